This design comes from an exercise in tuning for small area on the open sky130 flow, not from production work. RTL that was checked went through simulation tests only; none was proved equivalent to the original. The runs stand in the order in which they began. Some may have run side by side, so a run need not build on the results above it, and the first need not be the original design. Not every run is shown, and edits may drop behaviour that the tests do not exercise. Function not checked in runs 1 to 11 and 22: the RTL went through the layout flow alone. The clock port is modelled as an ideal driver, which makes a skipped or thinned clock tree look cheaper than it is; a real chip needs a root buffer or a tree. Power figures rest on the tool's default switching activity, not on a simulated workload.

===== design.v =====
module FPAdder(
  input 			 clk,
  input	[31:0] A_56,
  input 	[31:0] B_56,
  output reg  [31:0] sum_56
);  
	wire			 sA_56;
	wire			 sB_56;
	wire	 [7:0] eA_56;
	wire	 [7:0] eB_56;
	wire	[22:0] mA_56;
	wire	[22:0] mB_56;
  reg 	[22:0]t_mA_56;
  reg 	[22:0]t_mB_56;
  reg 	[7:0]t_eA_56;
  reg 	[7:0]t_eB_56;
	reg	   	 eA_larger_eB_56;
  reg	 [7:0] eA_minus_eB_56;
  reg	 [7:0] eB_minus_eA_56;
	reg	 [7:0] e_diff_56;
	reg  [22:0] m_small_56;
	reg  [22:0] m_large_56;
	reg	 [7:0] e_small_56;
	reg	 [7:0] e_large_56;
	reg	[22:0] m_shifted_56;
	reg	[22:0] m_sum_56;
	reg 			 m_of_56;
	reg		    sum_sign_56;
  reg [7:0]	e_large_of_56;
  reg [7:0]	e_large_nof_56;
	reg   [31:0] s1_A_56;
	reg   [31:0] s1_B_56;
	reg    [7:0] s1_eA_56;
	reg    [7:0] s1_eB_56;
	reg   [22:0] s1_mA_56;
	reg   [22:0] s1_mB_56;
	reg   [31:0] s2_A_56;
	reg   [31:0] s2_B_56;
	reg    [7:0] s2_eA_56;
	reg    [7:0] s2_eB_56;
	reg   [22:0] s2_mA_56;
	reg   [22:0] s2_mB_56;
	reg   [31:0] s3_A_56;
	reg   [31:0] s3_B_56;
	reg    [7:0] s3_eA_56;
	reg    [7:0] s3_eB_56;
	reg   [22:0] s3_mA_56;
	reg   [22:0] s3_mB_56;
	reg   [31:0] s4_A_56;
	reg   [31:0] s4_B_56;
	reg    [7:0] s4_eA_56;
	reg    [7:0] s4_eB_56;
	reg   [22:0] s4_mA_56;
	reg   [22:0] s4_mB_56;
  reg	   	 s1_eA_larger_eB_56;
  reg	 [7:0] s1_eA_minus_eB_56;
  reg	 [7:0] s1_eB_minus_eA_56;
	reg	 [7:0] s1_e_diff_56;
	reg 	[22:0] s1_m_small_56;
	reg 	[22:0] s1_m_large_56;
	reg	 [7:0] s1_e_small_56;
	reg	 [7:0] s1_e_large_56;
	reg	[22:0] s1_m_shifted_56;
	reg	[22:0] s1_m_sum_56;
	reg 			 s1_m_of_56;
	reg		    s1_sum_sign_56;
	reg [7:0]	 s1_e_large_of_56;
  reg [7:0]	 s1_e_large_nof_56;
  reg	   	 s2_eA_larger_eB_56;
  reg	 [7:0] s2_eA_minus_eB_56;
  reg	 [7:0] s2_eB_minus_eA_56;
	reg	 [7:0] s2_e_diff_56;
	reg 	[22:0] s2_m_small_56;
	reg 	[22:0] s2_m_large_56;
	reg	 [7:0] s2_e_small_56;
	reg	 [7:0] s2_e_large_56;
	reg	[22:0] s2_m_shifted_56;
	reg	[22:0] s2_m_sum_56;
	reg 			 s2_m_of_56;
	reg		    s2_sum_sign_56;
	reg [7:0]	 s2_e_large_of_56;
  reg [7:0]	 s2_e_large_nof_56;	
  reg	   	 s3_eA_larger_eB_56;
  reg	 [7:0] s3_eA_minus_eB_56;
  reg	 [7:0] s3_eB_minus_eA_56;
	reg	 [7:0] s3_e_diff_56;
	reg 	[22:0] s3_m_small_56;
	reg 	[22:0] s3_m_large_56;
	reg	 [7:0] s3_e_small_56;
	reg	 [7:0] s3_e_large_56;
	reg	[22:0] s3_m_shifted_56;
	reg	[22:0] s3_m_sum_56;
	reg 			 s3_m_of_56;
	reg		    s3_sum_sign_56;
	reg [7:0]	 s3_e_large_of_56;
  reg [7:0]	 s3_e_large_nof_56;	
  reg	   	 s4_eA_larger_eB_56;
  reg	 [7:0] s4_eA_minus_eB_56;
  reg	 [7:0] s4_eB_minus_eA_56;
	reg	 [7:0] s4_e_diff_56;
	reg 	[22:0] s4_m_small_56;
	reg 	[22:0] s4_m_large_56;
	reg	 [7:0] s4_e_small_56;
	reg	 [7:0] s4_e_large_56;
	reg	[22:0] s4_m_shifted_56;
	reg	[22:0] s4_m_sum_56;
	reg 			 s4_m_of_56;
	reg		    s4_sum_sign_56;
	reg [7:0]	 s4_e_large_of_56;
  reg [7:0]	 s4_e_large_nof_56;
	assign   eA_56[7:0] = A_56[30:23];
	assign  mA_56[22:0] = A_56[22:0];
	assign   eB_56[7:0] = B_56[30:23];
	assign  mB_56[22:0] = B_56[22:0];
	always@(posedge clk)
		begin
		  t_mA_56 <= A_56[22:0];
		  t_mB_56 <= B_56[22:0];
        t_eA_56 <= A_56[30:23];
		  t_eB_56 <= B_56[30:23];
		end
	always@(posedge clk)
		begin
			 s1_eA_larger_eB_56 <= (eA_56 > eB_56);
			 s1_eA_minus_eB_56  <=  eA_56 - eB_56;
			 s1_eB_minus_eA_56  <=  eB_56 - eA_56;
 			 s1_e_diff_56 <= 0;
			 s1_m_small_56 <= 0;
			 s1_m_large_56 <= 0;
			 s1_e_small_56 <= 0;
			 s1_e_large_56 <= 0;
			 s1_m_shifted_56 <= 0;
			 s1_m_sum_56 <= 0;
			 s1_m_of_56 <= 0;
			 s1_sum_sign_56 <= 0;
			 s1_e_large_of_56 <= 0;
			 s1_e_large_nof_56 <= 0;
			 s1_A_56 <= A_56;
			 s1_B_56 <= B_56;
			 s1_eA_56 <= eA_56;
			 s1_eB_56 <= eB_56;
			 s1_mA_56 <= mA_56;
			 s1_mB_56 <= mB_56;
	 	end
	always@(posedge clk)
		begin
			s2_e_small_56 <= s1_eA_larger_eB_56 ? s1_eB_56 : s1_eA_56;
			s2_m_small_56 <= s1_eA_larger_eB_56 ? s1_mB_56 : s1_mA_56;
			s2_e_large_56 <= s1_eA_larger_eB_56 ? s1_eA_56 : s1_eB_56;
			s2_m_large_56 <= s1_eA_larger_eB_56 ? s1_mA_56 : s1_mB_56;
			s2_e_diff_56  <= s1_eA_larger_eB_56 ? s1_eA_minus_eB_56 : s1_eB_minus_eA_56;
			s2_m_shifted_56	<=	s1_m_shifted_56;
			s2_m_sum_56			<=	s1_m_sum_56;
			s2_m_of_56			<=	s1_m_of_56;
			s2_sum_sign_56		<=	s1_sum_sign_56;
			s2_e_large_of_56	<=	s1_e_large_of_56;
			s2_e_large_nof_56	<=	s1_e_large_nof_56;
			s2_A_56 <= s1_A_56; 
			s2_B_56 <= s1_B_56; 
			s2_eA_56 <= s1_eA_56; 
			s2_eB_56 <= s1_eB_56;
			s2_mA_56 <= s1_mA_56;
			s2_mB_56 <= s1_mB_56;
		end
	always@(posedge clk)
		begin
			s3_m_shifted_56 <= s2_m_small_56 >> s2_e_diff_56;
	 		s3_eA_larger_eB_56<=	s2_eA_larger_eB_56;
			s3_eA_minus_eB_56	<=	s2_eA_minus_eB_56;
			s3_eB_minus_eA_56	<=	s2_eB_minus_eA_56;
			s3_e_diff_56		<=	s2_e_diff_56;
			s3_m_small_56		<=	s2_m_small_56;
			s3_m_large_56		<=	s2_m_large_56;
			s3_e_small_56		<=	s2_e_small_56;
			s3_e_large_56		<=	s2_e_large_56;
			s3_m_sum_56			<=	s2_m_sum_56;
			s3_m_of_56			<=	s2_m_of_56;
			s3_sum_sign_56		<=	s2_sum_sign_56;
			s3_e_large_of_56	<=	s2_e_large_of_56;
			s3_e_large_nof_56	<=	s2_e_large_nof_56;
			s3_A_56 <= s2_A_56; 
			s3_B_56 <= s2_B_56; 
			s3_eA_56 <= s2_eA_56; 
			s3_eB_56 <= s2_eB_56;
			s3_mA_56 <= s2_mA_56;
			s3_mB_56 <= s2_mB_56;
		end
	always@(posedge clk)
		begin
				if(s3_A_56[31] == s3_B_56[31])
				  begin
					 {s4_m_of_56,s4_m_sum_56} <= s3_m_large_56 + s3_m_shifted_56;
					 s4_e_large_of_56 <= s3_e_large_56 + 1;
					 s4_e_large_nof_56 <= s3_e_large_56;
				  end
				else
				  begin
					 if(s3_m_large_56 > s3_m_shifted_56)
					   begin
						 {s4_m_of_56,s4_m_sum_56} <= s3_m_large_56 - s3_m_shifted_56;
						 s4_e_large_of_56 <= s3_e_large_56 + 1;
						 s4_e_large_nof_56 <= s3_e_large_56;
						end 
					  else
					   begin
						 {s4_m_of_56,s4_m_sum_56} <= s3_m_shifted_56 - s3_m_large_56;
						 s4_e_large_of_56 <= s3_e_large_56 + 1;
						 s4_e_large_nof_56 <= s3_e_large_56;
						end 	
				  end
				if((s3_A_56[31]==1 & (s3_eA_56 > s3_eB_56))|(s3_B_56[31]==1 & (s3_eB_56 > s3_eA_56))|(s3_A_56[31]==1 & s3_B_56[31]==1))		 
					begin
						s4_sum_sign_56 <= 1;
					end
				else if((s3_eA_56 == s3_eB_56) & ((s3_A_56[31]==1 & (s3_mA_56 > s3_mB_56)) | (s3_B_56[31]==1 & (s3_mB_56 > s3_mA_56))))
					begin
						s4_sum_sign_56 <= 1;
					end
				else
					begin
						s4_sum_sign_56 <= 0;
					end	
			s4_eA_larger_eB_56<=	s3_eA_larger_eB_56;	
			s4_eA_minus_eB_56	<=	s3_eA_minus_eB_56;
			s4_eB_minus_eA_56	<=	s3_eB_minus_eA_56;	
			s4_e_diff_56		<=	s3_e_diff_56;
			s4_m_small_56		<=	s3_m_small_56;
			s4_m_large_56		<=	s3_m_large_56;
			s4_e_small_56		<=	s3_e_small_56;
			s4_e_large_56		<=	s3_e_large_56;
			s4_m_shifted_56	<=	s3_m_shifted_56;
			s4_A_56 <= s3_A_56;
			s4_B_56 <= s3_B_56;
			s4_eA_56 <= s3_eA_56;
			s4_eB_56 <= s3_eB_56;
			s4_mA_56 <= s3_mA_56;
			s4_mB_56 <= s3_mB_56;
		end
	always@(posedge clk)
		begin
			if(s4_A_56==32'b0)
			  begin
				 sum_56 = s4_B_56;
			  end
			else if(s4_B_56==32'b0)
			  begin
				 sum_56 = s4_A_56;
			  end
			else
			  begin
					if(s4_m_of_56==0 && s4_m_sum_56[22]==1)
					  begin
						 sum_56[31]   = s4_sum_sign_56;
						 sum_56[30:0] = {s4_e_large_nof_56,s4_m_sum_56};
					  end
					else if(s4_m_of_56==0 && s4_m_sum_56[22]==0)
					  begin
						 sum_56[31]   = s4_sum_sign_56;
						 sum_56[30:0] = {s4_e_large_nof_56-1,s4_m_sum_56[21:0],1'b0};
					  end	 
					else if(s4_m_of_56==1)
					  begin
						 sum_56[31]   = s4_sum_sign_56;
						 sum_56[30:0] = {s4_e_large_of_56,1'b1,s4_m_sum_56[22:1]}; 
					  end	 
				end
		end
endmodule		

===== run.sh =====
#!/bin/bash
# synth_recipe.tcl (not shown) runs the flow's synth.tcl, then flattens the netlist and writes it again
# the make line also repeats each setting of config.mk as NAME=value (left out here)
make -C /OpenROAD-flow-scripts/flow DESIGN_CONFIG=/design/flow/config.mk WORK_HOME=/design/flow/orfs CLKGATE_MAP_FILE= SYNTH_SCRIPT=/design/flow/synth_recipe.tcl finish

===== config.mk =====
export PLATFORM = sky130hd
export DESIGN_NAME = FPAdder
export DESIGN_NICKNAME = FPAdder
export VERILOG_FILES = /design/flow/design.v
export SDC_FILE = /design/flow/constraint.sdc
export NUM_CORES = 4
export LEC_CHECK = 0
export CAP_MARGIN = 20
export CORE_MARGIN = 2
export CORE_UTILIZATION = 40
export SLEW_MARGIN = 20

===== constraint.sdc =====
create_clock -name core_clock -period 4.0 [get_ports {clk}]
set_input_delay 0.8000 -clock core_clock [delete_from_list [all_inputs] [get_ports {clk}]]
set_output_delay 0.8000 -clock core_clock [all_outputs]
set_load 0.01 [all_outputs]

==> results.yml, run 1 <==
floorplanning:
  die_h_um: 216
  die_area_um2: 46600
  io_pins: 97
  initial_utilization_pct: 40.6
  core.rowCount: 77
  core_um2: 44200
  die_width_um: 216
detailed_routing:
  routed_wl_mm: 46.1
  drt-vias-per-instance: 5.07
  wl_per_cell_um: 18.7
  drtPass1Iterations: 6
  ant_nets: 0
  drc: 0
  drtIter0Drc: 1010
  vias: 12500
critical_path:
  critical-path-max-stage-delay_ns: 0.77
  rr_endpoint: "s4_m_sum_56[6]"
  r2r_slack_ns: 0.48
  worst-path-max-fanout: 19
  cp-start-kind: "flip-flop"
  setup.worst_path.start: "s3_m_large_56[19]"
  cp_cell_sequence: "inv_1 -> ha_1 -> nand2_2 -> o211ai_1 -> a31oi_1 -> nor2b_1 -> a21o_1 -> mux2_2 -> a32oi_1 -> xnor2_1"
  cp.required_ns: 4.51
  r2r_cells: 10
  slowest_stage: "a21o_1"
  crit_arrival_ns: 4.03
  r2r_start: "s3_m_large_56[19]"
  worst_setup_path_end_kind: "flip-flop"
  critPathKind: "reg -> reg"
clocking:
  cts_root_buffer: "clkbuf_16"
  ctsHtreeMaxLevel: 2
  cts_buffers: 47
  postCtsSetupRepairBufs: 0
  clk_latency_ns: 0.58
  cts-resized-gates: 0
  cts.sinks: 461
  clk_pin_slew_worst_paths_ns: 0.07
  cts_buffer_depth: 3
  cts_tree: "done"
  cts_hold_buf: 0
finish:
  nFillCells: 4067
  final_cells: 2461
  stdcell_area_um2: 21200
  nets: 2020
  diodes: 0
  synthToLayoutAreaGrowth_pct: 18.0
  layout-drive-gt1-share_pct: 10.8
yosys:
  avgSynthCellArea_um2: 10.4
  yosysUniqueCellTypes: 75
  synth-seq-cells: 461
  ys_seq_area_share_pct: 53.2
  synth_ff_type: "dfxtp_1"
  synth_area_um2: 17900
  async_flop_share_pct: 0
  yosysWarnings: 1
  synth_edf_count: 32
  netlist_instances: 1725
timing:
  max_slew_margin_pct: 31.6
  fin_skew_ns: 0.0125
  setup_tns_ns: 0
  hold_slack_ns: 0.322
  finalCritPeriodShare_pct: 88.0
  hold_viol: 0
  clock.fmax_ghz: 0.284
  rsz0062_at_grt: "false"
  layout_setup_ws_ns: 0.481
  setup_viol: 0
  worstMarginPinSlew_ns: 1.02
  drv_slew: 0
  period_needed_ns: 3.52
grt:
  antenna_found_initial: 1
  grt_max_degree: 62
  grt_usage_pct: 19.6
  grt_pass1_vias: 12100
  overflow: 0
  grt_pass1_wl_mm: 69.8
power:
  p_comb_share_pct: 20.2
  p_per_area_nw_per_um2: 610
  swShare_pct: 29.3
  p_leak_nw: 9.02
  switching_power_mw: 3.79
  p_seq_share_pct: 44.2
  peakVddDrop_uv: 374
  p_int_mw: 9.12
  clockPowerShare_pct: 35.6
min_path:
  hold_class: "reg -> reg"
  min_path_cells: 0
  min_from: "s2_mB_56[12]"
  whs_endpoint: "s3_mB_56[12]"
placed_design:
  dp.cells: 2374
  dpl_worst_slack_ns: 0.544
  dp_hpwl_mm: 35.5
  io_buffers: 96
  place_area_um2: 19500
  place_congestion: 0.941
outcome:
  outcome: "no timing/DRC/antenna violations"
run:
  drv_cap: 0
## how the worst max path moves through the flow
stage                                end  slack, ns  cells past startpoint
after global routing      s4_m_sum_56[6]       0.32                     10
after CTS                 s4_m_sum_56[6]       0.54                     11
after detailed placement  s4_m_sum_56[6]       0.54                     10
after floorplan           s4_m_sum_56[5]       1.33                     11
after global placement    s4_m_sum_56[6]       0.63                     11
final                     s4_m_sum_56[6]       0.48                     10
## power groups by stage
stage	Sequential (mW)	Clock, mW	Combinational, mW
detailed placement	5.83	0	2.55
CTS	5.73	4.71	2.57
finish	5.71	4.59	2.61
global placement	5.82	0	2.54
floorplan	5.57	0	1.85
global route	5.77	4.88	2.89
## critical path, delay by kind of cell (launching register included)
kind	cells	cell delay (ns)
adder cells (fa/ha/maj)	1	0.48
flip-flops	1	0.36
AND/OR/NAND/NOR	2	0.70
multiplexers	1	0.41
AO/OA/AOI/OAI	4	1.30
XOR/XNOR	1	0.14
buffers and inverters	1	0.06
## synthesized netlist by cell type, types with 3 or more instances
| master | n | area, µm² |
|---|---|---|
| a211o_1 | 4 | 35.0 |
| a211oi_1 | 20 | 150 |
| a21boi_0 | 3 | 22.5 |
| a21o_1 | 42 | 315 |
| a21oi_1 | 125 | 626 |
| a221oi_1 | 4 | 35.0 |
| a2bb2oi_1 | 3 | 26.3 |
| a311oi_1 | 3 | 26.3 |
| a31oi_1 | 27 | 169 |
| a32oi_1 | 6 | 52.6 |
| and2_1 | 6 | 37.5 |
| and3_1 | 5 | 31.3 |
| and4_1 | 3 | 26.3 |
| buf_1 | 12 | 45.0 |
| buf_2 | 10 | 50.1 |
| buf_4 | 10 | 75.1 |
| clkbuf_1 | 48 | 180 |
| dfxtp_1 | 429 | 8590 |
| edfxtp_1 | 32 | 961 |
| fa_1 | 5 | 100 |
| ha_1 | 118 | 1480 |
| inv_1 | 128 | 480 |
| mux2_2 | 83 | 935 |
| mux2i_1 | 47 | 470 |
| nand2_1 | 103 | 387 |
| nand2b_1 | 11 | 68.8 |
| nand3_1 | 17 | 85.1 |
| nand4_1 | 16 | 100 |
| nand4b_1 | 4 | 35.0 |
| nor2_1 | 130 | 488 |
| nor2b_1 | 19 | 119 |
| nor3_1 | 18 | 90.1 |
| nor4_1 | 19 | 119 |
| o211ai_1 | 16 | 120 |
| o21ai_0 | 80 | 400 |
| o21bai_1 | 10 | 75.1 |
| o221ai_1 | 3 | 26.3 |
| o22ai_1 | 5 | 31.3 |
| o31ai_1 | 5 | 37.5 |
| or2_2 | 6 | 37.5 |
| or3_1 | 5 | 31.3 |
| or4_1 | 3 | 22.5 |
| xnor2_1 | 34 | 298 |
| xor2_1 | 11 | 96.3 |
## kinds of logic (layout without fill, tap and decap cells)
logic type      after synthesis  count (layout)  synth area share [%]
buf+inv                     213             326                  4.83
xor+xnor                     45              45                  2.20
simple gates                372             372                  9.81
mux                         130             130                  7.83
other cells                   1              32                0.0209
flops                       461             461                  53.2
fa+ha+maj                   123             123                  8.79
compound gates              380             380                  13.3
## state kept, by name, summed over array words and instances, names as in the netlist, 8 cells and up
| signal | count |
|---|---|
| s3_m_shifted_56 | 23 |
| s2_m_large_56 | 23 |
| s1_mA_56 | 22 |
| s4_B_56 | 32 |
| s2_e_large_56 | 8 |
| s1_mB_56 | 22 |
| s3_mB_56 | 22 |
| s3_e_large_56 | 8 |
| s1_eB_minus_eA_56 | 8 |
| s2_mA_56 | 22 |
| s3_mA_56 | 22 |
| s2_mB_56 | 22 |
| s2_e_diff_56 | 8 |
| s4_A_56 | 32 |
| sum_56 | 32 |
| s2_m_small_56 | 23 |
| s4_e_large_of_56 | 8 |
| s4_m_sum_56 | 23 |
| s4_e_large_nof_56 | 8 |
| s3_m_large_56 | 23 |
## metrics by stage
step	util, %	total power [mW]
6_report	47.9	12.9
4_1_cts	47.8	13.0
2_1_floorplan	-	7.43
3_5_place_dp	44.1	8.38
5_1_grt	47.9	13.5
3_3_place_gp	44.1	8.37
## cells in the final DEF, fill, tap and decap left out, drive strengths merged, types with 5 or more instances in the layout
cell type      count
dfxtp            429
inv              138
nor2             130
a21oi            127
ha               118
nand2            104
clkdlybuf4s50     96
mux2              83
o21ai             81
clkbuf            57
mux2i             47
a21o              42
xnor2             34
edfxtp            32
conb              32
a31oi             27
a211oi            21
nor4              21
nor2b             19
nand3             19
nor3              18
nand4             16
o211ai            16
buf               14
nand2b            11
xor2              11
clkinv            11
o21bai            10
or2                7
and2               6
a32oi              6
bufinv             6
and3               5
o31ai              5
or3                5
o22ai              5
fa                 5
a221oi             5
## final cells by class
class	count	area [µm²]	share of cell area, %
timing repair buffer	110	1090	5.15
inverter	130	488	2.31
clock buffer	57	1310	6.16
tap	592	741	3.50
multi-input combinational	1082	7650	36.2
clock inverter	29	338	1.60
sequential	461	9550	45.1
## routing by layer
layer | vias up | GRT usage [%] | wire, µm
met4 | 0 | 4.85 | 902
met1 | 5934 | 28.5 | 22600
met5 | - | 0 | 0
li1 | 6124 | - | -
met2 | 357 | 30.1 | 19900
met3 | 68 | 3.51 | 2680
==> inputs of run 2 (changes only) <==
==> design.v (replaced) <==
module FPAdder(
  input             clk,
  input      [31:0] A_56,
  input      [31:0] B_56,
  output reg [31:0] sum_56
);
  wire        sA = A_56[31];
  wire        sB = B_56[31];
  wire  [7:0] eA = A_56[30:23];
  wire  [7:0] eB = B_56[30:23];
  wire [22:0] mA = A_56[22:0];
  wire [22:0] mB = B_56[22:0];
  wire        larger = eA > eB;
  wire  [7:0] ediff  = larger ? eA - eB : eB - eA;
  wire [22:0] ml     = larger ? mA : mB;
  wire [22:0] ms     = larger ? mB : mA;
  wire  [7:0] el     = larger ? eA : eB;
  wire        sL     = larger ? sA : sB;
  wire [22:0] sh     = ms >> ediff;
  wire        gt     = ml > sh;
  wire        lt     = sh > ml;
  wire        same   = sA == sB;
  wire [23:0] t      = same ? ml + sh : (gt ? ml - sh : sh - ml);
  wire        sign   = same ? sA : ((eA != eB) ? sL : (sL ? gt : lt));
  wire        zA     = A_56 == 32'b0;
  wire        zB     = B_56 == 32'b0;
  wire        byp    = zA | zB;
  reg         r1_byp, r1_sign;
  reg   [7:0] r1_e;
  reg  [23:0] r1_t;
  always @(posedge clk) begin
    r1_byp  <= byp;
    r1_sign <= zA ? sB : (zB ? sA : sign);
    r1_e    <= zA ? eB : (zB ? eA : el);
    r1_t    <= zA ? {1'b0, mB} : (zB ? {1'b0, mA} : t);
  end
  wire        keep = r1_byp | (~r1_t[23] & r1_t[22]);
  reg  [31:0] res;
  always @(*) begin
    if (keep)
      res = {r1_sign, r1_e, r1_t[22:0]};
    else if (r1_t[23])
      res = {r1_sign, r1_e + 8'd1, r1_t[23:1]};
    else
      res = {r1_sign, r1_e - 8'd1, r1_t[21:0], 1'b0};
  end
  reg [31:0] r2, r3, r4;
  always @(posedge clk) begin
    r2     <= res;
    r3     <= r2;
    r4     <= r3;
    sum_56 <= r4;
  end
endmodule
==> results.yml, run 2 <==
critical_path:
  path_delay_family: "compound AO/OA/AOI/OAI gates"
  worst-path-max-fanout: 5
  crit_arrival_ns: 6.36
  setup.worst_path.start: "A_56[23]"
  r2r_slack_ns: 1.24
  cp.required_ns: 4.31
  slowest_stage: "mux4_2"
  crit_path_end: "r1_t[7]"
  r2r_cells: 12
  worst_setup_path_end_kind: "flip-flop"
  cp_num_buf_inv: 7
  r2r_start: "r1_t[23]"
  rr_endpoint: "r2[30]"
  cp-start-kind: "input pin"
  critical-path-max-stage-delay_ns: 0.51
  cp_num_cells: 30
  critPathKind: "in -> reg"
finish:
  synthToLayoutAreaGrowth_pct: 59.4
  diodes: 0
  final_cell_mix: "buf_4, nand2_1, dfxtp_1"
  nets: 1950
  layout-drive-gt1-share_pct: 39.8
  final_common_cell: "buf_4"
  stdcell_area_um2: 17300
outcome:
  so_faults: "negative setup slack"
  outcome: "complete, but fails checks"
detailed_routing:
  routed_wl_mm: 42.0
  drt-vias-per-instance: 5.48
  drtPass1Iterations: 6
  vias: 11700
  ant_nets: 0
  wl_per_cell_um: 19.6
  drc: 0
  drtIter0Drc: 996
timing:
  clock.fmax_ghz: 0.165
  rsz0062_at_grt: "true"
  period_needed_ns: 6.05
  drv_slew: 0
  setup_viol: 25
  fin_skew_ns: 0.0201
  max_slew_margin_pct: 46.1
  hold_viol: 0
  finalCritPeriodShare_pct: 151
  layout_setup_ws_ns: -2.05
  worstMarginPinSlew_ns: 0.808
clocking:
  cts.sinks: 162
  clk_latency_ns: 0.43
  cts_root_buffer: "clkbuf_16"
  ctsHtreeMaxLevel: 4
  clk_pin_slew_worst_paths_ns: 0.07
  cts_buffers: 17
  cts_tree: "done"
  cts_hold_buf: 0
  cts_buffer_depth: 2
placed_design:
  dp_hpwl_mm: 32.6
  place_area_um2: 15200
  io_buffers: 96
  place_congestion: 0.985
yosys:
  synth-simple-area-share_pct: 17.2
  yosys.area.top_type_share_pct: 29.9
  synth_top_cell_by_area: "dfxtp_1"
  synth_compound_area_share_pct: 21.3
  synth_edf_count: 0
  avgSynthCellArea_um2: 8.39
  yosysWarnings: 1
  synth-adder-area-share_pct: 11.5
  async_flop_share_pct: 0
  synth_area_leaders: "dfxtp_1, ha_1, nand2_1"
  netlist_instances: 1293
  ys_seq_area_share_pct: 29.9
  yosysUniqueCellTypes: 79
  synth_area_um2: 10900
  ys_top_cells_by_count: "nand2_1, dfxtp_1, ha_1, a21oi_1, o21ai_0"
  synth-seq-cells: 162
  synth_xor_area_share_pct: 2.81
  yosysMostFrequentCell: "nand2_1"
  synth_top_family_by_area: "compound AO/OA/AOI/OAI gates"
  synth_mux_area_share_pct: 11.6
  synth_ff_type: "dfxtp_1"
grt:
  antenna_found_initial: 0
  grt_pass1_vias: 11600
  grt_usage_pct: 29.0
  overflow: 0
  grt_pass1_wl_mm: 64.1
  grt_max_degree: 42
floorplanning:
  core_um2: 26800
  core.rowCount: 60
  initial_utilization_pct: 40.5
  die_area_um2: 28500
  io_pins: 97
  die_h_um: 169
  die_width_um: 169
power:
  power_mw: 8.80
  p_leak_nw: 7.85
  peakVddDrop_uv: 309
  p_per_area_nw_per_um2: 509
min_path:
  hold_class: "reg -> reg"
run:
  drv_cap: 0
==> run 2: what timing repair did <==
item,4_1_cts,5_1_grt
pin swaps,101,78
endpoints found under the setup margin,25,25
cloned,2,0
gates resized for setup,228,92
setup buffers,40,15
==> run 2: layer usage <==
metal | part of all wire, % | global-route usage [%]
met5 | 0 | 0
met4 | 3.7 | 10.9
met3 | 6.1 | 3.11
met2 | 48 | 50.2
met1 | 43 | 37.4
==> run 2: worst reg2reg max path, cell delays in order, from the launching register on <==
cell and delay [ns]:
dfxtp_1 0.31, buf_4 0.34, inv_1 0.30, ha_1 0.35, a21o_1 0.16, a21oi_1 0.22
o21bai_1 0.09, a21oi_1 0.23, o21bai_1 0.10, a21oi_1 0.17, xnor2_1 0.13, nand2_1 0.08
xnor2_1 0.14
==> run 2: how the worst min path moves through the flow <==
stage,from,end,slack (ns),depth (start not counted)
after floorplan,r1_sign,r2[31],0.31,0
final,r2[9],r3[9],0.32,0
after global routing,r4[26],sum_56[26],0.32,0
after CTS,r2[9],r3[9],0.32,0
after global placement,r2[14],r3[14],0.31,0
after detailed placement,r2[3],r3[3],0.31,0
==> run 2: area by class of cell <==
class                   instances  area (µm²)
clock buffers                  17         425
clock inverters                14         121
fillers                      2222        9500
inverters                      86         330
multi-input cells             979        8220
flip-flops and latches        162        3240
well taps                     341         427
repair buffers                543        4540
==> run 2: per-stage QoR <==
step	TNS (ns)	hold WS, ns	instances	utilization [%]	setup WS [ns]
after floorplan	-42.01	0.310	1293	-	-1.92
after global placement	-72.13	0.310	2061	56.8	-3.25
after detailed placement	-72.33	0.312	2061	56.8	-3.20
after CTS	-43.41	0.321	2129	63.0	-1.94
after global routing	-50.94	0.324	2142	64.6	-2.27
final	-45.41	0.320	2142	64.6	-2.05
==> run 2: cell families (layout without fill, tap and decap cells) <==
| family | Yosys count | in the layout |
|---|---|---|
| xor gates and xnor gates | 34 | 34 |
| and+or+nand+nor | 404 | 405 |
| DFF | 162 | 162 |
| buffers and inverters | 153 | 660 |
| muxes | 93 | 93 |
| AOI/OAI and AO/OA | 351 | 351 |
| adders and majority gates | 96 | 96 |
==> run 2: report_power, final <==
| part | switching (mW) | internal (mW) |
|---|---|---|
| sequential | 0.259 | 2.37 |
| combinational | 2.30 | 2.35 |
| clock | 0.714 | 0.811 |
| total | 3.27 | 5.53 |
==> inputs of run 3 (changes only) <==
--- a/design.v
+++ b/design.v
@@ -27,24 +27,17 @@
   wire        byp    = zA | zB;
-  reg         r1_byp, r1_sign;
-  reg   [7:0] r1_e;
-  reg  [23:0] r1_t;
-  always @(posedge clk) begin
-    r1_byp  <= byp;
-    r1_sign <= zA ? sB : (zB ? sA : sign);
-    r1_e    <= zA ? eB : (zB ? eA : el);
-    r1_t    <= zA ? {1'b0, mB} : (zB ? {1'b0, mA} : t);
-  end
-  wire        keep = r1_byp | (~r1_t[23] & r1_t[22]);
-  reg  [31:0] res;
+  wire        keep = ~t[23] & t[22];
+  reg  [31:0] nrm;
   always @(*) begin
     if (keep)
-      res = {r1_sign, r1_e, r1_t[22:0]};
-    else if (r1_t[23])
-      res = {r1_sign, r1_e + 8'd1, r1_t[23:1]};
+      nrm = {sign, el, t[22:0]};
+    else if (t[23])
+      nrm = {sign, el + 8'd1, t[23:1]};
     else
-      res = {r1_sign, r1_e - 8'd1, r1_t[21:0], 1'b0};
+      nrm = {sign, el - 8'd1, t[21:0], 1'b0};
   end
-  reg [31:0] r2, r3, r4;
+  wire [31:0] res = zA ? B_56 : (zB ? A_56 : nrm);
+  reg [31:0] r1, r2, r3, r4;
   always @(posedge clk) begin
-    r2     <= res;
+    r1     <= res;
+    r2     <= r1;
     r3     <= r2;
==> results.yml, run 3 <==
outcome:
  outcome: "complete, but fails checks"
  so_faults: "negative setup slack"
floorplanning:
  core.rowCount: 61
  die_width_um: 172
  die_h_um: 172
  die_area_um2: 29400
  core_um2: 27700
  initial_utilization_pct: 40.5
  io_pins: 97
yosys:
  yosysUniqueCellTypes: 90
  ys_seq_area_share_pct: 28.5
  yosysMostFrequentCell: "dfxtp_1"
  netlist_instances: 1361
  synth_mux_area_share_pct: 9.03
  synth_ff_type: "dfxtp_1"
  synth_top_cell_by_area: "dfxtp_1"
  synth_xor_area_share_pct: 2.65
  synth-simple-area-share_pct: 18.8
  synth_area_leaders: "dfxtp_1, ha_1, nand2_1"
  avgSynthCellArea_um2: 8.25
  async_flop_share_pct: 0
  synth-adder-area-share_pct: 11.1
  synth_edf_count: 0
  synth_top_family_by_area: "compound AO/OA/AOI/OAI gates"
  synth-seq-cells: 160
  yosys.area.top_type_share_pct: 28.5
  synth_area_um2: 11200
  yosysWarnings: 1
  synth_compound_area_share_pct: 23.7
  ys_top_cells_by_count: "dfxtp_1, nand2_1, a21oi_1, nor2_1, ha_1"
critical_path:
  crit_arrival_ns: 7.71
  cp.required_ns: 4.32
  worst_setup_path_end_kind: "flip-flop"
  slowest_stage: "or4_4"
  critical-path-max-stage-delay_ns: 0.49
  path_delay_family: "compound AO/OA/AOI/OAI gates"
  cp-start-kind: "input pin"
  path_common_cell: "ha_4"
  critPathKind: "in -> reg"
  cp_num_buf_inv: 4
  worst-path-max-fanout: 8
timing:
  rsz0062_at_grt: "true"
  period_needed_ns: 7.39
  layout_setup_ws_ns: -3.39
  max_slew_margin_pct: 41.8
  setup_viol: 32
  hold_viol: 0
  worstMarginPinSlew_ns: 0.871
  fin_skew_ns: 0.0128
  clock.fmax_ghz: 0.135
  hold_slack_ns: 0.310
  finalCritPeriodShare_pct: 185
  drv_slew: 0
run:
  drv_cap: 0
detailed_routing:
  wl_per_cell_um: 21.4
  drtIter0Drc: 1720
  drt-vias-per-instance: 5.75
  routed_wl_mm: 51.4
  drc: 0
  ant_nets: 0
  vias: 13800
  drtPass1Iterations: 5
finish:
  final_common_cell: "buf_4"
  final_cell_mix: "buf_4, dfxtp_1, nand2_1"
  final_core_util_pct: 68.6
  layout-drive-gt1-share_pct: 43.6
  nets: 2179
  diodes: 0
  stdcell_area_um2: 19000
  synthToLayoutAreaGrowth_pct: 69.2
grt:
  overflow: 0
  grt_pass1_wl_mm: 77.1
  grt_pass1_vias: 13600
  antenna_found_initial: 0
  grt_usage_pct: 34.5
  grt_max_degree: 27
placed_design:
  io_buffers: 96
  place_area_um2: 16300
  place_congestion: 1.01
  dpl_worst_slack_ns: -4.61
  dp_hpwl_mm: 38.8
clocking:
  cts_tree: "done"
  clk_latency_ns: 0.45
  cts_root_buffer: "clkbuf_16"
  cts_buffers: 25
  cts.sinks: 160
  cts_buffer_depth: 3
  ctsHtreeMaxLevel: 4
  clk_pin_slew_worst_paths_ns: 0.05
  cts_hold_buf: 0
min_path:
  hold_class: "reg -> reg"
power:
  p_per_area_nw_per_um2: 540
  peakVddDrop_uv: 309
  p_leak_nw: 8.53
==> run 3: cells by family after synthesis <==
| kind of cell | count (synthesis) |
|---|---|
| buf+inv | 161 |
| xor+xnor | 34 |
| fa+ha+maj | 96 |
| mux | 75 |
| compound gates | 398 |
| flops | 160 |
| simple gates | 437 |
==> run 3: final cells by class <==
cell class                 instances  area [µm²]
fill                            2253        8710
clock buffer                      28         647
multi-input combinational       1041        8600
inverter                          84         318
tap                              378         473
timing repair buffer             706        5750
clock inverter                     2        10.0
sequential                       160        3200
==> run 3: per-layer routing <==
layer,part of all wire [%],GRT usage [%]
met1,41,44.4
met5,0,0
met4,5.1,16.4
met3,9.1,5.34
met2,45,56.4
==> run 3: final timing paths <==
kind                            startpoint  slack, ns     end  cells after the start
worst min-delay path                r2[13]       0.31  r3[13]                      0
worst max-delay path              A_56[23]      -3.39  r1[30]                     32
worst min register to register      r2[13]       0.31  r3[13]                      0
worst max register to register       r3[4]       3.59   r4[4]                      0
==> run 3: through the flow <==
stage / std cells / power [mW] / TNS, ns
floorplan: 1361 / 5.00 / -79.43
global placement: 2252 / 7.43 / -130.29
detailed placement: 2252 / 7.48 / -129.34
CTS: 2382 / 9.94 / -85.11
global route: 2399 / 10.8 / -97.25
finish: 2399 / 10.3 / -93.27
==> run 3: repair_timing <==
action	in CTS	in global routing
cloned	3	0
setup buffers	102	17
gates resized for setup	245	57
pin swaps	74	44
endpoints found under the setup margin	32	32
==> run 3: where the power goes <==
part	switching [mW]	total, mW	internal (mW)	leakage [nW]
Combinational	3.01	5.97	2.96	6.86
Sequential	0.182	2.58	2.40	1.35
Clock	0.586	1.71	1.12	0.325
==> inputs of run 4 (changes only) <==
==> design.v (replaced) <==
module FPAdder(
  input             clk,
  input      [31:0] A_56,
  input      [31:0] B_56,
  output reg [31:0] sum_56
);
  wire        sA = A_56[31];
  wire        sB = B_56[31];
  wire  [7:0] eA = A_56[30:23];
  wire  [7:0] eB = B_56[30:23];
  wire [22:0] mA = A_56[22:0];
  wire [22:0] mB = B_56[22:0];
  wire  [8:0] dsum   = {1'b0, eA} + {1'b0, ~eB};
  wire        larger = dsum[8];
  wire  [7:0] amt    = dsum[7:0] ^ {8{~larger}};
  wire [22:0] ms1    = larger ? {1'b0, mB[22:1]} : mA;
  wire [22:0] sh     = (|amt[7:5]) ? 23'd0 : (ms1 >> amt[4:0]);
  wire [22:0] ml     = larger ? mA : mB;
  wire  [7:0] el     = larger ? eA : eB;
  wire        sL     = larger ? sA : sB;
  wire        op     = sA ^ sB;
  wire        eqe    = eA == eB;
  wire        byp    = (A_56 == 32'd0) | (B_56 == 32'd0);
  wire        sg     = byp ? (sA | sB) : (op ? sL : sA);
  wire        f      = ~byp & op & eqe;
  reg  [22:0] r1_ml, r1_sh;
  reg   [7:0] r1_e;
  reg         r1_sg, r1_f, r1_op, r1_byp;
  always @(posedge clk) begin
    r1_ml  <= ml;
    r1_sh  <= sh;
    r1_e   <= el;
    r1_sg  <= sg;
    r1_f   <= f;
    r1_op  <= op;
    r1_byp <= byp;
  end
  wire [22:0] b  = r1_sh ^ {23{r1_op}};
  wire [22:0] p  = r1_ml ^ b;
  wire [22:0] g  = r1_ml & b;
  wire [22:0] G, P;              
  genvar i;
  generate
    for (i = 0; i < 23; i = i + 1) begin : pfx
      if (i == 0) begin : b0
        assign G[0] = g[0];
        assign P[0] = p[0];
      end else begin : bi
        assign G[i] = g[i] | (p[i] & G[i-1]);
        assign P[i] = p[i] & P[i-1];
      end
    end
  endgenerate
  wire        c   = G[22];
  wire        cin = r1_op & c;
  wire [22:0] cy  = {G[21:0] | (P[21:0] & {22{cin}}), cin};
  wire [22:0] z   = p ^ cy;
  wire        inv = r1_op & ~c;
  wire [23:0] t   = {~r1_op & c, z ^ {23{inv}}};
  wire        gt   = c;
  wire        lt   = ~c & ~P[22];
  wire        sign = r1_f ? (r1_sg ? gt : lt) : r1_sg;
  reg  [23:0] r2_t;
  reg   [7:0] r2_e;
  reg         r2_sign, r2_byp;
  always @(posedge clk) begin
    r2_t    <= t;
    r2_e    <= r1_e;
    r2_sign <= sign;
    r2_byp  <= r1_byp;
  end
  wire        keep = r2_byp | (~r2_t[23] & r2_t[22]);
  reg  [31:0] res;
  always @(*) begin
    if (keep)
      res = {r2_sign, r2_e, r2_t[22:0]};
    else if (r2_t[23])
      res = {r2_sign, r2_e + 8'd1, r2_t[23:1]};
    else
      res = {r2_sign, r2_e - 8'd1, r2_t[21:0], 1'b0};
  end
  reg [31:0] r3, r4;
  always @(posedge clk) begin
    r3     <= res;
    r4     <= r3;
    sum_56 <= r4;
  end
endmodule
==> results.yml, run 4 <==
critical_path:
  cp_num_buf_inv: 2
  worst_setup_path_end_kind: "flip-flop"
  worst-path-max-fanout: 6
  cp-start-kind: "input pin"
  critPathKind: "in -> reg"
  path_delay_family: "simple AND/OR/NAND/NOR gates"
  cp_cell_sequence: "clkdlybuf4s50_1 -> ha_1 -> inv_1 -> fa_1 -> nand2b_1 -> a21oi_1 -> o311ai_0 -> or4_1 -> mux2_4 -> or2_4 -> o21bai_1 -> o211ai_1"
  crit_arrival_ns: 3.97
  slowest_stage: "or4_1"
  cp.required_ns: 4.35
  critical-path-max-stage-delay_ns: 0.58
power:
  p_per_area_nw_per_um2: 646
  p_leak_nw: 4.44
  power_mw: 7.02
  peakVddDrop_uv: 346
placed_design:
  dpl_worst_slack_ns: -0.0381
  place_congestion: 0.939
  dp_hpwl_mm: 15.5
  io_buffers: 96
  place_area_um2: 10300
yosys:
  yosysMostFrequentCell: "dfxtp_1"
  netlist_instances: 864
  ys_top_cells_by_count: "dfxtp_1, nand2_1, nor2_1, a21oi_1, mux2i_1"
  yosysWarnings: 1
  synth_area_leaders: "dfxtp_1, mux2i_1, ha_1"
  synth_ff_type: "dfxtp_1"
  ys_seq_area_share_pct: 43.5
  async_flop_share_pct: 0
  yosysUniqueCellTypes: 67
  avgSynthCellArea_um2: 10.0
  synth-seq-cells: 188
  synth_area_um2: 8650
  synth_edf_count: 0
  synth_top_cell_by_area: "dfxtp_1"
  yosys.area.top_type_share_pct: 43.5
grt:
  grt_max_degree: 43
  grt_pass1_vias: 6075
  grt_pass1_wl_mm: 31.3
  antenna_found_initial: 0
  grt_usage_pct: 17.5
  overflow: 0
clocking:
  ctsHtreeMaxLevel: 4
  cts_hold_buf: 0
  cts-resized-gates: 0
  clk_pin_slew_worst_paths_ns: 0.07
  postCtsSetupRepairBufs: 0
  cts_tree: "done"
  cts_buffer_depth: 2
  clk_latency_ns: 0.43
  cts_buffers: 17
  cts_root_buffer: "clkbuf_16"
  cts.sinks: 188
floorplanning:
  die_area_um2: 22800
  core.rowCount: 53
  die_width_um: 151
  initial_utilization_pct: 40.9
  core_um2: 21200
  io_pins: 97
  die_h_um: 151
timing:
  hold_viol: 0
  period_needed_ns: 3.62
  setup_tns_ns: 0
  layout_setup_ws_ns: 0.382
  finalCritPeriodShare_pct: 90.5
  worstMarginPinSlew_ns: 0.977
  fin_skew_ns: 0.0110
  max_slew_margin_pct: 34.9
  clock.fmax_ghz: 0.276
  drv_slew: 0
  setup_viol: 0
  rsz0062_at_grt: "false"
detailed_routing:
  routed_wl_mm: 19.4
  drt-vias-per-instance: 5.04
  drtPass1Iterations: 4
  drtIter0Drc: 345
  wl_per_cell_um: 15.1
  ant_nets: 0
  drc: 0
  vias: 6470
run:
  drv_cap: 0
finish:
  diodes: 0
  final_core_util_pct: 51.3
  final_common_cell: "dfxtp_1"
  stdcell_area_um2: 10900
  synthToLayoutAreaGrowth_pct: 25.4
  nets: 1100
  layout-drive-gt1-share_pct: 14.5
  final_cell_mix: "dfxtp_1, clkdlybuf4s50_1, nand2_1"
outcome:
  outcome: "no timing/DRC/antenna violations"
min_path:
  hold_class: "reg -> reg"
## run 4: cell count changes after synthesis, sizes merged, moves of 17 or more
cell / before / now
nand2: 152 / 75
inv: 83 / 26
a21oi: 102 / 50
ha: 90 / 38
nor2: 102 / 60
o21ai: 83 / 42
buf: 42 / 11
dfxtp: 160 / 188
xor2: 9 / 32
mux2: 7 / 28
o22ai: 23 / 4
nand3: 32 / 15
## run 4: layout make-up
cell class | count | area [µm²]
fillers | 1923 | 10300
multi-input cells | 610 | 4620
flip-flops and latches | 188 | 3760
repair buffers | 152 | 1430
clock buffers | 17 | 425
well taps | 275 | 344
clock inverters | 15 | 176
inverters | 26 | 97.6
## run 4: routing by layer
layer,track usage (%),routed length [µm],vias to the layer above
met5,0,0,-
met4,6.26,399,0
met3,2.32,775,22
met2,28.6,8770,174
met1,23.7,9430,2900
li1,-,-,3374
## run 4: path summary, 6_finish.rpt
check	startpoint	endpoint	slack, ns	depth (start not counted)
max reg2reg	r1_op	r2_t[10]	0.44	11
min	r3[9]	r4[9]	0.32	0
min reg2reg	r3[9]	r4[9]	0.32	0
max	A_56[23]	r1_sh[3]	0.38	12
## run 4: kinds of logic after synthesis
family	after synthesis	share of synthesized area [%]
muxes	98	14.8
buffers and inverters	66	3.15
DFF	188	43.5
AOI/OAI and AO/OA	176	13.0
and+or+nand+nor	225	12.2
adders and majority gates	40	5.96
xor gates and xnor gates	71	7.36
## run 4: worst register-to-register path, cell delays in order, from the launching register on
cell	delay, ns
dfxtp_1	0.48
buf_4	0.29
xor2_1	0.10
ha_1	0.41
a211oi_1	0.12
o21ai_0	0.42
a221o_1	0.26
nand3_1	0.10
a21oi_1	0.69
a211oi_1	0.16
a211oi_1	0.29
xor2_1	0.16
## run 4: where the power goes
part           internal, mW  total, mW  switching [mW]
Sequential             2.58       2.81           0.224
Clock                 0.843       1.64           0.799
Combinational          1.29       2.57            1.28
## run 4: per-stage QoR
| step | std cells | hold slack, ns |
|---|---|---|
| after floorplan | 864 | 0.310 |
| after global placement | 1251 | 0.310 |
| after detailed placement | 1251 | 0.312 |
| after CTS | 1283 | 0.322 |
| after global routing | 1283 | 0.329 |
| final | 1283 | 0.323 |
==> inputs of run 5 (changes only) <==
--- a/config.mk
+++ b/config.mk
@@ -7,2 +7,3 @@
 export LEC_CHECK = 0
+export ABC_AREA = 1
 export CAP_MARGIN = 20
==> results.yml, run 5 <==
power:
  peakVddDrop_uv: 298
  p_leak_nw: 5.99
  power_mw: 7.97
  p_per_area_nw_per_um2: 646
yosys:
  yosysUniqueCellTypes: 42
  avgSynthCellArea_um2: 7.39
  yosysWarnings: 1
  async_flop_share_pct: 0
  synth_edf_count: 0
  synth_area_um2: 8740
  ys_seq_area_share_pct: 43.1
  synth-seq-cells: 188
  synth_area_leaders: "dfxtp_1, nand2_1, inv_1"
  yosys.area.top_type_share_pct: 43.1
  netlist_instances: 1182
  synth_top_cell_by_area: "dfxtp_1"
  ys_top_cells_by_count: "nand2_1, dfxtp_1, inv_1, o21ai_0, nor2_1"
  synth_ff_type: "dfxtp_1"
  yosysMostFrequentCell: "nand2_1"
grt:
  grt_pass1_vias: 7743
  grt_usage_pct: 19.7
  antenna_found_initial: 0
  grt_max_degree: 45
  grt_pass1_wl_mm: 37.2
  overflow: 0
clocking:
  cts_tree: "done"
  cts_root_buffer: "clkbuf_16"
  cts_buffer_depth: 2
  clk_latency_ns: 0.44
  clk_pin_slew_worst_paths_ns: 0.07
  cts_hold_buf: 0
  ctsHtreeMaxLevel: 4
  cts.sinks: 188
  cts_buffers: 17
detailed_routing:
  drtPass1Iterations: 7
  vias: 8216
  wl_per_cell_um: 13.1
  ant_nets: 0
  drtIter0Drc: 486
  routed_wl_mm: 23.1
  drt-vias-per-instance: 4.66
  drc: 0
finish:
  nets: 1576
  synthToLayoutAreaGrowth_pct: 41.1
  diodes: 0
  final_common_cell: "nand2_1"
  final_cell_mix: "nand2_1, buf_4, dfxtp_1"
  stdcell_area_um2: 12300
  layout-drive-gt1-share_pct: 23.8
floorplanning:
  initial_utilization_pct: 40.4
  die_area_um2: 23100
  die_width_um: 152
  core_um2: 21600
  core.rowCount: 54
  io_pins: 97
  die_h_um: 152
critical_path:
  crit_arrival_ns: 4.78
  crit_path_end: "r2_sign"
  worst-path-max-fanout: 4
  worst_setup_path_end_kind: "flip-flop"
  cp.required_ns: 4.32
  slowest_stage: "dfxtp_4"
  r2r_start: "r1_op"
  rr_endpoint: "r2_sign"
  cp-start-kind: "flip-flop"
  r2r_slack_ns: -0.47
  critical-path-max-stage-delay_ns: 0.37
  critPathKind: "reg -> reg"
  r2r_cells: 53
  path_common_cell: "nand2_2"
  setup.worst_path.start: "r1_op"
timing:
  clock.fmax_ghz: 0.224
  setup_tns_ns: -9.25
  fin_skew_ns: 0.0183
  drv_slew: 0
  finalCritPeriodShare_pct: 112
  rsz0062_at_grt: "true"
  worstMarginPinSlew_ns: 0.783
  setup_viol: 24
  period_needed_ns: 4.47
  layout_setup_ws_ns: -0.466
  max_slew_margin_pct: 47.5
  hold_viol: 0
placed_design:
  io_buffers: 96
  dp_hpwl_mm: 16.7
  dpl_worst_slack_ns: -0.384
  place_area_um2: 10900
  place_congestion: 0.899
outcome:
  so_faults: "negative setup slack"
  outcome: "complete, but fails checks"
run:
  drv_cap: 0
min_path:
  hold_class: "reg -> reg"
## run 5: repair_timing
item / in CTS / in global routing
pin swaps: 17 / 19
endpoints found under the setup margin: 23 / 38
gates cloned: 2 / 2
buffers inserted: 75 / 11
gates resized for setup: 18 / 56
## run 5: routing by layer
| metal | track usage [%] | share of wire, % | up-vias |
|---|---|---|---|
| li1 | - | - | 4352 |
| met1 | 24.4 | 44 | 3626 |
| met2 | 35.0 | 49 | 193 |
| met3 | 2.71 | 3.3 | 45 |
| met4 | 7.43 | 2.9 | 0 |
| met5 | 0 | 0 | - |
## run 5: worst min path at each step
stage,cells after the start,slack (ns),end,startpoint
5_1_grt,0,0.33,r2_e[6],r1_e[6]
4_1_cts,0,0.33,sum_56[16],r4[16]
3_5_place_dp,0,0.31,r4[12],r3[12]
2_1_floorplan,0,0.31,r2_byp,r1_byp
6_report,0,0.32,r2_e[4],r1_e[4]
3_3_place_gp,0,0.31,sum_56[30],r4[30]
## run 5: stage by stage
step | hold WS, ns | std cells | utilization, %
final | 0.325 | 1763 | 57.0
after global routing | 0.331 | 1763 | 57.0
after CTS | 0.327 | 1751 | 56.1
after detailed placement | 0.312 | 1644 | 50.3
after global placement | 0.310 | 1644 | 50.3
after floorplan | 0.310 | 1182 | -
## run 5: critical path, delay by kind of cell, from the launching register on
kind	cells	cell delay [ns]
XOR/XNOR	1	0.14
buffers and inverters	4	0.43
flip-flops	1	0.37
AO/OA/AOI/OAI	2	0.15
adder cells (fa/ha/maj)	1	0.32
AND/OR/NAND/NOR	45	2.98
## run 5: power breakdown
group,internal [mW],switching [mW]
clock,0.830,0.789
sequential,2.58,0.236
combinational,1.74,1.79
total,5.16,2.81
## run 5: area by class of cell
class,count,area [µm²]
Clock inverter,14,149
Tap cell,280,350
Sequential cell,188,3770
Timing Repair Buffer,317,2740
Multi-Input combinational cell,794,4320
Clock buffer,17,425
Fill cell,1994,9290
Inverter,153,581
## run 5: logic make-up (layout without fill, tap and decap cells)
family                     after synthesis  after routing  share of synthesized area [%]
DFF                                    188            188                           43.1
AOI/OAI and AO/OA                      196            196                           12.6
xor gates and xnor gates                38             38                           3.81
muxes                                    3              3                          0.344
adders and majority gates               40             40                           5.90
buffers and inverters                  200            501                           8.97
and+or+nand+nor                        517            517                           25.3
==> inputs of run 6 (changes only) <==
--- a/config.mk
+++ b/config.mk
@@ -7,6 +7,6 @@
 export LEC_CHECK = 0
-export ABC_AREA = 1
 export CAP_MARGIN = 20
 export CORE_MARGIN = 2
-export CORE_UTILIZATION = 40
+export CORE_UTILIZATION = 65
+export PLACE_DENSITY = 0.8
 export SLEW_MARGIN = 20
==> results.yml, run 6 <==
detailed_routing:
  met2WireLength_mm: 11.0
  drt-vias-per-instance: 6.17
  wl_per_cell_um: 19.4
  drc: 0
  vias: 7224
  wl_met1_mm: 9.17
  highest_layer: "met4"
  routed_wl_mm: 22.7
  routed-wl-met3_mm: 1.70
  drtIter0Drc: 678
  ant_nets: 0
  drtPass1Iterations: 6
floorplanning:
  io_pins: 97
  core_um2: 13100
  die_width_um: 119
  initial_utilization_pct: 65.9
  core.rowCount: 42
  die_h_um: 119
  die_area_um2: 14300
clocking:
  cts_root_buffer: "clkbuf_16"
  postCtsSetupRepairBufs: 0
  cts-resized-gates: 0
  clk_pin_slew_worst_paths_ns: 0.07
  cts_hold_buf: 0
  cts_tree: "done"
  cts_buffers: 17
  cts.sinks: 188
  clk_latency_ns: 0.43
  cts_buffer_depth: 2
  ctsHtreeMaxLevel: 4
grt:
  grt_usage_pct: 32.6
  grt_max_degree: 54
  overflow: 0
  grt_pass1_vias: 6981
  antenna_found_initial: 0
  grt_pass1_wl_mm: 36.4
critical_path:
  critical-path-max-stage-delay_ns: 0.57
  cp-start-kind: "flip-flop"
  worst-path-max-fanout: 29
  worst_setup_path_end_kind: "flip-flop"
  r2r_cells: 11
  crit_arrival_ns: 4.01
  r2r_slack_ns: 0.31
  critPathKind: "reg -> reg"
  cp_cell_sequence: "buf_12 -> xor2_1 -> ha_1 -> a21o_1 -> a2111oi_0 -> o31ai_1 -> nor3_2 -> nand2_1 -> a21boi_0 -> a21oi_1 -> a2bb2oi_1"
  r2r_start: "r1_op"
  cp_num_buf_inv: 1
  rr_endpoint: "r2_t[8]"
  cp.required_ns: 4.32
  slowest_stage: "a2111oi_0"
  cp_num_cells: 11
  path_delay_family: "compound AO/OA/AOI/OAI gates"
finish:
  final_core_util_pct: 80.8
  regArea_um2: 3760
  synthToLayoutAreaGrowth_pct: 22.7
  nets: 1086
  nFillCells: 777
  multi_input_area_um2: 4620
  final_cell_mix: "dfxtp_1, clkdlybuf4s50_1, nand2_1"
  layout-drive-gt1-share_pct: 13.2
  final_common_cell: "dfxtp_1"
  diodes: 0
yosys:
  avgSynthCellArea_um2: 10.0
  synth_area_um2: 8650
  ys_top_cells_by_count: "dfxtp_1, nand2_1, nor2_1, a21oi_1, mux2i_1"
  yosys.area.top_type_share_pct: 43.5
  yosysWarnings: 1
  async_flop_share_pct: 0
  ys_seq_area_share_pct: 43.5
  yosysUniqueCellTypes: 67
  synth_top_cell_by_area: "dfxtp_1"
  netlist_instances: 864
  synth_edf_count: 0
  yosysMostFrequentCell: "dfxtp_1"
  synth-seq-cells: 188
  synth_ff_type: "dfxtp_1"
  synth_area_leaders: "dfxtp_1, mux2i_1, ha_1"
timing:
  layout_setup_ws_ns: 0.311
  hold_slack_ns: 0.323
  setup_viol: 0
  rsz0062_at_grt: "false"
  worstMarginPinSlew_ns: 0.726
  max_slew_margin_pct: 51.2
  clock.fmax_ghz: 0.271
  drv_slew: 0
  period_needed_ns: 3.69
  fin_skew_ns: 0.00995
  finalCritPeriodShare_pct: 92.2
  hold_viol: 0
power:
  p_int_mw: 4.73
  switching_power_mw: 2.50
  p_seq_share_pct: 39.8
  peakVddDrop_uv: 366
  clockPowerShare_pct: 22.7
  p_leak_nw: 4.36
  p_per_area_nw_per_um2: 681
  swShare_pct: 34.6
  p_comb_share_pct: 37.5
placed_design:
  dp_hpwl_mm: 16.1
  io_buffers: 96
  dpl_worst_slack_ns: -0.0498
  place_congestion: 0.929
min_path:
  min_from: "r3[7]"
  hold_class: "reg -> reg"
  min_path_cells: 0
  whs_endpoint: "r4[7]"
outcome:
  outcome: "no timing/DRC/antenna violations"
run:
  drv_cap: 0
-- run 6: kinds of logic after synthesis --
group	after synthesis	share of synthesized area, %
xor+xnor	71	7.36
buf+inv	66	3.15
fa+ha+maj	40	5.96
compound gates	176	13.0
flops	188	43.5
mux	98	14.8
simple gates	225	12.2
-- run 6: worst max path at each step --
stage                        start   endpoint  slack (ns)
final                        r1_op    r2_t[8]        0.31
after global routing         r1_op    r2_t[8]         0.1
after CTS                 A_56[23]  r1_sh[19]        0.39
after detailed placement  A_56[23]  r1_sh[19]       -0.05
after global placement    A_56[23]   r1_sh[3]        0.05
after floorplan              r1_op   r2_t[16]        0.47
-- run 6: final cells by class --
class                   count  area share [%]
inverters                  26           0.919
clock inverters            14            1.41
flip-flops and latches    188            35.5
repair buffers            138            12.6
multi-input cells         610            43.5
clock buffers              18            4.04
well taps                 176            2.07
-- run 6: metal layers --
layer | global-route usage [%] | vias to the layer above
met4 | 15.8 | 0
met1 | 41.4 | 3351
met5 | 0 | -
li1 | - | 3350
met3 | 4.55 | 78
met2 | 54.7 | 445
-- run 6: power by group through the flow --
| stage | registers (mW) | logic [mW] | clock network (mW) |
|---|---|---|---|
| 3_3_place_gp | 2.83 | 2.47 | 0 |
| 4_1_cts | 2.88 | 2.66 | 1.65 |
| 2_1_floorplan | 2.88 | 1.57 | 0 |
| 5_1_grt | 2.93 | 2.90 | 1.73 |
| 6_report | 2.88 | 2.71 | 1.64 |
| 3_5_place_dp | 2.89 | 2.57 | 0 |
-- run 6: stage by stage --
stage	cell area (µm²)	setup TNS [ns]	instances	total power, mW
4_1_cts	10600	0	1170	7.18
3_5_place_dp	10000	-0.245	1138	5.46
2_1_floorplan	8650	0	864	4.45
3_3_place_gp	10000	0	1138	5.30
5_1_grt	10600	0	1170	7.56
6_report	10600	0	1170	7.23
==> inputs of run 7 (changes only) <==
--- a/config.mk
+++ b/config.mk
@@ -9,4 +9,6 @@
 export CORE_MARGIN = 2
-export CORE_UTILIZATION = 65
-export PLACE_DENSITY = 0.8
+export CORE_UTILIZATION = 40
+export CTS_BUF_LIST = sky130_fd_sc_hd__clkbuf_8
+export CTS_CLUSTER_DIAMETER = 100
+export CTS_CLUSTER_SIZE = 40
 export SLEW_MARGIN = 20
==> results.yml, run 7 <==
timing:
  worstMarginPinSlew_ns: 0.975
  period_needed_ns: 3.61
  rsz0062_at_grt: "false"
  hold_viol: 0
  clock.fmax_ghz: 0.277
  max_slew_margin_pct: 35.0
  finalCritPeriodShare_pct: 90.3
  fin_skew_ns: 0.0120
  drv_slew: 0
  setup_viol: 0
grt:
  grt_pass1_vias: 6078
  antenna_found_initial: 0
  grt_max_degree: 43
  grt_pass1_wl_mm: 31.3
  grt_usage_pct: 17.4
  overflow: 0
min_path:
  whs_endpoint: "r4[9]"
  hold_class: "reg -> reg"
  min_from: "r3[9]"
  min_path_cells: 0
finish:
  synthToLayoutAreaGrowth_pct: 23.2
  regArea_um2: 3760
  final_cell_mix: "dfxtp_1, clkdlybuf4s50_1, nand2_1"
  nets: 1100
  multi_input_area_um2: 4620
  nFillCells: 1953
  final_cells: 1283
  final_core_util_pct: 50.4
  final_common_cell: "dfxtp_1"
  diodes: 0
  layout-drive-gt1-share_pct: 14.5
clocking:
  ctsHtreeMaxLevel: 4
  postCtsSetupRepairBufs: 0
  cts.sinks: 188
  cts_root_buffer: "clkbuf_8"
  cts_buffer_depth: 2
  cts_buffers: 17
  cts_tree: "done"
  clk_latency_ns: 0.45
  cts_hold_buf: 0
  clk_pin_slew_worst_paths_ns: 0.11
  cts-resized-gates: 0
floorplanning:
  core_um2: 21200
  core.rowCount: 53
  die_width_um: 151
  initial_utilization_pct: 40.9
  io_pins: 97
  die_h_um: 151
  die_area_um2: 22800
yosys:
  synth_edf_count: 0
  synth_compound_area_share_pct: 13.0
  ys_top_cells_by_count: "dfxtp_1, nand2_1, nor2_1, a21oi_1, mux2i_1"
  async_flop_share_pct: 0
  synth_top_cell_by_area: "dfxtp_1"
  synth_area_leaders: "dfxtp_1, mux2i_1, ha_1"
  synth-adder-area-share_pct: 5.96
  netlist_instances: 864
  synth-simple-area-share_pct: 12.2
  synth-seq-cells: 188
  synth_area_um2: 8650
  synth_ff_type: "dfxtp_1"
  yosys.area.top_type_share_pct: 43.5
  yosysWarnings: 1
  synth_xor_area_share_pct: 7.36
  ys_seq_area_share_pct: 43.5
  yosysUniqueCellTypes: 67
  synth_mux_area_share_pct: 14.8
  synth_top_family_by_area: "multiplexers"
  yosysMostFrequentCell: "dfxtp_1"
  avgSynthCellArea_um2: 10.0
power:
  p_per_area_nw_per_um2: 618
  p_leak_nw: 4.35
  peakVddDrop_uv: 240
detailed_routing:
  routed_wl_mm: 19.4
  drt-vias-per-instance: 5.02
  ant_nets: 0
  drc: 0
  wl_per_cell_um: 15.1
  drtIter0Drc: 391
  drtPass1Iterations: 5
  vias: 6447
placed_design:
  dp_hpwl_mm: 15.5
  place_congestion: 0.939
  io_buffers: 96
  dp.cells: 1251
critical_path:
  r2r_slack_ns: 0.44
  worst-path-max-fanout: 6
  r2r_start: "r1_op"
  crit_arrival_ns: 3.99
  worst_setup_path_end_kind: "flip-flop"
  cp-start-kind: "input pin"
  setup.worst_path.start: "A_56[23]"
  rr_endpoint: "r2_t[10]"
  critPathKind: "in -> reg"
  r2r_cells: 12
  cp.required_ns: 4.37
run:
  drv_cap: 0
outcome:
  outcome: "no timing/DRC/antenna violations"
==> run 7: how the worst max path moves through the flow <==
stage / end / slack, ns / cells past startpoint
5_1_grt: r2_t[15] / 0.19 / 12
6_report: r1_sh[3] / 0.39 / 12
2_1_floorplan: r2_t[16] / 0.47 / 13
4_1_cts: r2_t[10] / 0.42 / 11
3_5_place_dp: r1_sh[3] / -0.04 / 12
3_3_place_gp: r1_sh[0] / 0.02 / 11
==> run 7: kinds of logic (layout without fill, tap and decap cells) <==
logic type	count (synthesis)	count (layout)
simple gates	225	225
flops	188	188
buf+inv	66	210
xor+xnor	71	71
mux	98	98
compound gates	176	176
fa+ha+maj	40	40
==> run 7: worst max-delay path, stage by stage <==
cell	delay [ns]
clkdlybuf4s50_1	0.54
ha_1	0.19
inv_1	0.05
fa_1	0.37
nand2b_1	0.21
a21oi_1	0.14
o311ai_0	0.27
or4_1	0.58
mux2_4	0.28
or2_4	0.28
o21bai_1	0.17
o211ai_1	0.10
==> run 7: area by class of cell <==
| cell class | instances | area share [%] |
|---|---|---|
| flip-flops and latches | 188 | 35.3 |
| repair buffers | 152 | 13.4 |
| clock buffers | 17 | 2.19 |
| inverters | 26 | 0.915 |
| multi-input cells | 610 | 43.3 |
| well taps | 275 | 3.23 |
| clock inverters | 15 | 1.65 |
==> run 7: power breakdown <==
part | internal, mW | total (mW) | switching (mW) | leakage [nW]
registers | 2.58 | 2.80 | 0.223 | 1.58
logic | 1.29 | 2.57 | 1.28 | 2.57
clock network | 0.477 | 1.22 | 0.747 | 0.198
total | 4.34 | 6.59 | 2.25 | 4.35
==> run 7: layer usage <==
| layer | GRT usage, % | up-vias | wire, µm |
|---|---|---|---|
| met4 | 6.26 | 0 | 449 |
| met3 | 2.56 | 29 | 796 |
| li1 | - | 3373 | - |
| met2 | 28.5 | 179 | 8750 |
| met5 | 0 | - | 0 |
| met1 | 23.5 | 2866 | 9440 |
==> run 7: metrics by stage <==
stage | TNS (ns) | setup WS (ns) | power, mW | hold WS (ns) | cell area [µm²]
final | 0 | 0.386 | 6.59 | 0.325 | 10700
after global routing | 0 | 0.189 | 7.04 | 0.330 | 10700
after CTS | 0 | 0.416 | 6.65 | 0.324 | 10700
after detailed placement | -0.0834 | -0.0381 | 5.41 | 0.312 | 10300
after global placement | 0 | 0.0192 | 5.38 | 0.310 | 10300
after floorplan | 0 | 0.467 | 4.45 | 0.310 | 8650
==> inputs of run 8 (changes only) <==
==> flow/run.sh (new file) <==
#!/bin/bash
# Standard ORFS layout, with plain buf_1 cells as the port buffers.
set -euo pipefail
bash standard.sh "BUFFER_PORTS_ARGS=-buffer_cell sky130_fd_sc_hd__buf_1" finish > flow_make.log 2>&1
==> standard.sh (new file) <==
#!/bin/bash
# synth_recipe.tcl (not shown) runs the flow's synth.tcl, then flattens the netlist and writes it again
# the make line also repeats each setting of config.mk as NAME=value (left out here)
make -C /OpenROAD-flow-scripts/flow DESIGN_CONFIG=/design/flow/config.mk WORK_HOME=/design/flow/orfs CLKGATE_MAP_FILE= SYNTH_SCRIPT=/design/flow/synth_recipe.tcl "${@:-finish}"
removed: run.sh
==> results.yml, run 8 <==
clocking:
  cts.sinks: 188
  cts_tree: "done"
  cts-resized-gates: 0
  cts_buffer_depth: 2
  postCtsSetupRepairBufs: 0
  cts_buffers: 17
  ctsHtreeMaxLevel: 4
  clk_pin_slew_worst_paths_ns: 0.09
  cts_hold_buf: 0
  cts_root_buffer: "clkbuf_8"
  clk_latency_ns: 0.47
grt:
  antenna_found_initial: 0
  grt_max_degree: 33
  grt_usage_pct: 17.4
  overflow: 0
  grt_pass1_wl_mm: 30.8
  grt_pass1_vias: 5915
timing:
  period_needed_ns: 3.50
  fin_skew_ns: 0.0137
  clock.fmax_ghz: 0.286
  drv_slew: 0
  hold_viol: 0
  rsz0062_at_grt: "false"
  finalCritPeriodShare_pct: 87.5
  worstMarginPinSlew_ns: 0.735
  setup_viol: 0
  max_slew_margin_pct: 50.4
  layout_setup_ws_ns: 0.499
  setup_tns_ns: 0
yosys:
  async_flop_share_pct: 0
  synth-seq-cells: 188
  ys_top_cells_by_count: "dfxtp_1, nand2_1, nor2_1, a21oi_1, mux2i_1"
  synth_top_cell_by_area: "dfxtp_1"
  yosys.area.top_type_share_pct: 43.5
  avgSynthCellArea_um2: 10.0
  yosysWarnings: 1
  synth_area_um2: 8650
  synth_area_leaders: "dfxtp_1, mux2i_1, ha_1"
  yosysMostFrequentCell: "dfxtp_1"
  synth_edf_count: 0
  synth_ff_type: "dfxtp_1"
  yosysUniqueCellTypes: 67
  ys_seq_area_share_pct: 43.5
  netlist_instances: 864
critical_path:
  worst_setup_path_end_kind: "flip-flop"
  cp-start-kind: "flip-flop"
  r2r_cells: 11
  crit_arrival_ns: 3.89
  worst-path-max-fanout: 13
  rr_endpoint: "r2_t[10]"
  critPathKind: "reg -> reg"
  crit_path_end: "r2_t[10]"
  setup.worst_path.start: "r1_op"
  cp.required_ns: 4.39
  r2r_slack_ns: 0.50
  r2r_start: "r1_op"
placed_design:
  place_congestion: 0.895
  io_buffers: 96
  dpl_worst_slack_ns: 0.194
  dp.cells: 1220
  dp_hpwl_mm: 15.4
min_path:
  hold_class: "reg -> reg"
  min_path_cells: 0
finish:
  final_cells: 1252
  final_cell_mix: "dfxtp_1, buf_1, nand2_1"
  nets: 1069
  final_common_cell: "dfxtp_1"
  layout-drive-gt1-share_pct: 11.9
  diodes: 0
  synthToLayoutAreaGrowth_pct: 13.9
detailed_routing:
  wl_per_cell_um: 15.5
  ant_nets: 0
  routed_wl_mm: 19.4
  drt-vias-per-instance: 5.12
  drtPass1Iterations: 5
  vias: 6412
  drtIter0Drc: 330
  drc: 0
power:
  peakVddDrop_uv: 268
  p_per_area_nw_per_um2: 640
  p_leak_nw: 3.96
floorplanning:
  die_width_um: 151
  die_h_um: 151
  initial_utilization_pct: 40.9
  io_pins: 97
  core.rowCount: 53
  core_um2: 21200
  die_area_um2: 22800
run:
  drv_cap: 0
outcome:
  outcome: "no timing/DRC/antenna violations"
[run 8: cell families (layout without fill, tap and decap cells)]
family                   Yosys count  after routing  synth area share (%)
AND/OR/NAND/NOR                  225            225                  12.2
flip-flops                       188            188                  43.5
AO/OA/AOI/OAI                    176            176                  13.0
multiplexers                      98             98                  14.8
XOR/XNOR                          71             71                  7.36
buffers and inverters             66            179                  3.15
adder cells (fa/ha/maj)           40             40                  5.96
[run 8: worst min-delay path by stage]
stage / startpoint / endpoint / slack, ns
floorplan: r1_byp / r2_byp / 0.31
global placement: r4[31] / sum_56[31] / 0.31
detailed placement: r3[21] / r4[21] / 0.31
CTS: r3[21] / r4[21] / 0.33
global route: r3[20] / r4[20] / 0.33
finish: r3[21] / r4[21] / 0.33
[run 8: stage by stage]
| stage | hold WS [ns] | util, % | cell area, µm² | power, mW |
|---|---|---|---|---|
| after floorplan | 0.310 | - | 8650 | 4.45 |
| after global placement | 0.311 | 44.6 | 9430 | 5.08 |
| after detailed placement | 0.312 | 44.6 | 9430 | 5.10 |
| after CTS | 0.330 | 46.5 | 9850 | 6.36 |
| after global routing | 0.332 | 46.6 | 9850 | 6.76 |
| final | 0.330 | 46.6 | 9850 | 6.30 |
[run 8: cell type report]
type | instances | area (µm²)
tap | 275 | 344
inverter | 26 | 97.6
multi-input combinational | 610 | 4620
sequential | 188 | 3760
clock inverter | 15 | 179
timing repair buffer | 121 | 611
clock buffer | 17 | 234
fill | 2044 | 11300
[run 8: report_power, final]
group / internal [mW] / switching, mW
clock network: 0.530 / 0.721
registers: 2.58 / 0.223
logic: 0.981 / 1.27
[run 8: worst max-delay path: stages, from the launching register on]
cell	delay [ns]
dfxtp_1	0.57
buf_12	0.21
xor2_1	0.15
ha_1	0.32
a211oi_1	0.29
o21ai_0	0.24
a221o_1	0.37
nand3_1	0.26
and3_1	0.46
a211oi_1	0.10
a211oi_1	0.28
xor2_1	0.18
[run 8: per-layer routing]
layer	vias up	global-route usage (%)	share of wire, %
met5	-	0	0
met4	0	7.38	2.6
met3	31	2.44	4.0
met2	193	26.9	44
met1	2886	24.3	49
li1	3302	-	-
==> inputs of run 9 (changes only) <==
==> flow/run.sh (replaced) <==
#!/bin/bash
# Standard ORFS layout, with plain buf_1 cells as the port buffers.
set -euo pipefail
bash standard.sh "BUFFER_PORTS_ARGS=-buffer_cell sky130_fd_sc_hd__buf_1" RECOVER_POWER=100 finish > flow_make.log 2>&1
==> results.yml, run 9 <==
outcome:
  outcome: "complete, but fails checks"
  so_faults: "max-capacitance violations, max-slew violations"
placed_design:
  dp_hpwl_mm: 15.4
  place_congestion: 0.895
  io_buffers: 96
  dp.cells: 1220
finish:
  nFillCells: 2053
  final_common_cell: "dfxtp_1"
  nets: 1069
  final_core_util_pct: 46.4
  layout-drive-gt1-share_pct: 9.42
  multi_input_area_um2: 4600
  regArea_um2: 3760
  final_cell_mix: "dfxtp_1, buf_1, nand2_1"
  diodes: 0
  final_cells: 1252
  synthToLayoutAreaGrowth_pct: 13.4
floorplanning:
  initial_utilization_pct: 40.9
  die_width_um: 151
  die_area_um2: 22800
  core_um2: 21200
  io_pins: 97
  die_h_um: 151
  core.rowCount: 53
critical_path:
  cp.required_ns: 4.41
  crit_arrival_ns: 4.09
  cp_cell_sequence: "buf_1 -> ha_1 -> inv_1 -> fa_1 -> nand2b_1 -> a211o_1 -> and2_0 -> or4_1 -> mux2_1 -> nor2b_1 -> a22o_1"
  worst_setup_path_end_kind: "flip-flop"
  cp-start-kind: "input pin"
  slowest_stage: "or4_1"
  critical-path-max-stage-delay_ns: 0.57
  path_delay_family: "simple AND/OR/NAND/NOR gates"
  worst-path-max-fanout: 10
  critPathKind: "in -> reg"
  cp_num_buf_inv: 2
grt:
  overflow: 0
  grt_usage_pct: 17.4
  grt_pass1_vias: 5915
  antenna_found_initial: 0
  grt_pass1_wl_mm: 30.8
  grt_max_degree: 33
yosys:
  netlist_instances: 864
  yosys.area.top_type_share_pct: 43.5
  synth-seq-cells: 188
  avgSynthCellArea_um2: 10.0
  synth_area_leaders: "dfxtp_1, mux2i_1, ha_1"
  async_flop_share_pct: 0
  ys_seq_area_share_pct: 43.5
  ys_top_cells_by_count: "dfxtp_1, nand2_1, nor2_1, a21oi_1, mux2i_1"
  synth_ff_type: "dfxtp_1"
  synth_edf_count: 0
  synth_area_um2: 8650
  synth_top_cell_by_area: "dfxtp_1"
  yosysUniqueCellTypes: 67
  yosysWarnings: 1
  yosysMostFrequentCell: "dfxtp_1"
timing:
  setup_viol: 0
  hold_viol: 0
  hold_slack_ns: 0.330
  clock.fmax_ghz: 0.272
  rsz0062_at_grt: "false"
  finalCritPeriodShare_pct: 91.9
  worstMarginPinSlew_ns: 1.54
  max_slew_margin_pct: -2.50
  drv_slew: 24
  period_needed_ns: 3.68
  setup_tns_ns: 0
  fin_skew_ns: 0.0125
clocking:
  cts_buffer_depth: 2
  ctsHtreeMaxLevel: 4
  cts_buffers: 17
  clk_pin_slew_worst_paths_ns: 0.10
  cts.sinks: 188
  cts_root_buffer: "clkbuf_8"
  postCtsSetupRepairBufs: 0
  cts_tree: "done"
  cts-resized-gates: 0
  clk_latency_ns: 0.47
  cts_hold_buf: 0
power:
  peakVddDrop_uv: 268
  p_per_area_nw_per_um2: 640
  p_leak_nw: 3.92
detailed_routing:
  wl_per_cell_um: 15.5
  drtIter0Drc: 403
  drtPass1Iterations: 5
  drt-vias-per-instance: 5.19
  ant_nets: 0
  drc: 0
  routed_wl_mm: 19.4
  vias: 6494
min_path:
  hold_class: "reg -> reg"
run:
  drv_cap: 1
-- run 9: changes by cell type in the layout (fill, tap and decap cells not counted), sizes merged --
cell and delta:
clkbuf +6, buf -6
-- run 9: final cells by class --
class                           instances  area share, %
Clock buffer                           17           2.38
Clock inverter                         15           1.82
Inverter                               26          0.995
Tap cell                              275           3.51
Sequential cell                       188           38.4
Timing Repair Buffer                  121           6.01
Multi-Input combinational cell        610           46.9
-- run 9: kinds of logic after synthesis --
kind of cell,synth area share [%]
and+or+nand+nor,12.2
DFF,43.5
AOI/OAI and AO/OA,13.0
muxes,14.8
xor gates and xnor gates,7.36
buffers and inverters,3.15
adders and majority gates,5.96
-- run 9: path summary, 6_finish.rpt --
check | start | to | slack [ns] | depth (start not counted)
max | A_56[23] | r1_sh[6] | 0.32 | 11
min | r3[21] | r4[21] | 0.33 | 0
max reg2reg | r1_op | r2_t[16] | 0.44 | 12
min reg2reg | r3[21] | r4[21] | 0.33 | 0
-- run 9: power by group --
group	internal (mW)	switching [mW]
logic	0.963	1.27
registers	2.58	0.223
clock network	0.530	0.718
-- run 9: through the flow --
| step | worst slack, ns | cell area [µm²] | total power, mW |
|---|---|---|---|
| floorplan | 0.467 | 8650 | 4.45 |
| global placement | 0.240 | 9430 | 5.08 |
| detailed placement | 0.194 | 9430 | 5.10 |
| CTS | 0.478 | 9850 | 6.36 |
| global route | 0.137 | 9810 | 6.74 |
| finish | 0.324 | 9810 | 6.28 |
-- run 9: metal layers --
metal	share of wire [%]	track usage, %	vias to the layer above
met5	0	0	-
met4	2.6	7.38	0
met3	4.6	2.44	31
met2	44	26.9	222
met1	49	24.3	2937
li1	-	-	3304
==> inputs of run 10 (changes only) <==
==> flow/run.sh (replaced) <==
#!/bin/bash
# Standard ORFS layout, with plain buf_1 cells as the port buffers.
set -euo pipefail
bash standard.sh "BUFFER_PORTS_ARGS=-buffer_cell sky130_fd_sc_hd__buf_1" finish > flow_make.log 2>&1
--- a/config.mk
+++ b/config.mk
@@ -9,3 +9,3 @@
 export CORE_MARGIN = 2
-export CORE_UTILIZATION = 40
+export CORE_UTILIZATION = 65
 export CTS_BUF_LIST = sky130_fd_sc_hd__clkbuf_8
@@ -13,2 +13,3 @@
 export CTS_CLUSTER_SIZE = 40
+export PLACE_DENSITY = 0.8
 export SLEW_MARGIN = 20
==> results.yml, run 10 <==
placed_design:
  place_congestion: 0.923
  dpl_worst_slack_ns: 0.198
  dp_hpwl_mm: 13.9
  io_buffers: 96
detailed_routing:
  vias: 6503
  ant_nets: 0
  drt-vias-per-instance: 5.64
  routed_wl_mm: 17.8
  drc: 0
  drtPass1Iterations: 4
  drtIter0Drc: 365
  wl_per_cell_um: 15.5
outcome:
  outcome: "no timing/DRC/antenna violations"
clocking:
  postCtsSetupRepairBufs: 0
  clk_latency_ns: 0.46
  cts_tree: "done"
  cts_buffers: 17
  cts-resized-gates: 0
  clk_pin_slew_worst_paths_ns: 0.10
  ctsHtreeMaxLevel: 4
  cts_root_buffer: "clkbuf_8"
  cts.sinks: 188
  cts_buffer_depth: 2
  cts_hold_buf: 0
power:
  power_mw: 6.25
  peakVddDrop_uv: 261
  p_per_area_nw_per_um2: 646
  p_leak_nw: 3.93
yosys:
  synth_area_um2: 8650
  synth_edf_count: 0
  netlist_instances: 864
  synth_top_cell_by_area: "dfxtp_1"
  ys_top_cells_by_count: "dfxtp_1, nand2_1, nor2_1, a21oi_1, mux2i_1"
  synth-seq-cells: 188
  avgSynthCellArea_um2: 10.0
  ys_seq_area_share_pct: 43.5
  synth_area_leaders: "dfxtp_1, mux2i_1, ha_1"
  yosysMostFrequentCell: "dfxtp_1"
  yosysWarnings: 1
  async_flop_share_pct: 0
  yosysUniqueCellTypes: 67
  synth_ff_type: "dfxtp_1"
  yosys.area.top_type_share_pct: 43.5
critical_path:
  rr_endpoint: "r2_sign"
  worst_setup_path_end_kind: "flip-flop"
  crit_arrival_ns: 3.93
  r2r_start: "r1_op"
  cp-start-kind: "flip-flop"
  cp.required_ns: 4.40
  r2r_cells: 11
  worst-path-max-fanout: 12
  r2r_slack_ns: 0.48
  critPathKind: "reg -> reg"
grt:
  grt_pass1_wl_mm: 28.6
  antenna_found_initial: 0
  overflow: 0
  grt_usage_pct: 25.3
  grt_max_degree: 54
  grt_pass1_vias: 5758
timing:
  layout_setup_ws_ns: 0.479
  hold_viol: 0
  period_needed_ns: 3.52
  rsz0062_at_grt: "false"
  finalCritPeriodShare_pct: 88.0
  setup_viol: 0
  max_slew_margin_pct: 47.0
  setup_tns_ns: 0
  worstMarginPinSlew_ns: 0.785
  drv_slew: 0
  clock.fmax_ghz: 0.284
  fin_skew_ns: 0.0111
floorplanning:
  die_h_um: 119
  core.rowCount: 42
  core_um2: 13100
  die_area_um2: 14300
  initial_utilization_pct: 65.9
  io_pins: 97
  die_width_um: 119
finish:
  nets: 1068
  synthToLayoutAreaGrowth_pct: 11.7
  final_cell_mix: "dfxtp_1, buf_1, nand2_1"
  final_common_cell: "dfxtp_1"
  final_core_util_pct: 73.6
  layout-drive-gt1-share_pct: 11.6
  diodes: 0
run:
  drv_cap: 0
min_path:
  min_path_cells: 0
  whs_endpoint: "sum_56[13]"
  hold_class: "reg -> reg"
  min_from: "r4[13]"
run 10: report_power, final:
part / leakage (nW) / switching, mW / internal (mW)
clock: 0.199 / 0.687 / 0.534
sequential: 1.58 / 0.232 / 2.58
combinational: 2.15 / 1.26 / 0.953
total: 3.93 / 2.18 / 4.07
run 10: per-layer routing:
metal	routed length, µm	global-route usage, %
met5	0	0
met4	530	9.49
met3	980	4.50
met2	8290	41.5
met1	8030	33.5
run 10: worst max-delay path: stages, from the launching register on:
cell and delay [ns]:
dfxtp_1 0.40, buf_4 0.25, buf_4 0.23, xor2_1 0.09, ha_1 0.19, a21o_1 0.21, a2111oi_1 0.49, nor4_1 0.17
nor3_2 0.42, nand2_1 0.39, or4_1 0.56, nand2_1 0.07
run 10: cell type report:
class                      count  area, µm²
inverter                      26       97.6
timing repair buffer         120        566
sequential                   188       3760
clock buffer                  18        248
clock inverter                14        158
tap                          176        220
multi-input combinational    610       4620
fill                        1010       3470
run 10: metrics by stage:
| stage | cells | hold WS, ns | area [µm²] |
|---|---|---|---|
| final | 1152 | 0.320 | 9670 |
| after global routing | 1152 | 0.328 | 9670 |
| after CTS | 1152 | 0.324 | 9670 |
| after detailed placement | 1120 | 0.312 | 9260 |
| after global placement | 1120 | 0.309 | 9260 |
| after floorplan | 864 | 0.310 | 8650 |
run 10: cells by family after synthesis:
family | after synthesis | synth area share (%)
AOI/OAI and AO/OA | 176 | 13.0
xor gates and xnor gates | 71 | 7.36
adders and majority gates | 40 | 5.96
buffers and inverters | 66 | 3.15
DFF | 188 | 43.5
muxes | 98 | 14.8
and+or+nand+nor | 225 | 12.2
run 10: how the worst max path moves through the flow:
| stage | end | cells after the start | startpoint |
|---|---|---|---|
| 2_1_floorplan | r2_t[16] | 13 | r1_op |
| 3_3_place_gp | r1_sh[1] | 13 | B_56[23] |
| 3_5_place_dp | r1_sh[1] | 12 | A_56[23] |
| 4_1_cts | r2_sign | 11 | r1_op |
| 5_1_grt | r2_t[8] | 12 | r1_op |
| 6_report | r2_sign | 11 | r1_op |
==> inputs of run 11 (changes only) <==
--- a/config.mk
+++ b/config.mk
@@ -9,3 +9,3 @@
 export CORE_MARGIN = 2
-export CORE_UTILIZATION = 65
+export CORE_UTILIZATION = 40
 export CTS_BUF_LIST = sky130_fd_sc_hd__clkbuf_8
@@ -13,3 +13,3 @@
 export CTS_CLUSTER_SIZE = 40
-export PLACE_DENSITY = 0.8
+export GPL_TIMING_DRIVEN = 0
 export SLEW_MARGIN = 20
==> results.yml, run 11 <==
finish:
  nets: 1084
  layout-drive-gt1-share_pct: 10.8
  synthToLayoutAreaGrowth_pct: 13.0
  final_cell_mix: "dfxtp_1, buf_1, nand2_1"
  nFillCells: 2082
  multi_input_area_um2: 4660
  regArea_um2: 3760
  final_core_util_pct: 46.2
  final_common_cell: "dfxtp_1"
  stdcell_area_um2: 9780
  diodes: 0
power:
  p_leak_nw: 3.89
  p_per_area_nw_per_um2: 637
  peakVddDrop_uv: 231
  power_mw: 6.22
critical_path:
  critPathKind: "reg -> reg"
  worst_setup_path_end_kind: "flip-flop"
  path_common_cell: "clkbuf_2"
  critical-path-max-stage-delay_ns: 0.64
  cp-start-kind: "flip-flop"
  slowest_stage: "a2111oi_1"
  crit_arrival_ns: 4.23
  worst-path-max-fanout: 10
  cp.required_ns: 4.38
  r2r_cells: 12
  cp_cell_sequence: "clkbuf_2 -> clkbuf_2 -> xor2_1 -> ha_1 -> a21o_1 -> a2111oi_1 -> o31ai_1 -> nor2_1 -> nand3_2 -> buf_2 -> a21oi_1 -> xnor2_1"
floorplanning:
  core.rowCount: 53
  core_um2: 21200
  die_width_um: 151
  die_h_um: 151
  die_area_um2: 22800
  io_pins: 97
  initial_utilization_pct: 40.9
yosys:
  synth_top_cell_by_area: "dfxtp_1"
  yosysUniqueCellTypes: 67
  yosys.area.top_type_share_pct: 43.5
  synth_area_leaders: "dfxtp_1, mux2i_1, ha_1"
  netlist_instances: 864
  yosysWarnings: 1
  synth_area_um2: 8650
  synth_ff_type: "dfxtp_1"
  ys_top_cells_by_count: "dfxtp_1, nand2_1, nor2_1, a21oi_1, mux2i_1"
  yosysMostFrequentCell: "dfxtp_1"
  synth_edf_count: 0
  ys_seq_area_share_pct: 43.5
  async_flop_share_pct: 0
  synth-seq-cells: 188
  avgSynthCellArea_um2: 10.0
detailed_routing:
  drtPass1Iterations: 5
  drt-vias-per-instance: 5.10
  drc: 0
  vias: 6459
  ant_nets: 0
  drtIter0Drc: 379
  wl_per_cell_um: 16.5
  routed_wl_mm: 20.9
timing:
  setup_viol: 0
  layout_setup_ws_ns: 0.148
  fin_skew_ns: 0.00948
  worstMarginPinSlew_ns: 0.837
  drv_slew: 0
  finalCritPeriodShare_pct: 96.3
  hold_slack_ns: 0.327
  period_needed_ns: 3.85
  rsz0062_at_grt: "false"
  clock.fmax_ghz: 0.260
  max_slew_margin_pct: 44.2
  hold_viol: 0
clocking:
  ctsHtreeMaxLevel: 4
  cts.sinks: 188
  cts_buffer_depth: 2
  cts_root_buffer: "clkbuf_8"
  clk_pin_slew_worst_paths_ns: 0.09
  clk_latency_ns: 0.46
  cts_buffers: 17
  cts_tree: "done"
grt:
  grt_max_degree: 17
  grt_pass1_wl_mm: 33.3
  overflow: 0
  grt_pass1_vias: 6248
  antenna_found_initial: 0
  grt_usage_pct: 18.9
placed_design:
  dpl_worst_slack_ns: -0.591
  dp_hpwl_mm: 16.6
  place_congestion: 0.926
  io_buffers: 96
  place_area_um2: 9360
outcome:
  outcome: "no timing/DRC/antenna violations"
min_path:
  hold_class: "reg -> reg"
  min_path_cells: 0
run:
  drv_cap: 0
[run 11: changes by cell type in the layout (fill, tap and decap cells not counted), sizes merged]
cell / previous run / this run
inv: 32 / 30
clkinvlp: 3 / 2
clkbuf: 18 / 47
clkinv: 4 / 6
buf: 120 / 107
[run 11: timing repair]
item                       in CTS  in global routing
setup endpoints to repair      23                 30
setup buffers                   0                  1
hold buffers                    0                  0
pin swaps                       0                  1
gates resized for setup         4                  9
[run 11: path summary, 6_finish.rpt]
check             startpoint  endpoint  slack (ns)
setup / recovery       r1_op   r2_t[1]        0.15
hold / removal         r3[1]     r4[1]        0.33
setup reg to reg       r1_op   r2_t[1]        0.15
hold reg to reg        r3[1]     r4[1]        0.33
[run 11: logic make-up (layout without fill, tap and decap cells)]
group           count (synthesis)  count (layout)  synth area share [%]
compound gates                176             176                  13.0
xor+xnor                       71              71                  7.36
fa+ha+maj                      40              40                  5.96
buf+inv                        66             193                  3.15
flops                         188             188                  43.5
mux                            98              98                  14.8
simple gates                  225             225                  12.2
[run 11: routing by layer]
layer	wire, µm	track usage (%)	vias up	part of all wire (%)
met2	9510	30.8	177	46
met1	10000	25.7	2925	48
li1	-	-	3331	-
met5	0	0	-	0
met3	891	2.50	26	4.3
met4	465	7.34	0	2.2
[run 11: area by class of cell]
| type | count | area share, % |
|---|---|---|
| inverter | 26 | 0.998 |
| timing repair buffer | 97 | 3.76 |
| clock inverter | 13 | 1.25 |
| tap | 275 | 3.52 |
| buffer | 39 | 1.80 |
| clock buffer | 18 | 2.53 |
| multi-input combinational | 610 | 47.6 |
| sequential | 188 | 38.5 |
[run 11: power by group]
| part | total [mW] | internal, mW | switching, mW | leakage, nW |
|---|---|---|---|---|
| clock | 1.16 | 0.509 | 0.649 | 0.191 |
| sequential | 2.80 | 2.58 | 0.222 | 1.58 |
| combinational | 2.27 | 0.937 | 1.33 | 2.12 |
| total | 6.22 | 4.02 | 2.20 | 3.89 |
[run 11: per-stage QoR]
stage | cells | setup TNS (ns)
6_report | 1266 | 0
5_1_grt | 1266 | 0
4_1_cts | 1266 | 0
3_5_place_dp | 1235 | -13.55
3_3_place_gp | 1235 | -13.63
2_1_floorplan | 864 | 0
[run 11: worst max-delay path, delay by kind of cell, from the launching register on]
family / cells / cell delay [ns]
buf+inv: 3 / 0.96
fa+ha+maj: 1 / 0.31
flops: 1 / 0.34
xor+xnor: 2 / 0.35
simple gates: 2 / 0.54
compound gates: 4 / 1.27
==> inputs of run 12 (changes only) <==
--- a/design.v
+++ b/design.v
@@ -25,2 +25,3 @@
   wire        f      = ~byp & op & eqe;
+  wire [22:0] mlx    = ml ^ {23{op}};
   reg  [22:0] r1_ml, r1_sh;
@@ -29,3 +30,3 @@
   always @(posedge clk) begin
-    r1_ml  <= ml;
+    r1_ml  <= mlx;
     r1_sh  <= sh;
@@ -37,5 +38,4 @@
   end
-  wire [22:0] b  = r1_sh ^ {23{r1_op}};
-  wire [22:0] p  = r1_ml ^ b;
-  wire [22:0] g  = r1_ml & b;
+  wire [22:0] p  = r1_ml ^ r1_sh;
+  wire [22:0] g  = r1_ml & r1_sh;
   wire [22:0] G, P;              
@@ -59,4 +59,4 @@
   wire [23:0] t   = {~r1_op & c, z ^ {23{inv}}};
-  wire        gt   = c;
-  wire        lt   = ~c & ~P[22];
+  wire        gt   = ~c & ~P[22];
+  wire        lt   = c;
   wire        sign = r1_f ? (r1_sg ? gt : lt) : r1_sg;
@@ -72,11 +72,15 @@
   wire        keep = r2_byp | (~r2_t[23] & r2_t[22]);
-  reg  [31:0] res;
+  wire        dec  = ~keep & ~r2_t[23];
+  wire        inc  = ~keep & r2_t[23];
+  wire  [7:0] eo   = r2_e + {{7{dec}}, inc | dec};
+  reg  [22:0] mo;
   always @(*) begin
     if (keep)
-      res = {r2_sign, r2_e, r2_t[22:0]};
+      mo = r2_t[22:0];
     else if (r2_t[23])
-      res = {r2_sign, r2_e + 8'd1, r2_t[23:1]};
+      mo = r2_t[23:1];
     else
-      res = {r2_sign, r2_e - 8'd1, r2_t[21:0], 1'b0};
+      mo = {r2_t[21:0], 1'b0};
   end
+  wire [31:0] res = {r2_sign, eo, mo};
   reg [31:0] r3, r4;
==> flow/run.sh (replaced) <==
#!/bin/bash
# Layout flow: the standard ORFS flow (standard.sh) with two changes:
#  - synthesis maps the logic with the ABC script flow/abc.script; the rest of
#    synthesis (register mapping, flattening, renaming) is the standard
#    synthesis script, unchanged;
#  - the port buffers are plain buf_1 cells.
# Each tool's output goes to the ORFS logs under orfs/logs/; make's own output
# to flow_make.log here.
set -euo pipefail
here=$(pwd)
# ORFS's synth.tcl with only the ABC script replaced
sed 's|^source \$::env(SCRIPTS_DIR)/synth_preamble.tcl$|&\nset abc_args [lreplace $abc_args 1 1 '"$here"'/flow/abc.script]|' \
  "$FLOW_HOME/scripts/synth.tcl" > "$here/synth_area.tcl"
grep -q "flow/abc.script" "$here/synth_area.tcl"
# The standard flow's synthesis script, sourcing the copy above
sed 's|source \$::env(SCRIPTS_DIR)/synth.tcl|source '"$here"'/synth_area.tcl|' \
  synth_recipe.tcl > "$here/synth_recipe_area.tcl"
grep -q "synth_area.tcl" "$here/synth_recipe_area.tcl"
bash standard.sh "SYNTH_SCRIPT=$here/synth_recipe_area.tcl" \
  "BUFFER_PORTS_ARGS=-buffer_cell sky130_fd_sc_hd__buf_1" finish > flow_make.log 2>&1
==> flow/abc.script (new file) <==
&get -n
&st
&dch
&nf -R 100
&st
&syn2
&if -g -K 6
&synch2
&nf -R 100
&st
&syn2
&if -g -K 6
&synch2
&nf -R 100
&st
&syn2
&if -g -K 6
&synch2
&nf -R 100
&st
&syn2
&if -g -K 6
&synch2
&nf -R 100
&st
&syn2
&if -g -K 6
&synch2
&nf -R 100
&put
buffer -c
topo
stime -c
upsize -c
dnsize -c
--- a/config.mk
+++ b/config.mk
@@ -13,3 +13,2 @@
 export CTS_CLUSTER_SIZE = 40
-export GPL_TIMING_DRIVEN = 0
 export SLEW_MARGIN = 20
==> results.yml, run 12 <==
floorplanning:
  die_h_um: 147
  core.rowCount: 52
  die_width_um: 147
  io_pins: 97
  core_um2: 20200
  die_area_um2: 21700
  initial_utilization_pct: 40.7
power:
  peakVddDrop_uv: 191
  power_mw: 5.75
  p_leak_nw: 4.00
  p_per_area_nw_per_um2: 604
critical_path:
  r2r_cells: 14
  cp.required_ns: 4.35
  path_common_cell: "o21ai_0"
  crit_path_end: "r1_sh[7]"
  worst_setup_path_end_kind: "flip-flop"
  rr_endpoint: "r2_t[2]"
  critical-path-max-stage-delay_ns: 0.37
  cp_cell_sequence: "buf_1 -> ha_1 -> inv_1 -> fa_1 -> nor2b_1 -> nor2_1 -> o21ai_0 -> and2_1 -> nor3_1 -> nor2_1 -> or2_1 -> buf_12 -> nor2_1 -> or3_1 -> o31ai_1 -> o21ai_0 -> o21ai_0 -> buf_4 -> nand2_1 -> o21ai_0"
  cp-start-kind: "input pin"
  slowest_stage: "fa_1"
  worst-path-max-fanout: 21
  critPathKind: "in -> reg"
  r2r_slack_ns: 0.64
  r2r_start: "r1_ml[12]"
  setup.worst_path.start: "A_56[23]"
  crit_arrival_ns: 4.00
grt:
  grt_usage_pct: 16.3
  antenna_found_initial: 0
  grt_max_degree: 45
  overflow: 0
  grt_pass1_wl_mm: 28.2
  grt_pass1_vias: 5617
detailed_routing:
  vias: 6133
  drc: 0
  drt-vias-per-instance: 4.84
  wl_per_cell_um: 13.8
  routed_wl_mm: 17.4
  drtIter0Drc: 272
  drtPass1Iterations: 6
  ant_nets: 0
clocking:
  cts-resized-gates: 0
  cts_root_buffer: "clkbuf_8"
  cts.sinks: 188
  cts_buffers: 17
  cts_tree: "done"
  cts_buffer_depth: 2
  clk_pin_slew_worst_paths_ns: 0.09
  ctsHtreeMaxLevel: 4
  cts_hold_buf: 0
  postCtsSetupRepairBufs: 0
  clk_latency_ns: 0.45
yosys:
  ys_seq_area_share_pct: 45.7
  synth_area_um2: 8230
  synth_edf_count: 0
  yosysMostFrequentCell: "dfxtp_1"
  async_flop_share_pct: 0
  ys_top_cells_by_count: "dfxtp_1, nor2_1, mux2i_1, xnor2_1, a21oi_1"
  yosys.area.top_type_share_pct: 45.7
  avgSynthCellArea_um2: 9.55
  synth-seq-cells: 188
  yosysWarnings: 1
  synth_top_cell_by_area: "dfxtp_1"
  synth_area_leaders: "dfxtp_1, mux2i_1, ha_1"
  yosysUniqueCellTypes: 63
  netlist_instances: 862
  synth_ff_type: "dfxtp_1"
placed_design:
  io_buffers: 96
  dp.cells: 1234
  place_congestion: 0.941
  dpl_worst_slack_ns: -0.0768
  dp_hpwl_mm: 14.0
timing:
  setup_viol: 0
  worstMarginPinSlew_ns: 0.888
  finalCritPeriodShare_pct: 91.2
  clock.fmax_ghz: 0.274
  fin_skew_ns: 0.0134
  drv_slew: 0
  max_slew_margin_pct: 40.4
  rsz0062_at_grt: "false"
  layout_setup_ws_ns: 0.353
  hold_slack_ns: 0.334
  period_needed_ns: 3.65
  hold_viol: 0
run:
  drv_cap: 0
finish:
  final_cell_mix: "dfxtp_1, nor2_1, buf_1"
  nets: 1089
  final_cells: 1266
  layout-drive-gt1-share_pct: 9.34
  diodes: 0
  final_common_cell: "dfxtp_1"
  synthToLayoutAreaGrowth_pct: 15.8
outcome:
  outcome: "no timing/DRC/antenna violations"
min_path:
  min_from: "r4[31]"
  hold_class: "reg -> reg"
[run 12: cell types whose count changed after synthesis, sizes merged, moves of 7 or more]
| cell | delta |
|---|---|
| mux2i | +15 |
| clkbuf | -14 |
| a211oi | -7 |
| nand2 | -27 |
| mux4 | -19 |
| nor2 | +62 |
| mux2 | -26 |
| buf | +7 |
| o31ai | +12 |
| xnor2 | +17 |
| xor2 | -13 |
| or3 | +14 |
| a21oi | +7 |
[run 12: kinds of logic after synthesis]
| kind of cell | synth area share (%) |
|---|---|
| flops | 45.7 |
| fa+ha+maj | 6.41 |
| buf+inv | 3.34 |
| simple gates | 14.5 |
| compound gates | 13.4 |
| xor+xnor | 8.07 |
| mux | 8.60 |
[run 12: metal layers]
layer	wire length, µm	vias to the layer above	track usage, %
li1	-	3254	-
met2	7700	180	25.3
met4	423	0	6.97
met3	823	22	3.40
met1	8490	2677	22.1
met5	0	-	0
[run 12: worst min path at each step]
stage               slack, ns         end  cells after the start
floorplan                0.31      r2_byp                      0
global placement         0.31     r2_e[7]                      0
detailed placement       0.31      r4[12]                      0
CTS                      0.33     r2_e[1]                      0
global route             0.34       r4[5]                      0
finish                   0.33  sum_56[31]                      0
[run 12: critical path, delay by kind of cell]
| kind | cells | cell delay, ns |
|---|---|---|
| AND/OR/NAND/NOR | 9 | 1.23 |
| AO/OA/AOI/OAI | 5 | 0.85 |
| adder cells (fa/ha/maj) | 2 | 0.57 |
| buffers and inverters | 4 | 0.54 |
[run 12: metrics by stage]
step	instance area [µm²]	utilization, %	TNS [ns]
finish	9530	47.1	0
global route	9530	47.1	0
CTS	9530	47.1	0
detailed placement	9100	45.0	-0.219
global placement	9100	45.0	0
floorplan	8230	-	0
[run 12: layout make-up]
class	instances	area, µm²
tap	270	338
clock inverter	15	200
sequential	188	3760
multi-input combinational	611	4200
fill	1980	10700
inverter	30	113
clock buffer	17	234
timing repair buffer	135	678
[run 12: where the power goes]
group	internal, mW	leakage, nW	switching [mW]	total (mW)
combinational	0.733	2.22	0.969	1.70
clock	0.539	0.208	0.734	1.27
sequential	2.56	1.58	0.214	2.78
==> inputs of run 13 (changes only) <==
==> flow/abc.script (replaced) <==
strash
&get -n
&st
&dch
&nf -R 1000
&put
==> results.yml, run 13 <==
detailed_routing:
  vias: 5872
  wl_per_cell_um: 14.2
  drtIter0Drc: 219
  drtPass1Iterations: 4
  routed_wl_mm: 17.8
  drc: 0
  drt-vias-per-instance: 4.71
  ant_nets: 0
clocking:
  cts.sinks: 188
  clk_latency_ns: 0.45
  cts_root_buffer: "clkbuf_8"
  ctsHtreeMaxLevel: 4
  cts_buffer_depth: 2
  cts_buffers: 17
  clk_pin_slew_worst_paths_ns: 0.11
  cts_hold_buf: 0
  cts_tree: "done"
yosys:
  synth_edf_count: 0
  avgSynthCellArea_um2: 10.4
  yosys.area.top_type_share_pct: 48.7
  yosysUniqueCellTypes: 36
  synth_ff_type: "dfxtp_1"
  ys_seq_area_share_pct: 48.7
  synth_area_um2: 7730
  synth_area_leaders: "dfxtp_1, mux2i_1, xnor2_1"
  netlist_instances: 743
  yosysWarnings: 1
  yosysMostFrequentCell: "dfxtp_1"
  synth_top_cell_by_area: "dfxtp_1"
  async_flop_share_pct: 0
  synth-seq-cells: 188
  ys_top_cells_by_count: "dfxtp_1, nand2_1, mux2i_1, xnor2_1, a21oi_1"
grt:
  grt_max_degree: 49
  overflow: 0
  grt_pass1_vias: 5568
  grt_pass1_wl_mm: 27.7
  grt_usage_pct: 17.3
  antenna_found_initial: 0
critical_path:
  cp.required_ns: 4.38
  cp-start-kind: "flip-flop"
  critPathKind: "reg -> reg"
  worst-path-max-fanout: 2
  path_common_cell: "buf_4"
  path_delay_family: "buffers and inverters"
  crit_arrival_ns: 5.50
  cp_num_buf_inv: 19
  critical-path-max-stage-delay_ns: 0.35
  slowest_stage: "dfxtp_2"
  worst_setup_path_end_kind: "flip-flop"
timing:
  max_slew_margin_pct: 47.5
  drv_slew: 0
  layout_setup_ws_ns: -1.12
  finalCritPeriodShare_pct: 128
  fin_skew_ns: 0.0143
  rsz0062_at_grt: "true"
  setup_viol: 24
  period_needed_ns: 5.12
  hold_viol: 0
  clock.fmax_ghz: 0.195
  worstMarginPinSlew_ns: 0.781
finish:
  diodes: 0
  final_cell_mix: "dfxtp_1, buf_4, buf_1"
  synthToLayoutAreaGrowth_pct: 32.8
  final_cells: 1248
  layout-drive-gt1-share_pct: 21.3
  stdcell_area_um2: 10300
  nets: 1081
  final_common_cell: "dfxtp_1"
power:
  switching_power_mw: 2.20
  p_seq_share_pct: 44.0
  clockPowerShare_pct: 19.3
  p_per_area_nw_per_um2: 623
  swShare_pct: 34.4
  p_comb_share_pct: 36.7
  peakVddDrop_uv: 235
  p_int_mw: 4.20
  p_leak_nw: 4.54
min_path:
  hold_class: "reg -> reg"
floorplanning:
  die_h_um: 143
  core.rowCount: 50
  io_pins: 97
  die_area_um2: 20500
  initial_utilization_pct: 41.1
  die_width_um: 143
  core_um2: 18800
run:
  drv_cap: 0
placed_design:
  place_area_um2: 9150
  dpl_worst_slack_ns: -0.837
  io_buffers: 96
  dp.cells: 1153
  dp_hpwl_mm: 12.7
  place_congestion: 0.929
outcome:
  outcome: "complete, but fails checks"
  so_faults: "negative setup slack"
==> run 13: path summary, 6_finish.rpt <==
path	start	cells past startpoint	slack, ns	to
min	r4[6]	0	0.33	sum_56[6]
max	r1_sh[1]	36	-1.12	r2_t[12]
max reg2reg	r1_sh[1]	36	-1.12	r2_t[12]
min reg2reg	r4[6]	0	0.33	sum_56[6]
==> run 13: power groups by stage <==
stage | sequential, mW | clock, mW | combinational, mW
floorplan | 2.90 | 0 | 1.39
global placement | 2.85 | 0 | 2.09
detailed placement | 2.86 | 0 | 2.10
CTS | 2.82 | 1.27 | 2.25
global route | 2.89 | 1.36 | 2.60
finish | 2.82 | 1.23 | 2.35
==> run 13: through the flow <==
stage | util, % | hold slack (ns) | TNS [ns] | power, mW
floorplan | - | 0.310 | -133.94 | 4.29
finish | 54.5 | 0.330 | -23.71 | 6.40
CTS | 53.3 | 0.335 | -17.73 | 6.34
global route | 54.5 | 0.335 | -32.69 | 6.85
detailed placement | 48.6 | 0.312 | -18.32 | 4.97
global placement | 48.6 | 0.310 | -15.24 | 4.95
==> run 13: layer usage <==
metal | GRT usage (%) | vias up | routed length [µm]
met5 | 0 | - | 0
met4 | 7.19 | 0 | 553
met3 | 3.02 | 25 | 574
met2 | 28.6 | 121 | 8350
met1 | 22.4 | 2626 | 8280
li1 | - | 3100 | -
==> run 13: kinds of logic after synthesis <==
family | count (synthesis) | share of synthesized area (%)
AOI/OAI and AO/OA | 138 | 11.4
buffers and inverters | 26 | 1.26
muxes | 85 | 11.2
xor gates and xnor gates | 93 | 10.5
adders and majority gates | 41 | 6.83
and+or+nand+nor | 172 | 10.1
DFF | 188 | 48.7
==> run 13: cell type report <==
cell class / count / area (µm²)
clock buffer: 17 / 234
clock inverter: 15 / 188
fill: 1728 / 8560
inverter: 26 / 125
multi-input combinational: 532 / 4280
sequential: 188 / 3760
tap: 260 / 325
timing repair buffer: 210 / 1350
==> run 13: repair_timing <==
action / CTS / global route
gates cloned: 3 / 2
setup buffers: 50 / 9
pin swaps: 10 / 21
gates resized for setup: 7 / 25
setup endpoints to repair: 24 / 24
==> inputs of run 14 (changes only) <==
==> flow/abc.script (replaced) <==
strash
&get -n
&st
&dch
&nf -R 1000
&put
topo
buffer -c
topo
upsize -c
dnsize -c
==> results.yml, run 14 <==
yosys:
  synth-seq-cells: 188
  synth_ff_type: "dfxtp_1"
  yosysUniqueCellTypes: 45
  synth_xor_area_share_pct: 10.3
  yosysWarnings: 1
  ys_top_cells_by_count: "dfxtp_1, nand2_1, mux2i_1, xnor2_1, a21oi_1"
  synth_area_um2: 7900
  synth-simple-area-share_pct: 9.94
  netlist_instances: 774
  synth_mux_area_share_pct: 10.9
  async_flop_share_pct: 0
  yosys.area.top_type_share_pct: 47.6
  avgSynthCellArea_um2: 10.2
  synth_top_cell_by_area: "dfxtp_1"
  ys_seq_area_share_pct: 47.6
  synth-adder-area-share_pct: 6.68
  synth_edf_count: 0
  synth_top_family_by_area: "compound AO/OA/AOI/OAI gates"
  yosysMostFrequentCell: "dfxtp_1"
  synth_area_leaders: "dfxtp_1, mux2i_1, xnor2_1"
  synth_compound_area_share_pct: 11.7
finish:
  final_cells: 1246
  final_cell_mix: "dfxtp_1, buf_4, buf_1"
  multi_input_area_um2: 4120
  final_common_cell: "dfxtp_1"
  nFillCells: 1820
  layout-drive-gt1-share_pct: 18.9
  regArea_um2: 3770
  nets: 1074
  diodes: 0
  synthToLayoutAreaGrowth_pct: 27.4
grt:
  antenna_found_initial: 0
  grt_usage_pct: 17.1
  grt_pass1_wl_mm: 27.6
  overflow: 0
  grt_max_degree: 40
  grt_pass1_vias: 5546
power:
  power_mw: 6.40
  switching_power_mw: 2.22
  clockPowerShare_pct: 19.6
  p_leak_nw: 4.55
  p_seq_share_pct: 44.0
  p_per_area_nw_per_um2: 635
  p_int_mw: 4.18
  p_comb_share_pct: 36.4
  peakVddDrop_uv: 253
  swShare_pct: 34.7
critical_path:
  worst-path-max-fanout: 20
  r2r_cells: 35
  cp-start-kind: "flip-flop"
  path_common_cell: "a21oi_2"
  slowest_stage: "dfxtp_2"
  crit_arrival_ns: 5.29
  critical-path-max-stage-delay_ns: 0.34
  r2r_slack_ns: -0.94
  critPathKind: "reg -> reg"
  cp.required_ns: 4.35
  worst_setup_path_end_kind: "flip-flop"
placed_design:
  place_congestion: 0.884
  dp_hpwl_mm: 13.2
  dp.cells: 1163
  io_buffers: 96
detailed_routing:
  drtIter0Drc: 253
  drt-vias-per-instance: 4.70
  drtPass1Iterations: 4
  wl_per_cell_um: 14.4
  routed_wl_mm: 18.0
  vias: 5857
  ant_nets: 0
  drc: 0
clocking:
  cts_hold_buf: 0
  cts_root_buffer: "clkbuf_8"
  clk_pin_slew_worst_paths_ns: 0.11
  cts.sinks: 188
  ctsHtreeMaxLevel: 4
  clk_latency_ns: 0.46
  cts_buffer_depth: 2
  cts_buffers: 17
  cts_tree: "done"
floorplanning:
  io_pins: 97
  die_area_um2: 20900
  die_width_um: 145
  core.rowCount: 51
  die_h_um: 145
  initial_utilization_pct: 40.7
  core_um2: 19400
timing:
  hold_viol: 0
  finalCritPeriodShare_pct: 123
  fin_skew_ns: 0.0174
  layout_setup_ws_ns: -0.938
  setup_viol: 24
  max_slew_margin_pct: 26.4
  period_needed_ns: 4.94
  worstMarginPinSlew_ns: 1.10
  clock.fmax_ghz: 0.203
  drv_slew: 0
  rsz0062_at_grt: "true"
outcome:
  outcome: "complete, but fails checks"
  so_faults: "negative setup slack"
run:
  drv_cap: 0
min_path:
  hold_class: "reg -> reg"
  min_path_cells: 0
## run 14: cell types whose count changed in the layout (fill, tap and decap cells not counted), sizes merged
cell,change
clkinv,-22
inv,+22
clkbuf,+1
buf,-5
nor2b,-3
## run 14: logic make-up (layout without fill, tap and decap cells)
family,count (synthesis),after routing
compound gates,138,138
xor+xnor,93,93
fa+ha+maj,41,41
buf+inv,57,264
flops,188,188
mux,85,85
simple gates,172,172
## run 14: critical path: cells and delay by family (launching register included)
kind | cells | cell delay (ns)
DFF | 1 | 0.34
buffers and inverters | 3 | 0.27
xor gates and xnor gates | 2 | 0.28
AOI/OAI and AO/OA | 18 | 2.79
and+or+nand+nor | 11 | 0.90
adders and majority gates | 1 | 0.23
## run 14: area by class of cell
| type | instances | share of cell area (%) |
|---|---|---|
| timing repair buffer | 206 | 13.1 |
| clock buffer | 17 | 2.32 |
| tap | 265 | 3.29 |
| sequential | 188 | 37.4 |
| inverter | 26 | 0.969 |
| clock inverter | 15 | 1.94 |
| multi-input combinational | 529 | 40.9 |
## run 14: path summary, 6_finish.rpt
path         endpoint      from
max          r2_t[10]  r1_sh[1]
min            r3[31]   r2_sign
max reg2reg  r2_t[10]  r1_sh[1]
min reg2reg    r3[31]   r2_sign
## run 14: what timing repair did
| action | CTS | global route |
|---|---|---|
| setup endpoints to repair | 24 | 24 |
| pin swaps | 11 | 9 |
| buffers inserted | 41 | 11 |
| gates cloned | 0 | 2 |
| gates resized for setup | 13 | 15 |
## run 14: power groups by stage
stage	clock (mW)	sequential, mW	combinational, mW
2_1_floorplan	0	2.90	1.38
3_3_place_gp	0	2.85	2.13
3_5_place_dp	0	2.87	2.13
4_1_cts	1.29	2.82	2.24
5_1_grt	1.37	2.89	2.56
6_report	1.25	2.82	2.33
## run 14: layer usage
layer  GRT usage [%]  up-vias  routed length [µm]  part of all wire, %
met4            6.69        0                 417                  2.3
met3            2.98       26                 543                  3.0
met2            27.9      112                8420                   47
met5               0        -                   0                    0
li1                -     3084                   -                    -
met1            22.5     2635                8570                   48
## run 14: per-stage QoR
stage | setup TNS, ns | area (µm²) | setup WS, ns | utilization [%] | hold WS (ns)
2_1_floorplan | -11.29 | 7970 | -0.558 | - | 0.310
3_3_place_gp | -13.21 | 9080 | -0.610 | 46.8 | 0.310
3_5_place_dp | -15.76 | 9080 | -0.719 | 46.8 | 0.312
4_1_cts | -15.44 | 9880 | -0.704 | 50.9 | 0.336
5_1_grt | -30.39 | 10100 | -1.34 | 51.9 | 0.336
6_report | -20.63 | 10100 | -0.938 | 51.9 | 0.332
==> inputs of run 15 (changes only) <==
==> flow/abc.script (replaced) <==
&get -n
&st
&dch
&nf -R 50
&st
&syn2
&if -g -K 6
&synch2
&nf -R 50
&st
&syn2
&if -g -K 6
&synch2
&nf -R 50
&st
&syn2
&if -g -K 6
&synch2
&nf -R 50
&st
&syn2
&if -g -K 6
&synch2
&nf -R 50
&st
&syn2
&if -g -K 6
&synch2
&nf -R 50
&put
buffer -c
topo
stime -c
upsize -c
dnsize -c
==> results.yml, run 15 <==
timing:
  period_needed_ns: 3.56
  setup_viol: 0
  worstMarginPinSlew_ns: 0.799
  finalCritPeriodShare_pct: 89.1
  hold_slack_ns: 0.326
  setup_tns_ns: 0
  rsz0062_at_grt: "false"
  hold_viol: 0
  clock.fmax_ghz: 0.281
  fin_skew_ns: 0.0208
  drv_slew: 0
  max_slew_margin_pct: 46.2
detailed_routing:
  vias: 6046
  drt-vias-per-instance: 4.95
  routed_wl_mm: 18.0
  drc: 0
  ant_nets: 0
  drtPass1Iterations: 5
  drtIter0Drc: 333
  wl_per_cell_um: 14.7
min_path:
  hold_class: "reg -> reg"
  min_from: "r3[11]"
  min_path_cells: 0
power:
  p_leak_nw: 3.94
  p_per_area_nw_per_um2: 614
  power_mw: 5.84
  peakVddDrop_uv: 239
yosys:
  yosysUniqueCellTypes: 61
  synth_ff_type: "dfxtp_1"
  synth_edf_count: 0
  synth_top_cell_by_area: "dfxtp_1"
  synth-seq-cells: 188
  async_flop_share_pct: 0
  netlist_instances: 834
  synth_area_um2: 8290
  ys_seq_area_share_pct: 45.4
  synth_area_leaders: "dfxtp_1, mux2i_1, xnor2_1"
  ys_top_cells_by_count: "dfxtp_1, nor2_1, mux2i_1, a21oi_1, xnor2_1"
  avgSynthCellArea_um2: 9.95
  yosys.area.top_type_share_pct: 45.4
  yosysWarnings: 1
  yosysMostFrequentCell: "dfxtp_1"
grt:
  grt_usage_pct: 16.8
  antenna_found_initial: 0
  grt_max_degree: 45
  grt_pass1_vias: 5616
  grt_pass1_wl_mm: 29.3
  overflow: 0
placed_design:
  place_area_um2: 9080
  place_congestion: 0.866
  io_buffers: 96
  dp_hpwl_mm: 14.1
finish:
  layout-drive-gt1-share_pct: 9.45
  synthToLayoutAreaGrowth_pct: 14.7
  stdcell_area_um2: 9510
  nFillCells: 2007
  final_core_util_pct: 46.9
  diodes: 0
  final_common_cell: "dfxtp_1"
  nets: 1045
  final_cell_mix: "dfxtp_1, buf_1, nor2_1"
critical_path:
  setup.worst_path.start: "B_56[27]"
  worst_setup_path_end_kind: "flip-flop"
  crit_arrival_ns: 3.90
  r2r_start: "r1_ml[1]"
  r2r_cells: 13
  cp-start-kind: "input pin"
  worst-path-max-fanout: 7
  cp.required_ns: 4.34
  critPathKind: "in -> reg"
floorplanning:
  core.rowCount: 52
  io_pins: 97
  die_width_um: 148
  core_um2: 20300
  initial_utilization_pct: 40.9
  die_area_um2: 21900
  die_h_um: 148
clocking:
  clk_latency_ns: 0.45
  cts_hold_buf: 0
  cts_buffers: 17
  ctsHtreeMaxLevel: 4
  postCtsSetupRepairBufs: 0
  cts_root_buffer: "clkbuf_8"
  cts_buffer_depth: 2
  cts_tree: "done"
  cts.sinks: 188
  clk_pin_slew_worst_paths_ns: 0.11
  cts-resized-gates: 0
outcome:
  outcome: "no timing/DRC/antenna violations"
run:
  drv_cap: 0
run 15: area by class of cell:
class,count,area (µm²),share of cell area (%)
multi-input combinational,577,4250,44.7
sequential,188,3760,39.6
timing repair buffer,122,606,6.37
clock inverter,15,193,2.03
tap,270,338,3.55
inverter,33,124,1.30
clock buffer,17,234,2.46
run 15: path summary, 6_finish.rpt:
| kind | slack, ns | to |
|---|---|---|
| worst max-delay path | 0.44 | r1_sh[2] |
| worst min-delay path | 0.33 | r4[11] |
| worst max register to register | 0.62 | r2_t[21] |
| worst min register to register | 0.33 | r4[11] |
run 15: per-layer routing:
| metal | wire, µm | GRT usage, % | up-vias |
|---|---|---|---|
| li1 | - | - | 3149 |
| met1 | 8990 | 23.9 | 2699 |
| met2 | 7970 | 26.3 | 188 |
| met3 | 906 | 2.90 | 10 |
| met4 | 157 | 4.67 | 0 |
| met5 | 0 | 0 | - |
run 15: critical path, stage by stage:
cell	delay (ns)
buf_1	0.10
inv_1	0.06
ha_1	0.32
a21o_1	0.20
or4_1	0.48
o21ai_4	0.25
mux4_2	0.55
a221oi_1	0.43
nor2_1	0.07
a21oi_1	0.27
nand2_1	0.10
a32o_1	0.26
run 15: report_power, final:
| group | internal [mW] | switching [mW] |
|---|---|---|
| Clock | 0.487 | 0.755 |
| Sequential | 2.58 | 0.216 |
| Combinational | 0.774 | 1.03 |
run 15: logic make-up (layout without fill, tap and decap cells):
family | count (synthesis) | after routing | synth area share [%]
and+or+nand+nor | 204 | 204 | 11.4
adders and majority gates | 41 | 41 | 6.37
buffers and inverters | 69 | 187 | 3.48
DFF | 188 | 188 | 45.4
muxes | 77 | 77 | 11.4
xor gates and xnor gates | 75 | 75 | 7.92
AOI/OAI and AO/OA | 180 | 180 | 14.0
run 15: through the flow:
| step | cells | setup slack, ns |
|---|---|---|
| after CTS | 1222 | 0.540 |
| after global routing | 1222 | 0.268 |
| after floorplan | 834 | 0.359 |
| final | 1222 | 0.437 |
| after global placement | 1190 | 0.129 |
| after detailed placement | 1190 | 0.0449 |
==> inputs of run 16 (changes only) <==
--- a/flow/run.sh
+++ b/flow/run.sh
@@ -19,2 +19,3 @@
 bash standard.sh "SYNTH_SCRIPT=$here/synth_recipe_area.tcl" \
-  "BUFFER_PORTS_ARGS=-buffer_cell sky130_fd_sc_hd__buf_1" finish > flow_make.log 2>&1
+  "BUFFER_PORTS_ARGS=-buffer_cell sky130_fd_sc_hd__buf_1" \
+  "CTS_ARGS=-sink_clustering_enable -repair_clock_nets -dont_use_dummy_load -sink_clustering_size 30 -sink_clustering_max_diameter 100 -buf_list sky130_fd_sc_hd__clkbuf_8" finish > flow_make.log 2>&1
==> results.yml, run 16 <==
clocking:
  postCtsSetupRepairBufs: 0
  clk_pin_slew_worst_paths_ns: 0.11
  cts_buffer_depth: 2
  ctsHtreeMaxLevel: 4
  cts_buffers: 17
  cts_tree: "done"
  cts_hold_buf: 0
  clk_latency_ns: 0.46
  cts_root_buffer: "clkbuf_8"
  cts.sinks: 188
  cts-resized-gates: 0
critical_path:
  r2r_cells: 13
  cp_cell_sequence: "buf_1 -> inv_1 -> ha_1 -> a21o_1 -> or4_1 -> o21ai_4 -> mux4_2 -> a221oi_1 -> nor2_1 -> a21oi_1 -> nand2_1 -> a32o_1"
  critical-path-max-stage-delay_ns: 0.55
  rr_endpoint: "r2_t[21]"
  critPathKind: "in -> reg"
  slowest_stage: "mux4_2"
  path_delay_family: "compound AO/OA/AOI/OAI gates"
  worst-path-max-fanout: 7
  cp_num_buf_inv: 2
  r2r_slack_ns: 0.60
  r2r_start: "r1_ml[1]"
  worst_setup_path_end_kind: "flip-flop"
  cp-start-kind: "input pin"
  crit_arrival_ns: 3.89
  cp.required_ns: 4.31
grt:
  antenna_found_initial: 0
  grt_pass1_vias: 5590
  grt_pass1_wl_mm: 29.2
  grt_max_degree: 45
  grt_usage_pct: 16.7
  overflow: 0
detailed_routing:
  drt-vias-per-instance: 4.96
  vias: 5986
  wl_per_cell_um: 14.9
  ant_nets: 0
  routed_wl_mm: 17.9
  drc: 0
  drtIter0Drc: 328
  drtPass1Iterations: 5
yosys:
  ys_top_cells_by_count: "dfxtp_1, nor2_1, mux2i_1, a21oi_1, xnor2_1"
  synth_area_um2: 8290
  ys_seq_area_share_pct: 45.4
  yosysUniqueCellTypes: 61
  synth_area_leaders: "dfxtp_1, mux2i_1, xnor2_1"
  async_flop_share_pct: 0
  yosysWarnings: 1
  synth_top_cell_by_area: "dfxtp_1"
  yosysMostFrequentCell: "dfxtp_1"
  synth_ff_type: "dfxtp_1"
  yosys.area.top_type_share_pct: 45.4
  avgSynthCellArea_um2: 9.95
  synth_edf_count: 0
  netlist_instances: 834
  synth-seq-cells: 188
run:
  drv_cap: 0
placed_design:
  place_congestion: 0.866
  dp.cells: 1190
  place_area_um2: 9080
  dp_hpwl_mm: 14.1
  io_buffers: 96
power:
  p_int_mw: 3.73
  p_seq_share_pct: 50.7
  clockPowerShare_pct: 16.6
  p_leak_nw: 3.85
  power_mw: 5.51
  p_comb_share_pct: 32.8
  swShare_pct: 32.3
  peakVddDrop_uv: 239
  p_per_area_nw_per_um2: 591
  switching_power_mw: 1.78
timing:
  max_slew_margin_pct: 47.8
  worstMarginPinSlew_ns: 0.774
  fin_skew_ns: 0.0490
  hold_viol: 0
  setup_tns_ns: 0
  clock.fmax_ghz: 0.280
  setup_viol: 0
  period_needed_ns: 3.58
  drv_slew: 0
  rsz0062_at_grt: "false"
  finalCritPeriodShare_pct: 89.4
finish:
  stdcell_area_um2: 9320
  final_common_cell: "dfxtp_1"
  layout-drive-gt1-share_pct: 8.00
  final_cell_mix: "dfxtp_1, buf_1, nor2_1"
  diodes: 0
  synthToLayoutAreaGrowth_pct: 12.4
  final_cells: 1207
  nets: 1045
  final_core_util_pct: 45.9
min_path:
  whs_endpoint: "r4[11]"
  hold_class: "reg -> reg"
  min_from: "r3[11]"
  min_path_cells: 0
floorplanning:
  io_pins: 97
  core.rowCount: 52
  die_h_um: 148
  core_um2: 20300
  die_width_um: 148
  die_area_um2: 21900
  initial_utilization_pct: 40.9
outcome:
  outcome: "no timing/DRC/antenna violations"
[run 16: worst max path at each step]
stage | from | endpoint | slack (ns) | cells past startpoint
floorplan | B_56[27] | r1_sh[2] | 0.36 | 11
global placement | A_56[27] | r1_sh[2] | 0.13 | 11
detailed placement | B_56[27] | r1_sh[2] | 0.04 | 12
CTS | B_56[27] | r1_sh[2] | 0.51 | 12
global route | A_56[23] | r1_sh[2] | 0.24 | 15
finish | B_56[27] | r1_sh[2] | 0.42 | 12
[run 16: kinds of logic (layout without fill, tap and decap cells)]
kind of cell | count (synthesis) | in the layout | synth area share, %
simple gates | 204 | 204 | 11.4
flops | 188 | 188 | 45.4
compound gates | 180 | 180 | 14.0
mux | 77 | 77 | 11.4
xor+xnor | 75 | 75 | 7.92
buf+inv | 69 | 172 | 3.48
fa+ha+maj | 41 | 41 | 6.37
[run 16: power by group through the flow]
| stage | sequential [mW] | combinational [mW] | clock [mW] |
|---|---|---|---|
| floorplan | 2.87 | 1.21 | 0 |
| global placement | 2.83 | 1.79 | 0 |
| detailed placement | 2.85 | 1.80 | 0 |
| CTS | 2.80 | 1.81 | 0.962 |
| global route | 2.86 | 2.02 | 1.05 |
| finish | 2.79 | 1.81 | 0.912 |
[run 16: worst register-to-register path, stage by stage (launching register included)]
cell      delay [ns]
dfxtp_1         0.32
ha_1            0.37
a211oi_2        0.24
o21ai_1         0.13
a221o_2         0.42
o311a_4         0.35
nand3_2         0.10
nand2_1         0.11
nor3_2          0.17
o21ai_1         0.15
a21oi_4         0.17
buf_4           0.32
mux2i_1         0.29
xnor2_1         0.14
[run 16: layer usage]
metal	GRT usage (%)	vias to the layer above	routed length, µm
met2	26.0	173	7760
li1	-	3129	-
met1	23.8	2662	9080
met4	4.86	0	267
met3	2.99	22	840
met5	0	-	0
[run 16: per-stage QoR]
stage	hold WS [ns]	setup WS, ns
2_1_floorplan	0.310	0.359
3_3_place_gp	0.310	0.129
3_5_place_dp	0.312	0.0449
4_1_cts	0.303	0.509
5_1_grt	0.306	0.237
6_report	0.299	0.422
[run 16: cell type report]
cell class,instances,area [µm²]
timing repair buffer,122,606
inverter,33,124
tap,270,338
fill,2013,11000
clock buffer,17,234
multi-input combinational,577,4250
sequential,188,3760
==> inputs of run 17 (changes only) <==
--- a/flow/run.sh
+++ b/flow/run.sh
@@ -20,2 +20,2 @@
   "BUFFER_PORTS_ARGS=-buffer_cell sky130_fd_sc_hd__buf_1" \
-  "CTS_ARGS=-sink_clustering_enable -repair_clock_nets -dont_use_dummy_load -sink_clustering_size 30 -sink_clustering_max_diameter 100 -buf_list sky130_fd_sc_hd__clkbuf_8" finish > flow_make.log 2>&1
+  "CTS_ARGS=-sink_clustering_enable -repair_clock_nets -dont_use_dummy_load -sink_clustering_size 50 -sink_clustering_max_diameter 200 -buf_list sky130_fd_sc_hd__clkbuf_8" finish > flow_make.log 2>&1
==> results.yml, run 17 <==
timing:
  hold_viol: 0
  worstMarginPinSlew_ns: 0.774
  layout_setup_ws_ns: 0.422
  drv_slew: 0
  rsz0062_at_grt: "false"
  period_needed_ns: 3.58
  setup_tns_ns: 0
  clock.fmax_ghz: 0.280
  setup_viol: 0
  fin_skew_ns: 0.0490
  max_slew_margin_pct: 47.8
  hold_slack_ns: 0.299
  finalCritPeriodShare_pct: 89.4
yosys:
  synth_top_cell_by_area: "dfxtp_1"
  synth-adder-area-share_pct: 6.37
  synth-seq-cells: 188
  yosysUniqueCellTypes: 61
  avgSynthCellArea_um2: 9.95
  async_flop_share_pct: 0
  synth_ff_type: "dfxtp_1"
  yosys.area.top_type_share_pct: 45.4
  synth_xor_area_share_pct: 7.92
  synth_area_leaders: "dfxtp_1, mux2i_1, xnor2_1"
  netlist_instances: 834
  synth_compound_area_share_pct: 14.0
  synth-simple-area-share_pct: 11.4
  synth_mux_area_share_pct: 11.4
  ys_seq_area_share_pct: 45.4
  synth_top_family_by_area: "compound AO/OA/AOI/OAI gates"
  yosysMostFrequentCell: "dfxtp_1"
  yosysWarnings: 1
  synth_area_um2: 8290
  ys_top_cells_by_count: "dfxtp_1, nor2_1, mux2i_1, a21oi_1, xnor2_1"
  synth_edf_count: 0
critical_path:
  cp_num_buf_inv: 2
  r2r_start: "r1_ml[1]"
  worst-path-max-fanout: 7
  setup.worst_path.start: "B_56[27]"
  critPathKind: "in -> reg"
  path_delay_family: "compound AO/OA/AOI/OAI gates"
  cp-start-kind: "input pin"
  crit_arrival_ns: 3.89
  cp_cell_sequence: "buf_1 -> inv_1 -> ha_1 -> a21o_1 -> or4_1 -> o21ai_4 -> mux4_2 -> a221oi_1 -> nor2_1 -> a21oi_1 -> nand2_1 -> a32o_1"
  cp.required_ns: 4.31
  worst_setup_path_end_kind: "flip-flop"
  critical-path-max-stage-delay_ns: 0.55
  slowest_stage: "mux4_2"
grt:
  antenna_found_initial: 0
  grt_pass1_vias: 5590
  grt_max_degree: 45
  overflow: 0
  grt_usage_pct: 16.7
  grt_pass1_wl_mm: 29.2
finish:
  final_cell_mix: "dfxtp_1, buf_1, nor2_1"
  final_cells: 1207
  multi_input_area_um2: 4250
  layout-drive-gt1-share_pct: 8.00
  nFillCells: 2013
  diodes: 0
  stdcell_area_um2: 9320
  regArea_um2: 3760
  final_core_util_pct: 45.9
  nets: 1045
  synthToLayoutAreaGrowth_pct: 12.4
  final_common_cell: "dfxtp_1"
clocking:
  cts.sinks: 188
  cts-resized-gates: 0
  ctsHtreeMaxLevel: 4
  clk_latency_ns: 0.46
  cts_hold_buf: 0
  postCtsSetupRepairBufs: 0
  cts_tree: "done"
  cts_buffer_depth: 2
  clk_pin_slew_worst_paths_ns: 0.11
  cts_buffers: 17
  cts_root_buffer: "clkbuf_8"
placed_design:
  io_buffers: 96
  dpl_worst_slack_ns: 0.0449
  place_area_um2: 9080
  place_congestion: 0.866
  dp_hpwl_mm: 14.1
  dp.cells: 1190
detailed_routing:
  drc: 0
  drtPass1Iterations: 5
  drt-vias-per-instance: 4.96
  routed_wl_mm: 17.9
  vias: 5986
  wl_per_cell_um: 14.9
  ant_nets: 0
  drtIter0Drc: 328
power:
  p_leak_nw: 3.85
  p_int_mw: 3.73
  p_per_area_nw_per_um2: 591
  p_comb_share_pct: 32.8
  p_seq_share_pct: 50.7
  peakVddDrop_uv: 239
  swShare_pct: 32.3
  clockPowerShare_pct: 16.6
  power_mw: 5.51
  switching_power_mw: 1.78
min_path:
  hold_class: "reg -> reg"
  min_from: "r3[11]"
outcome:
  outcome: "no timing/DRC/antenna violations"
floorplanning:
  die_area_um2: 21900
  core_um2: 20300
  core.rowCount: 52
  initial_utilization_pct: 40.9
  die_width_um: 148
  io_pins: 97
  die_h_um: 148
run:
  drv_cap: 0
==> run 17: cell counts in the layout (fill, tap and decap cells not counted) <==
No cell type changed its count.
==> run 17: path summary, 6_finish.rpt <==
check,cells past startpoint,slack [ns],to
worst max-delay path,12,0.42,r1_sh[2]
worst min-delay path,0,0.30,r4[11]
worst max register to register,13,0.60,r2_t[21]
worst min register to register,0,0.30,r4[11]
==> run 17: per-layer routing <==
metal	GRT usage, %	vias to the layer above	part of all wire [%]
li1	-	3129	-
met1	23.8	2662	51
met2	26.0	173	43
met3	2.99	22	4.7
met4	4.86	0	1.5
met5	0	-	0
==> run 17: cell families after synthesis <==
logic type / count (synthesis)
compound gates: 180
buf+inv: 69
xor+xnor: 75
fa+ha+maj: 41
simple gates: 204
mux: 77
flops: 188
==> run 17: worst reg2reg max path: stages, from the launching register on <==
cell	delay, ns
dfxtp_1	0.32
ha_1	0.37
a211oi_2	0.24
o21ai_1	0.13
a221o_2	0.42
o311a_4	0.35
nand3_2	0.10
nand2_1	0.11
nor3_2	0.17
o21ai_1	0.15
a21oi_4	0.17
buf_4	0.32
mux2i_1	0.29
xnor2_1	0.14
==> run 17: area by class of cell <==
class,count,area share [%]
Timing Repair Buffer,122,6.50
Multi-Input combinational cell,577,45.6
Tap cell,270,3.63
Sequential cell,188,40.4
Clock buffer,17,2.51
Inverter,33,1.33
==> run 17: power groups by stage <==
| stage | Combinational [mW] | Sequential, mW | Clock [mW] |
|---|---|---|---|
| after floorplan | 1.21 | 2.87 | 0 |
| final | 1.81 | 2.79 | 0.912 |
| after global routing | 2.02 | 2.86 | 1.05 |
| after global placement | 1.79 | 2.83 | 0 |
| after CTS | 1.81 | 2.80 | 0.962 |
| after detailed placement | 1.80 | 2.85 | 0 |
==> inputs of run 18 (changes only) <==
--- a/flow/run.sh
+++ b/flow/run.sh
@@ -20,2 +20,2 @@
   "BUFFER_PORTS_ARGS=-buffer_cell sky130_fd_sc_hd__buf_1" \
-  "CTS_ARGS=-sink_clustering_enable -repair_clock_nets -dont_use_dummy_load -sink_clustering_size 50 -sink_clustering_max_diameter 200 -buf_list sky130_fd_sc_hd__clkbuf_8" finish > flow_make.log 2>&1
+  "CTS_ARGS=-sink_clustering_enable -repair_clock_nets -dont_use_dummy_load -sink_clustering_size 50 -sink_clustering_max_diameter 200 -buf_list sky130_fd_sc_hd__clkbuf_16" finish > flow_make.log 2>&1
==> results.yml, run 18 <==
clocking:
  clk_pin_slew_worst_paths_ns: 0.08
  ctsHtreeMaxLevel: 4
  cts.sinks: 188
  cts_root_buffer: "clkbuf_16"
  clk_latency_ns: 0.43
  cts_hold_buf: 0
  cts_buffers: 17
  cts-resized-gates: 0
  cts_buffer_depth: 2
  postCtsSetupRepairBufs: 0
  cts_tree: "done"
timing:
  setup_tns_ns: 0
  layout_setup_ws_ns: 0.409
  max_slew_margin_pct: 46.9
  period_needed_ns: 3.59
  drv_slew: 0
  fin_skew_ns: 0.0319
  hold_viol: 0
  rsz0062_at_grt: "false"
  finalCritPeriodShare_pct: 89.8
  worstMarginPinSlew_ns: 0.788
  setup_viol: 0
  clock.fmax_ghz: 0.279
placed_design:
  place_congestion: 0.866
  dp_hpwl_mm: 14.1
  place_area_um2: 9080
  io_buffers: 96
  dpl_worst_slack_ns: 0.0449
yosys:
  ys_top_cells_by_count: "dfxtp_1, nor2_1, mux2i_1, a21oi_1, xnor2_1"
  yosysUniqueCellTypes: 61
  yosys.area.top_type_share_pct: 45.4
  ys_seq_area_share_pct: 45.4
  async_flop_share_pct: 0
  synth_area_um2: 8290
  synth-seq-cells: 188
  yosysMostFrequentCell: "dfxtp_1"
  synth_edf_count: 0
  synth_top_cell_by_area: "dfxtp_1"
  synth_area_leaders: "dfxtp_1, mux2i_1, xnor2_1"
  yosysWarnings: 1
  netlist_instances: 834
  synth_ff_type: "dfxtp_1"
  avgSynthCellArea_um2: 9.95
finish:
  stdcell_area_um2: 9510
  synthToLayoutAreaGrowth_pct: 14.7
  layout-drive-gt1-share_pct: 8.00
  final_cell_mix: "dfxtp_1, buf_1, nor2_1"
  final_common_cell: "dfxtp_1"
  diodes: 0
  nets: 1045
  nFillCells: 1995
  final_core_util_pct: 46.9
critical_path:
  cp_cell_sequence: "buf_1 -> inv_1 -> ha_1 -> a21o_1 -> or4_1 -> o21ai_4 -> mux4_2 -> a221oi_1 -> nor2_1 -> a21oi_1 -> nand2_1 -> a32o_1"
  critical-path-max-stage-delay_ns: 0.55
  path_delay_family: "compound AO/OA/AOI/OAI gates"
  crit_arrival_ns: 3.88
  cp.required_ns: 4.29
  cp_num_buf_inv: 2
  critPathKind: "in -> reg"
  worst_setup_path_end_kind: "flip-flop"
  worst-path-max-fanout: 7
  cp-start-kind: "input pin"
  slowest_stage: "mux4_2"
power:
  p_leak_nw: 3.94
  peakVddDrop_uv: 303
  power_mw: 5.92
  p_per_area_nw_per_um2: 623
detailed_routing:
  vias: 6018
  drtIter0Drc: 369
  drt-vias-per-instance: 4.99
  drtPass1Iterations: 5
  routed_wl_mm: 17.9
  wl_per_cell_um: 14.9
  ant_nets: 0
  drc: 0
floorplanning:
  die_h_um: 148
  initial_utilization_pct: 40.9
  die_area_um2: 21900
  io_pins: 97
  core.rowCount: 52
  die_width_um: 148
  core_um2: 20300
grt:
  grt_pass1_vias: 5578
  grt_pass1_wl_mm: 29.2
  grt_max_degree: 45
  antenna_found_initial: 0
  overflow: 0
  grt_usage_pct: 16.8
min_path:
  hold_class: "reg -> reg"
run:
  drv_cap: 0
outcome:
  outcome: "no timing/DRC/antenna violations"
run 18: cell counts after synthesis:
No cell type changed its count.
run 18: worst paths after layout:
check,start,to,slack [ns],cells past startpoint
worst min-delay path,r3[11],r4[11],0.31,0
worst max-delay path,B_56[27],r1_sh[2],0.41,12
worst max register to register,r1_ml[1],r2_t[21],0.64,13
worst min register to register,r3[11],r4[11],0.31,0
run 18: stage by stage:
| step | cells | hold slack, ns |
|---|---|---|
| floorplan | 834 | 0.310 |
| global placement | 1190 | 0.310 |
| detailed placement | 1190 | 0.312 |
| CTS | 1207 | 0.310 |
| global route | 1207 | 0.321 |
| finish | 1207 | 0.307 |
run 18: cell families (layout without fill, tap and decap cells):
family | after synthesis | in the layout | synth area share (%)
compound gates | 180 | 180 | 14.0
flops | 188 | 188 | 45.4
mux | 77 | 77 | 11.4
xor+xnor | 75 | 75 | 7.92
fa+ha+maj | 41 | 41 | 6.37
buf+inv | 69 | 172 | 3.48
simple gates | 204 | 204 | 11.4
run 18: cell type report:
class | count | area, µm² | area share [%]
timing repair buffer | 122 | 606 | 6.37
inverter | 33 | 124 | 1.30
multi-input combinational | 577 | 4250 | 44.7
tap | 270 | 338 | 3.55
clock buffer | 17 | 425 | 4.47
sequential | 188 | 3760 | 39.6
run 18: power breakdown:
group / switching (mW) / total, mW / internal (mW)
combinational: 1.03 / 1.80 / 0.774
sequential: 0.215 / 2.80 / 2.58
clock: 0.586 / 1.32 / 0.739
run 18: metal layers:
metal	up-vias	track usage, %	part of all wire, %
li1	3135	-	-
met1	2672	23.8	50
met2	185	25.9	43
met3	26	2.47	5.1
met4	0	6.19	1.9
met5	-	0	0
run 18: worst register-to-register path: cells and delay by family, from the launching register on:
| family | cells | cell delay [ns] |
|---|---|---|
| adders and majority gates | 1 | 0.37 |
| and+or+nand+nor | 3 | 0.38 |
| muxes | 1 | 0.28 |
| DFF | 1 | 0.31 |
| buffers and inverters | 1 | 0.32 |
| xor gates and xnor gates | 1 | 0.14 |
| AOI/OAI and AO/OA | 6 | 1.46 |
==> inputs of run 19 (changes only) <==
--- a/flow/run.sh
+++ b/flow/run.sh
@@ -20,2 +20,2 @@
   "BUFFER_PORTS_ARGS=-buffer_cell sky130_fd_sc_hd__buf_1" \
-  "CTS_ARGS=-sink_clustering_enable -repair_clock_nets -dont_use_dummy_load -sink_clustering_size 50 -sink_clustering_max_diameter 200 -buf_list sky130_fd_sc_hd__clkbuf_16" finish > flow_make.log 2>&1
+  "CTS_ARGS=-sink_clustering_enable -repair_clock_nets -dont_use_dummy_load -sink_clustering_size 30 -sink_clustering_max_diameter 100 -buf_list sky130_fd_sc_hd__clkbuf_8" finish > flow_make.log 2>&1
--- a/config.mk
+++ b/config.mk
@@ -13,2 +13,3 @@
 export CTS_CLUSTER_SIZE = 40
+export GPL_TIMING_DRIVEN = 0
 export SLEW_MARGIN = 20
==> results.yml, run 19 <==
min_path:
  hold_class: "reg -> reg"
timing:
  hold_slack_ns: 0.295
  drv_slew: 0
  setup_tns_ns: 0
  finalCritPeriodShare_pct: 97.2
  clock.fmax_ghz: 0.257
  hold_viol: 0
  fin_skew_ns: 0.0517
  worstMarginPinSlew_ns: 0.959
  period_needed_ns: 3.89
  setup_viol: 0
  max_slew_margin_pct: 35.6
  rsz0062_at_grt: "true"
finish:
  nFillCells: 2028
  nets: 1054
  diodes: 0
  stdcell_area_um2: 9240
  final_cell_mix: "dfxtp_1, buf_1, nor2_1"
  regArea_um2: 3760
  multi_input_area_um2: 4250
  final_common_cell: "dfxtp_1"
  synthToLayoutAreaGrowth_pct: 11.4
  layout-drive-gt1-share_pct: 6.34
clocking:
  ctsHtreeMaxLevel: 4
  clk_latency_ns: 0.45
  cts_tree: "done"
  postCtsSetupRepairBufs: 0
  cts_buffer_depth: 2
  cts_buffers: 17
  cts_hold_buf: 0
  cts.sinks: 188
  cts_root_buffer: "clkbuf_8"
  cts-resized-gates: 0
  clk_pin_slew_worst_paths_ns: 0.11
grt:
  grt_pass1_vias: 5547
  overflow: 0
  antenna_found_initial: 0
  grt_usage_pct: 16.8
  grt_max_degree: 22
  grtUsageMet1_pct: 23.6
  busiest_layer: "met2"
  grt_pass1_wl_mm: 29.2
  grt_util_met3_pct: 2.78
  met2_usage_pct: 26.2
critical_path:
  slowest_stage: "mux4_2"
  critPathKind: "in -> reg"
  cp.required_ns: 4.31
  crit_arrival_ns: 4.19
  cp-start-kind: "input pin"
  worst-path-max-fanout: 9
  cp_cell_sequence: "buf_1 -> inv_1 -> ha_1 -> a21o_1 -> or4_1 -> o21ai_4 -> mux4_2 -> a221oi_1 -> nor2_1 -> a21oi_1 -> nand2_1 -> a32o_1"
  worst_setup_path_end_kind: "flip-flop"
  critical-path-max-stage-delay_ns: 0.60
detailed_routing:
  drc: 0
  drt-vias-per-instance: 4.96
  wl_per_cell_um: 14.9
  ant_nets: 0
  vias: 6034
  drtPass1Iterations: 5
  routed_wl_mm: 18.1
  drtIter0Drc: 293
power:
  p_per_area_nw_per_um2: 590
  p_comb_share_pct: 32.4
  p_leak_nw: 3.79
  switching_power_mw: 1.77
  swShare_pct: 32.5
  p_int_mw: 3.68
  clockPowerShare_pct: 16.4
  p_seq_share_pct: 51.2
  power_mw: 5.45
  peakVddDrop_uv: 212
placed_design:
  place_congestion: 0.905
  io_buffers: 96
  dp_hpwl_mm: 14.6
  place_area_um2: 8990
floorplanning:
  core_um2: 20300
  core.rowCount: 52
  die_width_um: 148
  io_pins: 97
  initial_utilization_pct: 40.9
  die_h_um: 148
  die_area_um2: 21900
yosys:
  yosysMostFrequentCell: "dfxtp_1"
  ys_top_cells_by_count: "dfxtp_1, nor2_1, mux2i_1, a21oi_1, xnor2_1"
  synth_area_um2: 8290
  yosysUniqueCellTypes: 61
  synth_area_leaders: "dfxtp_1, mux2i_1, xnor2_1"
  synth_edf_count: 0
  yosysWarnings: 1
  ys_seq_area_share_pct: 45.4
  synth-seq-cells: 188
  synth_ff_type: "dfxtp_1"
  netlist_instances: 834
  synth_top_cell_by_area: "dfxtp_1"
  avgSynthCellArea_um2: 9.95
  yosys.area.top_type_share_pct: 45.4
  async_flop_share_pct: 0
run:
  drv_cap: 0
outcome:
  outcome: "no timing/DRC/antenna violations"
[run 19: cell types whose count changed in the layout (fill, tap and decap cells not counted), sizes merged]
cell    change
clkbuf     +21
buf        -12
[run 19: worst paths after layout]
check	to	cells past startpoint	start	slack, ns
worst max-delay path	r1_sh[2]	12	B_56[27]	0.11
worst min-delay path	r4[3]	0	r3[3]	0.29
worst max register to register	r2_t[1]	13	r1_ml[4]	0.77
worst min register to register	r4[3]	0	r3[3]	0.29
[run 19: power by group through the flow]
stage | clock network, mW | registers, mW | logic (mW)
CTS | 0.952 | 2.80 | 1.76
detailed placement | 0 | 2.84 | 1.75
finish | 0.896 | 2.79 | 1.76
global placement | 0 | 2.83 | 1.74
floorplan | 0 | 2.87 | 1.21
global route | 1.03 | 2.84 | 1.97
[run 19: per-layer routing]
layer / part of all wire (%) / vias to the layer above / wire length, µm
met2: 44 / 201 / 7890
li1: - / 3148 / -
met3: 5.3 / 22 / 966
met4: 2.0 / 0 / 367
met1: 49 / 2663 / 8840
met5: 0 / - / 0
[run 19: kinds of logic after synthesis]
| family | count (synthesis) | synth area share, % |
|---|---|---|
| xor gates and xnor gates | 75 | 7.92 |
| adders and majority gates | 41 | 6.37 |
| muxes | 77 | 11.4 |
| AOI/OAI and AO/OA | 180 | 14.0 |
| and+or+nand+nor | 204 | 11.4 |
| DFF | 188 | 45.4 |
| buffers and inverters | 69 | 3.48 |
[run 19: cell type report]
type                            count  area share [%]
Multi-Input combinational cell    577            46.1
Sequential cell                   188            40.7
Timing Repair Buffer               96            3.90
Tap cell                          270            3.66
Clock buffer                       17            2.53
Buffer                             35            1.77
Inverter                           33            1.34
[run 19: through the flow]
stage                     std cells  util [%]  worst slack [ns]
after global routing           1216      45.5           -0.0260
after floorplan                 834         -             0.359
final                          1216      45.5             0.113
after global placement         1200      44.3            -0.416
after CTS                      1217      45.5            0.0229
after detailed placement       1200      44.3            -0.448
[run 19: worst max-delay path, delay by kind of cell]
kind	cells	cell delay, ns
compound gates	5	1.65
simple gates	3	0.63
mux	1	0.60
fa+ha+maj	1	0.32
buf+inv	2	0.18
==> inputs of run 20 (changes only) <==
--- a/config.mk
+++ b/config.mk
@@ -7,3 +7,3 @@
 export LEC_CHECK = 0
-export CAP_MARGIN = 20
+export CAP_MARGIN = 5
 export CORE_MARGIN = 2
@@ -14,2 +14,2 @@
 export GPL_TIMING_DRIVEN = 0
-export SLEW_MARGIN = 20
+export SLEW_MARGIN = 5
==> results.yml, run 20 <==
finish:
  final_cells: 1216
  final_cell_mix: "dfxtp_1, buf_1, nor2_1"
  regArea_um2: 3760
  diodes: 0
  stdcell_area_um2: 9240
  nets: 1054
  nFillCells: 2028
  synthToLayoutAreaGrowth_pct: 11.4
  multi_input_area_um2: 4250
  layout-drive-gt1-share_pct: 6.34
  final_common_cell: "dfxtp_1"
floorplanning:
  die_area_um2: 21900
  die_width_um: 148
  core.rowCount: 52
  io_pins: 97
  initial_utilization_pct: 40.9
  core_um2: 20300
  die_h_um: 148
yosys:
  ys_top_cells_by_count: "dfxtp_1, nor2_1, mux2i_1, a21oi_1, xnor2_1"
  synth_edf_count: 0
  synth_mux_area_share_pct: 11.4
  synth_compound_area_share_pct: 14.0
  netlist_instances: 834
  synth_xor_area_share_pct: 7.92
  synth_ff_type: "dfxtp_1"
  ys_seq_area_share_pct: 45.4
  async_flop_share_pct: 0
  avgSynthCellArea_um2: 9.95
  yosys.area.top_type_share_pct: 45.4
  yosysUniqueCellTypes: 61
  synth_area_leaders: "dfxtp_1, mux2i_1, xnor2_1"
  yosysMostFrequentCell: "dfxtp_1"
  synth_top_cell_by_area: "dfxtp_1"
  synth-adder-area-share_pct: 6.37
  yosysWarnings: 1
  synth-seq-cells: 188
  synth_area_um2: 8290
  synth_top_family_by_area: "compound AO/OA/AOI/OAI gates"
  synth-simple-area-share_pct: 11.4
power:
  p_int_mw: 3.68
  power_mw: 5.45
  switching_power_mw: 1.77
  peakVddDrop_uv: 212
  p_seq_share_pct: 51.2
  p_per_area_nw_per_um2: 590
  p_leak_nw: 3.79
  clockPowerShare_pct: 16.4
  p_comb_share_pct: 32.4
  swShare_pct: 32.5
detailed_routing:
  routed_wl_mm: 18.1
  drtPass1Iterations: 5
  wl_per_cell_um: 14.9
  drt-vias-per-instance: 4.96
  vias: 6034
  drtIter0Drc: 293
  drc: 0
  ant_nets: 0
placed_design:
  dp.cells: 1200
  place_congestion: 0.905
  place_area_um2: 8990
  dp_hpwl_mm: 14.6
  io_buffers: 96
run:
  drv_cap: 0
critical_path:
  setup.worst_path.start: "B_56[27]"
  worst-path-max-fanout: 9
  worst_setup_path_end_kind: "flip-flop"
  crit_arrival_ns: 4.19
  cp-start-kind: "input pin"
  cp.required_ns: 4.31
  r2r_start: "r1_ml[4]"
  critPathKind: "in -> reg"
clocking:
  clk_latency_ns: 0.45
  cts-resized-gates: 0
  postCtsSetupRepairBufs: 0
  ctsHtreeMaxLevel: 4
  cts_hold_buf: 0
  cts.sinks: 188
  clk_pin_slew_worst_paths_ns: 0.11
  cts_tree: "done"
  cts_buffers: 17
  cts_buffer_depth: 2
  cts_root_buffer: "clkbuf_8"
timing:
  setup_viol: 0
  fin_skew_ns: 0.0517
  max_slew_margin_pct: 35.6
  clock.fmax_ghz: 0.257
  finalCritPeriodShare_pct: 97.2
  period_needed_ns: 3.89
  hold_viol: 0
  worstMarginPinSlew_ns: 0.959
  drv_slew: 0
  rsz0062_at_grt: "true"
grt:
  busiest_layer: "met2"
  grtUsageMet1_pct: 23.6
  grt_pass1_vias: 5547
  overflow: 0
  grt_max_degree: 22
  antenna_found_initial: 0
  grt_usage_pct: 16.8
  met2_usage_pct: 26.2
  grt_pass1_wl_mm: 29.2
  grt_util_met3_pct: 2.78
outcome:
  outcome: "no timing/DRC/antenna violations"
min_path:
  hold_class: "reg -> reg"
  min_from: "r3[3]"
## run 20: through the flow
step	TNS (ns)	setup WS, ns	util (%)	hold WS, ns
3_3_place_gp	-6.30	-0.416	44.3	0.311
6_report	0	0.113	45.5	0.295
3_5_place_dp	-6.47	-0.448	44.3	0.312
5_1_grt	-0.0435	-0.0260	45.5	0.301
2_1_floorplan	0	0.359	-	0.310
4_1_cts	0	0.0229	45.5	0.293
## run 20: final cells by class
cell class | instances | share of cell area (%)
inverters | 33 | 1.34
flip-flops and latches | 188 | 40.7
well taps | 270 | 3.66
clock buffers | 17 | 2.53
plain buffers | 35 | 1.77
multi-input cells | 577 | 46.1
repair buffers | 96 | 3.90
## run 20: cells by family after synthesis
group	count (synthesis)
buffers and inverters	69
adder cells (fa/ha/maj)	41
XOR/XNOR	75
AND/OR/NAND/NOR	204
AO/OA/AOI/OAI	180
multiplexers	77
flip-flops	188
## run 20: per-layer routing
metal / routed length (µm) / vias up
met2: 7890 / 201
met4: 367 / 0
met1: 8840 / 2663
li1: - / 3148
met3: 966 / 22
met5: 0 / -
## run 20: power by group through the flow
stage | Combinational [mW] | Clock, mW | Sequential [mW]
3_5_place_dp | 1.75 | 0 | 2.84
5_1_grt | 1.97 | 1.03 | 2.84
3_3_place_gp | 1.74 | 0 | 2.83
6_report | 1.76 | 0.896 | 2.79
4_1_cts | 1.76 | 0.952 | 2.80
2_1_floorplan | 1.21 | 0 | 2.87
## run 20: path summary, 6_finish.rpt
path | end | slack (ns) | cells past startpoint
min | r4[3] | 0.29 | 0
max | r1_sh[2] | 0.11 | 12
max reg2reg | r2_t[1] | 0.77 | 13
min reg2reg | r4[3] | 0.29 | 0
## run 20: worst max-delay path: stages
cell	delay, ns
buf_1	0.10
inv_1	0.08
ha_1	0.32
a21o_1	0.20
or4_1	0.47
o21ai_4	0.39
mux4_2	0.60
a221oi_1	0.44
nor2_1	0.07
a21oi_1	0.33
nand2_1	0.09
a32o_1	0.29
==> inputs of run 21 (changes only) <==
==> flow/abc.script (replaced) <==
&get -n
&st
&dch
&nf -R 100
&st
&syn2
&if -g -K 6
&synch2
&nf -R 100
&st
&syn2
&if -g -K 6
&synch2
&nf -R 100
&st
&syn2
&if -g -K 6
&synch2
&nf -R 100
&st
&syn2
&if -g -K 6
&synch2
&nf -R 100
&st
&syn2
&if -g -K 6
&synch2
&nf -R 100
&put
buffer -c
topo
stime -c
upsize -c
dnsize -c
--- a/config.mk
+++ b/config.mk
@@ -7,3 +7,3 @@
 export LEC_CHECK = 0
-export CAP_MARGIN = 5
+export CAP_MARGIN = 20
 export CORE_MARGIN = 2
@@ -14,2 +14,2 @@
 export GPL_TIMING_DRIVEN = 0
-export SLEW_MARGIN = 5
+export SLEW_MARGIN = 20
==> results.yml, run 21 <==
power:
  p_seq_share_pct: 51.7
  swShare_pct: 32.2
  peakVddDrop_uv: 226
  p_per_area_nw_per_um2: 580
  p_leak_nw: 3.83
  p_int_mw: 3.64
  p_comb_share_pct: 31.7
  switching_power_mw: 1.73
  clockPowerShare_pct: 16.7
yosys:
  async_flop_share_pct: 0
  netlist_instances: 862
  synth_edf_count: 0
  ys_top_cells_by_count: "dfxtp_1, nor2_1, mux2i_1, xnor2_1, a21oi_1"
  yosysUniqueCellTypes: 63
  synth_ff_type: "dfxtp_1"
  avgSynthCellArea_um2: 9.55
  yosysMostFrequentCell: "dfxtp_1"
  synth_area_um2: 8230
  synth_area_leaders: "dfxtp_1, mux2i_1, ha_1"
  synth-seq-cells: 188
  yosysWarnings: 1
  yosys.area.top_type_share_pct: 45.7
  synth_top_cell_by_area: "dfxtp_1"
  ys_seq_area_share_pct: 45.7
grt:
  overflow: 0
  grt_max_degree: 22
  grt_usage_pct: 17.2
  grt_pass1_vias: 5850
  grt_pass1_wl_mm: 29.8
  antenna_found_initial: 0
detailed_routing:
  wl_per_cell_um: 14.7
  drtIter0Drc: 239
  drc: 0
  vias: 6115
  ant_nets: 0
  drtPass1Iterations: 6
  routed_wl_mm: 18.3
  drt-vias-per-instance: 4.91
run:
  drv_cap: 0
critical_path:
  crit_arrival_ns: 4.09
  slowest_stage: "o21ai_0"
  cp.required_ns: 4.34
  worst_setup_path_end_kind: "flip-flop"
  cp-start-kind: "input pin"
  worst-path-max-fanout: 10
  critPathKind: "in -> reg"
  path_common_cell: "nor2_1"
  cp_cell_sequence: "buf_1 -> ha_1 -> inv_1 -> fa_1 -> nor2b_2 -> nor2_1 -> o21ai_0 -> and2_1 -> nor3_1 -> nor2_1 -> nor2_1 -> clkbuf_4 -> buf_2 -> nor2_1 -> o31ai_1 -> o21ai_0 -> o21ai_0 -> a32o_1"
  critical-path-max-stage-delay_ns: 0.54
finish:
  final_cell_mix: "dfxtp_1, nor2_1, buf_1"
  final_common_cell: "dfxtp_1"
  nets: 1084
  final_core_util_pct: 45.7
  diodes: 0
  layout-drive-gt1-share_pct: 6.15
  synthToLayoutAreaGrowth_pct: 12.3
  final_cells: 1246
floorplanning:
  core.rowCount: 52
  io_pins: 97
  die_area_um2: 21700
  core_um2: 20200
  initial_utilization_pct: 40.7
  die_h_um: 147
  die_width_um: 147
timing:
  setup_tns_ns: 0
  clock.fmax_ghz: 0.267
  drv_slew: 0
  hold_viol: 0
  hold_slack_ns: 0.310
  max_slew_margin_pct: 42.0
  setup_viol: 0
  period_needed_ns: 3.75
  worstMarginPinSlew_ns: 0.861
  finalCritPeriodShare_pct: 93.8
  fin_skew_ns: 0.0513
  layout_setup_ws_ns: 0.249
  rsz0062_at_grt: "true"
clocking:
  cts_buffers: 17
  cts_tree: "done"
  clk_pin_slew_worst_paths_ns: 0.09
  cts_hold_buf: 0
  cts.sinks: 188
  clk_latency_ns: 0.45
  cts_root_buffer: "clkbuf_8"
  ctsHtreeMaxLevel: 4
  cts_buffer_depth: 2
placed_design:
  place_congestion: 0.910
  dp.cells: 1228
  io_buffers: 96
  dpl_worst_slack_ns: -0.449
  dp_hpwl_mm: 14.9
min_path:
  hold_class: "reg -> reg"
outcome:
  outcome: "no timing/DRC/antenna violations"
-- run 21: cell types whose count changed after synthesis, sizes merged, moves of 5 or more --
cell    before  now
nor2        85  122
or3          1   17
o31ai        2   15
mux4        14    2
clkbuf      22   15
and3        11    6
-- run 21: per-layer routing --
metal	vias to the layer above	track usage, %	routed length, µm	share of wire, %
li1	3222	-	-	-
met1	2723	22.9	8770	48
met2	152	28.1	8320	45
met3	18	2.62	741	4.0
met4	0	7.07	490	2.7
met5	-	0	0	0
-- run 21: cell families (layout without fill, tap and decap cells) --
logic type | Yosys count | count (layout) | share of synthesized area (%)
compound gates | 171 | 171 | 13.4
xor+xnor | 75 | 75 | 8.07
fa+ha+maj | 41 | 41 | 6.41
buf+inv | 63 | 177 | 3.34
flops | 188 | 188 | 45.7
mux | 68 | 68 | 8.60
simple gates | 256 | 256 | 14.5
-- run 21: stage by stage --
stage,power (mW),cell area [µm²]
6_report,5.36,9240
5_1_grt,5.78,9240
4_1_cts,5.39,9160
3_5_place_dp,4.48,8930
3_3_place_gp,4.46,8930
2_1_floorplan,3.99,8230
-- run 21: worst paths after layout --
path         slack, ns  cells after the start  startpoint        to
max reg2reg       0.67                     16    r1_ml[1]  r2_t[21]
min               0.31                      0      r3[16]    r4[16]
max               0.25                     18    A_56[23]  r1_sh[3]
min reg2reg       0.31                      0      r3[16]    r4[16]
-- run 21: power groups by stage --
stage,clock [mW],sequential (mW),combinational [mW]
finish,0.894,2.77,1.70
global route,1.03,2.85,1.90
CTS,0.947,2.77,1.67
detailed placement,0,2.82,1.66
global placement,0,2.81,1.65
floorplan,0,2.85,1.14
-- run 21: critical path, delay by kind of cell --
kind	cells	cell delay [ns]
compound gates	5	1.31
simple gates	7	0.74
buf+inv	4	0.63
fa+ha+maj	2	0.62
-- run 21: layout make-up --
| class | instances | area (µm²) |
|---|---|---|
| Buffer | 33 | 186 |
| Timing Repair Buffer | 97 | 368 |
| Clock buffer | 17 | 234 |
| Fill cell | 2031 | 11000 |
| Sequential cell | 188 | 3760 |
| Inverter | 30 | 113 |
| Multi-Input combinational cell | 611 | 4240 |
| Tap cell | 270 | 338 |
-- run 21: timing repair --
| action | in CTS | in global routing |
|---|---|---|
| buffers inserted | 0 | 1 |
| endpoints found under the setup margin | 0 | 22 |
| gates resized for setup | 0 | 22 |
| hold endpoints to repair | 0 | 0 |
==> inputs of run 22 (changes only) <==
--- a/design.v
+++ b/design.v
@@ -16,3 +16,9 @@
   wire [22:0] ms1    = larger ? {1'b0, mB[22:1]} : mA;
-  wire [22:0] sh     = (|amt[7:5]) ? 23'd0 : (ms1 >> amt[4:0]);
+  wire [22:0] sl0 = ms1;
+  wire [22:0] sl1 = amt[0] ? (sl0 >> 1) : sl0;
+  wire [22:0] sl2 = amt[1] ? (sl1 >> 2) : sl1;
+  wire [22:0] sl3 = amt[2] ? (sl2 >> 4) : sl2;
+  wire [22:0] sl4 = amt[3] ? (sl3 >> 8) : sl3;
+  wire [22:0] sl5 = amt[4] ? (sl4 >> 16) : sl4;
+  wire [22:0] sh     = (|amt[7:5]) ? 23'd0 : sl5;
   wire [22:0] ml     = larger ? mA : mB;
==> flow/abc.script (replaced) <==
&get -n
&st
&dch
&nf -R 50
&st
&syn2
&if -g -K 6
&synch2
&nf -R 50
&st
&syn2
&if -g -K 6
&synch2
&nf -R 50
&st
&syn2
&if -g -K 6
&synch2
&nf -R 50
&st
&syn2
&if -g -K 6
&synch2
&nf -R 50
&st
&syn2
&if -g -K 6
&synch2
&nf -R 50
&put
buffer -c
topo
stime -c
upsize -c
dnsize -c
==> results.yml, run 22 <==
finish:
  diodes: 0
  layout-drive-gt1-share_pct: 8.65
  nFillCells: 1978
  final_cell_mix: "dfxtp_1, buf_1, nor2_1"
  nets: 998
  final_common_cell: "dfxtp_1"
  synthToLayoutAreaGrowth_pct: 11.4
  stdcell_area_um2: 9170
run:
  drv_cap: 0
yosys:
  synth_edf_count: 0
  async_flop_share_pct: 0
  yosysUniqueCellTypes: 68
  synth_ff_type: "dfxtp_1"
  ys_seq_area_share_pct: 45.7
  synth_area_um2: 8230
  synth_area_leaders: "dfxtp_1, mux2i_1, ha_1"
  netlist_instances: 778
  ys_top_cells_by_count: "dfxtp_1, nor2_1, mux2i_1, a21oi_1, xnor2_1"
  synth_top_cell_by_area: "dfxtp_1"
  yosysWarnings: 1
  synth-seq-cells: 188
  avgSynthCellArea_um2: 10.6
  yosys.area.top_type_share_pct: 45.7
  yosysMostFrequentCell: "dfxtp_1"
critical_path:
  cp_cell_sequence: "buf_1 -> ha_1 -> inv_1 -> fa_1 -> nor2b_1 -> o211ai_1 -> nand2_1 -> o22ai_1 -> buf_2 -> xnor2_1 -> clkbuf_1 -> a21oi_1 -> a21oi_1 -> nand2b_1 -> o41ai_1 -> a22o_1"
  path_common_cell: "a21oi_1"
  cp_num_buf_inv: 4
  cp.required_ns: 4.34
  critical-path-max-stage-delay_ns: 0.40
  cp-start-kind: "input pin"
  path_delay_family: "compound AO/OA/AOI/OAI gates"
  worst-path-max-fanout: 10
  worst_setup_path_end_kind: "flip-flop"
  slowest_stage: "clkbuf_1"
  crit_arrival_ns: 4.17
  critPathKind: "in -> reg"
clocking:
  cts.sinks: 188
  clk_pin_slew_worst_paths_ns: 0.11
  ctsHtreeMaxLevel: 4
  cts_root_buffer: "clkbuf_8"
  clk_latency_ns: 0.45
  postCtsSetupRepairBufs: 0
  cts_tree: "done"
  cts_buffer_depth: 2
  cts_buffers: 17
floorplanning:
  core_um2: 20200
  core.rowCount: 52
  die_h_um: 147
  die_area_um2: 21700
  io_pins: 97
  die_width_um: 147
  initial_utilization_pct: 40.7
timing:
  rsz0062_at_grt: "false"
  drv_slew: 0
  fin_skew_ns: 0.0498
  period_needed_ns: 3.83
  setup_viol: 0
  finalCritPeriodShare_pct: 95.7
  clock.fmax_ghz: 0.261
  setup_tns_ns: 0
  worstMarginPinSlew_ns: 0.721
  max_slew_margin_pct: 50.5
  hold_viol: 0
  hold_slack_ns: 0.299
detailed_routing:
  wl_per_cell_um: 15.2
  drtPass1Iterations: 4
  drt-vias-per-instance: 4.95
  ant_nets: 0
  vias: 5741
  drtIter0Drc: 244
  routed_wl_mm: 17.6
  drc: 0
power:
  p_per_area_nw_per_um2: 592
  power_mw: 5.43
  peakVddDrop_uv: 213
  p_leak_nw: 3.68
grt:
  overflow: 0
  grt_usage_pct: 16.7
  antenna_found_initial: 0
  grt_pass1_wl_mm: 29.0
  grt_pass1_vias: 5616
  grt_max_degree: 23
outcome:
  outcome: "no timing/DRC/antenna violations"
placed_design:
  place_congestion: 0.928
  place_area_um2: 8930
  dp_hpwl_mm: 14.2
  io_buffers: 96
min_path:
  hold_class: "reg -> reg"
## run 22: changes by cell type after synthesis, sizes merged, moves of 12 or more
| cell | change |
|---|---|
| mux4 | +18 |
| nor2 | -52 |
| o21ai | -14 |
| nand2 | -26 |
| or3 | -15 |
| o31ai | -12 |
## run 22: timing repair
| action | CTS | global route |
|---|---|---|
| gates resized for setup | 0 | 3 |
| setup endpoints to repair | 0 | 18 |
| hold buffers | 0 | 0 |
## run 22: worst paths after layout
| check | from | depth (start not counted) | end | slack [ns] |
|---|---|---|---|---|
| setup reg to reg | r1_ml[1] | 13 | r2_t[5] | 0.72 |
| hold / removal | r3[0] | 0 | r4[0] | 0.30 |
| setup / recovery | A_56[23] | 16 | r1_sh[0] | 0.17 |
| hold reg to reg | r3[0] | 0 | r4[0] | 0.30 |
## run 22: worst reg2reg max path, cell delays in order, from the launching register on
cell      delay (ns)
dfxtp_1         0.32
ha_1            0.38
a211oi_2        0.25
o21ai_1         0.12
a221o_2         0.40
o311a_4         0.35
nand3_2         0.10
nand3_2         0.09
o21a_4          0.19
and2_4          0.17
buf_6           0.13
a311o_1         0.35
a21oi_1         0.21
xnor2_1         0.09
## run 22: cell families after synthesis
kind of cell	synth area share (%)
multiplexers	14.6
AND/OR/NAND/NOR	9.67
XOR/XNOR	8.07
buffers and inverters	3.09
adder cells (fa/ha/maj)	6.42
AO/OA/AOI/OAI	12.4
flip-flops	45.7
## run 22: cell type report
cell class / count / area [µm²] / share of cell area [%]
plain buffers: 30 / 139 / 1.51
clock buffers: 17 / 234 / 2.55
inverters: 30 / 113 / 1.23
multi-input cells: 529 / 4220 / 46.0
flip-flops and latches: 188 / 3760 / 41.1
well taps: 270 / 338 / 3.69
repair buffers: 96 / 360 / 3.93
## run 22: metal layers
layer / vias to the layer above / routed length (µm) / track usage [%]
li1: 2995 / - / -
met1: 2586 / 8480 / 22.1
met2: 140 / 7990 / 27.9
met3: 20 / 669 / 2.65
met4: 0 / 432 / 6.35
met5: - / 0 / 0
## run 22: stage by stage
stage | util (%) | instances | worst slack (ns)
finish | 45.3 | 1160 | 0.173
CTS | 45.3 | 1161 | 0.0654
global placement | 44.1 | 1144 | -0.352
global route | 45.3 | 1160 | 0.0100
detailed placement | 44.1 | 1144 | -0.442
floorplan | - | 778 | 0.416
## run 22: where the power goes
part	total (mW)	internal [mW]	switching [mW]	leakage, nW
clock	0.905	0.377	0.528	0.122
combinational	1.74	0.730	1.01	1.98
sequential	2.79	2.57	0.215	1.58
total	5.43	3.68	1.75	3.68
==> inputs of run 23 (changes only) <==
--- a/design.v
+++ b/design.v
@@ -16,9 +16,3 @@
   wire [22:0] ms1    = larger ? {1'b0, mB[22:1]} : mA;
-  wire [22:0] sl0 = ms1;
-  wire [22:0] sl1 = amt[0] ? (sl0 >> 1) : sl0;
-  wire [22:0] sl2 = amt[1] ? (sl1 >> 2) : sl1;
-  wire [22:0] sl3 = amt[2] ? (sl2 >> 4) : sl2;
-  wire [22:0] sl4 = amt[3] ? (sl3 >> 8) : sl3;
-  wire [22:0] sl5 = amt[4] ? (sl4 >> 16) : sl4;
-  wire [22:0] sh     = (|amt[7:5]) ? 23'd0 : sl5;
+  wire [22:0] sh     = (|amt[7:5]) ? 23'd0 : (ms1 >> amt[4:0]);
   wire [22:0] ml     = larger ? mA : mB;
==> flow/abc.script (replaced) <==
&get -n
&st
&dch
&nf -R 100
&st
&syn2
&if -g -K 6
&synch2
&nf -R 100
&st
&syn2
&if -g -K 6
&synch2
&nf -R 100
&st
&syn2
&if -g -K 6
&synch2
&nf -R 100
&st
&syn2
&if -g -K 6
&synch2
&nf -R 100
&st
&syn2
&if -g -K 6
&synch2
&nf -R 100
&put
buffer -c
topo
stime -c
upsize -c
dnsize -c
--- a/config.mk
+++ b/config.mk
@@ -9,7 +9,5 @@
 export CORE_MARGIN = 2
-export CORE_UTILIZATION = 40
-export CTS_BUF_LIST = sky130_fd_sc_hd__clkbuf_8
-export CTS_CLUSTER_DIAMETER = 100
-export CTS_CLUSTER_SIZE = 40
+export CORE_UTILIZATION = 50
 export GPL_TIMING_DRIVEN = 0
+export PLACE_DENSITY = 0.75
 export SLEW_MARGIN = 20
==> results.yml, run 23 <==
outcome:
  outcome: "no timing/DRC/antenna violations"
detailed_routing:
  drtPass1Iterations: 5
  routed_wl_mm: 17.7
  drtIter0Drc: 433
  drc: 0
  wl_per_cell_um: 14.9
  vias: 6242
  drt-vias-per-instance: 5.24
  ant_nets: 0
finish:
  synthToLayoutAreaGrowth_pct: 11.1
  diodes: 0
  final_cell_mix: "dfxtp_1, nor2_1, buf_1"
  final_common_cell: "dfxtp_1"
  nets: 1084
  layout-drive-gt1-share_pct: 5.64
  stdcell_area_um2: 9150
timing:
  finalCritPeriodShare_pct: 96.3
  rsz0062_at_grt: "false"
  setup_viol: 0
  fin_skew_ns: 0.0356
  hold_slack_ns: 0.312
  max_slew_margin_pct: 42.5
  clock.fmax_ghz: 0.260
  worstMarginPinSlew_ns: 0.857
  period_needed_ns: 3.85
  hold_viol: 0
  drv_slew: 0
grt:
  grt_pass1_vias: 5838
  grt_usage_pct: 20.3
  grtUsageMet1_pct: 25.1
  grt_util_met3_pct: 3.61
  grt_max_degree: 20
  grt_pass1_wl_mm: 28.5
  busiest_layer: "met2"
  antenna_found_initial: 0
  met2_usage_pct: 34.0
  overflow: 0
clocking:
  cts_root_buffer: "clkbuf_8"
  cts.sinks: 188
  cts_buffers: 17
  ctsHtreeMaxLevel: 4
  cts_buffer_depth: 2
  clk_latency_ns: 0.46
  clk_pin_slew_worst_paths_ns: 0.09
  cts_tree: "done"
critical_path:
  cp.required_ns: 4.29
  worst_setup_path_end_kind: "flip-flop"
  cp-start-kind: "input pin"
  worst-path-max-fanout: 10
  crit_arrival_ns: 4.14
  critPathKind: "in -> reg"
min_path:
  hold_class: "reg -> reg"
yosys:
  ys_top_cells_by_count: "dfxtp_1, nor2_1, mux2i_1, xnor2_1, a21oi_1"
  synth-seq-cells: 188
  synth_top_cell_by_area: "dfxtp_1"
  async_flop_share_pct: 0
  yosysMostFrequentCell: "dfxtp_1"
  synth_area_leaders: "dfxtp_1, mux2i_1, ha_1"
  ys_seq_area_share_pct: 45.7
  yosys.area.top_type_share_pct: 45.7
  synth_ff_type: "dfxtp_1"
  netlist_instances: 862
  synth_edf_count: 0
  yosysUniqueCellTypes: 63
  synth_area_um2: 8230
  yosysWarnings: 1
  avgSynthCellArea_um2: 9.55
floorplanning:
  core_um2: 16000
  io_pins: 97
  core.rowCount: 46
  die_width_um: 132
  initial_utilization_pct: 51.4
  die_h_um: 132
  die_area_um2: 17500
power:
  p_leak_nw: 3.81
  power_mw: 5.36
  p_per_area_nw_per_um2: 586
  peakVddDrop_uv: 259
placed_design:
  place_congestion: 0.910
  dp_hpwl_mm: 14.3
  place_area_um2: 8860
  io_buffers: 96
run:
  drv_cap: 0
-- run 23: cell types whose count changed after synthesis, sizes merged, moves of 7 or more --
cell	delta
or3	+15
nand2	+26
nor2	+52
mux4	-18
o31ai	+12
mux2	-7
o21ai	+14
-- run 23: per-stage QoR --
step | util [%] | setup WS [ns] | setup TNS [ns] | cells
CTS | 56.9 | 0.152 | 0 | 1191
finish | 57.2 | 0.149 | 0 | 1192
global placement | 55.4 | -0.471 | -4.98 | 1174
global route | 57.2 | 0.00367 | 0 | 1192
detailed placement | 55.4 | -0.455 | -5.00 | 1174
floorplan | - | 0.419 | 0 | 862
-- run 23: routing by layer --
layer / part of all wire, % / up-vias
met1: 45 / 2759
met3: 4.8 / 38
met5: 0 / -
met4: 3.4 / 0
met2: 47 / 224
li1: - / 3221
-- run 23: timing repair --
action	in CTS	in global routing
resized for setup	1	11
endpoints found under the setup margin	1	16
hold endpoints to repair	0	0
buffers inserted	0	1
hold buffers	0	0
-- run 23: worst max-delay path: stages --
cell      delay (ns)
buf_1           0.15
ha_1            0.20
inv_1           0.06
fa_1            0.40
nor2b_1         0.19
nor2_1          0.06
o21ai_0         0.18
and2_1          0.18
nor3_1          0.05
nor2_1          0.11
or2_1           0.19
clkbuf_4        0.24
buf_2           0.29
buf_1           0.51
mux2i_1         0.40
xnor2_1         0.13
-- run 23: area by class of cell --
type                       instances  area, µm²
fill                            1500       6850
multi-input combinational        611       4220
sequential                       188       3760
timing repair buffer              97        368
tap                              216        270
clock buffer                      17        234
buffer                            33        176
inverter                          30        113
-- run 23: worst paths after layout --
| check | slack [ns] | end | start | cells after the start |
|---|---|---|---|---|
| worst max-delay path | 0.15 | r1_ml[18] | A_56[23] | 16 |
| worst min-delay path | 0.31 | r4[15] | r3[15] | 0 |
| worst max register to register | 0.65 | r2_t[21] | r1_ml[12] | 14 |
| worst min register to register | 0.31 | r4[15] | r3[15] | 0 |
-- run 23: kinds of logic (layout without fill, tap and decap cells) --
family                     count (synthesis)  count (layout)  synth area share [%]
adders and majority gates                 41              41                  6.41
muxes                                     68              68                  8.60
AOI/OAI and AO/OA                        171             171                  13.4
and+or+nand+nor                          256             256                  14.5
xor gates and xnor gates                  75              75                  8.07
buffers and inverters                     63             177                  3.34
DFF                                      188             188                  45.7
-- run 23: where the power goes --
group / switching (mW) / leakage, nW / internal, mW
sequential: 0.209 / 1.58 / 2.56
clock: 0.511 / 0.122 / 0.375
combinational: 1.01 / 2.12 / 0.693
==> inputs of run 24 (changes only) <==
--- a/config.mk
+++ b/config.mk
@@ -9,5 +9,5 @@
 export CORE_MARGIN = 2
-export CORE_UTILIZATION = 50
+export CORE_UTILIZATION = 40
 export GPL_TIMING_DRIVEN = 0
-export PLACE_DENSITY = 0.75
+export PLACE_DENSITY = 0.8
 export SLEW_MARGIN = 20
==> results.yml, run 24 <==
finish:
  layout-drive-gt1-share_pct: 5.85
  stdcell_area_um2: 9220
  final_cell_mix: "dfxtp_1, nor2_1, buf_1"
  final_core_util_pct: 45.5
  diodes: 0
  final_common_cell: "dfxtp_1"
  final_cells: 1245
  synthToLayoutAreaGrowth_pct: 11.9
  nFillCells: 1965
  nets: 1083
timing:
  fin_skew_ns: 0.0469
  hold_viol: 0
  max_slew_margin_pct: 37.7
  layout_setup_ws_ns: 0.230
  hold_slack_ns: 0.292
  finalCritPeriodShare_pct: 94.3
  rsz0062_at_grt: "true"
  period_needed_ns: 3.77
  drv_slew: 0
  worstMarginPinSlew_ns: 0.927
  setup_tns_ns: 0
  setup_viol: 0
  clock.fmax_ghz: 0.265
clocking:
  cts_buffers: 17
  cts_hold_buf: 0
  clk_latency_ns: 0.45
  clk_pin_slew_worst_paths_ns: 0.09
  cts-resized-gates: 0
  cts_buffer_depth: 2
  cts.sinks: 188
  cts_root_buffer: "clkbuf_8"
  ctsHtreeMaxLevel: 4
  cts_tree: "done"
  postCtsSetupRepairBufs: 0
yosys:
  synth_top_cell_by_area: "dfxtp_1"
  synth-seq-cells: 188
  synth_edf_count: 0
  async_flop_share_pct: 0
  yosysMostFrequentCell: "dfxtp_1"
  netlist_instances: 862
  yosysUniqueCellTypes: 63
  yosys.area.top_type_share_pct: 45.7
  ys_top_cells_by_count: "dfxtp_1, nor2_1, mux2i_1, xnor2_1, a21oi_1"
  synth_area_um2: 8230
  synth_area_leaders: "dfxtp_1, mux2i_1, ha_1"
  avgSynthCellArea_um2: 9.55
  ys_seq_area_share_pct: 45.7
  yosysWarnings: 1
  synth_ff_type: "dfxtp_1"
min_path:
  hold_class: "reg -> reg"
  min_from: "r4[19]"
critical_path:
  cp_num_cells: 21
  setup.worst_path.start: "B_56[23]"
  r2r_slack_ns: 0.66
  worst_setup_path_end_kind: "flip-flop"
  cp.required_ns: 4.34
  worst-path-max-fanout: 10
  r2r_start: "r1_ml[1]"
  path_delay_family: "compound AO/OA/AOI/OAI gates"
  path_common_cell: "nor2_1"
  critical-path-max-stage-delay_ns: 0.42
  critPathKind: "in -> reg"
  cp_num_buf_inv: 4
  crit_arrival_ns: 4.11
  cp-start-kind: "input pin"
  slowest_stage: "fa_1"
  crit_path_end: "r1_sh[2]"
  cp_cell_sequence: "buf_1 -> inv_1 -> ha_1 -> inv_1 -> fa_1 -> nor2b_2 -> nor2_1 -> o21ai_0 -> and2_1 -> nor3_1 -> nor2_1 -> nor2_1 -> buf_2 -> nor2_1 -> or3_1 -> o31ai_1 -> a221oi_4 -> nor2_1 -> a41oi_2 -> nand2_1 -> a32o_1"
  rr_endpoint: "r2_t[21]"
  r2r_cells: 16
detailed_routing:
  wl_met1_mm: 8.59
  met2WireLength_mm: 8.16
  wl_per_cell_um: 14.7
  highest_layer: "met4"
  ant_nets: 0
  drc: 0
  drtIter0Drc: 358
  drt-vias-per-instance: 5.07
  vias: 6313
  routed-wl-met3_mm: 1.03
  drtPass1Iterations: 5
  routed_wl_mm: 18.3
power:
  p_per_area_nw_per_um2: 582
  power_mw: 5.37
  swShare_pct: 32.4
  peakVddDrop_uv: 237
  p_leak_nw: 3.82
  p_int_mw: 3.63
  clockPowerShare_pct: 16.7
  switching_power_mw: 1.74
  p_comb_share_pct: 31.6
  p_seq_share_pct: 51.8
placed_design:
  place_area_um2: 8930
  dpl_worst_slack_ns: -0.478
  place_congestion: 0.937
  io_buffers: 96
  dp.cells: 1228
  dp_hpwl_mm: 14.9
run:
  drv_cap: 0
floorplanning:
  core_um2: 20200
  die_width_um: 147
  core.rowCount: 52
  io_pins: 97
  die_h_um: 147
  initial_utilization_pct: 40.7
  die_area_um2: 21700
grt:
  grt_pass1_wl_mm: 29.9
  grt_usage_pct: 17.2
  grt_max_degree: 22
  antenna_found_initial: 0
  overflow: 0
  grt_pass1_vias: 5982
outcome:
  outcome: "no timing/DRC/antenna violations"
-- run 24: cell counts after synthesis --
No cell type changed its count.
-- run 24: cells by family (layout without fill, tap and decap cells) --
family | count (synthesis) | after routing | synth area share (%)
multiplexers | 68 | 68 | 8.60
AND/OR/NAND/NOR | 256 | 256 | 14.5
XOR/XNOR | 75 | 75 | 8.07
adder cells (fa/ha/maj) | 41 | 41 | 6.41
AO/OA/AOI/OAI | 171 | 171 | 13.4
flip-flops | 188 | 188 | 45.7
buffers and inverters | 63 | 176 | 3.34
-- run 24: how the worst min path moves through the flow --
stage / endpoint / slack [ns] / cells past startpoint
4_1_cts: sum_56[19] / 0.30 / 0
2_1_floorplan: r2_byp / 0.31 / 0
3_5_place_dp: r4[17] / 0.31 / 0
5_1_grt: sum_56[19] / 0.30 / 0
6_report: sum_56[19] / 0.29 / 0
3_3_place_gp: r2_e[3] / 0.31 / 0
-- run 24: final cells by class --
type / instances / area [µm²] / area share, %
multi-input cells: 611 / 4230 / 45.9
flip-flops and latches: 188 / 3760 / 40.8
repair buffers: 96 / 362 / 3.92
well taps: 270 / 338 / 3.67
clock buffers: 17 / 234 / 2.54
plain buffers: 33 / 175 / 1.90
inverters: 30 / 113 / 1.22
-- run 24: power groups by stage --
stage               clock network (mW)  logic, mW  registers, mW
CTS                              0.929       1.66           2.78
floorplan                            0       1.14           2.85
global placement                     0       1.63           2.80
global route                      1.01       1.89           2.85
detailed placement                   0       1.65           2.83
finish                           0.895       1.69           2.78
-- run 24: worst reg2reg max path: cells and delay by family (launching register included) --
| kind | cells | cell delay (ns) |
|---|---|---|
| compound gates | 6 | 1.28 |
| xor+xnor | 1 | 0.13 |
| fa+ha+maj | 1 | 0.35 |
| buf+inv | 1 | 0.21 |
| flops | 1 | 0.32 |
| mux | 1 | 0.24 |
| simple gates | 6 | 0.71 |
-- run 24: layer usage --
layer / GRT usage, % / vias to the layer above
li1: - / 3219
met1: 23.0 / 2838
met2: 27.7 / 220
met3: 2.96 / 36
met4: 7.21 / 0
met5: 0 / -
==> inputs of run 25 (changes only) <==
==> flow/run.sh (replaced) <==
#!/bin/bash
# Layout flow: the standard ORFS flow (standard.sh) with these changes:
#  - synthesis maps the logic with the ABC script flow/abc.script; the rest of
#    synthesis (register mapping, flattening, renaming) is the standard
#    synthesis script, unchanged;
#  - the port buffers are plain buf_1 cells;
#  - clock tree synthesis uses clkbuf_8 cells and no dummy loads, and its leaf
#    level is then rebuilt as six clkbuf_16 buffers, each driving an equal,
#    compact group of registers (flow/merge_cts.tcl); the root buffer drives
#    the six, so every register sees the same two buffers.
# Each tool's output goes to the ORFS logs under orfs/logs/; make's own output
# to flow_make*.log and the clock tree step's to clock_leaves.log, here.
set -euo pipefail
here=$(pwd)
results=$here/orfs/results/sky130hd/FPAdder/base
# ORFS's synth.tcl with only the ABC script replaced
sed 's|^source \$::env(SCRIPTS_DIR)/synth_preamble.tcl$|&\nset abc_args [lreplace $abc_args 1 1 '"$here"'/flow/abc.script]|' \
  "$FLOW_HOME/scripts/synth.tcl" > "$here/synth_area.tcl"
grep -q "flow/abc.script" "$here/synth_area.tcl"
# The standard flow's synthesis script, sourcing the copy above
sed 's|source \$::env(SCRIPTS_DIR)/synth.tcl|source '"$here"'/synth_area.tcl|' \
  synth_recipe.tcl > "$here/synth_recipe_area.tcl"
grep -q "synth_area.tcl" "$here/synth_recipe_area.tcl"
args=("SYNTH_SCRIPT=$here/synth_recipe_area.tcl"
  "BUFFER_PORTS_ARGS=-buffer_cell sky130_fd_sc_hd__buf_1"
  "CTS_ARGS=-sink_clustering_enable -repair_clock_nets -dont_use_dummy_load -buf_list sky130_fd_sc_hd__clkbuf_8")
bash standard.sh "${args[@]}" cts > flow_make_cts.log 2>&1
cat > "$here/clock_leaves.tcl" <<EOT
source $here/flow/merge_cts.tcl
read_db $results/4_cts.odb
merge_clock_leaves 2 3 sky130_fd_sc_hd__clkbuf_16 sky130_fd_sc_hd__clkbuf_8
detailed_placement
check_placement -verbose
write_db $results/4_cts.odb
EOT
openroad -no_init -exit "$here/clock_leaves.tcl" > clock_leaves.log 2>&1
bash standard.sh "${args[@]}" finish > flow_make.log 2>&1
==> flow/merge_cts.tcl (new file) <==
# Replace the clock tree's leaf level: the registers are split into nx * ny
# groups of equal size by position (nx parts in x, each in ny parts in y), and
# each group is driven by one leaf buffer (leafmaster) at its centre; the root
# buffer drives these. Leaf buffers left without registers are removed.
proc inst_center {inst} {
  set b [$inst getBBox]
  return [list [expr {([$b xMin] + [$b xMax]) / 2}] [expr {([$b yMin] + [$b yMax]) / 2}]]
}
proc merge_clock_leaves {nx ny leafmaster rootmaster} {
  set db [ord::get_db]
  set block [ord::get_db_block]
  set big [$db findMaster $leafmaster]
  set root ""
  foreach inst [$block getInsts] {
    if {[string match "clkbuf_0_*" [$inst getName]]} { set root $inst }
  }
  if {$root == ""} { error "no root clock buffer" }
  $root swapMaster [$db findMaster $rootmaster]
  set rootnet [[$root findITerm X] getNet]
  set leaves {}
  set sinks {}
  foreach it [$rootnet getITerms] {
    set inst [$it getInst]
    if {$inst == $root} continue
    if {![string match "*clkbuf*" [[$inst getMaster] getName]]} { error "root drives [$inst getName]" }
    lappend leaves $inst
    foreach st [[[$inst findITerm X] getNet] getITerms] {
      if {[$st getInst] == $inst} continue
      if {[$st getIoType] != "INPUT"} continue
      set c [inst_center [$st getInst]]
      lappend sinks [list [lindex $c 0] [lindex $c 1] $st]
    }
  }
  set ng [expr {$nx * $ny}]
  if {[llength $leaves] < $ng} { error "only [llength $leaves] leaf buffers" }
  # nx * ny groups of equal size: split by x into nx parts, each by y into ny
  set sx [lsort -integer -index 0 $sinks]
  set n [llength $sx]
  set groups {}
  for {set i 0} {$i < $nx} {incr i} {
    set part [lrange $sx [expr {$i * $n / $nx}] [expr {($i + 1) * $n / $nx - 1}]]
    set sy [lsort -integer -index 1 $part]
    set m [llength $sy]
    for {set j 0} {$j < $ny} {incr j} {
      lappend groups [lrange $sy [expr {$j * $m / $ny}] [expr {($j + 1) * $m / $ny - 1}]]
    }
  }
  set keep [lrange $leaves 0 [expr {$ng - 1}]]
  foreach l $keep g $groups {
    set knet [[$l findITerm X] getNet]
    set ax 0; set ay 0
    foreach s $g {
      set it [lindex $s 2]
      $it disconnect
      $it connect $knet
      incr ax [lindex $s 0]; incr ay [lindex $s 1]
    }
    set n [llength $g]
    $l swapMaster $big
    $l setLocation [expr {$ax / $n}] [expr {$ay / $n}]
    $l setPlacementStatus PLACED
    puts "clock leaf [$l getName]: $n registers"
  }
  foreach l [lrange $leaves $ng end] {
    set net [[$l findITerm X] getNet]
    foreach it [$net getITerms] {
      if {[$it getInst] != $l} { error "leaf [$l getName] still drives [[$it getInst] getName]" }
    }
    [$l findITerm A] disconnect
    [$l findITerm X] disconnect
    odb::dbInst_destroy $l
    odb::dbNet_destroy $net
  }
}
==> results.yml, run 25 <==
placed_design:
  io_buffers: 96
  place_congestion: 0.937
  dpl_worst_slack_ns: -0.478
  dp.cells: 1228
  dp_hpwl_mm: 14.9
critical_path:
  cp-start-kind: "input pin"
  crit_arrival_ns: 4.10
  r2r_slack_ns: 0.68
  path_common_cell: "nor2_1"
  setup.worst_path.start: "B_56[23]"
  cp.required_ns: 4.35
  critPathKind: "in -> reg"
  worst-path-max-fanout: 10
  cp_cell_sequence: "buf_1 -> inv_1 -> ha_1 -> inv_1 -> fa_1 -> nor2b_2 -> nor2_1 -> o21ai_0 -> and2_1 -> nor3_1 -> nor2_1 -> or2_1 -> clkbuf_4 -> xnor2_1 -> nor2_1 -> a22oi_1 -> a32o_1"
  rr_endpoint: "r2_t[21]"
  critical-path-max-stage-delay_ns: 0.76
  r2r_start: "r1_ml[1]"
  worst_setup_path_end_kind: "flip-flop"
  r2r_cells: 16
  slowest_stage: "xnor2_1"
floorplanning:
  core_um2: 20200
  initial_utilization_pct: 40.7
  io_pins: 97
  die_area_um2: 21700
  die_width_um: 147
  core.rowCount: 52
  die_h_um: 147
finish:
  final_cell_mix: "dfxtp_1, nor2_1, buf_1"
  layout-drive-gt1-share_pct: 5.07
  diodes: 0
  synthToLayoutAreaGrowth_pct: 11.2
  final_cells: 1237
  final_common_cell: "dfxtp_1"
  final_core_util_pct: 45.2
  nets: 1075
detailed_routing:
  wl_met1_mm: 8.68
  routed_wl_mm: 18.3
  ant_nets: 0
  drtIter0Drc: 427
  drc: 0
  wl_per_cell_um: 14.8
  highest_layer: "met4"
  vias: 6232
  drtPass1Iterations: 5
  drt-vias-per-instance: 5.04
  routed-wl-met3_um: 955
  met2WireLength_mm: 8.07
timing:
  period_needed_ns: 3.75
  finalCritPeriodShare_pct: 93.7
  clock.fmax_ghz: 0.267
  max_slew_margin_pct: 38.2
  layout_setup_ws_ns: 0.253
  setup_viol: 0
  drv_slew: 0
  fin_skew_ns: 0.00894
  worstMarginPinSlew_ns: 0.921
  hold_viol: 0
clocking:
  cts_hold_buf: 0
  cts.sinks: 188
  clk_pin_slew_worst_paths_ns: 0.11
  clk_latency_ns: 0.41
power:
  peakVddDrop_uv: 249
  power_mw: 5.26
  p_per_area_nw_per_um2: 574
  p_leak_nw: 3.78
yosys:
  synth_ff_type: "dfxtp_1"
  synth_area_um2: 8230
  avgSynthCellArea_um2: 9.55
  ys_seq_area_share_pct: 45.7
  yosys.area.top_type_share_pct: 45.7
  synth_area_leaders: "dfxtp_1, mux2i_1, ha_1"
  async_flop_share_pct: 0
  synth_top_cell_by_area: "dfxtp_1"
  yosysMostFrequentCell: "dfxtp_1"
  yosysWarnings: 1
  ys_top_cells_by_count: "dfxtp_1, nor2_1, mux2i_1, xnor2_1, a21oi_1"
  yosysUniqueCellTypes: 63
  synth_edf_count: 0
  synth-seq-cells: 188
  netlist_instances: 862
grt:
  grt_pass1_vias: 5892
  antenna_found_initial: 0
  grt_pass1_wl_mm: 29.7
  grt_usage_pct: 17.1
  overflow: 0
  grt_max_degree: 33
run:
  drv_cap: 0
min_path:
  min_from: "r1_e[2]"
  min_path_cells: 0
  hold_class: "reg -> reg"
  whs_endpoint: "r2_e[2]"
outcome:
  outcome: "no timing/DRC/antenna violations"
-- run 25: worst max path at each step --
stage                endpoint
CTS                  r1_sh[2]
global route        r1_sh[13]
global placement     r1_sh[2]
floorplan            r1_sh[2]
detailed placement   r1_sh[2]
finish               r1_sh[5]
-- run 25: cell type report --
| cell class | count | area [µm²] |
|---|---|---|
| fillers | 1977 | 11100 |
| multi-input cells | 611 | 4220 |
| flip-flops and latches | 188 | 3760 |
| repair buffers | 98 | 377 |
| well taps | 270 | 338 |
| plain buffers | 33 | 178 |
| clock buffers | 7 | 164 |
| inverters | 30 | 113 |
-- run 25: logic make-up (layout without fill, tap and decap cells) --
kind of cell             count (synthesis)  in the layout  synth area share [%]
multiplexers                            68             68                  8.60
AO/OA/AOI/OAI                          171            171                  13.4
buffers and inverters                   63            168                  3.34
flip-flops                             188            188                  45.7
AND/OR/NAND/NOR                        256            256                  14.5
adder cells (fa/ha/maj)                 41             41                  6.41
XOR/XNOR                                75             75                  8.07
-- run 25: timing repair --
action | in CTS | in global routing
setup endpoints to repair | 0 | 19
gates resized for setup | 0 | 14
setup buffers | 0 | 2
-- run 25: worst max-delay path, delay by kind of cell --
kind | cells | cell delay, ns
AO/OA/AOI/OAI | 3 | 0.64
XOR/XNOR | 1 | 0.76
adder cells (fa/ha/maj) | 2 | 0.42
buffers and inverters | 4 | 0.46
AND/OR/NAND/NOR | 7 | 1.03
-- run 25: through the flow --
| stage | hold slack (ns) | setup TNS, ns | cell area (µm²) |
|---|---|---|---|
| floorplan | 0.310 | 0 | 8230 |
| global placement | 0.310 | -5.53 | 8930 |
| detailed placement | 0.312 | -5.11 | 8930 |
| CTS | 0.297 | 0 | 9160 |
| global route | 0.341 | -0.0129 | 9150 |
| finish | 0.332 | 0 | 9150 |
-- run 25: routing by layer --
metal / track usage [%] / vias to the layer above
li1: - / 3201
met1: 23.1 / 2814
met2: 27.5 / 187
met3: 2.69 / 30
met4: 6.78 / 0
met5: 0 / -
-- run 25: power by group --
group	switching, mW	internal [mW]
Clock	0.485	0.295
Combinational	1.01	0.693
Sequential	0.214	2.56
Total	1.71	3.55
==> inputs of run 26 (changes only) <==
--- a/design.v
+++ b/design.v
@@ -1 +1,165 @@
+module FPAdder_add(
+  input  [22:0] ml,
+  input  [22:0] sh,
+  input         op,
+  input         f,
+  input         sg,
+  output [23:0] t,
+  output        sign
+);
+  wire [22:0] p  = ml ^ sh;
+  wire [22:0] g  = ml & sh;
+  wire [22:0] G, P;              
+  wire bg0 = g[1] | (p[1] & g[0]);
+  wire bp0 = p[1] & p[0];
+  wire bg1 = g[3] | (p[3] & g[2]);
+  wire bp1 = p[3] & p[2];
+  wire bg2 = g[5] | (p[5] & g[4]);
+  wire bp2 = p[5] & p[4];
+  wire bg3 = g[7] | (p[7] & g[6]);
+  wire bp3 = p[7] & p[6];
+  wire bg4 = g[9] | (p[9] & g[8]);
+  wire bp4 = p[9] & p[8];
+  wire bg5 = g[11] | (p[11] & g[10]);
+  wire bp5 = p[11] & p[10];
+  wire bg6 = g[13] | (p[13] & g[12]);
+  wire bp6 = p[13] & p[12];
+  wire bg7 = g[15] | (p[15] & g[14]);
+  wire bp7 = p[15] & p[14];
+  wire bg8 = g[17] | (p[17] & g[16]);
+  wire bp8 = p[17] & p[16];
+  wire bg9 = g[19] | (p[19] & g[18]);
+  wire bp9 = p[19] & p[18];
+  wire bg10 = g[21] | (p[21] & g[20]);
+  wire bp10 = p[21] & p[20];
+  wire bg11 = bg1 | (bp1 & bg0);
+  wire bp11 = bp1 & bp0;
+  wire bg12 = bg3 | (bp3 & bg2);
+  wire bp12 = bp3 & bp2;
+  wire bg13 = bg5 | (bp5 & bg4);
+  wire bp13 = bp5 & bp4;
+  wire bg14 = bg7 | (bp7 & bg6);
+  wire bp14 = bp7 & bp6;
+  wire bg15 = bg9 | (bp9 & bg8);
+  wire bp15 = bp9 & bp8;
+  wire bg16 = bg12 | (bp12 & bg11);
+  wire bp16 = bp12 & bp11;
+  wire bg17 = bg14 | (bp14 & bg13);
+  wire bp17 = bp14 & bp13;
+  wire bg18 = bg17 | (bp17 & bg16);
+  wire bp18 = bp17 & bp16;
+  wire bg19 = bg13 | (bp13 & bg16);
+  wire bp19 = bp13 & bp16;
+  wire bg20 = bg15 | (bp15 & bg18);
+  wire bp20 = bp15 & bp18;
+  wire bg21 = bg2 | (bp2 & bg11);
+  wire bp21 = bp2 & bp11;
+  wire bg22 = bg4 | (bp4 & bg16);
+  wire bp22 = bp4 & bp16;
+  wire bg23 = bg6 | (bp6 & bg19);
+  wire bp23 = bp6 & bp19;
+  wire bg24 = bg8 | (bp8 & bg18);
+  wire bp24 = bp8 & bp18;
+  wire bg25 = bg10 | (bp10 & bg20);
+  wire bp25 = bp10 & bp20;
+  wire bg26 = g[2] | (p[2] & bg0);
+  wire bp26 = p[2] & bp0;
+  wire bg27 = g[4] | (p[4] & bg11);
+  wire bp27 = p[4] & bp11;
+  wire bg28 = g[6] | (p[6] & bg21);
+  wire bp28 = p[6] & bp21;
+  wire bg29 = g[8] | (p[8] & bg16);
+  wire bp29 = p[8] & bp16;
+  wire bg30 = g[10] | (p[10] & bg22);
+  wire bp30 = p[10] & bp22;
+  wire bg31 = g[12] | (p[12] & bg19);
+  wire bp31 = p[12] & bp19;
+  wire bg32 = g[14] | (p[14] & bg23);
+  wire bp32 = p[14] & bp23;
+  wire bg33 = g[16] | (p[16] & bg18);
+  wire bp33 = p[16] & bp18;
+  wire bg34 = g[18] | (p[18] & bg24);
+  wire bp34 = p[18] & bp24;
+  wire bg35 = g[20] | (p[20] & bg20);
+  wire bp35 = p[20] & bp20;
+  wire bg36 = g[22] | (p[22] & bg25);
+  wire bp36 = p[22] & bp25;
+  assign G[0] = g[0];
+  assign P[0] = p[0];
+  assign G[1] = bg0;
+  assign P[1] = bp0;
+  assign G[2] = bg26;
+  assign P[2] = bp26;
+  assign G[3] = bg11;
+  assign P[3] = bp11;
+  assign G[4] = bg27;
+  assign P[4] = bp27;
+  assign G[5] = bg21;
+  assign P[5] = bp21;
+  assign G[6] = bg28;
+  assign P[6] = bp28;
+  assign G[7] = bg16;
+  assign P[7] = bp16;
+  assign G[8] = bg29;
+  assign P[8] = bp29;
+  assign G[9] = bg22;
+  assign P[9] = bp22;
+  assign G[10] = bg30;
+  assign P[10] = bp30;
+  assign G[11] = bg19;
+  assign P[11] = bp19;
+  assign G[12] = bg31;
+  assign P[12] = bp31;
+  assign G[13] = bg23;
+  assign P[13] = bp23;
+  assign G[14] = bg32;
+  assign P[14] = bp32;
+  assign G[15] = bg18;
+  assign P[15] = bp18;
+  assign G[16] = bg33;
+  assign P[16] = bp33;
+  assign G[17] = bg24;
+  assign P[17] = bp24;
+  assign G[18] = bg34;
+  assign P[18] = bp34;
+  assign G[19] = bg20;
+  assign P[19] = bp20;
+  assign G[20] = bg35;
+  assign P[20] = bp35;
+  assign G[21] = bg25;
+  assign P[21] = bp25;
+  assign G[22] = bg36;
+  assign P[22] = bp36;
+  wire        c   = G[22];
+  wire        cin = op & c;
+  wire [22:0] cy  = {G[21:0] | (P[21:0] & {22{cin}}), cin};
+  wire [22:0] z   = p ^ cy;
+  wire        inv = op & ~c;
+  assign t = {~op & c, z ^ {23{inv}}};
+  wire        gt  = ~c & ~P[22];
+  wire        lt  = c;
+  assign sign = f ? (sg ? gt : lt) : sg;
+endmodule
+module FPAdder_norm(
+  input  [23:0] t,
+  input   [7:0] e,
+  input         sign,
+  input         byp,
+  output [31:0] res
+);
+  wire        keep = byp | (~t[23] & t[22]);
+  wire        dec  = ~keep & ~t[23];
+  wire        inc  = ~keep & t[23];
+  wire  [7:0] eo   = e + {{7{dec}}, inc | dec};
+  reg  [22:0] mo;
+  always @(*) begin
+    if (keep)
+      mo = t[22:0];
+    else if (t[23])
+      mo = t[23:1];
+    else
+      mo = {t[21:0], 1'b0};
+  end
+  assign res = {sign, eo, mo};
+endmodule
 module FPAdder(
@@ -38,26 +202,6 @@
   end
-  wire [22:0] p  = r1_ml ^ r1_sh;
-  wire [22:0] g  = r1_ml & r1_sh;
-  wire [22:0] G, P;              
-  genvar i;
-  generate
-    for (i = 0; i < 23; i = i + 1) begin : pfx
-      if (i == 0) begin : b0
-        assign G[0] = g[0];
-        assign P[0] = p[0];
-      end else begin : bi
-        assign G[i] = g[i] | (p[i] & G[i-1]);
-        assign P[i] = p[i] & P[i-1];
-      end
-    end
-  endgenerate
-  wire        c   = G[22];
-  wire        cin = r1_op & c;
-  wire [22:0] cy  = {G[21:0] | (P[21:0] & {22{cin}}), cin};
-  wire [22:0] z   = p ^ cy;
-  wire        inv = r1_op & ~c;
-  wire [23:0] t   = {~r1_op & c, z ^ {23{inv}}};
-  wire        gt   = ~c & ~P[22];
-  wire        lt   = c;
-  wire        sign = r1_f ? (r1_sg ? gt : lt) : r1_sg;
+  wire [23:0] t;
+  wire        sign;
+  FPAdder_add u_add (.ml(r1_ml), .sh(r1_sh), .op(r1_op), .f(r1_f), .sg(r1_sg),
+                     .t(t), .sign(sign));
   reg  [23:0] r2_t;
@@ -71,16 +215,4 @@
   end
-  wire        keep = r2_byp | (~r2_t[23] & r2_t[22]);
-  wire        dec  = ~keep & ~r2_t[23];
-  wire        inc  = ~keep & r2_t[23];
-  wire  [7:0] eo   = r2_e + {{7{dec}}, inc | dec};
-  reg  [22:0] mo;
-  always @(*) begin
-    if (keep)
-      mo = r2_t[22:0];
-    else if (r2_t[23])
-      mo = r2_t[23:1];
-    else
-      mo = {r2_t[21:0], 1'b0};
-  end
-  wire [31:0] res = {r2_sign, eo, mo};
+  wire [31:0] res;
+  FPAdder_norm u_norm (.t(r2_t), .e(r2_e), .sign(r2_sign), .byp(r2_byp), .res(res));
   reg [31:0] r3, r4;
--- a/flow/run.sh
+++ b/flow/run.sh
@@ -2,5 +2,6 @@
 # Layout flow: the standard ORFS flow (standard.sh) with these changes:
-#  - synthesis maps the logic with the ABC script flow/abc.script; the rest of
-#    synthesis (register mapping, flattening, renaming) is the standard
-#    synthesis script, unchanged;
+#  - synthesis keeps the design's modules (SYNTH_HIERARCHICAL 1; all registers
+#    are in the top module) and maps each module's logic with its own ABC
+#    script (flow/abc_modules.tcl); the rest of synthesis (register mapping,
+#    flattening, renaming) is the standard synthesis script, unchanged;
 #  - the port buffers are plain buf_1 cells;
@@ -15,6 +16,6 @@
 results=$here/orfs/results/sky130hd/FPAdder/base
-# ORFS's synth.tcl with only the ABC script replaced
-sed 's|^source \$::env(SCRIPTS_DIR)/synth_preamble.tcl$|&\nset abc_args [lreplace $abc_args 1 1 '"$here"'/flow/abc.script]|' \
+# ORFS's synth.tcl with its abc call replaced by flow/abc_modules.tcl
+sed 's|^  log_cmd abc {\*}\$abc_args$|  source '"$here"'/flow/abc_modules.tcl|' \
   "$FLOW_HOME/scripts/synth.tcl" > "$here/synth_area.tcl"
-grep -q "flow/abc.script" "$here/synth_area.tcl"
+grep -q "flow/abc_modules.tcl" "$here/synth_area.tcl"
 # The standard flow's synthesis script, sourcing the copy above
==> flow/abc_add.script (new file) <==
strash
&get -n
&st
&dch
&nf -R 1000
&put
topo
buffer -c
topo
upsize -c
dnsize -c
==> flow/abc_modules.tcl (new file) <==
# Sourced by the synthesis script in place of its single abc call: each module
# of the design is mapped with its own ABC script from this folder.
#   FPAdder      (stage 1 logic, timing-critical)  abc.script
#   FPAdder_add  (stage 2 adder)                   abc_add.script
#   FPAdder_norm (stage 3 normalisation)           abc_norm.script
set abc_dir [file dirname [file normalize [info script]]]
set abc_rest [lrange $abc_args 2 end]
foreach {mod scr} {FPAdder abc.script FPAdder_add abc_add.script FPAdder_norm abc_norm.script} {
  log_cmd abc -script $abc_dir/$scr {*}$abc_rest $mod
}
==> flow/abc_norm.script (new file) <==
strash
&get -n
&st
&dch
&nf -R 1000
&put
--- a/config.mk
+++ b/config.mk
@@ -13 +13,2 @@
 export SLEW_MARGIN = 20
+export SYNTH_HIERARCHICAL = 1
==> results.yml, run 26 <==
detailed_routing:
  drt-vias-per-instance: 5.22
  ant_nets: 0
  wl_per_cell_um: 15.2
  drc: 0
  routed_wl_mm: 18.2
  drtPass1Iterations: 5
  drtIter0Drc: 429
  vias: 6244
timing:
  max_slew_margin_pct: 35.5
  layout_setup_ws_ns: 0.168
  worstMarginPinSlew_ns: 0.960
  finalCritPeriodShare_pct: 95.8
  setup_tns_ns: 0
  setup_viol: 0
  hold_viol: 0
  period_needed_ns: 3.83
  fin_skew_ns: 0.00974
  hold_slack_ns: 0.331
  rsz0062_at_grt: "true"
  drv_slew: 0
  clock.fmax_ghz: 0.261
critical_path:
  critPathKind: "in -> reg"
  worst_setup_path_end_kind: "flip-flop"
  cp-start-kind: "input pin"
  worst-path-max-fanout: 10
  r2r_start: "r2_t[23]"
  crit_arrival_ns: 4.13
  cp.required_ns: 4.30
  setup.worst_path.start: "B_56[23]"
floorplanning:
  die_area_um2: 21200
  die_h_um: 145
  core_um2: 19500
  initial_utilization_pct: 41.0
  core.rowCount: 51
  io_pins: 97
  die_width_um: 145
yosys:
  ys_seq_area_share_pct: 47.0
  synth-seq-cells: 188
  avgSynthCellArea_um2: 9.66
  synth_top_cell_by_area: "dfxtp_1"
  yosysMostFrequentCell: "dfxtp_1"
  async_flop_share_pct: 0
  synth_xor_area_share_pct: 10.3
  synth-adder-area-share_pct: 5.56
  synth_compound_area_share_pct: 14.3
  yosysWarnings: 8
  synth_ff_type: "dfxtp_1"
  yosysUniqueCellTypes: 67
  synth_top_family_by_area: "compound AO/OA/AOI/OAI gates"
  synth_area_um2: 8010
  synth_mux_area_share_pct: 5.92
  yosys.area.top_type_share_pct: 47.0
  synth_edf_count: 0
  netlist_instances: 829
  synth-simple-area-share_pct: 14.1
  ys_top_cells_by_count: "dfxtp_1, nand2_1, nor2_1, xnor2_1, a21oi_1"
  synth_area_leaders: "dfxtp_1, xnor2_1, ha_1"
run:
  drv_cap: 0
finish:
  nFillCells: 1875
  final_common_cell: "dfxtp_1"
  layout-drive-gt1-share_pct: 5.47
  final_cell_mix: "dfxtp_1, buf_1, nand2_1"
  final_core_util_pct: 45.5
  diodes: 0
  nets: 1034
  synthToLayoutAreaGrowth_pct: 11.0
  final_cells: 1197
power:
  p_leak_nw: 3.58
  peakVddDrop_uv: 258
  p_per_area_nw_per_um2: 614
grt:
  grt_max_degree: 35
  grt_pass1_wl_mm: 29.4
  antenna_found_initial: 0
  grt_pass1_vias: 5825
  grt_usage_pct: 17.0
  overflow: 0
min_path:
  min_from: "r3[25]"
  hold_class: "reg -> reg"
clocking:
  clk_latency_ns: 0.41
  cts.sinks: 188
  clk_pin_slew_worst_paths_ns: 0.11
placed_design:
  dp_hpwl_mm: 14.7
  dpl_worst_slack_ns: -0.342
  place_congestion: 0.967
  io_buffers: 96
  dp.cells: 1190
outcome:
  outcome: "no timing/DRC/antenna violations"
[run 26: cell types whose count changed after synthesis, moves of 6 or more]
| cell | before | now |
|---|---|---|
| nand2_1 | 48 | 93 |
| nor2_1 | 122 | 86 |
| mux2i_1 | 64 | 35 |
| a22oi_1 | 4 | 26 |
| xnor2_1 | 55 | 68 |
| inv_1 | 29 | 17 |
| o21ai_0 | 37 | 25 |
| o31ai_1 | 15 | 3 |
| or3_1 | 17 | 6 |
| a21o_1 | 12 | 4 |
| nor3_1 | 7 | 13 |
[run 26: per-stage QoR]
step	cell area [µm²]	power [mW]
finish	8890	5.46
global route	8890	5.84
CTS	8940	5.58
detailed placement	8710	4.70
global placement	8700	4.66
floorplan	8010	4.17
[run 26: layer usage]
layer,global-route usage (%),up-vias,share of wire [%],wire [µm]
met5,0,-,0,0
met4,5.98,0,2.4,430
met3,2.60,27,6.6,1190
met2,27.0,240,44,7970
met1,23.8,2864,47,8600
li1,-,3113,-,-
[run 26: final timing paths]
kind              endpoint  slack (ns)  cells past startpoint
hold / removal      r4[25]        0.33                      0
setup / recovery  r1_sh[0]        0.17                     16
setup reg to reg    r3[30]        1.09                      7
hold reg to reg     r4[25]        0.33                      0
[run 26: logic make-up after synthesis]
group | count (synthesis)
mux | 41
fa+ha+maj | 35
xor+xnor | 92
simple gates | 254
compound gates | 173
buf+inv | 46
flops | 188
[run 26: layout make-up]
type	instances	area, µm²	area share [%]
Tap cell	265	332	3.73
Inverter	19	71.3	0.802
Multi-Input combinational cell	595	4040	45.5
Buffer	27	158	1.77
Timing Repair Buffer	96	360	4.05
Clock buffer	7	164	1.84
Sequential cell	188	3760	42.3
[run 26: power by group]
part / leakage, nW / switching [mW] / internal [mW]
registers: 1.58 / 0.223 / 2.58
logic: 1.92 / 1.12 / 0.750
clock network: 0.0811 / 0.483 / 0.295
[run 26: modules after synthesis, one instance, submodules excluded]
module,copies in the design,flip-flops and latches,cell area [µm²],cells inside
FPAdder,1,188,6220,566
FPAdder_add,1,0,1190,159
FPAdder_norm,1,0,597,104
[run 26: critical path, cell delays in order]
cell	delay (ns)
buf_1	0.10
inv_1	0.09
ha_1	0.21
fa_1	0.41
a21o_1	0.21
a21oi_2	0.21
nor2_1	0.11
nor2_4	0.29
buf_2	0.32
nor2_1	0.10
o31ai_2	0.40
nor2_1	0.10
a211oi_1	0.22
a21o_1	0.15
inv_1	0.05
a222oi_1	0.33
[run 26: timing repair]
action | CTS | global route
setup buffers | 0 | 0
setup endpoints to repair | 0 | 6
hold buffers | 0 | 0
gates resized for setup | 0 | 5
==> inputs of run 27 (changes only) <==
==> flow/abc_add.script (replaced) <==
strash
&get -n
&st
&dch
&nf -R 1000
&put
==> results.yml, run 27 <==
outcome:
  outcome: "no timing/DRC/antenna violations"
timing:
  clock.fmax_ghz: 0.259
  drv_slew: 0
  setup_viol: 0
  layout_setup_ws_ns: 0.142
  hold_viol: 0
  worstMarginPinSlew_ns: 0.876
  finalCritPeriodShare_pct: 96.4
  rsz0062_at_grt: "false"
  fin_skew_ns: 0.0117
  period_needed_ns: 3.86
  setup_tns_ns: 0
  max_slew_margin_pct: 41.2
yosys:
  synth-seq-cells: 188
  yosysWarnings: 8
  yosys.area.top_type_share_pct: 47.5
  netlist_instances: 825
  yosysMostFrequentCell: "dfxtp_1"
  synth_edf_count: 0
  synth_top_cell_by_area: "dfxtp_1"
  synth_area_leaders: "dfxtp_1, xnor2_1, ha_1"
  avgSynthCellArea_um2: 9.61
  async_flop_share_pct: 0
  ys_top_cells_by_count: "dfxtp_1, nand2_1, nor2_1, xnor2_1, a21oi_1"
  yosysUniqueCellTypes: 62
  synth_area_um2: 7930
  ys_seq_area_share_pct: 47.5
  synth_ff_type: "dfxtp_1"
critical_path:
  worst-path-max-fanout: 10
  critPathKind: "in -> reg"
  cp.required_ns: 4.29
  slowest_stage: "fa_1"
  path_common_cell: "nand2_1"
  cp-start-kind: "input pin"
  critical-path-max-stage-delay_ns: 0.42
  cp_cell_sequence: "buf_1 -> inv_1 -> ha_1 -> fa_1 -> a21o_1 -> a21oi_2 -> nor2_1 -> or2_1 -> buf_6 -> buf_2 -> nor2_1 -> nor3_1 -> a21oi_1 -> mux2i_1 -> nand2_1 -> nand2_1 -> nand2_1 -> o32ai_2"
  worst_setup_path_end_kind: "flip-flop"
  crit_arrival_ns: 4.15
floorplanning:
  die_area_um2: 21000
  initial_utilization_pct: 40.7
  core_um2: 19500
  core.rowCount: 51
  io_pins: 97
  die_h_um: 145
  die_width_um: 145
grt:
  overflow: 0
  grt_pass1_wl_mm: 30.1
  grt_usage_pct: 18.3
  grt_pass1_vias: 5791
  grt_max_degree: 35
  antenna_found_initial: 0
placed_design:
  io_buffers: 96
  dp_hpwl_mm: 14.7
  place_area_um2: 8640
  dpl_worst_slack_ns: -0.413
  place_congestion: 0.954
  dp.cells: 1187
power:
  peakVddDrop_uv: 234
  p_seq_share_pct: 51.3
  p_per_area_nw_per_um2: 617
  switching_power_mw: 1.84
  clockPowerShare_pct: 14.4
  p_comb_share_pct: 34.3
  p_leak_nw: 3.54
  swShare_pct: 33.6
  p_int_mw: 3.63
detailed_routing:
  drtIter0Drc: 382
  vias: 6280
  routed_wl_mm: 18.6
  wl_per_cell_um: 15.6
  drt-vias-per-instance: 5.25
  ant_nets: 0
  drc: 0
  drtPass1Iterations: 5
finish:
  layout-drive-gt1-share_pct: 4.51
  stdcell_area_um2: 8860
  final_cells: 1196
  final_core_util_pct: 45.5
  synthToLayoutAreaGrowth_pct: 11.8
  diodes: 0
  final_common_cell: "dfxtp_1"
  nets: 1033
  final_cell_mix: "dfxtp_1, buf_1, nand2_1"
clocking:
  cts.sinks: 188
  clk_latency_ns: 0.42
  clk_pin_slew_worst_paths_ns: 0.11
run:
  drv_cap: 0
min_path:
  hold_class: "reg -> reg"
## run 27: cell count changes in the layout (fill, tap and decap cells not counted), sizes merged
cell | previous run | this run
inv | 17 | 13
buf | 110 | 108
clkinv | 2 | 6
clkbuf | 20 | 21
## run 27: layer usage
| layer | vias up | share of wire [%] | routed length [µm] | global-route usage, % |
|---|---|---|---|---|
| li1 | 3101 | - | - | - |
| met1 | 2834 | 45 | 8450 | 24.5 |
| met2 | 303 | 43 | 8090 | 29.1 |
| met3 | 42 | 7.8 | 1450 | 3.72 |
| met4 | 0 | 3.5 | 652 | 6.80 |
| met5 | - | 0 | 0 | 0 |
## run 27: stage by stage
step / hold slack, ns / power (mW)
finish: 0.335 / 5.47
global route: 0.340 / 5.86
CTS: 0.306 / 5.57
detailed placement: 0.312 / 4.69
global placement: 0.310 / 4.65
floorplan: 0.310 / 4.15
## run 27: cell type report
class | instances | area [µm²]
clock buffer | 7 | 164
sequential | 188 | 3760
timing repair buffer | 99 | 390
tap | 265 | 332
multi-input combinational | 595 | 4030
buffer | 23 | 111
inverter | 19 | 71.3
fill | 1852 | 10600
## run 27: power groups by stage
stage	logic, mW	clock network [mW]	registers (mW)
2_1_floorplan	1.27	0	2.89
3_3_place_gp	1.82	0	2.83
3_5_place_dp	1.83	0	2.86
4_1_cts	1.84	0.912	2.82
5_1_grt	2.08	0.886	2.90
6_report	1.87	0.788	2.80
## run 27: cell families (layout without fill, tap and decap cells)
| family | after synthesis | in the layout | synth area share, % |
|---|---|---|---|
| and+or+nand+nor | 254 | 254 | 14.2 |
| DFF | 188 | 188 | 47.5 |
| AOI/OAI and AO/OA | 173 | 173 | 14.1 |
| xor gates and xnor gates | 92 | 92 | 10.4 |
| buffers and inverters | 42 | 148 | 2.26 |
| muxes | 41 | 41 | 5.98 |
| adders and majority gates | 35 | 35 | 5.62 |
## run 27: per-module statistics from Yosys, one instance, submodules excluded
module | cells | area [µm²]
FPAdder_add | 155 | 1110
FPAdder_norm | 104 | 597
FPAdder | 566 | 6220
## run 27: critical path, delay by kind of cell
kind                     cells  cell delay [ns]
AO/OA/AOI/OAI                4             0.93
adder cells (fa/ha/maj)      2             0.63
buffers and inverters        4             0.65
multiplexers                 1             0.27
AND/OR/NAND/NOR              7             0.87
## run 27: repair_timing
| action | 4_1_cts | 5_1_grt |
|---|---|---|
| hold buffers | 0 | 0 |
| setup buffers | 0 | 2 |
| gates resized for setup | 0 | 9 |
| endpoints found under the setup margin | 0 | 12 |
## run 27: final timing paths
path	from	to	slack, ns	cells after the start
worst max-delay path	B_56[23]	r1_sh[3]	0.14	18
worst min-delay path	r3[25]	r4[25]	0.33	0
worst max register to register	r1_sh[1]	r2_t[3]	0.56	12
worst min register to register	r3[25]	r4[25]	0.33	0
==> inputs of run 28 (changes only) <==
==> flow/abc.script (replaced) <==
strash
&get -n
&st
&dch
&nf -R 1000
&put
topo
buffer -c
topo
upsize -c
dnsize -c
==> results.yml, run 28 <==
yosys:
  synth_area_leaders: "dfxtp_1, mux2i_1, xnor2_1"
  synth_area_um2: 7880
  synth_ff_type: "dfxtp_1"
  yosysWarnings: 8
  synth-seq-cells: 188
  netlist_instances: 797
  ys_seq_area_share_pct: 47.8
  yosys.area.top_type_share_pct: 47.8
  yosysUniqueCellTypes: 53
  async_flop_share_pct: 0
  yosysMostFrequentCell: "dfxtp_1"
  ys_top_cells_by_count: "dfxtp_1, nand2_1, mux2i_1, xnor2_1, a21oi_1"
  avgSynthCellArea_um2: 9.89
  synth_top_cell_by_area: "dfxtp_1"
  synth_edf_count: 0
timing:
  clock.fmax_ghz: 0.268
  worstMarginPinSlew_ns: 0.902
  drv_slew: 0
  setup_viol: 0
  max_slew_margin_pct: 39.7
  period_needed_ns: 3.73
  finalCritPeriodShare_pct: 93.3
  rsz0062_at_grt: "false"
  hold_viol: 0
  fin_skew_ns: 0.00732
  hold_slack_ns: 0.332
detailed_routing:
  ant_nets: 0
  wl_met1_mm: 7.88
  highest_layer: "met4"
  wl_per_cell_um: 15.7
  routed_wl_mm: 18.3
  routed-wl-met3_um: 567
  drtIter0Drc: 424
  drtPass1Iterations: 4
  drt-vias-per-instance: 4.94
  met2WireLength_mm: 9.40
  drc: 0
  vias: 5762
grt:
  grt_max_degree: 35
  grt_pass1_vias: 5497
  antenna_found_initial: 0
  overflow: 0
  grt_usage_pct: 18.0
  grt_pass1_wl_mm: 28.4
placed_design:
  dp_hpwl_mm: 14.9
  io_buffers: 96
  place_congestion: 0.936
  dp.cells: 1159
clocking:
  cts-resized-gates: 0
  cts.sinks: 188
  clk_pin_slew_worst_paths_ns: 0.11
  postCtsSetupRepairBufs: 0
  cts_hold_buf: 0
  clk_latency_ns: 0.40
power:
  p_seq_share_pct: 50.9
  swShare_pct: 34.1
  p_per_area_nw_per_um2: 630
  clockPowerShare_pct: 14.0
  p_leak_nw: 3.65
  p_comb_share_pct: 35.1
  peakVddDrop_uv: 266
  p_int_mw: 3.64
  switching_power_mw: 1.88
critical_path:
  r2r_slack_ns: 0.43
  critPathKind: "in -> reg"
  worst_setup_path_end_kind: "flip-flop"
  r2r_start: "r1_ml[1]"
  setup.worst_path.start: "B_56[23]"
  cp.required_ns: 4.31
  crit_arrival_ns: 4.04
  critical-path-max-stage-delay_ns: 0.41
  path_common_cell: "mux2i_1"
  worst-path-max-fanout: 10
  cp_num_buf_inv: 3
  path_delay_family: "multiplexers"
  cp_cell_sequence: "buf_1 -> inv_1 -> ha_1 -> fa_1 -> nand3_1 -> nand2_1 -> a21oi_4 -> buf_2 -> mux2i_1 -> mux2i_1 -> mux2i_1 -> mux2i_1 -> o211ai_1 -> o21ai_0 -> and2_1"
  slowest_stage: "fa_1"
  cp-start-kind: "input pin"
finish:
  final_common_cell: "dfxtp_1"
  final_cell_mix: "dfxtp_1, nand2_1, buf_1"
  layout-drive-gt1-share_pct: 4.33
  synthToLayoutAreaGrowth_pct: 11.2
  nets: 1003
  diodes: 0
  final_cells: 1166
  nFillCells: 1866
floorplanning:
  io_pins: 97
  initial_utilization_pct: 40.6
  die_width_um: 144
  core_um2: 19400
  core.rowCount: 51
  die_area_um2: 20800
  die_h_um: 144
min_path:
  min_from: "r3[24]"
  hold_class: "reg -> reg"
run:
  drv_cap: 0
outcome:
  outcome: "no timing/DRC/antenna violations"
-- run 28: area by class of cell --
type,instances,area [µm²],area share (%)
clock buffers,7,164,1.87
inverters,16,60.1,0.686
multi-input cells,570,3950,45.0
flip-flops and latches,188,3760,43.0
repair buffers,97,375,4.29
well taps,265,332,3.79
plain buffers,23,120,1.37
-- run 28: path summary, 6_finish.rpt --
| path | cells past startpoint | to |
|---|---|---|
| worst min-delay path | 0 | r4[24] |
| worst max-delay path | 15 | r1_sh[1] |
| worst max register to register | 12 | r2_t[20] |
| worst min register to register | 0 | r4[24] |
-- run 28: per-stage QoR --
step	utilization [%]	setup TNS, ns	instance area, µm²	setup WS [ns]	total power, mW
3_5_place_dp	44.3	-0.330	8590	-0.153	4.78
4_1_cts	45.5	0	8830	0.295	5.66
5_1_grt	45.2	0	8760	0.00677	5.92
2_1_floorplan	-	0	7880	0.616	4.21
3_3_place_gp	44.2	-0.863	8570	-0.170	4.73
6_report	45.2	0	8760	0.270	5.52
-- run 28: power groups by stage --
stage / sequential [mW] / clock (mW) / combinational, mW
after detailed placement: 2.86 / 0 / 1.92
after global placement: 2.83 / 0 / 1.89
final: 2.81 / 0.773 / 1.94
after floorplan: 2.89 / 0 / 1.33
after global routing: 2.89 / 0.875 / 2.16
after CTS: 2.82 / 0.915 / 1.92
-- run 28: layer usage --
metal / vias to the layer above / global-route usage, %
met4: 0 / 6.95
met3: 26 / 2.25
met5: - / 0
met2: 123 / 33.0
li1: 2972 / -
met1: 2641 / 21.3
-- run 28: worst reg2reg max path, delay by kind of cell (launching register included) --
family	cells	cell delay, ns
flops	1	0.33
fa+ha+maj	1	0.32
compound gates	8	1.93
xor+xnor	2	0.34
simple gates	1	0.53
-- run 28: logic make-up after synthesis --
family	share of synthesized area (%)
mux	10.0
fa+ha+maj	5.65
simple gates	12.0
compound gates	11.5
flops	47.8
buf+inv	2.29
xor+xnor	10.8
-- run 28: modules after synthesis, one instance, submodules excluded --
module / flops+latches / area, µm² / times used
FPAdder: 188 / 6170 / 1
FPAdder_add: 0 / 1110 / 1
FPAdder_norm: 0 / 597 / 1
==> inputs of run 29 (changes only) <==
==> flow/abc.script (replaced) <==
strash
&get -n
&st
&dch
&nf -R 1000
&put
==> results.yml, run 29 <==
outcome:
  outcome: "no timing/DRC/antenna violations"
run:
  drv_cap: 0
clocking:
  clk_latency_ns: 0.41
  clk_pin_slew_worst_paths_ns: 0.11
  cts_hold_buf: 0
  cts.sinks: 188
finish:
  final_core_util_pct: 47.0
  multi_input_area_um2: 3950
  regArea_um2: 3760
  synthToLayoutAreaGrowth_pct: 14.6
  nets: 993
  nFillCells: 1820
  layout-drive-gt1-share_pct: 4.15
  diodes: 0
  final_cell_mix: "dfxtp_1, nand2_1, buf_1"
  final_common_cell: "dfxtp_1"
detailed_routing:
  ant_nets: 0
  drc: 0
  drtIter0Drc: 335
  drt-vias-per-instance: 5.07
  drtPass1Iterations: 5
  wl_per_cell_um: 14.9
  routed_wl_mm: 16.8
  vias: 5702
grt:
  busiest_layer: "met2"
  grt_max_degree: 35
  grtUsageMet1_pct: 22.6
  antenna_found_initial: 0
  grt_util_met3_pct: 1.98
  overflow: 0
  grt_usage_pct: 16.9
  met2_usage_pct: 27.9
  grt_pass1_vias: 5382
  grt_pass1_wl_mm: 27.2
yosys:
  avgSynthCellArea_um2: 9.93
  yosysMostFrequentCell: "dfxtp_1"
  synth_area_leaders: "dfxtp_1, mux2i_1, xnor2_1"
  async_flop_share_pct: 0
  netlist_instances: 775
  ys_top_cells_by_count: "dfxtp_1, nand2_1, mux2i_1, a21oi_1, xnor2_1"
  synth_top_cell_by_area: "dfxtp_1"
  yosysWarnings: 8
  synth_area_um2: 7690
  yosys.area.top_type_share_pct: 48.9
  synth_edf_count: 0
  synth_ff_type: "dfxtp_1"
  synth-seq-cells: 188
  yosysUniqueCellTypes: 39
  ys_seq_area_share_pct: 48.9
power:
  p_per_area_nw_per_um2: 628
  p_leak_nw: 3.66
  peakVddDrop_uv: 264
timing:
  fin_skew_ns: 0.0101
  finalCritPeriodShare_pct: 94.0
  hold_slack_ns: 0.335
  rsz0062_at_grt: "false"
  setup_viol: 0
  clock.fmax_ghz: 0.266
  drv_slew: 0
  setup_tns_ns: 0
  period_needed_ns: 3.76
  hold_viol: 0
  max_slew_margin_pct: 45.3
  worstMarginPinSlew_ns: 0.817
floorplanning:
  io_pins: 97
  die_width_um: 143
  core.rowCount: 50
  die_area_um2: 20400
  die_h_um: 143
  initial_utilization_pct: 41.0
  core_um2: 18800
placed_design:
  place_congestion: 0.936
  dp_hpwl_mm: 13.3
  io_buffers: 96
critical_path:
  cp_num_buf_inv: 5
  cp_cell_sequence: "buf_1 -> clkinv_8 -> ha_4 -> fa_2 -> nand3_2 -> nand2_2 -> a21oi_4 -> buf_16 -> xnor2_2 -> buf_6 -> buf_6 -> mux2i_1 -> mux2i_1 -> o21ai_0 -> nand2_1 -> a21oi_1"
  worst-path-max-fanout: 12
  crit_arrival_ns: 4.08
  path_delay_family: "buffers and inverters"
  cp.required_ns: 4.32
  slowest_stage: "fa_2"
  critical-path-max-stage-delay_ns: 0.35
  critPathKind: "in -> reg"
  worst_setup_path_end_kind: "flip-flop"
  cp-start-kind: "input pin"
min_path:
  hold_class: "reg -> reg"
-- run 29: final cells by class --
cell class | count | area share, %
buffer | 1 | 0.0852
multi-input combinational | 570 | 44.9
sequential | 188 | 42.7
tap | 234 | 3.32
timing repair buffer | 109 | 6.36
clock buffer | 7 | 1.86
inverter | 16 | 0.823
-- run 29: layer usage --
| layer | vias up | routed length, µm |
|---|---|---|
| met2 | 180 | 7900 |
| met1 | 2546 | 7650 |
| li1 | 2952 | - |
| met3 | 24 | 805 |
| met5 | - | 0 |
| met4 | 0 | 419 |
-- run 29: timing repair --
action	in CTS	in global routing
buffers inserted	0	3
setup endpoints to repair	0	5
endpoints found under the hold margin	0	0
gates resized for setup	0	0
-- run 29: cell families (layout without fill, tap and decap cells) --
logic type | after synthesis | count (layout) | synth area share (%)
AO/OA/AOI/OAI | 147 | 147 | 11.2
XOR/XNOR | 96 | 96 | 10.9
adder cells (fa/ha/maj) | 35 | 35 | 5.79
buffers and inverters | 17 | 133 | 0.878
flip-flops | 188 | 188 | 48.9
multiplexers | 79 | 79 | 10.3
AND/OR/NAND/NOR | 213 | 213 | 12.0
-- run 29: final timing paths --
| kind | startpoint | endpoint | slack [ns] | cells past startpoint |
|---|---|---|---|---|
| worst max-delay path | B_56[23] | r1_sh[10] | 0.24 | 16 |
| worst min-delay path | r4[27] | sum_56[27] | 0.33 | 0 |
| worst max register to register | r1_sh[2] | r2_t[20] | 0.31 | 12 |
| worst min register to register | r4[27] | sum_56[27] | 0.33 | 0 |
-- run 29: report_power, final --
part | internal [mW] | total [mW] | switching, mW
clock | 0.296 | 0.786 | 0.491
sequential | 2.59 | 2.81 | 0.225
combinational | 0.799 | 1.94 | 1.14
total | 3.68 | 5.54 | 1.86
-- run 29: Yosys stat by module (local to each module, per instance) --
module	cells inside	cell area [µm²]
FPAdder	516	5990
FPAdder_add	155	1110
FPAdder_norm	104	597
-- run 29: per-stage QoR --
step / cells / setup WS (ns) / total power, mW / area, µm²
2_1_floorplan: 775 / -1.64 / 4.19 / 7740
3_3_place_gp: 1105 / -3.28 / 4.68 / 8390
3_5_place_dp: 1115 / -0.247 / 4.78 / 8630
4_1_cts: 1132 / 0.204 / 5.66 / 8860
5_1_grt: 1125 / 0.0270 / 5.92 / 8810
6_report: 1125 / 0.242 / 5.54 / 8810
==> inputs of run 30 (changes only) <==
--- a/design.v
+++ b/design.v
@@ -152,3 +152,13 @@
   wire        inc  = ~keep & t[23];
-  wire  [7:0] eo   = e + {{7{dec}}, inc | dec};
+  wire  [8:0] ci, bi;
+  assign ci[0] = inc;
+  assign bi[0] = dec;
+  genvar k;
+  generate
+    for (k = 0; k < 8; k = k + 1) begin : eadj
+      assign ci[k+1] = ci[k] &  e[k];
+      assign bi[k+1] = bi[k] & ~e[k];
+    end
+  endgenerate
+  wire  [7:0] eo   = e ^ ci[7:0] ^ bi[7:0];
   reg  [22:0] mo;
==> flow/abc.script (replaced) <==
strash
&get -n
&st
&dch
&nf -R 1000
&put
topo
buffer -c
topo
upsize -c
dnsize -c
==> results.yml, run 30 <==
yosys:
  ys_top_cells_by_count: "dfxtp_1, mux2i_1, nand2_1, xnor2_1, a21oi_1"
  synth_area_leaders: "dfxtp_1, mux2i_1, xnor2_1"
  netlist_instances: 775
  yosys.area.top_type_share_pct: 48.0
  yosysUniqueCellTypes: 52
  ys_seq_area_share_pct: 48.0
  yosysWarnings: 8
  synth_area_um2: 7850
  avgSynthCellArea_um2: 10.1
  yosysMostFrequentCell: "dfxtp_1"
  synth_ff_type: "dfxtp_1"
  synth_top_cell_by_area: "dfxtp_1"
  async_flop_share_pct: 0
  synth-seq-cells: 188
  synth_edf_count: 0
timing:
  max_slew_margin_pct: 43.2
  rsz0062_at_grt: "false"
  layout_setup_ws_ns: 0.338
  worstMarginPinSlew_ns: 0.847
  finalCritPeriodShare_pct: 91.5
  period_needed_ns: 3.66
  fin_skew_ns: 0.0105
  clock.fmax_ghz: 0.273
  drv_slew: 0
  hold_viol: 0
  setup_viol: 0
detailed_routing:
  drtIter0Drc: 357
  vias: 5579
  drt-vias-per-instance: 4.88
  drtPass1Iterations: 5
  drc: 0
  routed_wl_mm: 16.7
  ant_nets: 0
  wl_per_cell_um: 14.6
floorplanning:
  die_width_um: 144
  die_area_um2: 20800
  core_um2: 19300
  io_pins: 97
  core.rowCount: 51
  initial_utilization_pct: 40.6
  die_h_um: 144
grt:
  grt_pass1_wl_mm: 26.5
  met2_usage_pct: 26.9
  grtUsageMet1_pct: 21.2
  busiest_layer: "met2"
  overflow: 0
  antenna_found_initial: 0
  grt_max_degree: 33
  grt_usage_pct: 16.4
  grt_util_met3_pct: 2.19
  grt_pass1_vias: 5197
critical_path:
  r2r_start: "r1_ml[2]"
  cp_cell_sequence: "ha_1 -> nand2_1 -> o21ai_0 -> a21oi_1 -> o21ai_0 -> a21oi_1 -> o21ai_0 -> a21oi_1 -> nor2b_1 -> a21boi_0 -> xor2_1 -> xnor2_1"
  worst_setup_path_end_kind: "flip-flop"
  slowest_stage: "nor2b_1"
  cp_num_buf_inv: 0
  worst-path-max-fanout: 9
  r2r_slack_ns: 0.34
  critical-path-max-stage-delay_ns: 0.61
  path_delay_family: "compound AO/OA/AOI/OAI gates"
  setup.worst_path.start: "r1_ml[2]"
  cp-start-kind: "flip-flop"
  cp.required_ns: 4.29
  crit_arrival_ns: 3.96
  critPathKind: "reg -> reg"
min_path:
  hold_class: "reg -> reg"
  min_from: "r4[23]"
finish:
  multi_input_area_um2: 3920
  stdcell_area_um2: 8720
  regArea_um2: 3760
  diodes: 0
  layout-drive-gt1-share_pct: 4.44
  nFillCells: 1846
  synthToLayoutAreaGrowth_pct: 11.2
  final_cell_mix: "dfxtp_1, buf_1, nand2_1, mux2i_1, xnor2_1"
  final_common_cell: "dfxtp_1"
  nets: 986
clocking:
  clk_pin_slew_worst_paths_ns: 0.11
  postCtsSetupRepairBufs: 0
  clk_latency_ns: 0.41
  cts_hold_buf: 0
  cts.sinks: 188
  cts-resized-gates: 0
run:
  drv_cap: 0
placed_design:
  place_area_um2: 8560
  place_congestion: 0.905
  dp_hpwl_mm: 13.6
  dpl_worst_slack_ns: 0.0779
  io_buffers: 96
power:
  peakVddDrop_uv: 257
  p_per_area_nw_per_um2: 602
  p_leak_nw: 3.66
outcome:
  outcome: "no timing/DRC/antenna violations"
## run 30: cell count changes after synthesis, sizes merged, moves of 6 or more
cell and change:
inv +10, buf +13, clkinv -10, mux2i +6, nand2 -20, a21oi -9
nor3 +6, clkbuf +9
## run 30: layout make-up
class,count,area share (%)
Multi-Input combinational cell,548,44.9
Buffer,23,1.28
Inverter,16,0.688
Sequential cell,188,43.1
Timing Repair Buffer,97,4.30
Clock buffer,7,1.88
Tap cell,265,3.80
## run 30: layer usage
layer  vias to the layer above  part of all wire (%)  wire length [µm]
li1                       2916                     -                 -
met1                      2474                    47              7780
met4                         0                   3.3               549
met2                       164                    45              7470
met5                         -                     0                 0
met3                        25                   5.2               859
## run 30: cell families (layout without fill, tap and decap cells)
family,after synthesis,in the layout,share of synthesized area [%]
simple gates,200,200,12.0
flops,188,188,48.0
compound gates,132,132,10.2
xor+xnor,91,91,10.3
mux,85,85,10.8
fa+ha+maj,40,40,6.47
buf+inv,39,143,2.18
## run 30: worst paths after layout
path / end / cells after the start
setup / recovery: r2_t[20] / 12
hold / removal: sum_56[23] / 0
setup reg to reg: r2_t[20] / 12
hold reg to reg: sum_56[23] / 0
## run 30: per-module statistics from Yosys, one instance, submodules excluded
module,cells inside,copies in the design,flip-flops and latches
FPAdder_norm,95,1,0
FPAdder,525,1,188
FPAdder_add,155,1,0
## run 30: power breakdown
group          total [mW]  leakage, nW  internal, mW  switching (mW)
Clock               0.787       0.0811         0.295           0.492
Combinational        1.75         2.01         0.701            1.05
Sequential           2.72         1.58          2.52           0.201
## run 30: metrics by stage
step / std cells / hold slack [ns] / util [%] / power (mW) / TNS [ns]
5_1_grt: 1144 / 0.338 / 45.1 / 5.59 / 0
2_1_floorplan: 775 / 0.310 / - / 4.02 / 0
4_1_cts: 1154 / 0.313 / 45.5 / 5.39 / 0
6_report: 1144 / 0.328 / 45.1 / 5.25 / 0
3_3_place_gp: 1136 / 0.311 / 44.2 / 4.48 / -0.430
3_5_place_dp: 1137 / 0.312 / 44.3 / 4.50 / 0

[static timing again, ports no longer ideal]
Ports are ideal in the flow. The routed layouts listed here were re-timed in OpenROAD.
Step 1, drivers: a clkbuf_16 drives clk and a buf_2 each remaining input, both assumed.
Step 2 moves the port delays by t, midway between the first and last clock arrival at a register: inputs arrive t later, outputs are due t later. That takes back most of the time a late clock gives input paths.
Three values: ideal ports, drivers, drivers and shift; two values: the first two.
| run | t, ns | setup WS [ns] | worst setup path after step 2 | worst register clock-pin slew, ns |
|---|---|---|---|---|
| run 1 | 0.623 | 0.481 / 0.481 / 0.481 | register to register | 0.07 / 0.07 |
| run 2 | 0.468 | -2.050 / -2.058 / -2.526 | input to register | 0.08 / 0.08 |
| run 3 | 0.479 | -3.393 / -3.408 / -3.888 | input to register | 0.06 / 0.06 |
| run 4 | 0.459 | 0.382 / 0.388 / -0.071 | input to register | 0.08 / 0.08 |
| run 5 | 0.469 | -0.466 / -0.466 / -0.466 | register to register | 0.08 / 0.08 |
| run 6 | 0.467 | 0.311 / 0.311 / -0.095 | input to register | 0.07 / 0.07 |
| run 7 | 0.478 | 0.386 / 0.390 / -0.088 | input to register | 0.11 / 0.11 |
| run 8 | 0.495 | 0.499 / 0.499 / 0.169 | input to register | 0.10 / 0.10 |
| run 9 | 0.494 | 0.324 / 0.328 / -0.167 | input to register | 0.10 / 0.10 |
| run 10 | 0.479 | 0.479 / 0.479 / 0.144 | input to register | 0.10 / 0.10 |
| run 11 | 0.495 | 0.148 / 0.148 / -0.322 | input to register | 0.10 / 0.10 |
| run 12 | 0.485 | 0.353 / 0.370 / -0.116 | input to register | 0.11 / 0.11 |
| run 13 | 0.477 | -1.123 / -1.123 / -1.123 | register to register | 0.11 / 0.11 |
| run 14 | 0.483 | -0.938 / -0.938 / -0.938 | register to register | 0.11 / 0.11 |
| run 15 | 0.476 | 0.437 / 0.447 / -0.029 | input to register | 0.12 / 0.12 |
| run 16 | 0.471 | 0.422 / 0.433 / -0.038 | input to register | 0.11 / 0.11 |
| run 17 | 0.471 | 0.422 / 0.433 / -0.038 | input to register | 0.11 / 0.11 |
| run 18 | 0.455 | 0.409 / 0.430 / -0.025 | input to register | 0.08 / 0.08 |
| run 19 | 0.455 | 0.113 / 0.126 / -0.329 | input to register | 0.11 / 0.11 |
| run 20 | 0.455 | 0.113 / 0.126 / -0.329 | input to register | 0.11 / 0.11 |
| run 21 | 0.468 | 0.249 / 0.267 / -0.201 | input to register | 0.11 / 0.11 |
| run 22 | 0.462 | 0.173 / 0.184 / -0.278 | input to register | 0.11 / 0.11 |
| run 23 | 0.472 | 0.149 / 0.156 / -0.316 | input to register | 0.10 / 0.10 |
| run 24 | 0.465 | 0.230 / 0.246 / -0.219 | input to register | 0.11 / 0.11 |
| run 25 | 0.441 | 0.253 / 0.263 / -0.178 | input to register | 0.11 / 0.11 |
| run 26 | 0.428 | 0.168 / 0.169 / -0.259 | input to register | 0.11 / 0.11 |
| run 27 | 0.447 | 0.142 / 0.155 / -0.292 | input to register | 0.11 / 0.11 |
| run 28 | 0.436 | 0.270 / 0.277 / -0.160 | input to register | 0.11 / 0.11 |
| run 29 | 0.432 | 0.242 / 0.252 / -0.180 | input to register | 0.11 / 0.11 |
| run 30 | 0.448 | 0.338 / 0.338 / -0.001 | input to register | 0.11 / 0.11 |
For run 3, which loses most, drivers alone change the setup slack by -0.015 ns; drivers and shift together by -0.495 ns.
